Source: an optimization exercise on an open RTL-to-GDS flow (aim: small area). Production flows keep margins and buffers that such runs may drop.
Only simulation tests tie the RTL to the original design; equivalence was not proved.
Order is by start time. A run may have started before the one above it ended, and the first run may already hold edits.
The series may have gaps, and a smaller design here may also do less where the tests do not look.
Power is estimated from default activity; no workload was simulated.

`design/flow/run.sh`:
```
#!/bin/bash
# synth_recipe.tcl (not shown) runs the flow's synth.tcl, then flattens the netlist and writes it again
# the make line also repeats each setting of config.mk as NAME=value (left out here)
make -C /OpenROAD-flow-scripts/flow DESIGN_CONFIG=/design/flow/config.mk WORK_HOME=/design/flow/orfs CLKGATE_MAP_FILE= SYNTH_SCRIPT=/design/flow/synth_recipe.tcl finish
```
`design/flow/constraint.sdc`:
```
create_clock -name core_clock -period 10.0 [get_ports {clk}]
set_input_delay 2.0000 -clock core_clock [delete_from_list [all_inputs] [get_ports {clk}]]
set_output_delay 2.0000 -clock core_clock [all_outputs]
set_load 0.01 [all_outputs]
```
`design/flow/config.mk`:
```
export PLATFORM = sky130hd
export DESIGN_NAME = pid_periph
export DESIGN_NICKNAME = pid_periph
export VERILOG_FILES = /design/flow/design.v
export SDC_FILE = /design/flow/constraint.sdc
export NUM_CORES = 4
export LEC_CHECK = 0
export CAP_MARGIN = 20
export CORE_MARGIN = 2
export CORE_UTILIZATION = 40
export SLEW_MARGIN = 20
```
`design/flow/design.v`:
```
`timescale 1ns/1ps
module AXILiteS_s_axi_Reg_Interface
#(parameter
    C_S_AXI_ADDR_WIDTH = 8,
    C_S_AXI_DATA_WIDTH = 32
)(
    input  wire                          ACLK,
    input  wire                          ARESET,
    input  wire [C_S_AXI_ADDR_WIDTH-1:0] AWADDR,
    input  wire                          AWVALID,
    output wire                          AWREADY,
    input  wire [C_S_AXI_DATA_WIDTH-1:0] WDATA,
    input  wire [C_S_AXI_DATA_WIDTH/8-1:0] WSTRB,
    input  wire                          WVALID,
    output wire                          WREADY,
    output wire [1:0]                    BRESP,
    output wire                          BVALID,
    input  wire                          BREADY,
    input  wire [C_S_AXI_ADDR_WIDTH-1:0] ARADDR,
    input  wire                          ARVALID,
    output wire                          ARREADY,
    output wire [C_S_AXI_DATA_WIDTH-1:0] RDATA,
    output wire [1:0]                    RRESP,
    output wire                          RVALID,
    input  wire                          RREADY,
    output wire [31:0]                   reg0_out,
    output wire [31:0]                   reg1_out,
    output wire [31:0]                   reg2_out,
    output wire [31:0]                   reg3_out,
    output wire [31:0]                   reg4_out,
    output wire [31:0]                   reg5_out,
    output wire [31:0]                   reg6_out,
    output wire [31:0]                   reg7_out,
    output wire [31:0]                   reg8_out,
    output wire [31:0]                   reg9_out,
    output wire [31:0]                   reg10_out,
    output wire [31:0]                   reg11_out,
    output wire [31:0]                   reg12_out,
    output wire [31:0]                   reg13_out,
    output wire [31:0]                   reg14_out,
    output wire [31:0]                   reg15_out,
    output wire [31:0]                   reg16_out,
    output wire [31:0]                   reg17_out,
    output wire [31:0]                   reg18_out,
    output wire [31:0]                   reg19_out,
    output wire [31:0]                   reg20_out,
    output wire [31:0]                   reg21_out,
    output wire [31:0]                   reg22_out,
    output wire [31:0]                   reg23_out,
    output wire [31:0]                   reg24_out,
    output wire [31:0]                   reg25_out,
    output wire [31:0]                   reg26_out,
    output wire [31:0]                   reg27_out,
    output wire [31:0]                   reg28_out,
    output wire [31:0]                   reg29_out,
    output wire [31:0]                   reg30_out,
    output wire [31:0]                   reg31_out,        
    input wire [31:0]                   reg0_in,
    input wire [31:0]                   reg1_in,
    input wire [31:0]                   reg2_in,
    input wire [31:0]                   reg3_in,
    input wire [31:0]                   reg4_in,
    input wire [31:0]                   reg5_in,
    input wire [31:0]                   reg6_in,
    input wire [31:0]                   reg7_in,
    input wire [31:0]                   reg8_in,
    input wire [31:0]                   reg9_in,
    input wire [31:0]                   reg10_in,
    input wire [31:0]                   reg11_in,
    input wire [31:0]                   reg12_in,
    input wire [31:0]                   reg13_in,
    input wire [31:0]                   reg14_in,
    input wire [31:0]                   reg15_in,
    input wire [31:0]                   reg16_in,
    input wire [31:0]                   reg17_in,
    input wire [31:0]                   reg18_in,
    input wire [31:0]                   reg19_in,
    input wire [31:0]                   reg20_in,
    input wire [31:0]                   reg21_in,
    input wire [31:0]                   reg22_in,
    input wire [31:0]                   reg23_in,
    input wire [31:0]                   reg24_in,
    input wire [31:0]                   reg25_in,
    input wire [31:0]                   reg26_in,
    input wire [31:0]                   reg27_in,
    input wire [31:0]                   reg28_in,
    input wire [31:0]                   reg29_in,
    input wire [31:0]                   reg30_in,
    input wire [31:0]                   reg31_in        
);
localparam
    ADDR_OUT_REG0             = 8'h00,
    ADDR_OUT_REG1             = 8'h04,
    ADDR_OUT_REG2             = 8'h08,
    ADDR_OUT_REG3             = 8'h0C,
    ADDR_OUT_REG4             = 8'h10,
    ADDR_OUT_REG5             = 8'h14,
    ADDR_OUT_REG6             = 8'h18,
    ADDR_OUT_REG7             = 8'h1C,
    ADDR_OUT_REG8             = 8'h20,
    ADDR_OUT_REG9             = 8'h24,
    ADDR_OUT_REG10            = 8'h28,
    ADDR_OUT_REG11            = 8'h2C,
    ADDR_OUT_REG12            = 8'h30,
    ADDR_OUT_REG13            = 8'h34,
    ADDR_OUT_REG14            = 8'h38,
    ADDR_OUT_REG15            = 8'h3C,
    ADDR_OUT_REG16            = 8'h40,
    ADDR_OUT_REG17            = 8'h44,
    ADDR_OUT_REG18            = 8'h48,
    ADDR_OUT_REG19            = 8'h4C,
    ADDR_OUT_REG20            = 8'h50,
    ADDR_OUT_REG21            = 8'h54,
    ADDR_OUT_REG22            = 8'h58,
    ADDR_OUT_REG23            = 8'h5C,
    ADDR_OUT_REG24            = 8'h60,
    ADDR_OUT_REG25            = 8'h64,
    ADDR_OUT_REG26            = 8'h68,
    ADDR_OUT_REG27            = 8'h6C,
    ADDR_OUT_REG28            = 8'h70,
    ADDR_OUT_REG29            = 8'h74,
    ADDR_OUT_REG30            = 8'h78,
    ADDR_OUT_REG31            = 8'h7C,
    ADDR_IN_REG0             = 8'h80,
    ADDR_IN_REG1             = 8'h84,
    ADDR_IN_REG2             = 8'h88,
    ADDR_IN_REG3             = 8'h8C,
    ADDR_IN_REG4             = 8'h90,
    ADDR_IN_REG5             = 8'h94,
    ADDR_IN_REG6             = 8'h98,
    ADDR_IN_REG7             = 8'h9C,
    ADDR_IN_REG8             = 8'hA0,
    ADDR_IN_REG9             = 8'hA4,
    ADDR_IN_REG10            = 8'hA8,
    ADDR_IN_REG11            = 8'hAC,
    ADDR_IN_REG12            = 8'hB0,
    ADDR_IN_REG13            = 8'hB4,
    ADDR_IN_REG14            = 8'hB8,
    ADDR_IN_REG15            = 8'hBC,
    ADDR_IN_REG16            = 8'hC0,
    ADDR_IN_REG17            = 8'hC4,
    ADDR_IN_REG18            = 8'hC8,
    ADDR_IN_REG19            = 8'hCC,
    ADDR_IN_REG20            = 8'hD0,
    ADDR_IN_REG21            = 8'hD4,
    ADDR_IN_REG22            = 8'hD8,
    ADDR_IN_REG23            = 8'hDC,
    ADDR_IN_REG24            = 8'hE0,
    ADDR_IN_REG25            = 8'hE4,
    ADDR_IN_REG26            = 8'hE8,
    ADDR_IN_REG27            = 8'hEC,
    ADDR_IN_REG28            = 8'hF0,
    ADDR_IN_REG29            = 8'hF4,
    ADDR_IN_REG30            = 8'hF8,
    ADDR_IN_REG31            = 8'hFC,
    WRIDLE                  = 2'd0,
    WRDATA                  = 2'd1,
    WRRESP                  = 2'd2,
    WRRESET                 = 2'd3,
    RDIDLE                  = 2'd0,
    RDDATA                  = 2'd1,
    RDRESET                 = 2'd2,
    ADDR_BITS         = C_S_AXI_ADDR_WIDTH;
    wire                          ACLK_EN;
    assign ACLK_EN = 1'b1;
    reg  [1:0]                    wstate;
    reg  [1:0]                    wnext;
    reg  [ADDR_BITS-1:0]          waddr;
    wire [31:0]                   wmask;
    wire                          aw_hs;
    wire                          w_hs;
    reg  [1:0]                    rstate;
    reg  [1:0]                    rnext;
    reg  [31:0]                   rdata;
    wire                          ar_hs;
    wire [ADDR_BITS-1:0]          raddr;
    reg [31:0]                   reg0_out_r;
    reg [31:0]                   reg1_out_r;
    reg [31:0]                   reg2_out_r;
    reg [31:0]                   reg3_out_r;
    reg [31:0]                   reg4_out_r;
    reg [31:0]                   reg5_out_r;
    reg [31:0]                   reg6_out_r;
    reg [31:0]                   reg7_out_r;
    reg [31:0]                   reg8_out_r;
    reg [31:0]                   reg9_out_r;
    reg [31:0]                   reg10_out_r;
    reg [31:0]                   reg11_out_r;
    reg [31:0]                   reg12_out_r;
    reg [31:0]                   reg13_out_r;
    reg [31:0]                   reg14_out_r;
    reg [31:0]                   reg15_out_r;
    reg [31:0]                   reg16_out_r;
    reg [31:0]                   reg17_out_r;
    reg [31:0]                   reg18_out_r;
    reg [31:0]                   reg19_out_r;
    reg [31:0]                   reg20_out_r;
    reg [31:0]                   reg21_out_r;
    reg [31:0]                   reg22_out_r;
    reg [31:0]                   reg23_out_r;
    reg [31:0]                   reg24_out_r;
    reg [31:0]                   reg25_out_r;
    reg [31:0]                   reg26_out_r;
    reg [31:0]                   reg27_out_r;
    reg [31:0]                   reg28_out_r;
    reg [31:0]                   reg29_out_r;
    reg [31:0]                   reg30_out_r;
    reg [31:0]                   reg31_out_r;      
    assign AWREADY = (wstate == WRIDLE);
    assign WREADY  = (wstate == WRDATA);
    assign BRESP   = 2'b00;   
    assign BVALID  = (wstate == WRRESP);
    assign wmask   = { {8{WSTRB[3]}}, {8{WSTRB[2]}}, {8{WSTRB[1]}}, {8{WSTRB[0]}} };
    assign aw_hs   = AWVALID & AWREADY;
    assign w_hs    = WVALID & WREADY;
    always @(posedge ACLK) begin
        if (ARESET)
            wstate <= WRRESET;
        else if (ACLK_EN)
            wstate <= wnext;
    end
    always @(*) begin
        case (wstate)
            WRIDLE:
                if (AWVALID)
                    wnext = WRDATA;
                else
                    wnext = WRIDLE;
            WRDATA:
                if (WVALID)
                    wnext = WRRESP;
                else
                    wnext = WRDATA;
            WRRESP:
                if (BREADY)
                    wnext = WRIDLE;
                else
                    wnext = WRRESP;
            default:
                wnext = WRIDLE;
        endcase
    end
    always @(posedge ACLK) begin
        if (ACLK_EN) begin
            if (aw_hs)
                waddr <= AWADDR[ADDR_BITS-1:0];
        end
    end
    assign ARREADY = (rstate == RDIDLE);
    assign RDATA   = rdata;
    assign RRESP   = 2'b00;   
    assign RVALID  = (rstate == RDDATA);
    assign ar_hs   = ARVALID & ARREADY;
    assign raddr   = ARADDR[ADDR_BITS-1:0];
    always @(posedge ACLK) begin
        if (ARESET)
            rstate <= RDRESET;
        else if (ACLK_EN)
            rstate <= rnext;
    end
    always @(*) begin
        case (rstate)
            RDIDLE:
                if (ARVALID)
                    rnext = RDDATA;
                else
                    rnext = RDIDLE;
            RDDATA:
                if (RREADY & RVALID)
                    rnext = RDIDLE;
                else
                    rnext = RDDATA;
            default:
                rnext = RDIDLE;
        endcase
    end
    always @(posedge ACLK) begin
        if (ACLK_EN) begin
            if (ar_hs) begin
                rdata <= 32'b0;
                case (raddr)
                    ADDR_IN_REG0: begin
                        rdata <= reg0_in;
                    end
                    ADDR_IN_REG1: begin
                        rdata <= reg1_in;
                    end
                    ADDR_IN_REG2: begin
                        rdata <= reg2_in;
                    end
                    ADDR_IN_REG3: begin
                        rdata <= reg3_in;
                    end
                    ADDR_IN_REG4: begin
                        rdata <= reg4_in;
                    end
                    ADDR_IN_REG5: begin
                        rdata <= reg5_in;
                    end
                    ADDR_IN_REG6: begin
                        rdata <= reg6_in;
                    end
                    ADDR_IN_REG7: begin
                        rdata <= reg7_in;
                    end
                    ADDR_IN_REG8: begin
                        rdata <= reg8_in;
                    end
                    ADDR_IN_REG9: begin
                        rdata <= reg9_in;
                    end
                    ADDR_IN_REG10: begin
                        rdata <= reg10_in;
                    end
                    ADDR_IN_REG11: begin
                        rdata <= reg11_in;
                    end
                    ADDR_IN_REG12: begin
                        rdata <= reg12_in;
                    end
                    ADDR_IN_REG13: begin
                        rdata <= reg13_in;
                    end
                    ADDR_IN_REG14: begin
                        rdata <= reg14_in;
                    end
                    ADDR_IN_REG15: begin
                        rdata <= reg15_in;
                    end
                    ADDR_IN_REG16: begin
                        rdata <= reg16_in;
                    end
                    ADDR_IN_REG17: begin
                        rdata <= reg17_in;
                    end
                    ADDR_IN_REG18: begin
                        rdata <= reg18_in;
                    end
                    ADDR_IN_REG19: begin
                        rdata <= reg19_in;
                    end
                    ADDR_IN_REG20: begin
                        rdata <= reg20_in;
                    end
                    ADDR_IN_REG21: begin
                        rdata <= reg21_in;
                    end
                    ADDR_IN_REG22: begin
                        rdata <= reg22_in;
                    end
                    ADDR_IN_REG23: begin
                        rdata <= reg23_in;
                    end
                    ADDR_IN_REG24: begin
                        rdata <= reg24_in;
                    end
                    ADDR_IN_REG25: begin
                        rdata <= reg25_in;
                    end
                    ADDR_IN_REG26: begin
                        rdata <= reg26_in;
                    end
                    ADDR_IN_REG27: begin
                        rdata <= reg27_in;
                    end
                    ADDR_IN_REG28: begin
                        rdata <= reg28_in;
                    end
                    ADDR_IN_REG29: begin
                        rdata <= reg29_in;
                    end
                    ADDR_IN_REG30: begin
                        rdata <= reg30_in;
                    end
                    ADDR_IN_REG31: begin
                        rdata <= reg31_in;
                    end
                endcase
            end
        end
    end
    assign reg0_out   = reg0_out_r;
    assign reg1_out   = reg1_out_r;
    assign reg2_out   = reg2_out_r;
    assign reg3_out   = reg3_out_r;
    assign reg4_out   = reg4_out_r;
    assign reg5_out   = reg5_out_r;
    assign reg6_out   = reg6_out_r;
    assign reg7_out   = reg7_out_r;
    assign reg8_out   = reg8_out_r;
    assign reg9_out   = reg9_out_r;
    assign reg10_out   = reg10_out_r;
    assign reg11_out   = reg11_out_r;
    assign reg12_out   = reg12_out_r;
    assign reg13_out   = reg13_out_r;
    assign reg14_out   = reg14_out_r;
    assign reg15_out   = reg15_out_r;
    assign reg16_out   = reg16_out_r;
    assign reg17_out   = reg17_out_r;
    assign reg18_out   = reg18_out_r;
    assign reg19_out   = reg19_out_r;
    assign reg20_out   = reg20_out_r;
    assign reg21_out   = reg21_out_r;
    assign reg22_out   = reg22_out_r;
    assign reg23_out   = reg23_out_r;
    assign reg24_out   = reg24_out_r;
    assign reg25_out   = reg25_out_r;
    assign reg26_out   = reg26_out_r;
    assign reg27_out   = reg27_out_r;
    assign reg28_out   = reg28_out_r;
    assign reg29_out   = reg29_out_r;
    assign reg30_out   = reg30_out_r;
    assign reg31_out   = reg31_out_r;
    always @(posedge ACLK) begin
        if (ARESET) begin
            reg0_out_r <= 0;
            reg1_out_r <= 0;
            reg2_out_r <= 0;
            reg3_out_r <= 0;
            reg4_out_r <= 0;
            reg5_out_r <= 0;
            reg6_out_r <= 0;
            reg7_out_r <= 0;
            reg8_out_r <= 0;
            reg9_out_r <= 0;
            reg10_out_r <= 0;
            reg11_out_r <= 0;
            reg12_out_r <= 0;
            reg13_out_r <= 0;
            reg14_out_r <= 0;
            reg15_out_r <= 0;
            reg16_out_r <= 0;
            reg17_out_r <= 0;
            reg18_out_r <= 0;
            reg19_out_r <= 0;
            reg20_out_r <= 0;
            reg21_out_r <= 0;
            reg22_out_r <= 0;
            reg23_out_r <= 0;
            reg24_out_r <= 0;
            reg25_out_r <= 0;
            reg26_out_r <= 0;
            reg27_out_r <= 0;
            reg28_out_r <= 0;
            reg29_out_r <= 0;
            reg30_out_r <= 0;
            reg31_out_r <= 0;
        end else if (ACLK_EN) begin
            if (w_hs) begin
                case (waddr)
                    ADDR_OUT_REG0: reg0_out_r[31:0] <= (WDATA[31:0] & wmask) | (reg0_out_r[31:0] & ~wmask);
                    ADDR_OUT_REG1: reg1_out_r[31:0] <= (WDATA[31:0] & wmask) | (reg1_out_r[31:0] & ~wmask);
                    ADDR_OUT_REG2: reg2_out_r[31:0] <= (WDATA[31:0] & wmask) | (reg2_out_r[31:0] & ~wmask);
                    ADDR_OUT_REG3: reg3_out_r[31:0] <= (WDATA[31:0] & wmask) | (reg3_out_r[31:0] & ~wmask);
                    ADDR_OUT_REG4: reg4_out_r[31:0] <= (WDATA[31:0] & wmask) | (reg4_out_r[31:0] & ~wmask);
                    ADDR_OUT_REG5: reg5_out_r[31:0] <= (WDATA[31:0] & wmask) | (reg5_out_r[31:0] & ~wmask);
                    ADDR_OUT_REG6: reg6_out_r[31:0] <= (WDATA[31:0] & wmask) | (reg6_out_r[31:0] & ~wmask);
                    ADDR_OUT_REG7: reg7_out_r[31:0] <= (WDATA[31:0] & wmask) | (reg7_out_r[31:0] & ~wmask);
                    ADDR_OUT_REG8: reg8_out_r[31:0] <= (WDATA[31:0] & wmask) | (reg8_out_r[31:0] & ~wmask);
                    ADDR_OUT_REG9: reg9_out_r[31:0] <= (WDATA[31:0] & wmask) | (reg9_out_r[31:0] & ~wmask);
                    ADDR_OUT_REG10: reg10_out_r[31:0] <= (WDATA[31:0] & wmask) | (reg10_out_r[31:0] & ~wmask);
                    ADDR_OUT_REG11: reg11_out_r[31:0] <= (WDATA[31:0] & wmask) | (reg11_out_r[31:0] & ~wmask);
                    ADDR_OUT_REG12: reg12_out_r[31:0] <= (WDATA[31:0] & wmask) | (reg12_out_r[31:0] & ~wmask);
                    ADDR_OUT_REG13: reg13_out_r[31:0] <= (WDATA[31:0] & wmask) | (reg13_out_r[31:0] & ~wmask);
                    ADDR_OUT_REG14: reg14_out_r[31:0] <= (WDATA[31:0] & wmask) | (reg14_out_r[31:0] & ~wmask);
                    ADDR_OUT_REG15: reg15_out_r[31:0] <= (WDATA[31:0] & wmask) | (reg15_out_r[31:0] & ~wmask);
                    ADDR_OUT_REG16: reg16_out_r[31:0] <= (WDATA[31:0] & wmask) | (reg16_out_r[31:0] & ~wmask);
                    ADDR_OUT_REG17: reg17_out_r[31:0] <= (WDATA[31:0] & wmask) | (reg17_out_r[31:0] & ~wmask);
                    ADDR_OUT_REG18: reg18_out_r[31:0] <= (WDATA[31:0] & wmask) | (reg18_out_r[31:0] & ~wmask);
                    ADDR_OUT_REG19: reg19_out_r[31:0] <= (WDATA[31:0] & wmask) | (reg19_out_r[31:0] & ~wmask);
                    ADDR_OUT_REG20: reg20_out_r[31:0] <= (WDATA[31:0] & wmask) | (reg20_out_r[31:0] & ~wmask);
                    ADDR_OUT_REG21: reg21_out_r[31:0] <= (WDATA[31:0] & wmask) | (reg21_out_r[31:0] & ~wmask);
                    ADDR_OUT_REG22: reg22_out_r[31:0] <= (WDATA[31:0] & wmask) | (reg22_out_r[31:0] & ~wmask);
                    ADDR_OUT_REG23: reg23_out_r[31:0] <= (WDATA[31:0] & wmask) | (reg23_out_r[31:0] & ~wmask);
                    ADDR_OUT_REG24: reg24_out_r[31:0] <= (WDATA[31:0] & wmask) | (reg24_out_r[31:0] & ~wmask);
                    ADDR_OUT_REG25: reg25_out_r[31:0] <= (WDATA[31:0] & wmask) | (reg25_out_r[31:0] & ~wmask);
                    ADDR_OUT_REG26: reg26_out_r[31:0] <= (WDATA[31:0] & wmask) | (reg26_out_r[31:0] & ~wmask);
                    ADDR_OUT_REG27: reg27_out_r[31:0] <= (WDATA[31:0] & wmask) | (reg27_out_r[31:0] & ~wmask);
                    ADDR_OUT_REG28: reg28_out_r[31:0] <= (WDATA[31:0] & wmask) | (reg28_out_r[31:0] & ~wmask);
                    ADDR_OUT_REG29: reg29_out_r[31:0] <= (WDATA[31:0] & wmask) | (reg29_out_r[31:0] & ~wmask);
                    ADDR_OUT_REG30: reg30_out_r[31:0] <= (WDATA[31:0] & wmask) | (reg30_out_r[31:0] & ~wmask);
                    ADDR_OUT_REG31: reg31_out_r[31:0] <= (WDATA[31:0] & wmask) | (reg31_out_r[31:0] & ~wmask);
                endcase
            end  
        end
    end
endmodule
`timescale 1ns/1ps
module Quad_decoder #
(
    parameter integer COUNT_BITS = 16,    
    parameter         SATURATE   = 0      
)
(
    input  wire clk,
    input  wire rst,          
    input  wire A1,
    input  wire B1,
    input  wire A2,
    input  wire B2,
    output wire [31:0] count_out
);
    reg a1_ff1, a1_ff2, b1_ff1, b1_ff2;
    reg a2_ff1, a2_ff2, b2_ff1, b2_ff2;
    always @(posedge clk) begin
        a1_ff1 <= A1;  a1_ff2 <= a1_ff1;
        b1_ff1 <= B1;  b1_ff2 <= b1_ff1;
        a2_ff1 <= A2;  a2_ff2 <= a2_ff1;
        b2_ff1 <= B2;  b2_ff2 <= b2_ff1;
    end
    wire a1_s = a1_ff2, b1_s = b1_ff2;
    wire a2_s = a2_ff2, b2_s = b2_ff2;
    reg [1:0] st1, st2;               
    wire [1:0] now1 = {a1_s, b1_s};
    wire [1:0] now2 = {a2_s, b2_s};
    reg [COUNT_BITS-1:0] cnt1, cnt2;
    function [COUNT_BITS-1:0] inc;
        input [COUNT_BITS-1:0] x;
        begin
            if (SATURATE && &x) inc = x;             
            else                inc = x + {{(COUNT_BITS-1){1'b0}},1'b1};
        end
    endfunction
    function [COUNT_BITS-1:0] dec;
        input [COUNT_BITS-1:0] x;
        begin
            if (SATURATE && (x == {COUNT_BITS{1'b0}})) dec = x;  
            else                                       dec = x - {{(COUNT_BITS-1){1'b0}},1'b1};
        end
    endfunction
    function [1:0] quad_step;
        input [1:0] prev;
        input [1:0] curr;
        begin
            case ({prev,curr})
                4'b00_01, 4'b01_11, 4'b11_10, 4'b10_00: quad_step = 2'b01;  
                4'b00_10, 4'b10_11, 4'b11_01, 4'b01_00: quad_step = 2'b11;  
                default:                                   quad_step = 2'b00;  
            endcase
        end
    endfunction
    always @(posedge clk) begin
        if (rst) begin
            st1  <= 2'b00;
            st2  <= 2'b00;
            cnt1 <= {1'b1, {COUNT_BITS-1{1'b0}}};
            cnt2 <= {1'b1, {COUNT_BITS-1{1'b0}}};
        end else begin
            case (quad_step(st1, now1))
                2'b01: cnt1 <= inc(cnt1);
                2'b11: cnt1 <= dec(cnt1);
                default: ;  
            endcase
            st1 <= now1;
            case (quad_step(st2, now2))
                2'b01: cnt2 <= inc(cnt2);
                2'b11: cnt2 <= dec(cnt2);
                default: ;  
            endcase
            st2 <= now2;
        end
    end
    assign count_out = { cnt2[15:0], cnt1[15:0] };
endmodule
`timescale 1ns/1ps
module pwm_generator #(
    parameter integer MAX_COUNT = 10000   
)(
    input  wire                  clk,
    input  wire                  rst,           
    input  wire signed [31:0]    duty_in,       
    output reg                   Dir_A,         
    output reg                   Dir_B,         
    output reg                   PWM_Out        
);
    reg [31:0] cnt;
    reg [31:0] duty_mag_lat;
    wire [31:0] duty_abs = duty_in[31] ? (~duty_in + 32'd1) : duty_in;
    always @(posedge clk) begin
        if (rst) begin
            cnt          <= 32'd0;
            duty_mag_lat <= 32'd0;
            Dir_A        <= 1'b0;
            Dir_B        <= 1'b0;
            PWM_Out      <= 1'b0;
        end else begin
            if (cnt >= (MAX_COUNT-1))
                cnt <= 32'd0;
            else
                cnt <= cnt + 32'd1;
            if (cnt == 32'd0) begin
                if (duty_in > 0) begin
                    Dir_A <= 1'b1;
                    Dir_B <= 1'b0;
                end else if (duty_in < 0) begin
                    Dir_A <= 1'b0;
                    Dir_B <= 1'b1;
                end else begin
                    Dir_A <= 1'b0;
                    Dir_B <= 1'b0;
                end
                if (duty_abs >= MAX_COUNT[31:0])
                    duty_mag_lat <= MAX_COUNT[31:0];
                else
                    duty_mag_lat <= duty_abs;
            end
            PWM_Out <= (duty_mag_lat != 32'd0) && (cnt < duty_mag_lat);
        end
    end
endmodule
module custom_bram_controller #(
    parameter BASE_ADDR = 32'h4000_0000,   
    parameter NUM_LOC  = 4           
)(
    input A_CLK,
    input A_RESETN,
    input [32*NUM_LOC -1:0] write_data,   
    input [NUM_LOC-1:0]  read_strobe,     
    input [NUM_LOC-1:0] write_strobe,    
    output reg [32*NUM_LOC - 1:0] read_data,
    output reg [NUM_LOC-1:0]  read_done,     
    output reg [NUM_LOC-1:0] write_done,    
    output reg [31:0] addrb,
    output clkb,
    output reg [31:0] dinb,
    input [31:0] doutb,
    output reg enb,
    output rstb,
    output reg [3:0] web
);
    assign clkb = A_CLK;
    assign rstb = !A_RESETN;
    reg [$clog2(NUM_LOC)-1:0] reg_counter;
    reg [$clog2(NUM_LOC)-1:0] last_reg_counter;
    localparam  ST_CHECK_READ   = 2'b00,
                ST_READ_VAL     = 2'b01,
                ST_CHECK_WRITE  = 2'b10,
                ST_WRITE_VAL    = 2'b11;
    reg [1:0] state;
    always @(posedge A_CLK) begin
        if (!A_RESETN) begin
            state <= ST_CHECK_READ;
            reg_counter <= 0;
        end else begin
            case (state)
                ST_CHECK_READ: begin
                    if (read_strobe[reg_counter]) begin
                        state <= ST_READ_VAL;
                    end else begin
                        state <= ST_CHECK_WRITE;
                    end
                end
                ST_READ_VAL: begin
                    state <= ST_CHECK_WRITE;
                end
                ST_CHECK_WRITE: begin
                    if (write_strobe[reg_counter]) begin
                        state <= ST_WRITE_VAL;
                    end else begin
                        state <= ST_CHECK_READ;
                        if (reg_counter == NUM_LOC - 1) begin
                            reg_counter <= 0;
                        end else begin
                            reg_counter <= reg_counter + 1;
                        end
                        last_reg_counter <= reg_counter;
                    end
                end
                ST_WRITE_VAL: begin
                    state <= ST_CHECK_READ;
                    if (reg_counter == NUM_LOC - 1) begin
                        reg_counter <= 0;
                    end else begin
                        reg_counter <= reg_counter + 1;
                    end
                    last_reg_counter <= reg_counter;
                end
                default: begin
                    state <= ST_CHECK_READ;
                    reg_counter <= 0;
                end
            endcase
        end
    end
    always @(posedge A_CLK) begin
        if (!A_RESETN) begin
            enb        <= 1'b0;
            web        <= 4'b0000;
            addrb      <= 32'b0;
            dinb       <= 32'd0;
            write_done <= 'd0;
            read_done  <= 'd0;
            read_data  <= 'd0;
        end else begin
            enb        <= 1'b0;
            web        <= 4'b0000;
            dinb       <= 32'd0;
            case (state)
                ST_WRITE_VAL: begin
                    enb   <= 1'b1;
                    web   <= 4'b1111;
                    addrb <= BASE_ADDR + (reg_counter << 2);
                    dinb  <= write_data[reg_counter*32 +: 32];  
                    write_done[reg_counter] <= 1'b1;
                end
                ST_READ_VAL: begin
                    enb   <= 1'b1;
                    web   <= 4'b0000;
                    addrb <= BASE_ADDR + (reg_counter << 2);
                    read_data[reg_counter*32 +: 32] <= doutb;
                    read_done[reg_counter] <= 1'b1;
                end
                default: begin
                    write_done[last_reg_counter] <= 1'b0;
                    read_done[last_reg_counter]  <= 1'b0;
                end
            endcase
        end
    end
endmodule
module slot0_reader #(
    parameter integer NUM_LOC  = 4,
    parameter integer WORD_W   = 32
)(
    input  wire                      clk,
    input  wire                      rstn,          
    input  wire [WORD_W*NUM_LOC-1:0] read_data,
    input  wire [NUM_LOC-1:0]        read_done,
    output wire [NUM_LOC-1:0]        read_strobe,
    output reg  [WORD_W-1:0]         slot0_value
);
    assign read_strobe = { {(NUM_LOC-1){1'b0}}, 1'b1 };
    always @(posedge clk) begin
        if (!rstn) begin
            slot0_value <= {WORD_W{1'b0}};
        end else if (read_done[0]) begin
            slot0_value <= read_data[0*WORD_W +: WORD_W];
        end
    end
endmodule
`timescale 1ns/1ps
module split32 (
    input  wire [31:0] data_in,
    output wire out16,
    output wire out15, output wire out14, output wire out13, output wire out12,
    output wire out11, output wire out10, output wire out9,  output wire out8,
    output wire out7,  output wire out6,  output wire out5,  output wire out4,
    output wire out3,  output wire out2,  output wire out1,  output wire out0
);
    assign {out16,
            out15, out14, out13, out12,
            out11, out10, out9,  out8,
            out7,  out6,  out5,  out4,
            out3,  out2,  out1,  out0} = data_in[16:0];
endmodule
module led_driver (
    input  wire [31:0] data_in,               
    output wire [15:0] led_16bits_tri_o       
);
    assign led_16bits_tri_o = data_in[31:16];
endmodule
`timescale 1ns/1ps
module pid_periph (
    input  wire        clk,
    input  wire        rst,             
    input  wire [7:0]  AWADDR,
    input  wire        AWVALID,
    output wire        AWREADY,
    input  wire [31:0] WDATA,
    input  wire [3:0]  WSTRB,
    input  wire        WVALID,
    output wire        WREADY,
    output wire [1:0]  BRESP,
    output wire        BVALID,
    input  wire        BREADY,
    input  wire [7:0]  ARADDR,
    input  wire        ARVALID,
    output wire        ARREADY,
    output wire [31:0] RDATA,
    output wire [1:0]  RRESP,
    output wire        RVALID,
    input  wire        RREADY,
    output wire [31:0] mac_sub_a,
    output wire [31:0] mac_sub_b,
    output wire [31:0] mac_sub_c,
    output wire [31:0] mac_add_a,
    output wire [31:0] mac_add_b,
    output wire [31:0] mac_add_c,
    output wire [31:0] mul_a,
    output wire [31:0] mul_b,
    output wire [31:0] add_a,
    output wire [31:0] add_b,
    output wire [31:0] sub_a,
    output wire [31:0] sub_b,
    output wire [16:0] fpu_ctrl,
    input  wire [31:0] mac_sub_r,
    input  wire [31:0] mac_add_r,
    input  wire [31:0] mul_r,
    input  wire [31:0] add_r,
    input  wire [31:0] sub_r,
    input  wire [16:0] fpu_status,
    input  wire        A1,
    input  wire        B1,
    input  wire        A2,
    input  wire        B2,
    output wire        Dir_A,
    output wire        Dir_B,
    output wire        PWM_Out,
    output wire [31:0] addrb,
    output wire [31:0] dinb,
    input  wire [31:0] doutb,
    output wire        enb,
    output wire        rstb,
    output wire [3:0]  web,
    output wire [15:0] led
);
    wire        rstn = ~rst;
    wire [31:0] reg13_out;
    wire [31:0] reg14_out;
    wire [31:0] quad_count;
    wire [31:0] unused_out0, unused_out15, unused_out16, unused_out17, unused_out18,
                unused_out19, unused_out20, unused_out21, unused_out22, unused_out23,
                unused_out24, unused_out25, unused_out26, unused_out27, unused_out28,
                unused_out29, unused_out30, unused_out31;
    AXILiteS_s_axi_Reg_Interface #(
        .C_S_AXI_ADDR_WIDTH (8),
        .C_S_AXI_DATA_WIDTH (32)
    ) u_regs (
        .ACLK      (clk),
        .ARESET    (rst),
        .AWADDR    (AWADDR),
        .AWVALID   (AWVALID),
        .AWREADY   (AWREADY),
        .WDATA     (WDATA),
        .WSTRB     (WSTRB),
        .WVALID    (WVALID),
        .WREADY    (WREADY),
        .BRESP     (BRESP),
        .BVALID    (BVALID),
        .BREADY    (BREADY),
        .ARADDR    (ARADDR),
        .ARVALID   (ARVALID),
        .ARREADY   (ARREADY),
        .RDATA     (RDATA),
        .RRESP     (RRESP),
        .RVALID    (RVALID),
        .RREADY    (RREADY),
        .reg0_out  (unused_out0),
        .reg1_out  (mac_sub_a),
        .reg2_out  (mac_sub_b),
        .reg3_out  (mac_sub_c),
        .reg4_out  (mac_add_a),
        .reg5_out  (mac_add_b),
        .reg6_out  (mac_add_c),
        .reg7_out  (mul_a),
        .reg8_out  (mul_b),
        .reg9_out  (add_a),
        .reg10_out (add_b),
        .reg11_out (sub_a),
        .reg12_out (sub_b),
        .reg13_out (reg13_out),
        .reg14_out (reg14_out),
        .reg15_out (unused_out15),
        .reg16_out (unused_out16),
        .reg17_out (unused_out17),
        .reg18_out (unused_out18),
        .reg19_out (unused_out19),
        .reg20_out (unused_out20),
        .reg21_out (unused_out21),
        .reg22_out (unused_out22),
        .reg23_out (unused_out23),
        .reg24_out (unused_out24),
        .reg25_out (unused_out25),
        .reg26_out (unused_out26),
        .reg27_out (unused_out27),
        .reg28_out (unused_out28),
        .reg29_out (unused_out29),
        .reg30_out (unused_out30),
        .reg31_out (unused_out31),
        .reg0_in   (32'hBEEFBABE),
        .reg1_in   (mac_sub_r),
        .reg2_in   (mac_add_r),
        .reg3_in   (mul_r),
        .reg4_in   (add_r),
        .reg5_in   (sub_r),
        .reg6_in   ({15'd0, fpu_status}),
        .reg7_in   (quad_count),
        .reg8_in   (32'd0),
        .reg9_in   (32'd0),
        .reg10_in  (32'd0),
        .reg11_in  (32'd0),
        .reg12_in  (32'd0),
        .reg13_in  (32'd0),
        .reg14_in  (32'd0),
        .reg15_in  (32'd0),
        .reg16_in  (32'd0),
        .reg17_in  (32'd0),
        .reg18_in  (32'd0),
        .reg19_in  (32'd0),
        .reg20_in  (32'd0),
        .reg21_in  (32'd0),
        .reg22_in  (32'd0),
        .reg23_in  (32'd0),
        .reg24_in  (32'd0),
        .reg25_in  (32'd0),
        .reg26_in  (32'd0),
        .reg27_in  (32'd0),
        .reg28_in  (32'd0),
        .reg29_in  (32'd0),
        .reg30_in  (32'd0),
        .reg31_in  (32'd0)
    );
    split32 u_split (
        .data_in (reg13_out),
        .out16 (fpu_ctrl[16]),
        .out15 (fpu_ctrl[15]), .out14 (fpu_ctrl[14]), .out13 (fpu_ctrl[13]), .out12 (fpu_ctrl[12]),
        .out11 (fpu_ctrl[11]), .out10 (fpu_ctrl[10]), .out9  (fpu_ctrl[9]),  .out8  (fpu_ctrl[8]),
        .out7  (fpu_ctrl[7]),  .out6  (fpu_ctrl[6]),  .out5  (fpu_ctrl[5]),  .out4  (fpu_ctrl[4]),
        .out3  (fpu_ctrl[3]),  .out2  (fpu_ctrl[2]),  .out1  (fpu_ctrl[1]),  .out0  (fpu_ctrl[0])
    );
    Quad_decoder #(
        .COUNT_BITS (16),
        .SATURATE   (0)
    ) u_quad (
        .clk       (clk),
        .rst       (rst),
        .A1        (A1),
        .B1        (B1),
        .A2        (A2),
        .B2        (B2),
        .count_out (quad_count)
    );
    pwm_generator #(
        .MAX_COUNT (4096)
    ) u_pwm (
        .clk     (clk),
        .rst     (rst),
        .duty_in (reg14_out),
        .Dir_A   (Dir_A),
        .Dir_B   (Dir_B),
        .PWM_Out (PWM_Out)
    );
    wire [127:0] bram_read_data;
    wire [3:0]   bram_read_done;
    wire [3:0]   bram_read_strobe;
    wire [3:0]   bram_write_done;
    wire         bram_clkb;
    wire [31:0]  slot0_value;
    custom_bram_controller #(
        .BASE_ADDR (32'h0000_0000),
        .NUM_LOC   (4)
    ) u_bram (
        .A_CLK        (clk),
        .A_RESETN     (rstn),
        .write_data   (128'd0),
        .read_strobe  (bram_read_strobe),
        .write_strobe (4'd0),
        .read_data    (bram_read_data),
        .read_done    (bram_read_done),
        .write_done   (bram_write_done),
        .addrb        (addrb),
        .clkb         (bram_clkb),
        .dinb         (dinb),
        .doutb        (doutb),
        .enb          (enb),
        .rstb         (rstb),
        .web          (web)
    );
    slot0_reader #(
        .NUM_LOC (4),
        .WORD_W  (32)
    ) u_slot0 (
        .clk         (clk),
        .rstn        (rstn),
        .read_data   (bram_read_data),
        .read_done   (bram_read_done),
        .read_strobe (bram_read_strobe),
        .slot0_value (slot0_value)
    );
    led_driver u_led (
        .data_in          (slot0_value),
        .led_16bits_tri_o (led)
    );
endmodule
```
==> run notes, run 1 <==
- Syn_area_per_cell: 8.23 µm²
- Most used DFF post-synth: dfxtp_1
- Drt pass-1 iters: 7
- Num rows: 95
- FF-to-FF path depth: 15
- Clock transition at path regs: 0.06 ns
- Synth cell types: 66
- GP Congestion: 0.890
- Clock Tree Buf Depth: 3
- Final WS setup: 4.93 ns
- Syn. warnings: 5
- # fillers: 6329
- Crit share post-route: 0.507
- Worst hold stages: 0
- R2R Path Start: u_quad.b2_ff2
- Drt total wl: 107000 µm
- CP required: 8.00 ns
- Kind of critical path: in2out
- Post-synthesis sequential area ratio: 0.483
- CP endpoint kind: primary output
- CTS resizes: 0
- CP peak stage delay: 0.66 ns
- Hold Path Sink: u_quad.b1_ff2
- Max stage delay cell, worst path: clkdlybuf4s50_1
- Io pins: 803
- IO buf count: 720
- # DRC: 0
- Worst R2R End: u_quad.cnt2[15]
- Number of global-route vias before repair: 24500
- Slew @ Worst Pin: 1.16 ns
- # H-tree levels: 3
- Die area: 69600 µm²
- Startpoint types: input port
- Setup Fix Bufs, Post-CTS: 0
- Core ar.: 67000 µm²
- Die X: 264 µm
- Root Buffer Master: clkbuf_16
- Async set or reset register ratio after synthesis: 0
- Crit-path max FO: 91
- Avg WL per Cell: 22.3 µm
- FF+latch count, synth: 631
- Area contributors post-synth: dfxtp_1, a21oi_1, nand3_1
- Die Span Y: 264 µm
- Number of synthesized flops with an enable pin: 42
- Antenna violations before repair: 7
- CP Cell Sequence: buf_8 > clkdlybuf4s50_1
- Top cell type's share of synthesized area: 0.437
- Clock latency (worst-skew pair): 0.61 ns
- Maximum VDD drop: 0.119 mV
- Area delta synth->final: 36.7%
- Unrepaired setup endpoints after global routing: false
- Vias: 26100
- Status: timing/DRC/antenna clean
- Post-DR vias/cell: 5.42
- Rel. slew slack: 0.227
- Worst EP arrival: 3.07 ns
- Largest net degree at the start of global routing: 211
- Total grt overflow: 0
- Max Cap Viol: 0
- Crit-path leading delay family: buffers and inverters
- PD cells: 162 nW/µm²
- CTS Buf Count: 71
- Most numerous cell in the Yosys netlist: nand2_1
- Crit path buf inv count: 2
- Final setup viols: 0
- CTS Hold Bufs: 0
- Clock Sinks: 631
- Hold Startpoint: u_quad.b1_ff1
- Max Slew Vio Count: 0
- Hold Crit Class: reg2reg
- Final ANT Viol Nets: 0
- Mapped Cells: 3280
- Final Hold Vio Count: 0
- Setup WS pre-CTS: 4.58 ns
- TNS Setup: 0 ns
- R2R Setup Slk: 5.09 ns
- Final net count: 4222
- Hold WS: 0.331 ns
- Final HPWL DP: 76500 µm
- Share of cells above drive strength 1: 0.0512
- First-pass GRT wire length: 159000 µm
- Final Skew: 0.0202 ns
- CTS tree: built
- Global-route usage over all layers: 0.296
- Commonest cells in the netlist: nand2_1, dfxtp_1, a21oi_1
- Synth area leader: dfxtp_1
- Initial Utilization: 0.403
- Leak: 12.7 nW
- FMAX: 197 MHz
- Minimum clock period: 5.07 ns
- Cell Area, Synth: 27000 µm²
- DR iter-0 viols: 2098
[cell type report]
cell class              count  area (µm²)  share of cell area
repair buffers            759        7510               0.203
clock inverters            24         330             0.00895
diodes                      7        17.5            0.000475
clock buffers             102        2080              0.0562
flip-flops and latches    631       13100               0.354
inverters                  57         214             0.00580
well taps                 873        1090              0.0296
multi-input cells        2356       12600               0.342
[power by group]
part	switching, W	internal [W]	leakage, nW
sequential	0.0000643	0.00260	5.19
combinational	0.000354	0.000252	6.35
clock	0.00109	0.00163	1.18
[logic make-up after synthesis]
kind of cell | share of synthesized area
adder cells (fa/ha/maj) | 0.0348
multiplexers | 0.0140
other | 0.000139
buffers and inverters | 0.0650
flip-flops | 0.483
AO/OA/AOI/OAI | 0.160
XOR/XNOR | 0.0162
AND/OR/NAND/NOR | 0.227
[how the worst max path moves through the flow]
stage	from	endpoint	slack [ns]	cells past startpoint
floorplan	u_quad.b2_ff2	u_quad.cnt2[15]	5.84	15
global placement	WVALID	register	4.56	8
detailed placement	WVALID	register	4.58	8
CTS	rst	rstb	4.88	2
global route	u_quad.b2_ff2	u_quad.cnt2[15]	4.77	15
finish	rst	rstb	4.93	2
[per-stage QoR]
stage / power, W / utilization / instance area (µm²) / cells
global route: 0.00619 / 0.550 / 36900 / 4809
floorplan: 0.00308 / - / 27300 / 3365
CTS: 0.00603 / 0.550 / 36900 / 4802
global placement: 0.00332 / 0.514 / 34500 / 4676
detailed placement: 0.00332 / 0.514 / 34500 / 4676
finish: 0.00599 / 0.550 / 36900 / 4809
[cell usage in the layout (no fill, tap or decap), types with 10 or more instances in the layout]
cell               n
nor3_1            42
xnor2_1           33
buf_4             42
o21ai_0           40
clkbuf_1          15
o21ai_2           10
clkbuf_16         73
a22oi_1           43
nand3_1          496
edfxtp_1          42
a211oi_1          12
inv_1             57
a21o_1            23
a221oi_1          26
nor2_2            13
dfxtp_1          589
mux2i_1           30
clkdlybuf4s50_1  715
a21oi_1          511
xor2_1            16
conb_1            86
nand2_1          599
clkbuf_8          14
nand4_1           13
clkinv_2          11
nor2_1            99
a22o_1            21
ha_1              72
nor4_1            27
[layer usage]
metal | GRT usage | up-vias | routed length (µm)
met5 | 0 | - | 0
met4 | 0.105 | 0 | 3460
met3 | 0.0856 | 165 | 9520
met2 | 0.487 | 1011 | 50400
met1 | 0.368 | 12400 | 43900
li1 | - | 12500 | -
==> inputs of run 2 (changes only) <==
==> design/flow/design.v (replaced) <==
`timescale 1ns/1ps
module AXILiteS_s_axi_Reg_Interface (
    input  wire         ACLK,
    input  wire         ARESET,
    input  wire [7:0]   AWADDR,
    input  wire         AWVALID,
    output wire         AWREADY,
    input  wire [31:0]  WDATA,
    input  wire [3:0]   WSTRB,
    input  wire         WVALID,
    output wire         WREADY,
    output wire [1:0]   BRESP,
    output wire         BVALID,
    input  wire         BREADY,
    input  wire [7:0]   ARADDR,
    input  wire         ARVALID,
    output wire         ARREADY,
    output wire [31:0]  RDATA,
    output wire [1:0]   RRESP,
    output wire         RVALID,
    input  wire         RREADY,
    output reg  [383:0] regs_out,      
    output reg  [16:0]  reg13_out,
    output reg  [11:0]  duty_lo,       
    output reg          duty_z1,       
    output reg          duty_o1,       
    output reg          duty_z2,       
    output reg          duty_o2,       
    output reg          duty_z3,       
    output reg          duty_o3,       
    output reg          duty_s,        
    input  wire [31:0]  reg0_in,
    input  wire [31:0]  reg1_in,
    input  wire [31:0]  reg2_in,
    input  wire [31:0]  reg3_in,
    input  wire [31:0]  reg4_in,
    input  wire [31:0]  reg5_in,
    input  wire [31:0]  reg6_in,
    input  wire [31:0]  reg7_in
);
    reg aw_rdy, w_rdy, b_vld;
    reg ar_rdy, r_vld;
    reg [3:0]  waddr;    
    reg [31:0] rdata;
    assign AWREADY = aw_rdy;
    assign WREADY  = w_rdy;
    assign BVALID  = b_vld;
    assign BRESP   = 2'b00;
    assign ARREADY = ar_rdy;
    assign RVALID  = r_vld;
    assign RRESP   = 2'b00;
    assign RDATA   = rdata;
    always @(posedge ACLK) begin
        if (ARESET) begin
            aw_rdy <= 1'b0;
            w_rdy  <= 1'b0;
            b_vld  <= 1'b0;
            ar_rdy <= 1'b0;
            r_vld  <= 1'b0;
        end else begin
            aw_rdy <= (~aw_rdy & ~w_rdy & ~b_vld) | (aw_rdy & ~AWVALID) | (b_vld & BREADY);
            w_rdy  <= (aw_rdy & AWVALID) | (w_rdy & ~WVALID);
            b_vld  <= (w_rdy & WVALID) | (b_vld & ~BREADY);
            ar_rdy <= (~ar_rdy & ~r_vld) | (ar_rdy & ~ARVALID) | (r_vld & RREADY);
            r_vld  <= (ar_rdy & ARVALID) | (r_vld & ~RREADY);
        end
    end
    always @(posedge ACLK)
        if (aw_rdy)
            waddr <= (AWADDR[7:6] == 2'b00 && AWADDR[1:0] == 2'b00) ? AWADDR[5:2] : 4'd0;
    always @(posedge ACLK)
        if (~r_vld) begin
            if (ARADDR[7:5] == 3'b100 && ARADDR[1:0] == 2'b00)
                case (ARADDR[4:2])
                    3'd0: rdata <= reg0_in;
                    3'd1: rdata <= reg1_in;
                    3'd2: rdata <= reg2_in;
                    3'd3: rdata <= reg3_in;
                    3'd4: rdata <= reg4_in;
                    3'd5: rdata <= reg5_in;
                    3'd6: rdata <= reg6_in;
                    default: rdata <= reg7_in;
                endcase
            else
                rdata <= 32'd0;
        end
    wire        we = w_rdy & WVALID;
    wire [31:0] wd = WDATA & {32{~ARESET}};
    wire [3:0]  wb = WSTRB & {4{we}};
    genvar r, b;
    generate
        for (r = 1; r <= 12; r = r + 1) begin : g_reg
            for (b = 0; b < 4; b = b + 1) begin : g_byte
                always @(posedge ACLK)
                    if (ARESET | (wb[b] & (waddr == r)))
                        regs_out[(r-1)*32 + b*8 +: 8] <= wd[b*8 +: 8];
            end
        end
    endgenerate
    wire sel13 = (waddr == 4'd13);
    always @(posedge ACLK) if (ARESET | (wb[0] & sel13)) reg13_out[7:0]  <= wd[7:0];
    always @(posedge ACLK) if (ARESET | (wb[1] & sel13)) reg13_out[15:8] <= wd[15:8];
    always @(posedge ACLK) if (ARESET | (wb[2] & sel13)) reg13_out[16]   <= wd[16];
    wire sel14 = (waddr == 4'd14);
    always @(posedge ACLK) if (ARESET | (wb[0] & sel14)) duty_lo[7:0] <= wd[7:0];
    always @(posedge ACLK)
        if (ARESET | (wb[1] & sel14)) begin
            duty_lo[11:8] <= wd[11:8];
            duty_z1 <= ~|wd[15:12];
            duty_o1 <= &wd[15:12];
        end
    always @(posedge ACLK)
        if (ARESET | (wb[2] & sel14)) begin
            duty_z2 <= ~|wd[23:16];
            duty_o2 <= &wd[23:16];
        end
    always @(posedge ACLK)
        if (ARESET | (wb[3] & sel14)) begin
            duty_s  <= wd[31];
            duty_z3 <= ~|wd[30:24];
            duty_o3 <= &wd[30:24];
        end
endmodule
`timescale 1ns/1ps
module Quad_decoder (
    input  wire        clk,
    input  wire        rst,
    input  wire        A1,
    input  wire        B1,
    input  wire        A2,
    input  wire        B2,
    output wire [31:0] count_out
);
    reg a1_ff1, a1_ff2, b1_ff1, b1_ff2;
    reg a2_ff1, a2_ff2, b2_ff1, b2_ff2;
    always @(posedge clk) begin
        a1_ff1 <= A1;  a1_ff2 <= a1_ff1;
        b1_ff1 <= B1;  b1_ff2 <= b1_ff1;
        a2_ff1 <= A2;  a2_ff2 <= a2_ff1;
        b2_ff1 <= B2;  b2_ff2 <= b2_ff1;
    end
    reg [1:0]  st1, st2;
    reg [15:0] cnt1, cnt2;
    wire step1 = a1_ff2 ^ b1_ff2 ^ st1[1] ^ st1[0];
    wire down1 = a1_ff2 ^ st1[0];
    wire step2 = a2_ff2 ^ b2_ff2 ^ st2[1] ^ st2[0];
    wire down2 = a2_ff2 ^ st2[0];
    always @(posedge clk) begin
        if (rst) begin
            st1 <= 2'b00;
            st2 <= 2'b00;
        end else begin
            st1 <= {a1_ff2, b1_ff2};
            st2 <= {a2_ff2, b2_ff2};
        end
    end
    always @(posedge clk) begin
        if (rst)
            cnt1 <= 16'h8000;
        else if (step1)
            cnt1 <= cnt1 + {{15{down1}}, 1'b1};
    end
    always @(posedge clk) begin
        if (rst)
            cnt2 <= 16'h8000;
        else if (step2)
            cnt2 <= cnt2 + {{15{down2}}, 1'b1};
    end
    assign count_out = {cnt2, cnt1};
endmodule
`timescale 1ns/1ps
module pwm_generator (
    input  wire        clk,
    input  wire        rst,
    input  wire [11:0] duty_lo,
    input  wire        duty_z1, duty_o1, duty_z2, duty_o2, duty_z3, duty_o3,
    input  wire        duty_s,
    output reg         Dir_A,
    output reg         Dir_B,
    output reg         PWM_Out
);
    reg [11:0] cnt;
    reg [11:0] lim;
    reg        le;
    wire small_pos = duty_z1 & duty_z2 & duty_z3;    
    wire small_neg = duty_o1 & duty_o2 & duty_o3;    
    always @(posedge clk) begin
        if (rst) begin
            cnt     <= 12'd0;
            lim     <= 12'd0;
            le      <= 1'b0;
            Dir_A   <= 1'b0;
            Dir_B   <= 1'b0;
            PWM_Out <= 1'b0;
        end else begin
            cnt <= cnt + 12'd1;
            if (cnt == 12'd0) begin
                Dir_A <= ~duty_s & ~(small_pos & (duty_lo == 12'd0));
                Dir_B <= duty_s;
                if (duty_s) begin
                    lim <= small_neg ? ~duty_lo : 12'hFFF;
                    le  <= 1'b1;
                end else begin
                    lim <= small_pos ? duty_lo : 12'hFFF;
                    le  <= ~small_pos;
                end
            end
            PWM_Out <= le ? (cnt <= lim) : (cnt < lim);
        end
    end
endmodule
`timescale 1ns/1ps
module custom_bram_controller (
    input  wire        clk,
    input  wire        rst,
    output wire        enb,
    output wire        capture,     
    output wire [31:0] addrb,
    output wire [31:0] dinb,
    output wire [3:0]  web,
    output wire        rstb
);
    reg [3:0] phase;
    always @(posedge clk) begin
        if (rst || phase == 4'd8)
            phase <= 4'd0;
        else
            phase <= phase + 4'd1;
    end
    assign enb     = (phase == 4'd2);
    assign capture = (phase == 4'd2);
    assign addrb   = 32'd0;
    assign dinb    = 32'd0;
    assign web     = 4'd0;
    assign rstb    = rst;
endmodule
`timescale 1ns/1ps
module slot0_reader (
    input  wire        clk,
    input  wire        rst,
    input  wire [15:0] doutb_hi,
    input  wire        capture,
    output reg  [15:0] slot0_hi
);
    reg [15:0] sample;
    always @(posedge clk)
        sample <= doutb_hi;
    always @(posedge clk) begin
        if (rst)
            slot0_hi <= 16'd0;
        else if (capture)
            slot0_hi <= sample;
    end
endmodule
`timescale 1ns/1ps
module split32 (
    input  wire [16:0] data_in,
    output wire [16:0] data_out
);
    assign data_out = data_in;
endmodule
module led_driver (
    input  wire [15:0] data_in,
    output wire [15:0] led_16bits_tri_o
);
    assign led_16bits_tri_o = data_in;
endmodule
`timescale 1ns/1ps
module pid_periph (
    input  wire        clk,
    input  wire        rst,             
    input  wire [7:0]  AWADDR,
    input  wire        AWVALID,
    output wire        AWREADY,
    input  wire [31:0] WDATA,
    input  wire [3:0]  WSTRB,
    input  wire        WVALID,
    output wire        WREADY,
    output wire [1:0]  BRESP,
    output wire        BVALID,
    input  wire        BREADY,
    input  wire [7:0]  ARADDR,
    input  wire        ARVALID,
    output wire        ARREADY,
    output wire [31:0] RDATA,
    output wire [1:0]  RRESP,
    output wire        RVALID,
    input  wire        RREADY,
    output wire [31:0] mac_sub_a,
    output wire [31:0] mac_sub_b,
    output wire [31:0] mac_sub_c,
    output wire [31:0] mac_add_a,
    output wire [31:0] mac_add_b,
    output wire [31:0] mac_add_c,
    output wire [31:0] mul_a,
    output wire [31:0] mul_b,
    output wire [31:0] add_a,
    output wire [31:0] add_b,
    output wire [31:0] sub_a,
    output wire [31:0] sub_b,
    output wire [16:0] fpu_ctrl,
    input  wire [31:0] mac_sub_r,
    input  wire [31:0] mac_add_r,
    input  wire [31:0] mul_r,
    input  wire [31:0] add_r,
    input  wire [31:0] sub_r,
    input  wire [16:0] fpu_status,
    input  wire        A1,
    input  wire        B1,
    input  wire        A2,
    input  wire        B2,
    output wire        Dir_A,
    output wire        Dir_B,
    output wire        PWM_Out,
    output wire [31:0] addrb,
    output wire [31:0] dinb,
    input  wire [31:0] doutb,
    output wire        enb,
    output wire        rstb,
    output wire [3:0]  web,
    output wire [15:0] led
);
    wire [383:0] regs_out;
    wire [16:0]  reg13_out;
    wire [11:0]  duty_lo;
    wire         duty_z1, duty_o1, duty_z2, duty_o2, duty_z3, duty_o3, duty_s;
    wire [31:0]  quad_count;
    AXILiteS_s_axi_Reg_Interface u_regs (
        .ACLK      (clk),
        .ARESET    (rst),
        .AWADDR    (AWADDR),
        .AWVALID   (AWVALID),
        .AWREADY   (AWREADY),
        .WDATA     (WDATA),
        .WSTRB     (WSTRB),
        .WVALID    (WVALID),
        .WREADY    (WREADY),
        .BRESP     (BRESP),
        .BVALID    (BVALID),
        .BREADY    (BREADY),
        .ARADDR    (ARADDR),
        .ARVALID   (ARVALID),
        .ARREADY   (ARREADY),
        .RDATA     (RDATA),
        .RRESP     (RRESP),
        .RVALID    (RVALID),
        .RREADY    (RREADY),
        .regs_out  (regs_out),
        .reg13_out (reg13_out),
        .duty_lo   (duty_lo),
        .duty_z1   (duty_z1),
        .duty_o1   (duty_o1),
        .duty_z2   (duty_z2),
        .duty_o2   (duty_o2),
        .duty_z3   (duty_z3),
        .duty_o3   (duty_o3),
        .duty_s    (duty_s),
        .reg0_in   (32'hBEEFBABE),
        .reg1_in   (mac_sub_r),
        .reg2_in   (mac_add_r),
        .reg3_in   (mul_r),
        .reg4_in   (add_r),
        .reg5_in   (sub_r),
        .reg6_in   ({15'd0, fpu_status}),
        .reg7_in   (quad_count)
    );
    assign {sub_b, sub_a, add_b, add_a, mul_b, mul_a,
            mac_add_c, mac_add_b, mac_add_a, mac_sub_c, mac_sub_b, mac_sub_a} = regs_out;
    split32 u_split (
        .data_in  (reg13_out),
        .data_out (fpu_ctrl)
    );
    Quad_decoder u_quad (
        .clk       (clk),
        .rst       (rst),
        .A1        (A1),
        .B1        (B1),
        .A2        (A2),
        .B2        (B2),
        .count_out (quad_count)
    );
    pwm_generator u_pwm (
        .clk     (clk),
        .rst     (rst),
        .duty_lo (duty_lo),
        .duty_z1 (duty_z1),
        .duty_o1 (duty_o1),
        .duty_z2 (duty_z2),
        .duty_o2 (duty_o2),
        .duty_z3 (duty_z3),
        .duty_o3 (duty_o3),
        .duty_s  (duty_s),
        .Dir_A   (Dir_A),
        .Dir_B   (Dir_B),
        .PWM_Out (PWM_Out)
    );
    wire        capture;
    wire [15:0] slot0_hi;
    custom_bram_controller u_bram (
        .clk     (clk),
        .rst     (rst),
        .enb     (enb),
        .capture (capture),
        .addrb   (addrb),
        .dinb    (dinb),
        .web     (web),
        .rstb    (rstb)
    );
    slot0_reader u_slot0 (
        .clk      (clk),
        .rst      (rst),
        .doutb_hi (doutb[31:16]),
        .capture  (capture),
        .slot0_hi (slot0_hi)
    );
    led_driver u_led (
        .data_in          (slot0_hi),
        .led_16bits_tri_o (led)
    );
endmodule
==> run 2 against run 1 <==
Net effect:
- via count down 37%
- first-iteration DRC count down 58%
- utilization is 2.6 points higher
- global-route usage fell by 2.1 points
- cell count down 33%
- final area shrank 12%
- largest cell class unchanged
- largest power group is now sequential cells
==> run notes, run 2 <==
- Status: timing/DRC/antenna clean
- Worst EP arrival: 2.94 ns
- R2R Path Start: u_quad.a1_ff2
- Dpl cells: 3122
- Biggest register: u_regs.regs_out
- # fillers: 4639
- Final ANT Viol Nets: 0
- Met1 Use GR: 0.289
- Worst hold stages: 0
- Number of synthesized flops with an enable pin: 456
- Largest regs: u_regs.regs_out (384), u_regs.rdata (32), u_regs.reg13_out (17)
- Async set or reset register ratio after synthesis: 0
- CTS tree: built
- Max Slew Vio Count: 0
- CP endpoint kind: primary output
- Cell Area, Synth: 22600 µm²
- Sequential power share: 0.480
- First-pass GRT wire length: 114000 µm
- Startpoint types: register
- Number of global-route vias before repair: 16300
- Kind of critical path: reg2out
- Sw Pwr: 0.00152 W
- Clock Power Share: 0.352
- Root Buffer Master: clkbuf_16
- Drt pass-1 iters: 5
- Mapped Cells: 1678
- Core ar.: 56100 µm²
- CTS Hold Bufs: 0
- GRT met3 Usage: 0.0933
- Final HPWL DP: 62600 µm
- Most used DFF post-synth: edfxtp_1
- Drt total wl: 82900 µm
- Hold Crit Class: reg2reg
- Vias: 16500
- Commonest non-fill, non-tap cell in the layout: clkdlybuf4s50_1
- Hold Startpoint: u_quad.a2_ff1
- Final Hold Vio Count: 0
- TNS Setup: 0 ns
- CTS Buf Count: 58
- Num rows: 87
- CP required: 8.00 ns
- FMAX: 202 MHz
- CP peak stage delay: 0.64 ns
- Total grt overflow: 0
- Sw frac: 0.260
- Synth area leader: edfxtp_1
- Post-synthesis sequential area ratio: 0.707
- Clock Sinks: 569
- Setup Fix Bufs, Post-CTS: 0
- Commonest cells in the netlist: edfxtp_1, nand2_1, nor2_1
- M2 GR Usage: 0.488
- Adder-cell share of the synthesized area: 0.0290
- Leak: 12.0 nW
- Rel. slew slack: 0.245
- Post-synthesis mux area share: 0.0154
- Final WS setup: 5.06 ns
- Worst R2R End: u_quad.cnt1[12]
- Max stage delay cell, worst path: clkdlybuf4s50_1
- Compound-Gate Fraction of Synth Area: 0.100
- IO buf count: 714
- Layout Cells excl Fill: 3232
- # H-tree levels: 2
- Most numerous cell in the Yosys netlist: edfxtp_1
- Final Skew: 0.0183 ns
- CP Cell Sequence: inv_1 > ha_1 > nand2_1 > clkinv_1 > clkdlybuf4s50_1
- Final setup viols: 0
- Syn. warnings: 5
- Xor/xnor cell area share of the yosys netlist: 0.0128
- Crit path launch: u_bram.phase[0]
- Setup WS pre-CTS: 5.10 ns
- Top cell type's share of synthesized area: 0.607
- Antenna violations before repair: 7
- Final net count: 2751
- Largest net degree at the start of global routing: 67
- Clock transition at path regs: 0.06 ns
- Internal power: 0.00434 W
- Syn_area_per_cell: 13.4 µm²
- Power share of the combinational group: 0.169
- CTS resizes: 0
- Minimum clock period: 4.94 ns
- Die X: 241 µm
- Slew @ Worst Pin: 1.12 ns
- Most frequent cells in the layout: clkdlybuf4s50_1, edfxtp_1, nand2_1
- Die area: 58300 µm²
- Clock latency (worst-skew pair): 0.62 ns
- GP Congestion: 0.951
- Max FFs per register: 384
- Area delta synth->final: 43.2%
- FF+latch count, synth: 569
- R2R Setup Slk: 7.22 ns
- Crit-path max FO: 17
- # DRC: 0
- Unrepaired setup endpoints after global routing: false
- Crit share post-route: 0.494
- Avg WL per Cell: 25.7 µm
- Combinational family with the most area after synthesis: compound AO/OA/AOI/OAI gates
- Hold Path Sink: u_quad.a2_ff2
- Max Cap Viol: 0
- FF-to-FF path depth: 11
- Die Span Y: 241 µm
- Global-route usage over all layers: 0.274
- PD cells: 182 nW/µm²
- Synth cell types: 68
- Share of cells above drive strength 1: 0.0704
- Area contributors post-synth: edfxtp_1, dfxtp_1, nand2_1
- Initial Utilization: 0.402
- Io pins: 803
- Clock Tree Buf Depth: 3
- Maximum VDD drop: 0.180 mV
- Post-DR vias/cell: 5.11
- DR iter-0 viols: 889
- Busiest layer in global routing: met2
- Synth Area in Simple Gates: 0.0933
[run 2: cell count changes in the layout (fill, tap and decap cells not counted), moves of 24 or more]
cell      previous run  this run
a21oi_1            511       105
a22oi_1             43         3
dfxtp_1            589       113
edfxtp_1            42       456
inv_1               57        27
nand2_1            599       171
nand3_1            496        22
nor2b_1              9        39
nor3_1              42        18
o21ai_0             40        77
[run 2: area by class of cell]
class	count	area, µm²	share of cell area
Clock inverter	33	265	0.00821
Timing Repair Buffer	765	7510	0.233
Antenna cell	4	10.0	0.000310
Sequential cell	569	16000	0.494
Clock buffer	71	1520	0.0471
Tap cell	756	946	0.0293
Multi-Input combinational cell	1003	5980	0.185
Inverter	31	116	0.00360
[run 2: worst max-delay path by stage]
stage | to | slack [ns] | depth (start not counted)
floorplan | rstb | 5.88 | 1
global placement | u_regs.rdata[12] | 5.12 | 7
detailed placement | u_regs.rdata[12] | 5.10 | 7
CTS | enb | 4.96 | 5
global route | enb | 4.85 | 5
finish | enb | 5.06 | 5
[run 2: cell families after synthesis]
kind of cell	Yosys count
buffers and inverters	177
adder cells (fa/ha/maj)	51
XOR/XNOR	33
AND/OR/NAND/NOR	457
other	1
AO/OA/AOI/OAI	357
flip-flops	569
multiplexers	33
[run 2: routing by layer]
metal,wire length [µm],up-vias
li1,-,7580
met1,28500,8084
met2,42400,698
met3,7910,143
met4,4150,4
met5,27,-
[run 2: power by group through the flow]
| stage | combinational, W | sequential (W) | clock (W) |
|---|---|---|---|
| floorplan | 0.000460 | 0.00289 | 0 |
| global placement | 0.000973 | 0.00286 | 0 |
| detailed placement | 0.000984 | 0.00286 | 0 |
| CTS | 0.000989 | 0.00282 | 0.00210 |
| global route | 0.00107 | 0.00283 | 0.00220 |
| finish | 0.000988 | 0.00281 | 0.00206 |
[run 2: worst max-delay path: cells and delay by family, from the launching register on]
family                   cells  cell delay, ns
adder cells (fa/ha/maj)      1            0.19
buffers and inverters        3            1.32
flip-flops                   1            0.37
AND/OR/NAND/NOR              1            0.45
[run 2: stage by stage]
stage	utilization	power, W	area [µm²]	hold slack, ns
after floorplan	-	0.00335	22800	0.310
after global routing	0.576	0.00610	32300	0.330
after detailed placement	0.543	0.00385	30500	0.315
final	0.576	0.00586	32300	0.326
after global placement	0.543	0.00383	30500	0.313
after CTS	0.575	0.00590	32300	0.329
==> inputs of run 3 (changes only) <==
==> design/flow/flow/run.sh (new file) <==
#!/bin/bash
# The standard layout, with the smallest buffer on every port and a clock tree
# without dummy loads.
set -euo pipefail
export BUFFER_PORTS_ARGS="-buffer_cell sky130_fd_sc_hd__buf_1"
export CTS_ARGS="-sink_clustering_enable -repair_clock_nets -dont_use_dummy_load"
bash standard.sh > standard.log 2>&1
==> design/flow/standard.sh (new file) <==
#!/bin/bash
# synth_recipe.tcl (not shown) runs the flow's synth.tcl, then flattens the netlist and writes it again
# the make line also repeats each setting of config.mk as NAME=value (left out here)
make -C /OpenROAD-flow-scripts/flow DESIGN_CONFIG=/design/flow/config.mk WORK_HOME=/design/flow/orfs CLKGATE_MAP_FILE= SYNTH_SCRIPT=/design/flow/synth_recipe.tcl "${@:-finish}"
removed: design/flow/run.sh
==> run 3 against run 2 <==
Net effect:
- clock skew rose by 0.044 ns
- area after synthesis unchanged
- die area unchanged
- synthesized cell count unchanged
- combinational power shrank about 20%
- maximum frequency is 9.0% higher
- critical path type unchanged
- critical endpoint unchanged
==> run notes, run 3 <==
- Clock Tree Buf Depth: 3
- Clock latency (worst-skew pair): 0.62 ns
- Die X: 241 µm
- Clock Sinks: 569
- Worst EP arrival: 2.54 ns
- FF-to-FF path depth: 10
- Worst hold stages: 0
- Total grt overflow: 0
- Drt pass-1 iters: 6
- Final net count: 2748
- Max stage delay cell, worst path: clkinv_1
- Commonest cells in the netlist: edfxtp_1, nand2_1, nor2_1
- Synth cell types: 68
- Root Buffer Master: clkbuf_16
- Final setup viols: 0
- Mapped Cells: 1678
- First-pass GRT wire length: 106000 µm
- Final ANT Viol Nets: 0
- CTS Hold Bufs: 0
- Antenna violations before repair: 4
- Crit-path leading delay family: buffers and inverters
- # H-tree levels: 2
- Hold Crit Class: reg2reg
- Crit path buf inv count: 3
- IO buf count: 714
- Worst R2R End: u_quad.cnt2[12]
- Syn_area_per_cell: 13.4 µm²
- DP Area: 26000 µm²
- R2R Setup Slk: 6.82 ns
- Vias: 16300
- Number of synthesized flops with an enable pin: 456
- FF+latch count, synth: 569
- Die area: 58300 µm²
- Leak: 10.0 nW
- PD cells: 197 nW/µm²
- Max FFs per register: 384
- Area delta synth->final: 21.9%
- Most numerous cell in the Yosys netlist: edfxtp_1
- Setup Fix Bufs, Post-CTS: 0
- ANT cells: 0
- Avg WL per Cell: 24.5 µm
- CTS resizes: 0
- Largest regs: u_regs.regs_out (384), u_regs.rdata (32), u_regs.reg13_out (17)
- Crit-path max FO: 17
- Post-synthesis sequential area ratio: 0.707
- Io pins: 803
- Rel. slew slack: 0.258
- Final Skew: 0.0619 ns
- Max Slew Vio Count: 0
- Most used DFF post-synth: edfxtp_1
- Final Hold Vio Count: 0
- TNS Setup: 0 ns
- R2R Path Start: u_quad.a2_ff2
- Share of cells above drive strength 1: 0.0619
- FMAX: 220 MHz
- Dpl cells: 3119
- Commonest non-fill, non-tap cell in the layout: buf_1
- Critical Path Stages: 5
- DR iter-0 viols: 1063
- CP required: 8.00 ns
- Global-route usage over all layers: 0.254
- Hold Path Sink: u_quad.a2_ff2
- Max Cap Viol: 0
- Fin area: 27500 µm²
- Post-DR vias/cell: 5.12
- Layout Cells excl Fill: 3179
- # DRC: 0
- Final HPWL DP: 58600 µm
- Core ar.: 56100 µm²
- CTS Buf Count: 57
- CP peak stage delay: 0.60 ns
- Biggest register: u_regs.regs_out
- Synth area leader: edfxtp_1
- Die Span Y: 241 µm
- GP Congestion: 0.912
- Number of global-route vias before repair: 15800
- # fillers: 5065
- Minimum clock period: 4.54 ns
- Kind of critical path: reg2out
- Top cell type's share of synthesized area: 0.607
- CP endpoint kind: primary output
- Drt total wl: 77900 µm
- Crit share post-route: 0.454
- Cell Area, Synth: 22600 µm²
- Unrepaired setup endpoints after global routing: false
- Area contributors post-synth: edfxtp_1, dfxtp_1, nand2_1
- Clock transition at path regs: 0.05 ns
- Slew @ Worst Pin: 1.11 ns
- Startpoint types: register
- Hold Startpoint: u_quad.a2_ff1
- Status: timing/DRC/antenna clean
- CTS tree: built
- Largest net degree at the start of global routing: 66
- Most frequent cells in the layout: buf_1, edfxtp_1, nand2_1
- Maximum VDD drop: 0.173 mV
- Syn. warnings: 5
- PnR Total Power: 0.00541 W
- CP Cell Sequence: inv_1 > ha_1 > nand2_1 > clkinv_1 > buf_1
- Async set or reset register ratio after synthesis: 0
- Num rows: 87
- Initial Utilization: 0.402
[run 3: stage by stage]
step | util | setup WS, ns | hold slack [ns]
final | 0.490 | 5.46 | 0.329
after global routing | 0.490 | 5.30 | 0.336
after CTS | 0.490 | 5.42 | 0.327
after detailed placement | 0.464 | 5.25 | 0.316
after global placement | 0.464 | 5.22 | 0.315
after floorplan | - | 5.88 | 0.310
[run 3: cell type report]
| class | instances | area (µm²) | share of cell area |
|---|---|---|---|
| timing repair buffer | 763 | 3060 | 0.111 |
| inverter | 31 | 116 | 0.00423 |
| sequential | 569 | 16000 | 0.580 |
| clock buffer | 57 | 1430 | 0.0519 |
| tap | 756 | 946 | 0.0344 |
| multi-input combinational | 1003 | 5990 | 0.218 |
[run 3: report_power, final]
| part | internal [W] | switching (W) | total (W) |
|---|---|---|---|
| Sequential | 0.00273 | 0.0000871 | 0.00282 |
| Combinational | 0.000272 | 0.000521 | 0.000793 |
| Clock | 0.000992 | 0.000813 | 0.00180 |
[run 3: cell families (layout without fill, tap and decap cells)]
family | Yosys count | count (layout) | share of synthesized area
multiplexers | 33 | 33 | 0.0154
buffers and inverters | 177 | 851 | 0.0420
XOR/XNOR | 33 | 33 | 0.0128
AO/OA/AOI/OAI | 357 | 357 | 0.100
other | 1 | 72 | 0.000166
flip-flops | 569 | 569 | 0.707
AND/OR/NAND/NOR | 457 | 457 | 0.0933
adder cells (fa/ha/maj) | 51 | 51 | 0.0290
[run 3: worst max path at each step]
| stage | startpoint | endpoint | slack, ns |
|---|---|---|---|
| 4_1_cts | u_bram.phase[0] | enb | 5.42 |
| 3_3_place_gp | ARADDR[3] | u_regs.rdata[12] | 5.22 |
| 5_1_grt | u_bram.phase[0] | enb | 5.30 |
| 3_5_place_dp | ARADDR[3] | u_regs.rdata[12] | 5.25 |
| 2_1_floorplan | rst | rstb | 5.88 |
| 6_report | u_bram.phase[0] | enb | 5.46 |
[run 3: layer usage]
metal / vias up / global-route usage / part of all wire
li1: 7532 / - / -
met1: 7835 / 0.275 / 0.35
met2: 785 / 0.462 / 0.52
met3: 123 / 0.0732 / 0.089
met4: 6 / 0.110 / 0.043
met5: - / 0 / 0.00055
[run 3: worst register-to-register path, cell delays in order (launching register included)]
cell	delay, ns
dfxtp_1	0.36
xor2_2	0.78
inv_2	0.09
fa_1	0.43
nand2b_1	0.20
a21oi_1	0.24
o31a_1	0.27
o2111a_1	0.24
nor3_1	0.05
or3_1	0.30
a21oi_1	0.14
==> inputs of run 4 (changes only) <==
==> design/flow/flow/run.sh (replaced) <==
#!/bin/bash
# The standard layout, with the smallest buffer on every port and a smaller
# clock tree (clkbuf_8 leaves, no dummy loads); placement is not timing
# driven, so synthesis buffers are removed by a hook before placement.
set -euo pipefail
export BUFFER_PORTS_ARGS="-buffer_cell sky130_fd_sc_hd__buf_1"
export CTS_ARGS="-sink_clustering_enable -repair_clock_nets -dont_use_dummy_load -buf_list sky130_fd_sc_hd__clkbuf_8 -sink_clustering_size 15 -sink_clustering_max_diameter 60"
export PRE_GLOBAL_PLACE_TCL="$PWD/flow/pre_gpl.tcl"
bash standard.sh > standard.log 2>&1
==> design/flow/flow/pre_gpl.tcl (new file) <==
remove_buffers
--- a/design/flow/config.mk
+++ b/design/flow/config.mk
@@ -7,5 +7,6 @@
 export LEC_CHECK = 0
 export CAP_MARGIN = 20
 export CORE_MARGIN = 2
-export CORE_UTILIZATION = 40
+export CORE_UTILIZATION = 70
+export GPL_TIMING_DRIVEN = 0
 export SLEW_MARGIN = 20
==> run 4 against run 3 <==
Net effect:
- the run now fails in I/O pin placement
- area after synthesis stayed put
- synthesized cell count stayed put
==> run notes, run 4 <==
- Initial Utilization: 0.713
- Top cell type's share of synthesized area: 0.607
- FF+latch count, synth: 569
- Post-synthesis sequential area ratio: 0.707
- Syn. warnings: 5
- Number of synthesized flops with an enable pin: 456
- Syn_area_per_cell: 13.4 µm²
- Num rows: 65
- Async set or reset register ratio after synthesis: 0
- Die X: 184 µm
- Run Error: [ERROR PPL-0024] Number of IO pins (803) exceeds maximum number of available positions (658). Increase the die perimeter from 734.08um to 1092.08um.
- Most used DFF post-synth: edfxtp_1
- Synth area leader: edfxtp_1
- Most numerous cell in the Yosys netlist: edfxtp_1
- Status: aborted with a tool error
- Commonest cells in the netlist: edfxtp_1, nand2_1, nor2_1
- Synth cell types: 68
- Stop stage: I/O pin placement
- Area contributors post-synth: edfxtp_1, dfxtp_1, nand2_1
- Die Span Y: 184 µm
- Cell Area, Synth: 22600 µm²
- Mapped Cells: 1678
==> run 4: cell counts after synthesis <==
Identical to the previous run, type by type.
==> run 4: cell families after synthesis <==
| group | count (synthesis) | synth area share |
|---|---|---|
| flip-flops | 569 | 0.707 |
| AND/OR/NAND/NOR | 457 | 0.0933 |
| AO/OA/AOI/OAI | 357 | 0.100 |
| buffers and inverters | 177 | 0.0420 |
| adder cells (fa/ha/maj) | 51 | 0.0290 |
| XOR/XNOR | 33 | 0.0128 |
| multiplexers | 33 | 0.0154 |
| other | 1 | 0.000166 |
==> inputs of run 5 (changes only) <==
==> design/flow/flow/run.sh (replaced) <==
#!/bin/bash
# The standard layout, with the smallest buffer on every port and a smaller
# clock tree (clkbuf_8 leaves, no dummy loads).
set -euo pipefail
export BUFFER_PORTS_ARGS="-buffer_cell sky130_fd_sc_hd__buf_1"
export CTS_ARGS="-sink_clustering_enable -repair_clock_nets -dont_use_dummy_load -buf_list sky130_fd_sc_hd__clkbuf_8 -sink_clustering_size 15 -sink_clustering_max_diameter 60"
bash standard.sh > standard.log 2>&1
--- a/design/flow/config.mk
+++ b/design/flow/config.mk
@@ -7,6 +7,5 @@
 export LEC_CHECK = 0
 export CAP_MARGIN = 20
 export CORE_MARGIN = 2
-export CORE_UTILIZATION = 70
-export GPL_TIMING_DRIVEN = 0
+export CORE_UTILIZATION = 60
 export SLEW_MARGIN = 20
removed: design/flow/flow/pre_gpl.tcl
==> run 5 against run 4 <==
Net effect:
- the flow again stops in I/O pin placement
- synthesized cell count stayed put
- area after synthesis stayed put
==> run notes, run 5 <==
- Status: aborted with a tool error
- Stop stage: I/O pin placement
- Run Error: [ERROR PPL-0024] Number of IO pins (803) exceeds maximum number of available positions (710). Increase the die perimeter from 791.62um to 1092.08um.
- Adder-cell share of the synthesized area: 0.0290
- Die X: 198 µm
- Commonest cells in the netlist: edfxtp_1, nand2_1, nor2_1
- Num rows: 71
- Die Span Y: 198 µm
- Synth area leader: edfxtp_1
- FF+latch count, synth: 569
- Area contributors post-synth: edfxtp_1, dfxtp_1, nand2_1
- Top cell type's share of synthesized area: 0.607
- Syn. warnings: 5
- Most numerous cell in the Yosys netlist: edfxtp_1
- Xor/xnor cell area share of the yosys netlist: 0.0128
- Post-synthesis mux area share: 0.0154
- Post-synthesis sequential area ratio: 0.707
- Synth Area in Simple Gates: 0.0933
- Mapped Cells: 1678
- Most used DFF post-synth: edfxtp_1
- Combinational family with the most area after synthesis: compound AO/OA/AOI/OAI gates
- Syn_area_per_cell: 13.4 µm²
- Compound-Gate Fraction of Synth Area: 0.100
- Number of synthesized flops with an enable pin: 456
- Async set or reset register ratio after synthesis: 0
- Synth cell types: 68
- Initial Utilization: 0.605
- Cell Area, Synth: 22600 µm²
-- run 5: cell counts after synthesis --
No cell type changed its count.
-- run 5: kinds of logic after synthesis --
family	after synthesis
and+or+nand+nor	457
DFF	569
muxes	33
adders and majority gates	51
xor gates and xnor gates	33
other	1
AOI/OAI and AO/OA	357
buffers and inverters	177
==> inputs of run 6 (changes only) <==
--- a/design/flow/flow/run.sh
+++ b/design/flow/flow/run.sh
@@ -4,4 +4,5 @@
 set -euo pipefail
 export BUFFER_PORTS_ARGS="-buffer_cell sky130_fd_sc_hd__buf_1"
 export CTS_ARGS="-sink_clustering_enable -repair_clock_nets -dont_use_dummy_load -buf_list sky130_fd_sc_hd__clkbuf_8 -sink_clustering_size 15 -sink_clustering_max_diameter 60"
+export PLACE_PINS_ARGS="-min_distance 1 -min_distance_in_tracks"
 bash standard.sh > standard.log 2>&1
==> run 6 against run 5 <==
Net effect:
- now clean on timing, DRC and antenna
- synthesized cell count unchanged
- area after synthesis did not move
==> run notes, run 6 <==
- Minimum clock period: 4.73 ns
- Total grt overflow: 0
- Mapped Cells: 1678
- DP Area: 25600 µm²
- Hold Crit Class: reg2reg
- Fin area: 26200 µm²
- Root Buffer Master: clkbuf_8
- Die area: 39200 µm²
- Final ANT Viol Nets: 0
- Clock Tree Buf Depth: 3
- Io pins: 803
- CTS tree: built
- Share of cells above drive strength 1: 0.0534
- TNS Setup: 0 ns
- DR iter-0 viols: 1054
- First-pass GRT wire length: 93600 µm
- Max stage delay cell, worst path: clkbuf_4
- Startpoint types: input port
- CTS Hold Bufs: 0
- FMAX: 212 MHz
- Number of synthesized flops with an enable pin: 456
- PD cells: 178 nW/µm²
- Most frequent cells in the layout: buf_1, edfxtp_1, nand2_1
- # H-tree levels: 2
- Unrepaired setup endpoints after global routing: false
- FF+latch count, synth: 569
- Area contributors post-synth: edfxtp_1, dfxtp_1, nand2_1
- Largest regs: u_regs.regs_out (384), u_regs.rdata (32), u_regs.reg13_out (17)
- Post-DR vias/cell: 5.74
- Crit path buf inv count: 2
- Commonest non-fill, non-tap cell in the layout: buf_1
- Synth area leader: edfxtp_1
- Final setup viols: 0
- Met1 Use GR: 0.373
- Die X: 198 µm
- Vias: 16500
- Final net count: 2723
- Num rows: 71
- Maximum VDD drop: 0.134 mV
- Crit share post-route: 0.473
- GRT met3 Usage: 0.129
- Worst EP arrival: 2.73 ns
- Syn. warnings: 5
- Slew @ Worst Pin: 1.09 ns
- CP peak stage delay: 0.50 ns
- CP required: 8.00 ns
- Setup Fix Bufs, Post-CTS: 0
- Cell Area, Synth: 22600 µm²
- # DRC: 0
- Syn_area_per_cell: 13.4 µm²
- Leak: 9.56 nW
- Most used DFF post-synth: edfxtp_1
- # fillers: 2773
- Drt pass-1 iters: 7
- Post-synthesis sequential area ratio: 0.707
- Async set or reset register ratio after synthesis: 0
- Number of global-route vias before repair: 15800
- Top cell type's share of synthesized area: 0.607
- Busiest layer in global routing: met2
- Largest net degree at the start of global routing: 88
- Initial Utilization: 0.605
- Biggest register: u_regs.regs_out
- Final Hold Vio Count: 0
- Antenna violations before repair: 5
- Kind of critical path: in2out
- Avg WL per Cell: 22.7 µm
- Clock transition at path regs: 0.09 ns
- Max Slew Vio Count: 0
- Max Cap Viol: 0
- Most numerous cell in the Yosys netlist: edfxtp_1
- CTS Buf Count: 45
- Final Skew: 0.0712 ns
- Crit-path leading delay family: buffers and inverters
- Crit-path max FO: 38
- Commonest cells in the netlist: edfxtp_1, nand2_1, nor2_1
- Final HPWL DP: 47400 µm
- Synth cell types: 68
- Area delta synth->final: 16.3%
- M2 GR Usage: 0.508
- CP endpoint kind: primary output
- Global-route usage over all layers: 0.324
- Clock latency (worst-skew pair): 0.64 ns
- Max FFs per register: 384
- Drt total wl: 65300 µm
- Die Span Y: 198 µm
- GP Congestion: 0.970
- Core ar.: 37300 µm²
- CP Cell Sequence: clkbuf_4 > buf_1
- CTS resizes: 0
- Rel. slew slack: 0.272
- Status: timing/DRC/antenna clean
- Clock Sinks: 569
- IO buf count: 714
[run 6: cell counts after synthesis]
Identical to the previous run, type by type.
[run 6: kinds of logic (layout without fill, tap and decap cells)]
family / count (synthesis) / count (layout) / share of synthesized area
adder cells (fa/ha/maj): 51 / 51 / 0.0290
other: 1 / 78 / 0.000166
XOR/XNOR: 33 / 33 / 0.0128
buffers and inverters: 177 / 826 / 0.0420
AND/OR/NAND/NOR: 457 / 457 / 0.0933
multiplexers: 33 / 33 / 0.0154
flip-flops: 569 / 569 / 0.707
AO/OA/AOI/OAI: 357 / 357 / 0.100
[run 6: routing by layer]
metal  vias up  wire (µm)
met2       945      30300
met3       204       7680
met1      7909      23100
met4         4       4060
li1       7459          -
met5         -        128
[run 6: final timing paths]
path	startpoint	end	slack, ns	depth (start not counted)
max reg2reg	u_quad.a2_ff2	u_quad.cnt2[12]	7.24	11
max	rst	rstb	5.27	2
min reg2reg	u_quad.b2_ff1	u_quad.b2_ff2	0.33	0
min	u_quad.b2_ff1	u_quad.b2_ff2	0.33	0
[run 6: layout make-up]
class	count	area, µm²	share of cell area
multi-input cells	1003	5980	0.228
repair buffers	750	2950	0.113
flip-flops and latches	569	16000	0.608
clock buffers	45	619	0.0236
inverters	31	116	0.00444
well taps	474	593	0.0226
diodes	6	15.0	0.000572
[run 6: power by group]
group          total (W)  internal, W  switching (W)
registers        0.00281      0.00272      0.0000833
logic           0.000770     0.000268       0.000502
clock network    0.00108     0.000403       0.000680
[run 6: through the flow]
step / worst slack, ns / total power (W) / std cells / util / hold slack [ns]
after CTS: 5.30 / 0.00468 / 2870 / 0.702 / 0.336
final: 5.27 / 0.00466 / 2878 / 0.703 / 0.334
after floorplan: 5.88 / 0.00335 / 1749 / - / 0.310
after global routing: 5.21 / 0.00485 / 2876 / 0.703 / 0.349
after detailed placement: 5.15 / 0.00362 / 2825 / 0.685 / 0.315
after global placement: 5.20 / 0.00359 / 2825 / 0.685 / 0.313
==> inputs of run 7 (changes only) <==
==> design/flow/flow/run.sh (replaced) <==
#!/bin/bash
# The standard layout, with the smallest buffer on every port and a smaller
# clock tree (clkbuf_8 leaves, no dummy loads); placement is not timing
# driven, so synthesis buffers are removed by a hook before placement.
set -euo pipefail
export BUFFER_PORTS_ARGS="-buffer_cell sky130_fd_sc_hd__buf_1"
export CTS_ARGS="-sink_clustering_enable -repair_clock_nets -dont_use_dummy_load -buf_list sky130_fd_sc_hd__clkbuf_8 -sink_clustering_size 15 -sink_clustering_max_diameter 60"
export PRE_GLOBAL_PLACE_TCL="$PWD/flow/pre_gpl.tcl"
export PLACE_PINS_ARGS="-min_distance 1 -min_distance_in_tracks"
bash standard.sh > standard.log 2>&1
==> design/flow/flow/pre_gpl.tcl (new file) <==
remove_buffers
--- a/design/flow/config.mk
+++ b/design/flow/config.mk
@@ -7,5 +7,6 @@
 export LEC_CHECK = 0
 export CAP_MARGIN = 20
 export CORE_MARGIN = 2
-export CORE_UTILIZATION = 60
+export CORE_UTILIZATION = 70
+export GPL_TIMING_DRIVEN = 0
 export SLEW_MARGIN = 20
==> run 7 against run 6 <==
Net effect:
- still clean
- combinational power grew 0.9%
- sequential cell count is the same
- wire length shrank 1.3%
- worst hold slack lost 0.0067 ns
- clock power is essentially flat
- worst setup slack lost 0.12 ns
- critical path type unchanged
- highest routed layer unchanged
==> run notes, run 7 <==
- CP required: 8.00 ns
- Mapped Cells: 1678
- Kind of critical path: in2out
- Die area: 33700 µm²
- Crit path launch: rst
- Crit share post-route: 0.485
- Root Buffer Master: clkbuf_8
- Synth cell types: 68
- Rel. slew slack: 0.229
- Antenna violations before repair: 6
- Vias: 16900
- Setup Fix Bufs, Post-CTS: 0
- CTS Buf Count: 46
- Largest regs: u_regs.regs_out (384), u_regs.rdata (32), u_regs.reg13_out (17)
- Num rows: 65
- Max Slew Vio Count: 0
- Biggest register: u_regs.regs_out
- Final ANT Viol Nets: 0
- GP Congestion: 0.930
- Top cell type's share of synthesized area: 0.607
- Clock Sinks: 569
- Post-DR vias/cell: 6.08
- First-pass GRT wire length: 91300 µm
- Core ar.: 31600 µm²
- FMAX: 206 MHz
- R2R Path Start: u_quad.st2[0]
- Busiest layer in global routing: met2
- Share of cells above drive strength 1: 0.0501
- Met1 Use GR: 0.433
- Number of synthesized flops with an enable pin: 456
- CTS tree: built
- Drt total wl: 64400 µm
- Unrepaired setup endpoints after global routing: false
- CTS Hold Bufs: 0
- Async set or reset register ratio after synthesis: 0
- Final Util: 0.827
- Layout Cells excl Fill: 2781
- Area contributors post-synth: edfxtp_1, dfxtp_1, nand2_1
- Sequential cell area: 16000 µm²
- Max Cap Viol: 0
- Initial Utilization: 0.713
- GRT met3 Usage: 0.0998
- Most numerous cell in the Yosys netlist: edfxtp_1
- Post-synthesis sequential area ratio: 0.707
- Io pins: 803
- Drt pass-1 iters: 6
- Slew @ Worst Pin: 1.15 ns
- Synth area leader: edfxtp_1
- Global-route usage over all layers: 0.361
- Maximum VDD drop: 0.169 mV
- Minimum clock period: 4.85 ns
- Cell Area, Synth: 22600 µm²
- Commonest cells in the netlist: edfxtp_1, nand2_1, nor2_1
- IO buf count: 714
- FF+latch count, synth: 569
- Die X: 184 µm
- PD cells: 179 nW/µm²
- Max stage delay cell, worst path: buf_2
- Crit-path max FO: 30
- Syn_area_per_cell: 13.4 µm²
- Final HPWL DP: 45900 µm
- # fillers: 1814
- Worst EP arrival: 2.85 ns
- Largest net degree at the start of global routing: 42
- Number of global-route vias before repair: 15800
- M2 GR Usage: 0.610
- Total grt overflow: 0
- Area delta synth->final: 15.9%
- Die Span Y: 184 µm
- Critical Path Stages: 2
- Avg WL per Cell: 23.2 µm
- Crit-path leading delay family: buffers and inverters
- Clock Tree Buf Depth: 3
- Syn. warnings: 5
- Commonest non-fill, non-tap cell in the layout: buf_1
- Final net count: 2699
- R2R Setup Slk: 6.80 ns
- Dpl cells: 2730
- Clock transition at path regs: 0.09 ns
- CP endpoint kind: primary output
- Final Hold Vio Count: 0
- PnR Total Power: 0.00468 W
- CP peak stage delay: 0.62 ns
- CP Cell Sequence: buf_2 > buf_1
- DP Area: 25400 µm²
- Status: timing/DRC/antenna clean
- Crit path buf inv count: 2
- Hold Crit Class: reg2reg
- # H-tree levels: 2
- DR iter-0 viols: 1909
- Clock latency (worst-skew pair): 0.59 ns
- CP Capture Point: rstb
- Final WS setup: 5.15 ns
- Area of the multi-input gates: 6060 µm²
- Fin area: 26200 µm²
- Final setup viols: 0
- Leak: 9.50 nW
- Startpoint types: input port
- Final Skew: 0.0579 ns
- Worst R2R End: u_quad.cnt2[14]
- Most frequent cells in the layout: buf_1, edfxtp_1, nand2_1
- CTS resizes: 0
- FF-to-FF path depth: 9
- # DRC: 0
- Setup WS pre-CTS: 5.20 ns
- Most used DFF post-synth: edfxtp_1
- Max FFs per register: 384
## run 7: cell counts after synthesis
No cell type changed its count.
## run 7: layer usage
layer | share of wire | wire (µm)
met4 | 0.051 | 3260
met5 | 0.00020 | 13
met1 | 0.34 | 21600
met3 | 0.12 | 7550
met2 | 0.50 | 32000
## run 7: how the worst min path moves through the flow
stage,startpoint,to,slack (ns),depth (start not counted)
after global routing,u_quad.b1_ff1,u_quad.b1_ff2,0.35,0
after detailed placement,u_quad.b1_ff1,u_quad.b1_ff2,0.31,0
after floorplan,u_quad.a1_ff1,u_quad.a1_ff2,0.31,0
after CTS,u_quad.b1_ff1,u_quad.b1_ff2,0.33,0
final,u_quad.b1_ff1,u_quad.b1_ff2,0.33,0
after global placement,u_quad.a2_ff1,u_quad.a2_ff2,0.31,0
## run 7: layout make-up
class | count | share of cell area
antenna | 5 | 0.000478
clock buffer | 46 | 0.0242
inverter | 31 | 0.00445
multi-input combinational | 1003 | 0.232
sequential | 569 | 0.610
tap | 402 | 0.0192
timing repair buffer | 725 | 0.110
## run 7: metrics by stage
stage / TNS (ns) / hold slack [ns]
3_3_place_gp: -176.99 / 0.312
4_1_cts: 0 / 0.332
5_1_grt: 0 / 0.346
2_1_floorplan: 0 / 0.310
3_5_place_dp: 0 / 0.315
6_report: 0 / 0.327
## run 7: cell families (layout without fill, tap and decap cells)
group / count (synthesis) / after routing / share of synthesized area
AOI/OAI and AO/OA: 357 / 357 / 0.100
xor gates and xnor gates: 33 / 33 / 0.0128
adders and majority gates: 51 / 51 / 0.0290
buffers and inverters: 177 / 802 / 0.0420
DFF: 569 / 569 / 0.707
muxes: 33 / 33 / 0.0154
other: 1 / 77 / 0.000166
and+or+nand+nor: 457 / 457 / 0.0933
## run 7: power by group
part	switching, W	internal, W
logic	0.000510	0.000267
clock network	0.000684	0.000412
registers	0.0000782	0.00272
total	0.00127	0.00340
==> inputs of run 8 (changes only) <==
--- a/design/flow/design.v
+++ b/design/flow/design.v
@@ -68,54 +68,57 @@
     always @(posedge ACLK)
         if (aw_rdy)
             waddr <= (AWADDR[7:6] == 2'b00 && AWADDR[1:0] == 2'b00) ? AWADDR[5:2] : 4'd0;
-    always @(posedge ACLK)
-        if (~r_vld) begin
-            if (ARADDR[7:5] == 3'b100 && ARADDR[1:0] == 2'b00)
-                case (ARADDR[4:2])
-                    3'd0: rdata <= reg0_in;
-                    3'd1: rdata <= reg1_in;
-                    3'd2: rdata <= reg2_in;
-                    3'd3: rdata <= reg3_in;
-                    3'd4: rdata <= reg4_in;
-                    3'd5: rdata <= reg5_in;
-                    3'd6: rdata <= reg6_in;
-                    default: rdata <= reg7_in;
-                endcase
-            else
-                rdata <= 32'd0;
+    wire       rvalid_addr = (ARADDR[7:5] == 3'b100) && (ARADDR[1:0] == 2'b00);
+    wire [7:0] rsel;
+    genvar k;
+    generate
+        for (k = 0; k < 8; k = k + 1) begin : g_rsel
+            assign rsel[k] = rvalid_addr & (ARADDR[4:2] == k);
         end
+    endgenerate
+    wire [31:0] rmux = ({32{rsel[0]}} & reg0_in) | ({32{rsel[1]}} & reg1_in) |
+                       ({32{rsel[2]}} & reg2_in) | ({32{rsel[3]}} & reg3_in) |
+                       ({32{rsel[4]}} & reg4_in) | ({32{rsel[5]}} & reg5_in) |
+                       ({32{rsel[6]}} & reg6_in) | ({32{rsel[7]}} & reg7_in);
+    always @(posedge ACLK)
+        if (~r_vld)
+            rdata <= rmux;
     wire        we = w_rdy & WVALID;
     wire [31:0] wd = WDATA & {32{~ARESET}};
-    wire [3:0]  wb = WSTRB & {4{we}};
+    wire [3:0]  wb = (WSTRB & {4{we}}) | {4{ARESET}};
+    wire [15:0] sel;
     genvar r, b;
     generate
+        for (r = 0; r < 16; r = r + 1) begin : g_sel
+            assign sel[r] = (waddr == r) | ARESET;
+        end
         for (r = 1; r <= 12; r = r + 1) begin : g_reg
             for (b = 0; b < 4; b = b + 1) begin : g_byte
                 always @(posedge ACLK)
-                    if (ARESET | (wb[b] & (waddr == r)))
+                    if (sel[r] & wb[b])
                         regs_out[(r-1)*32 + b*8 +: 8] <= wd[b*8 +: 8];
             end
         end
     endgenerate
-    wire sel13 = (waddr == 4'd13);
-    always @(posedge ACLK) if (ARESET | (wb[0] & sel13)) reg13_out[7:0]  <= wd[7:0];
-    always @(posedge ACLK) if (ARESET | (wb[1] & sel13)) reg13_out[15:8] <= wd[15:8];
-    always @(posedge ACLK) if (ARESET | (wb[2] & sel13)) reg13_out[16]   <= wd[16];
-    wire sel14 = (waddr == 4'd14);
-    always @(posedge ACLK) if (ARESET | (wb[0] & sel14)) duty_lo[7:0] <= wd[7:0];
+    wire sel13 = sel[13];
+    always @(posedge ACLK) if (wb[0] & sel13) reg13_out[7:0]  <= wd[7:0];
+    always @(posedge ACLK) if (wb[1] & sel13) reg13_out[15:8] <= wd[15:8];
+    always @(posedge ACLK) if (wb[2] & sel13) reg13_out[16]   <= wd[16];
+    wire sel14 = sel[14];
+    always @(posedge ACLK) if (wb[0] & sel14) duty_lo[7:0] <= wd[7:0];
     always @(posedge ACLK)
-        if (ARESET | (wb[1] & sel14)) begin
+        if (wb[1] & sel14) begin
             duty_lo[11:8] <= wd[11:8];
             duty_z1 <= ~|wd[15:12];
             duty_o1 <= &wd[15:12];
         end
     always @(posedge ACLK)
-        if (ARESET | (wb[2] & sel14)) begin
+        if (wb[2] & sel14) begin
             duty_z2 <= ~|wd[23:16];
             duty_o2 <= &wd[23:16];
         end
     always @(posedge ACLK)
-        if (ARESET | (wb[3] & sel14)) begin
+        if (wb[3] & sel14) begin
             duty_s  <= wd[31];
             duty_z3 <= ~|wd[30:24];
             duty_o3 <= &wd[30:24];
@@ -123,12 +126,7 @@
 endmodule
 `timescale 1ns/1ps
 module Quad_decoder (
-    input  wire        clk,
-    input  wire        rst,
-    input  wire        A1,
-    input  wire        B1,
-    input  wire        A2,
-    input  wire        B2,
+    input  wire        clk, rst, A1, B1, A2, B2,
     output wire [31:0] count_out
 );
     reg a1_ff1, a1_ff2, b1_ff1, b1_ff2;
@@ -146,25 +144,21 @@
     wire step2 = a2_ff2 ^ b2_ff2 ^ st2[1] ^ st2[0];
     wire down2 = a2_ff2 ^ st2[0];
     always @(posedge clk) begin
-        if (rst) begin
-            st1 <= 2'b00;
-            st2 <= 2'b00;
-        end else begin
-            st1 <= {a1_ff2, b1_ff2};
-            st2 <= {a2_ff2, b2_ff2};
-        end
-    end
-    always @(posedge clk) begin
-        if (rst)
-            cnt1 <= 16'h8000;
-        else if (step1)
-            cnt1 <= cnt1 + {{15{down1}}, 1'b1};
+        if (rst) begin st1 <= 2'b00; st2 <= 2'b00; end
+        else begin st1 <= {a1_ff2, b1_ff2}; st2 <= {a2_ff2, b2_ff2}; end
     end
+    wire [15:0] x1 = cnt1 ^ {16{down1}};
+    wire [15:0] x2 = cnt2 ^ {16{down2}};
+    wire [15:0] t1, t2;
+    assign t1[0] = step1; assign t2[0] = step2;
+    genvar i;
+    generate for (i = 1; i < 16; i = i + 1) begin : g
+        assign t1[i] = t1[i-1] & x1[i-1];
+        assign t2[i] = t2[i-1] & x2[i-1];
+    end endgenerate
     always @(posedge clk) begin
-        if (rst)
-            cnt2 <= 16'h8000;
-        else if (step2)
-            cnt2 <= cnt2 + {{15{down2}}, 1'b1};
+        if (rst) begin cnt1 <= 16'h8000; cnt2 <= 16'h8000; end
+        else begin cnt1 <= cnt1 ^ t1; cnt2 <= cnt2 ^ t2; end
     end
     assign count_out = {cnt2, cnt1};
 endmodule
@@ -184,6 +178,20 @@
     reg        le;
     wire small_pos = duty_z1 & duty_z2 & duty_z3;    
     wire small_neg = duty_o1 & duty_o2 & duty_o3;    
+    wire is_small  = duty_s ? small_neg : small_pos;
+    wire [11:0] tog;
+    wire [12:0] c;
+    assign tog[0] = 1'b1;
+    assign c[0]   = le;
+    genvar i;
+    generate
+        for (i = 0; i < 12; i = i + 1) begin : g_bit
+            if (i > 0) begin : g_tog
+                assign tog[i] = tog[i-1] & cnt[i-1];
+            end
+            assign c[i+1] = (lim[i] & ~cnt[i]) | (c[i] & (lim[i] | ~cnt[i]));
+        end
+    endgenerate
     always @(posedge clk) begin
         if (rst) begin
             cnt     <= 12'd0;
@@ -193,19 +201,14 @@
             Dir_B   <= 1'b0;
             PWM_Out <= 1'b0;
         end else begin
-            cnt <= cnt + 12'd1;
+            cnt <= cnt ^ tog;
             if (cnt == 12'd0) begin
                 Dir_A <= ~duty_s & ~(small_pos & (duty_lo == 12'd0));
                 Dir_B <= duty_s;
-                if (duty_s) begin
-                    lim <= small_neg ? ~duty_lo : 12'hFFF;
-                    le  <= 1'b1;
-                end else begin
-                    lim <= small_pos ? duty_lo : 12'hFFF;
-                    le  <= ~small_pos;
-                end
+                lim   <= (duty_lo ^ {12{duty_s}}) | {12{~is_small}};
+                le    <= duty_s | ~small_pos;
             end
-            PWM_Out <= le ? (cnt <= lim) : (cnt < lim);
+            PWM_Out <= c[12];
         end
     end
 endmodule
==> design/flow/flow/run.sh (replaced) <==
#!/bin/bash
# The standard layout, with the smallest buffer on every port and a smaller
# clock tree (clkbuf_8 leaves, no dummy loads).
set -euo pipefail
export BUFFER_PORTS_ARGS="-buffer_cell sky130_fd_sc_hd__buf_1"
export CTS_ARGS="-sink_clustering_enable -repair_clock_nets -dont_use_dummy_load -buf_list sky130_fd_sc_hd__clkbuf_8 -sink_clustering_size 15 -sink_clustering_max_diameter 60"
export PLACE_PINS_ARGS="-min_distance 1 -min_distance_in_tracks"
bash standard.sh > standard.log 2>&1
--- a/design/flow/config.mk
+++ b/design/flow/config.mk
@@ -7,6 +7,5 @@
 export LEC_CHECK = 0
 export CAP_MARGIN = 20
 export CORE_MARGIN = 2
-export CORE_UTILIZATION = 70
-export GPL_TIMING_DRIVEN = 0
+export CORE_UTILIZATION = 60
 export SLEW_MARGIN = 20
removed: design/flow/flow/pre_gpl.tcl
==> run 8 against run 7 <==
Net effect:
- area after synthesis fell by 5.1%
- worst hold slack improved by 0.0057 ns
- critical endpoint is now u_regs.rdata[27]
- clock skew rose by 0.018 ns
- cell count fell by 4.6%
- critical path type is now in2reg
- final area fell by 4.2%
- sequential cell count did not move
- utilization fell by 12 points
- die area rose by 10%
- combinational power fell by 34%
- first-iteration DRC count fell by 38%
==> run notes, run 8 <==
- Status: timing/DRC/antenna clean
- Startpoint types: input port
- Async set or reset register ratio after synthesis: 0
- Syn. warnings: 5
- Final Hold Vio Count: 0
- Max FFs per register: 384
- FMAX: 221 MHz
- Critical Path Stages: 8
- Synth cell types: 69
- First-pass GRT wire length: 85400 µm
- Drt pass-1 iters: 5
- Most numerous cell in the Yosys netlist: edfxtp_1
- Clock transition at path regs: 0.10 ns
- CP peak stage delay: 0.72 ns
- Final ANT Viol Nets: 0
- GP Congestion: 0.963
- Syn_area_per_cell: 14.7 µm²
- Commonest non-fill, non-tap cell in the layout: buf_1
- TNS Setup: 0 ns
- Sequential power share: 0.635
- Clock Sinks: 569
- Final HPWL DP: 44500 µm
- Slew @ Worst Pin: 1.12 ns
- Crit share post-route: 0.453
- Hold Crit Class: reg2reg
- R2R Setup Slk: 7.37 ns
- Num rows: 69
- Commonest cells in the netlist: edfxtp_1, nor2_1, dfxtp_1
- Initial Utilization: 0.605
- CTS Buf Count: 45
- CTS Hold Bufs: 0
- IO buf count: 714
- Post-synthesis sequential area ratio: 0.745
- Max Cap Viol: 0
- Setup Fix Bufs, Post-CTS: 0
- Most frequent cells in the layout: buf_1, edfxtp_1, nor2_1
- CP required: 10.43 ns
- Max Slew Vio Count: 0
- Biggest register: u_regs.regs_out
- Post-DR vias/cell: 5.63
- Minimum clock period: 4.53 ns
- Top cell type's share of synthesized area: 0.640
- Avg WL per Cell: 23.3 µm
- Most used DFF post-synth: edfxtp_1
- Clock Tree Buf Depth: 3
- Total grt overflow: 0
- Mapped Cells: 1461
- Root Buffer Master: clkbuf_8
- PD cells: 175 nW/µm²
- FF-to-FF path depth: 11
- Max stage delay cell, worst path: buf_1
- Sw frac: 0.254
- R2R Path Start: u_pwm.cnt[0]
- Antenna violations before repair: 10
- Synth area leader: edfxtp_1
- Unrepaired setup endpoints after global routing: false
- FF+latch count, synth: 569
- Share of cells above drive strength 1: 0.0572
- Rel. slew slack: 0.251
- Vias: 14900
- Number of global-route vias before repair: 14000
- Final net count: 2473
- Cell Area, Synth: 21400 µm²
- Crit path launch: ARADDR[4]
- Global-route usage over all layers: 0.316
- Drt total wl: 61800 µm
- Worst EP arrival: 4.96 ns
- Largest regs: u_regs.regs_out (384), u_regs.rdata (32), u_regs.reg13_out (17)
- Final Util: 0.708
- Die X: 193 µm
- Area delta synth->final: 17.0%
- Power share of the combinational group: 0.117
- Largest net degree at the start of global routing: 82
- Leak: 8.60 nW
- # DRC: 0
- Area contributors post-synth: edfxtp_1, dfxtp_1, buf_4
- Sw Pwr: 0.00111 W
- Crit-path leading delay family: buffers and inverters
- Crit-path max FO: 39
- DR iter-0 viols: 1178
- Maximum VDD drop: 0.152 mV
- Clock latency (worst-skew pair): 0.63 ns
- Internal power: 0.00328 W
- Final setup viols: 0
- CTS resizes: 0
- PnR Total Power: 0.00439 W
- CTS tree: built
- Number of synthesized flops with an enable pin: 456
- CP Capture Point: u_regs.rdata[27]
- Crit path buf inv count: 3
- Die Span Y: 193 µm
- Core ar.: 35400 µm²
- Final Skew: 0.0755 ns
- Kind of critical path: in2reg
- Worst R2R End: u_pwm.cnt[10]
- Die area: 37200 µm²
- CP endpoint kind: register
- Io pins: 803
- Clock Power Share: 0.248
- # H-tree levels: 2
- CP Cell Sequence: buf_1 > inv_1 > nor3_4 > buf_4 > nand2_1 > o211ai_1 > o21ai_0 > nand3_1
==> run 8: cell types whose count changed after synthesis, moves of 15 or more <==
cell / delta
nand2_1: -95
o21ai_0: -50
a21oi_1: -43
ha_1: -35
a221oi_1: +20
a311oi_1: +18
nor2_1: +15
==> run 8: final cells by class <==
class,count,area [µm²]
Antenna cell,7,17.5
Clock buffer,45,619
Fill cell,2567,10300
Inverter,35,131
Multi-Input combinational cell,785,4780
Sequential cell,569,16000
Tap cell,461,577
Timing Repair Buffer,751,2960
==> run 8: power by group through the flow <==
stage	clock, W	sequential (W)	combinational (W)
finish	0.00109	0.00279	0.000515
global route	0.00119	0.00280	0.000556
CTS	0.00111	0.00279	0.000508
detailed placement	0	0.00284	0.000505
global placement	0	0.00283	0.000496
floorplan	0	0.00287	0.000263
==> run 8: how the worst min path moves through the flow <==
stage	to	slack [ns]	startpoint	depth (start not counted)
finish	u_quad.a2_ff2	0.33	u_quad.a2_ff1	0
global route	u_quad.b1_ff2	0.34	u_quad.b1_ff1	0
CTS	u_quad.b1_ff2	0.34	u_quad.b1_ff1	0
detailed placement	u_quad.b1_ff2	0.32	u_quad.b1_ff1	0
global placement	u_quad.b1_ff2	0.31	u_quad.b1_ff1	0
floorplan	u_quad.a1_ff2	0.31	u_quad.a1_ff1	0
==> run 8: through the flow <==
step | cell area (µm²) | worst slack, ns | std cells | hold WS (ns)
2_1_floorplan | 21700 | 5.88 | 1532 | 0.310
5_1_grt | 25000 | 5.26 | 2651 | 0.343
6_report | 25000 | 5.47 | 2653 | 0.333
3_5_place_dp | 24400 | 4.80 | 2601 | 0.317
3_3_place_gp | 24400 | 4.88 | 2601 | 0.312
4_1_cts | 25000 | 5.40 | 2646 | 0.340
==> run 8: cell families (layout without fill, tap and decap cells) <==
family / after synthesis / count (layout) / synth area share
other: 1 / 79 / 0.000175
buffers and inverters: 178 / 831 / 0.0466
and+or+nand+nor: 377 / 377 / 0.0868
adders and majority gates: 16 / 16 / 0.00912
muxes: 31 / 31 / 0.0157
DFF: 569 / 569 / 0.745
AOI/OAI and AO/OA: 238 / 238 / 0.0753
xor gates and xnor gates: 51 / 51 / 0.0212
==> run 8: metal layers <==
metal	vias to the layer above	global-route usage	wire length, µm
met5	-	0	49
met4	8	0.168	3380
met3	162	0.128	8210
met2	937	0.491	28500
met1	7147	0.380	21700
li1	6683	-	-
==> inputs of run 9 (changes only) <==
==> design/flow/flow/run.sh (replaced) <==
#!/bin/bash
# The standard layout with these changes:
# - synthesis maps logic with an area-oriented ABC script (flow/abc.script)
#   instead of ORFS's delay-oriented one; everything else in synthesis,
#   including flip-flop mapping and naming, is ORFS's own script unchanged;
# - the smallest buffer (buf_1) on every port;
# - a smaller clock tree (clkbuf_8, small sink clusters, no dummy loads);
# - pins may sit one track apart.
set -euo pipefail
WORK="$PWD"
rm -rf "$WORK/scripts"
cp -r "$FLOW_HOME/scripts" "$WORK/scripts"
cp "$WORK/flow/abc.script" "$WORK/scripts/abc_speed.script"
export SCRIPTS_DIR="$WORK/scripts"
export BUFFER_PORTS_ARGS="-buffer_cell sky130_fd_sc_hd__buf_1"
export CTS_ARGS="-sink_clustering_enable -repair_clock_nets -dont_use_dummy_load -buf_list sky130_fd_sc_hd__clkbuf_8 -sink_clustering_size 15 -sink_clustering_max_diameter 60"
export PLACE_PINS_ARGS="-min_distance 1 -min_distance_in_tracks"
bash standard.sh > standard.log 2>&1
==> design/flow/flow/abc.script (new file) <==
&get -n
&st
&dc2
&dch
&nf -a -p
&put
==> run 9 against run 8 <==
Net effect:
- still clean
- sequential share of layout area grew 2.2 points
- die area decreased by 5.1%
- count of clock-buffer cells in the layout grew 1
- via count shrank 2.7%
- wire length shrank 2.2%
- synthesized cell count fell by 13%
- sequential cell count did not move
- critical path depth is 6 lower
- critical endpoint is now rstb
- largest cell class unchanged
==> run notes, run 9 <==
- # fillers: 2360
- IO buf count: 714
- Total grt overflow: 0
- PD cells: 177 nW/µm²
- Share of cells above drive strength 1: 0.0460
- Final Hold Vio Count: 0
- Post-synthesis sequential area ratio: 0.786
- Crit-path leading delay family: buffers and inverters
- Num rows: 67
- Clock latency (worst-skew pair): 0.61 ns
- Mapped Cells: 1276
- Clock Tree Buf Depth: 3
- Root Buffer Master: clkbuf_8
- Initial Utilization: 0.607
- Antenna violations before repair: 3
- FMAX: 204 MHz
- Max Cap Viol: 0
- CTS resizes: 0
- Most used DFF post-synth: edfxtp_1
- Post-DR vias/cell: 5.77
- Largest regs: u_regs.regs_out (384), u_regs.rdata (32), u_regs.reg13_out (17)
- Number of global-route vias before repair: 13700
- Commonest cells in the netlist: edfxtp_1, nor2_1, dfxtp_1
- Synth area leader: edfxtp_1
- Status: timing/DRC/antenna clean
- Crit-path max FO: 59
- Most numerous cell in the Yosys netlist: edfxtp_1
- Max FFs per register: 384
- Unrepaired setup endpoints after global routing: false
- Minimum clock period: 4.90 ns
- Max stage delay cell, worst path: clkbuf_4
- Hold WS: 0.337 ns
- Drt pass-1 iters: 7
- Area contributors post-synth: edfxtp_1, dfxtp_1, buf_4
- CP peak stage delay: 0.63 ns
- Startpoint types: input port
- CP Cell Sequence: clkbuf_4 > buf_1
- Setup WS pre-CTS: 5.11 ns
- Die Span Y: 188 µm
- Clock transition at path regs: 0.09 ns
- TNS Setup: 0 ns
- CP required: 8.00 ns
- Crit path buf inv count: 2
- Final net count: 2354
- PnR Total Power: 0.00429 W
- Syn_area_per_cell: 15.9 µm²
- Maximum VDD drop: 0.146 mV
- Cell Area, Synth: 20300 µm²
- # H-tree levels: 2
- Avg WL per Cell: 24.0 µm
- Setup Fix Bufs, Post-CTS: 0
- Biggest register: u_regs.regs_out
- Die area: 35300 µm²
- Final WS setup: 5.10 ns
- # DRC: 0
- Rel. slew slack: 0.244
- Global-route usage over all layers: 0.331
- Max Slew Vio Count: 0
- Hold Crit Class: reg2reg
- Largest net degree at the start of global routing: 60
- Io pins: 803
- Async set or reset register ratio after synthesis: 0
- Most frequent cells in the layout: buf_1, edfxtp_1, dfxtp_1
- Core ar.: 33400 µm²
- CTS Hold Bufs: 0
- Final Skew: 0.0342 ns
- Leak: 8.35 nW
- Final Util: 0.724
- Kind of critical path: in2out
- Final setup viols: 0
- Clock Sinks: 569
- FF+latch count, synth: 569
- Synth cell types: 41
- Commonest non-fill, non-tap cell in the layout: buf_1
- Final ANT Viol Nets: 0
- Vias: 14500
- CTS Buf Count: 46
- Syn. warnings: 5
- Die X: 188 µm
- Number of synthesized flops with an enable pin: 456
- Area delta synth->final: 19.2%
- DR iter-0 viols: 1380
- Final HPWL DP: 42800 µm
- Top cell type's share of synthesized area: 0.674
- CTS tree: built
- Slew @ Worst Pin: 1.13 ns
- Drt total wl: 60400 µm
- Crit share post-route: 0.490
- Worst EP arrival: 2.90 ns
- First-pass GRT wire length: 85600 µm
- CP endpoint kind: primary output
- GP Congestion: 0.986
run 9: cell types whose count changed after synthesis, moves of 17 or more:
cell      before  now
nand2_1       76   15
a22oi_1        5   62
clkbuf_1      52    0
inv_1         34    0
a221oi_1      32    0
a222oi_1       1   25
a311oi_1      20    0
mux2i_1       19    0
nor2_1       136  117
o22ai_1       22    3
clkinv_1       1   19
o21a_1         1   18
run 9: where the power goes:
part / internal [W] / leakage (nW) / switching [W]
sequential: 0.00271 / 5.41 / 0.0000581
combinational: 0.000119 / 2.62 / 0.000310
clock: 0.000412 / 0.331 / 0.000689
total: 0.00324 / 8.35 / 0.00106
run 9: final timing paths:
check	startpoint	end	slack [ns]	cells past startpoint
worst max-delay path	rst	rstb	5.10	2
worst max register to register	u_quad.a1_ff2	u_quad.cnt1[15]	6.37	9
worst min-delay path	u_quad.a2_ff1	u_quad.a2_ff2	0.34	0
worst min register to register	u_quad.a2_ff1	u_quad.a2_ff2	0.34	0
run 9: kinds of logic (layout without fill, tap and decap cells):
family          Yosys count  after routing  share of synthesized area
flops                   569            569                      0.786
simple gates            306            306                     0.0762
compound gates          262            262                     0.0850
buf+inv                  92            811                     0.0305
xor+xnor                 31             31                     0.0134
fa+ha+maj                14             14                    0.00863
other cells               1             76                   0.000185
mux                       1              1                   0.000554
run 9: stage by stage:
| step | instance area [µm²] | std cells |
|---|---|---|
| global route | 24200 | 2517 |
| finish | 24200 | 2518 |
| floorplan | 20600 | 1347 |
| detailed placement | 23600 | 2468 |
| CTS | 24200 | 2514 |
| global placement | 23600 | 2468 |
run 9: final cells by class:
| cell class | instances | area (µm²) | share of cell area |
|---|---|---|---|
| diodes | 4 | 10.0 | 0.000413 |
| clock buffers | 46 | 633 | 0.0261 |
| inverters | 19 | 72.6 | 0.00300 |
| multi-input cells | 686 | 4060 | 0.168 |
| flip-flops and latches | 569 | 16000 | 0.659 |
| well taps | 448 | 561 | 0.0232 |
| repair buffers | 746 | 2920 | 0.121 |
run 9: routing by layer:
metal | wire length [µm] | GRT usage | vias up | share of wire
met3 | 7360 | 0.125 | 237 | 0.12
met2 | 28200 | 0.519 | 969 | 0.47
li1 | - | - | 6315 | -
met1 | 21200 | 0.399 | 7008 | 0.35
met5 | 0 | 0.00275 | - | 0
met4 | 3700 | 0.181 | 0 | 0.061
==> inputs of run 10 (changes only) <==
--- a/design/flow/config.mk
+++ b/design/flow/config.mk
@@ -5,7 +5,7 @@
 export SDC_FILE = /design/flow/constraint.sdc
 export NUM_CORES = 4
 export LEC_CHECK = 0
-export CAP_MARGIN = 20
+export CAP_MARGIN = 0
 export CORE_MARGIN = 2
 export CORE_UTILIZATION = 60
-export SLEW_MARGIN = 20
+export SLEW_MARGIN = 0
==> run 10 against run 9 <==
Net effect:
- still clean
- register-to-register slack gained 0.03 ns
- cell count is the same
- clock power is essentially flat
- count of clock-buffer cells in the layout is the same
- area after synthesis is the same
- sequential cell count is the same
- clock skew grew 0.073 ns
- via count grew 0.19%
- worst hold slack gained 0.0030 ns
- synthesized cell count is the same
- wire length grew 0.21%
- global-route usage grew 0.12 points
- critical path type unchanged
- highest routed layer is now met5
==> run notes, run 10 <==
- Sequential cell area: 16000 µm²
- Final Skew: 0.107 ns
- Post-DR vias/cell: 5.78
- Die area: 35300 µm²
- Leak: 8.35 nW
- Max Slew Vio Count: 0
- Most frequent cells in the layout: buf_1, edfxtp_1, dfxtp_1
- Clock latency (worst-skew pair): 0.63 ns
- Initial Utilization: 0.607
- Biggest register: u_regs.regs_out
- FF-to-FF path depth: 9
- Max Cap Viol: 0
- Syn_area_per_cell: 15.9 µm²
- Most used DFF post-synth: edfxtp_1
- Max FFs per register: 384
- GP Congestion: 0.986
- Largest regs: u_regs.regs_out (384), u_regs.rdata (32), u_regs.reg13_out (17)
- Global-route usage over all layers: 0.332
- Rel. slew slack: 0.115
- Top cell type's share of synthesized area: 0.674
- DR iter-0 viols: 1412
- Share of cells above drive strength 1: 0.0440
- Num rows: 67
- Worst EP arrival: 2.95 ns
- Vias: 14600
- Area contributors post-synth: edfxtp_1, dfxtp_1, buf_4
- Synth cell types: 41
- Maximum VDD drop: 0.152 mV
- CTS tree: built
- Total grt overflow: 0
- Largest net degree at the start of global routing: 60
- Crit share post-route: 0.495
- CP Cell Sequence: clkbuf_4 > buf_1
- Most numerous cell in the Yosys netlist: edfxtp_1
- CTS Buf Count: 46
- Async set or reset register ratio after synthesis: 0
- Drt total wl: 60500 µm
- Minimum clock period: 4.95 ns
- Mapped Cells: 1276
- Final Hold Vio Count: 0
- CP required: 8.00 ns
- Commonest non-fill, non-tap cell in the layout: buf_1
- Setup Fix Bufs, Post-CTS: 0
- Number of global-route vias before repair: 13800
- Synth area leader: edfxtp_1
- Dpl cells: 2468
- CP endpoint kind: primary output
- Clock transition at path regs: 0.08 ns
- R2R Setup Slk: 6.40 ns
- Crit-path max FO: 59
- Post-synthesis sequential area ratio: 0.786
- IO buf count: 714
- Unrepaired setup endpoints after global routing: false
- FMAX: 202 MHz
- Hold Startpoint: u_quad.a1_ff1
- TNS Setup: 0 ns
- Final setup viols: 0
- Drt pass-1 iters: 6
- CTS Hold Bufs: 0
- Avg WL per Cell: 24.0 µm
- Status: timing/DRC/antenna clean
- Slew @ Worst Pin: 1.32 ns
- First-pass GRT wire length: 85700 µm
- Root Buffer Master: clkbuf_8
- CP peak stage delay: 0.59 ns
- Hold Path Sink: u_quad.a1_ff2
- Worst R2R End: u_quad.cnt1[15]
- R2R Path Start: u_quad.a1_ff2
- Setup WS pre-CTS: 5.12 ns
- Die X: 188 µm
- Clock Sinks: 569
- Area of the multi-input gates: 4050 µm²
- Number of synthesized flops with an enable pin: 456
- Final HPWL DP: 43000 µm
- # fillers: 2358
- Final WS setup: 5.05 ns
- Worst hold stages: 0
- Max stage delay cell, worst path: clkbuf_4
- PD cells: 177 nW/µm²
- # DRC: 0
- Syn. warnings: 5
- Clock Tree Buf Depth: 3
- CTS resizes: 0
- Kind of critical path: in2out
- Final net count: 2354
- Area delta synth->final: 19.2%
- Io pins: 803
- Crit path buf inv count: 2
- Crit-path leading delay family: buffers and inverters
- Die Span Y: 188 µm
- Final ANT Viol Nets: 0
- Layout Cells excl Fill: 2518
- Startpoint types: input port
- FF+latch count, synth: 569
- Hold Crit Class: reg2reg
- Commonest cells in the netlist: edfxtp_1, nor2_1, dfxtp_1
- # H-tree levels: 2
- Core ar.: 33400 µm²
- Antenna violations before repair: 5
- Cell Area, Synth: 20300 µm²
run 10: cell types whose count changed in the layout (fill, tap and decap cells not counted):
cell,previous run,this run
nor2b_2,5,2
clkinv_1,18,19
clkinv_2,1,0
nor2b_1,47,50
run 10: layout make-up:
cell class / count / share of cell area
Timing Repair Buffer: 746 / 0.121
Sequential cell: 569 / 0.659
Tap cell: 448 / 0.0232
Antenna cell: 4 / 0.000414
Clock buffer: 46 / 0.0262
Multi-Input combinational cell: 686 / 0.167
Inverter: 19 / 0.00295
run 10: power by group:
part | switching, W | leakage, nW | internal, W
Sequential | 0.0000580 | 5.41 | 0.00271
Combinational | 0.000310 | 2.61 | 0.000119
Clock | 0.000684 | 0.331 | 0.000412
Total | 0.00105 | 8.35 | 0.00324
run 10: kinds of logic (layout without fill, tap and decap cells):
logic type,Yosys count,after routing,share of synthesized area
DFF,569,569,0.786
and+or+nand+nor,306,306,0.0762
muxes,1,1,0.000554
buffers and inverters,92,811,0.0305
xor gates and xnor gates,31,31,0.0134
AOI/OAI and AO/OA,262,262,0.0850
other,1,76,0.000185
adders and majority gates,14,14,0.00863
run 10: per-stage QoR:
step	hold WS, ns	util	total power (W)	area (µm²)
CTS	0.337	0.723	0.00430	24200
global route	0.350	0.724	0.00442	24200
finish	0.340	0.724	0.00429	24200
floorplan	0.310	-	0.00304	20600
global placement	0.312	0.704	0.00322	23600
detailed placement	0.315	0.704	0.00324	23600
run 10: layer usage:
metal | GRT usage | part of all wire | routed length (µm) | up-vias
met4 | 0.192 | 0.065 | 3940 | 2
li1 | - | - | - | 6325
met1 | 0.400 | 0.35 | 21000 | 6989
met3 | 0.119 | 0.12 | 7210 | 233
met2 | 0.520 | 0.47 | 28300 | 1008
met5 | 0.00962 | 0.00079 | 48 | -
run 10: how the worst max path moves through the flow:
| stage | start | to | slack (ns) | depth (start not counted) |
|---|---|---|---|---|
| after detailed placement | rst | rstb | 5.12 | 2 |
| after global routing | rst | rstb | 5.04 | 2 |
| after floorplan | ARADDR[6] | u_regs.rdata[0] | 5.32 | 6 |
| final | rst | rstb | 5.05 | 2 |
| after global placement | rst | rstb | 5.13 | 2 |
| after CTS | rst | rstb | 5.12 | 2 |
==> inputs of run 11 (changes only) <==
--- a/design/flow/flow/run.sh
+++ b/design/flow/flow/run.sh
@@ -5,7 +5,8 @@
 #   including flip-flop mapping and naming, is ORFS's own script unchanged;
 # - the smallest buffer (buf_1) on every port;
 # - a smaller clock tree (clkbuf_8, small sink clusters, no dummy loads);
-# - pins may sit one track apart.
+# - pins may sit one track apart;
+# - constant outputs share their tie cells.
 set -euo pipefail
 WORK="$PWD"
 rm -rf "$WORK/scripts"
@@ -15,4 +16,5 @@
 export BUFFER_PORTS_ARGS="-buffer_cell sky130_fd_sc_hd__buf_1"
 export CTS_ARGS="-sink_clustering_enable -repair_clock_nets -dont_use_dummy_load -buf_list sky130_fd_sc_hd__clkbuf_8 -sink_clustering_size 15 -sink_clustering_max_diameter 60"
 export PLACE_PINS_ARGS="-min_distance 1 -min_distance_in_tracks"
+export SKIP_REPAIR_TIE_FANOUT=1
 bash standard.sh > standard.log 2>&1
--- a/design/flow/config.mk
+++ b/design/flow/config.mk
@@ -5,7 +5,7 @@
 export SDC_FILE = /design/flow/constraint.sdc
 export NUM_CORES = 4
 export LEC_CHECK = 0
-export CAP_MARGIN = 0
+export CAP_MARGIN = 20
 export CORE_MARGIN = 2
 export CORE_UTILIZATION = 60
-export SLEW_MARGIN = 0
+export SLEW_MARGIN = 20
==> run 11 against run 10 <==
Net effect:
- sequential cell count unchanged
- cell count decreased by 2.5%
- maximum frequency grew 3.2%
- die area did not move
- sequential share of layout area grew 0.61 points
- final area is 0.91% lower
- non-clock buffer count rose by 9
- still clean
- global-route usage is 1.1 points lower
- highest routed layer unchanged
==> run notes, run 11 <==
- Max FFs per register: 384
- Async set or reset register ratio after synthesis: 0
- Commonest non-fill, non-tap cell in the layout: buf_1
- Biggest register: u_regs.regs_out
- CTS Buf Count: 44
- Mapped Cells: 1276
- Kind of critical path: in2out
- Drt pass-1 iters: 8
- CTS Hold Bufs: 0
- Global-route usage over all layers: 0.321
- Leak: 8.15 nW
- Top cell type's share of synthesized area: 0.674
- Area delta synth->final: 18.1%
- Synth cell types: 41
- PD cells: 178 nW/µm²
- Most numerous cell in the Yosys netlist: edfxtp_1
- Final ANT Viol Nets: 0
- Syn_area_per_cell: 15.9 µm²
- Largest net degree at the start of global routing: 73
- Clock transition at path regs: 0.09 ns
- Worst R2R End: u_quad.cnt1[15]
- Worst EP arrival: 2.79 ns
- Final setup viols: 0
- GP Congestion: 0.955
- Die X: 188 µm
- Startpoint types: input port
- Core ar.: 33400 µm²
- Compound-Gate Fraction of Synth Area: 0.0850
- Clock Tree Buf Depth: 3
- Max Cap Viol: 0
- Crit-path max FO: 48
- CP Cell Sequence: clkbuf_4 > buf_1
- Clock Sinks: 569
- Final Hold Vio Count: 0
- Post-DR vias/cell: 5.81
- FF+latch count, synth: 569
- Share of cells above drive strength 1: 0.0490
- Unrepaired setup endpoints after global routing: false
- FMAX: 209 MHz
- Setup Fix Bufs, Post-CTS: 0
- Die area: 35300 µm²
- Final HPWL DP: 41700 µm
- Worst hold stages: 0
- Clock latency (worst-skew pair): 0.62 ns
- Final net count: 2290
- Synth Area in Simple Gates: 0.0762
- Post-synthesis sequential area ratio: 0.786
- Status: timing/DRC/antenna clean
- Hold Startpoint: u_quad.a2_ff1
- R2R Path Start: u_quad.a1_ff2
- Fin area: 24000 µm²
- Initial Utilization: 0.607
- Cell Area, Synth: 20300 µm²
- Post-synthesis mux area share: 0.000554
- Rel. slew slack: 0.214
- First-pass GRT wire length: 83600 µm
- CP peak stage delay: 0.57 ns
- Total grt overflow: 0
- DR iter-0 viols: 1405
- Root Buffer Master: clkbuf_8
- Die Span Y: 188 µm
- Adder-cell share of the synthesized area: 0.00863
- Most used DFF post-synth: edfxtp_1
- # DRC: 0
- Crit path buf inv count: 2
- Combinational family with the most area after synthesis: compound AO/OA/AOI/OAI gates
- IO buf count: 714
- Most frequent cells in the layout: buf_1, edfxtp_1, dfxtp_1
- CP endpoint kind: primary output
- Drt total wl: 58300 µm
- Io pins: 803
- # H-tree levels: 2
- Critical Path Stages: 2
- CP required: 8.00 ns
- Commonest cells in the netlist: edfxtp_1, nor2_1, dfxtp_1
- Vias: 14300
- Hold Crit Class: reg2reg
- CTS resizes: 0
- Crit-path leading delay family: buffers and inverters
- Hold WS: 0.343 ns
- Hold Path Sink: u_quad.a2_ff2
- R2R Setup Slk: 6.78 ns
- Avg WL per Cell: 23.7 µm
- Slew @ Worst Pin: 1.18 ns
- Largest regs: u_regs.regs_out (384), u_regs.rdata (32), u_regs.reg13_out (17)
- Minimum clock period: 4.79 ns
- Xor/xnor cell area share of the yosys netlist: 0.0134
- Syn. warnings: 5
- Number of synthesized flops with an enable pin: 456
- CTS tree: built
- TNS Setup: 0 ns
- Maximum VDD drop: 0.163 mV
- Max stage delay cell, worst path: clkbuf_4
- Max Slew Vio Count: 0
- Num rows: 67
- Crit share post-route: 0.479
- Synth area leader: edfxtp_1
- DP Area: 23300 µm²
- # fillers: 2370
- FF-to-FF path depth: 9
- Number of global-route vias before repair: 13700
- Final Skew: 0.0800 ns
- Antenna violations before repair: 4
- Area contributors post-synth: edfxtp_1, dfxtp_1, buf_4
run 11: cell counts after synthesis:
No cell type changed its count.
run 11: worst max-delay path by stage:
stage / startpoint / to / slack, ns
6_report: rst / rstb / 5.21
5_1_grt: rst / rstb / 5.16
4_1_cts: rst / rstb / 5.19
3_5_place_dp: rst / rstb / 5.19
3_3_place_gp: rst / u_bram.phase[3] / 5.21
2_1_floorplan: ARADDR[6] / u_regs.rdata[0] / 5.32
run 11: through the flow:
step | utilization | setup slack, ns | cells | total power (W)
2_1_floorplan | - | 5.32 | 1276 | 0.00304
3_3_place_gp | 0.698 | 5.21 | 2406 | 0.00322
3_5_place_dp | 0.698 | 5.19 | 2406 | 0.00324
4_1_cts | 0.716 | 5.19 | 2450 | 0.00427
5_1_grt | 0.717 | 5.16 | 2453 | 0.00440
6_report | 0.717 | 5.21 | 2454 | 0.00426
run 11: layout make-up:
cell class	instances	area, µm²	area share
diodes	4	10.0	0.000417
well taps	448	561	0.0234
clock buffers	44	606	0.0253
inverters	19	72.6	0.00303
multi-input cells	615	3790	0.158
repair buffers	755	2990	0.125
flip-flops and latches	569	16000	0.665
run 11: worst reg2reg max path: cells and delay by family (launching register included):
family,cells,cell delay (ns)
AOI/OAI and AO/OA,5,1.10
and+or+nand+nor,2,0.83
xor gates and xnor gates,2,0.77
DFF,1,0.40
run 11: per-layer routing:
metal,vias up,wire [µm],track usage,share of wire
li1,6268,-,-,-
met1,6862,20300,0.378,0.35
met2,902,27800,0.520,0.48
met3,221,6660,0.116,0.11
met4,2,3420,0.171,0.059
met5,-,71,0.0151,0.0012
run 11: where the power goes:
| group | leakage [nW] | internal (W) | switching, W | total [W] |
|---|---|---|---|---|
| sequential | 5.41 | 0.00270 | 0.0000575 | 0.00276 |
| combinational | 2.43 | 0.000122 | 0.000306 | 0.000428 |
| clock | 0.316 | 0.000395 | 0.000677 | 0.00107 |
| total | 8.15 | 0.00322 | 0.00104 | 0.00426 |
run 11: cells by family (layout without fill, tap and decap cells):
logic type / Yosys count / count (layout)
buffers and inverters: 92 / 818
adder cells (fa/ha/maj): 14 / 14
multiplexers: 1 / 1
AO/OA/AOI/OAI: 262 / 262
AND/OR/NAND/NOR: 306 / 306
XOR/XNOR: 31 / 31
flip-flops: 569 / 569
other: 1 / 5
==> inputs of run 12 (changes only) <==
--- a/design/flow/design.v
+++ b/design/flow/design.v
@@ -169,7 +169,7 @@
     input  wire [11:0] duty_lo,
     input  wire        duty_z1, duty_o1, duty_z2, duty_o2, duty_z3, duty_o3,
     input  wire        duty_s,
-    output reg         Dir_A,
+    output wire        Dir_A,
     output reg         Dir_B,
     output reg         PWM_Out
 );
@@ -192,18 +192,17 @@
             assign c[i+1] = (lim[i] & ~cnt[i]) | (c[i] & (lim[i] | ~cnt[i]));
         end
     endgenerate
+    assign Dir_A = ~Dir_B & (le | (|lim));
     always @(posedge clk) begin
         if (rst) begin
             cnt     <= 12'd0;
             lim     <= 12'd0;
             le      <= 1'b0;
-            Dir_A   <= 1'b0;
             Dir_B   <= 1'b0;
             PWM_Out <= 1'b0;
         end else begin
             cnt <= cnt ^ tog;
             if (cnt == 12'd0) begin
-                Dir_A <= ~duty_s & ~(small_pos & (duty_lo == 12'd0));
                 Dir_B <= duty_s;
                 lim   <= (duty_lo ^ {12{duty_s}}) | {12{~is_small}};
                 le    <= duty_s | ~small_pos;
==> design/flow/flow/abc.script (replaced) <==
&get -n
&st
&dc2
&dch -f
&nf -a -p -R 1000
&put
==> run 12 against run 11 <==
Net effect:
- clock skew is 0.038 ns lower
- worst setup slack better by 0.16 ns
- via count is 3.6% lower
- sequential power hardly changed
- utilization is 0.25 points lower
- first-iteration DRC count is 24% lower
- synthesized cell count is 0.71% lower
- register-to-register slack worse by 0.76 ns
==> run notes, run 12 <==
- Die Span Y: 188 µm
- First-pass GRT wire length: 79600 µm
- DR top layer: met4
- # DRC: 0
- Drt total wl: 55500 µm
- CTS Buf Count: 45
- Clock Sinks: 568
- Largest net degree at the start of global routing: 73
- Clock latency (worst-skew pair): 0.59 ns
- Unrepaired setup endpoints after global routing: false
- Post-synthesis sequential area ratio: 0.788
- Commonest non-fill, non-tap cell in the layout: buf_1
- Critical Path Most Common Cell: clkinv_1
- Mapped Cells: 1267
- Num rows: 67
- CTS tree: built
- # fillers: 2392
- Met2 wire len: 26800 µm
- Most used DFF post-synth: edfxtp_1
- Max FFs per register: 384
- Root Buffer Master: clkbuf_8
- GP Congestion: 0.913
- Synth cell types: 36
- Area contributors post-synth: edfxtp_1, dfxtp_1, buf_4
- Rel. slew slack: 0.191
- FF+latch count, synth: 568
- Post-Route M1 WL: 19800 µm
- Clock transition at path regs: 0.09 ns
- Share of cells above drive strength 1: 0.0484
- Crit path launch: u_bram.phase[0]
- Crit share post-route: 0.463
- Layout Cells excl Fill: 2432
- Slew @ Worst Pin: 1.21 ns
- Synth area leader: edfxtp_1
- Kind of critical path: reg2out
- PD cells: 178 nW/µm²
- Syn_area_per_cell: 16.0 µm²
- Most numerous cell in the Yosys netlist: edfxtp_1
- Biggest register: u_regs.regs_out
- Max stage delay cell, worst path: clkinv_1
- Crit-path max FO: 17
- CP endpoint kind: primary output
- IO buf count: 714
- Final Skew: 0.0422 ns
- Async set or reset register ratio after synthesis: 0
- Max Cap Viol: 0
- Number of synthesized flops with an enable pin: 456
- Drt pass-1 iters: 9
- Largest regs: u_regs.regs_out (384), u_regs.rdata (32), u_regs.reg13_out (17)
- Die X: 188 µm
- Leak: 8.02 nW
- Global-route usage over all layers: 0.304
- Setup Fix Bufs, Post-CTS: 0
- CTS resizes: 0
- Max Slew Vio Count: 0
- Startpoint types: register
- Commonest cells in the netlist: edfxtp_1, dfxtp_1, nor2_1
- Io pins: 803
- Core ar.: 33400 µm²
- Minimum clock period: 4.63 ns
- Final net count: 2270
- # H-tree levels: 2
- CP Cell Sequence: clkinv_1 > ha_1 > nand2_1 > clkinv_1 > buf_1
- Status: timing/DRC/antenna clean
- Number of global-route vias before repair: 13300
- Post-DR vias/cell: 5.65
- Syn. warnings: 5
- Worst EP arrival: 2.63 ns
- Final Hold Vio Count: 0
- R2R Setup Slk: 6.02 ns
- Avg WL per Cell: 22.8 µm
- Antenna violations before repair: 2
- Most frequent cells in the layout: buf_1, edfxtp_1, dfxtp_1
- Clock Tree Buf Depth: 3
- Hold Startpoint: u_quad.a2_ff1
- R2R Path Start: u_quad.a1_ff2
- CP required: 8.00 ns
- Initial Utilization: 0.606
- Area delta synth->final: 17.9%
- CTS Hold Bufs: 0
- Die area: 35200 µm²
- Hold Crit Class: reg2reg
- Dpl cells: 2385
- Final setup viols: 0
- TNS Setup: 0 ns
- Final HPWL DP: 39500 µm
- FMAX: 216 MHz
- DR iter-0 viols: 1069
- Total grt overflow: 0
- WL met3: 5530 µm
- CP peak stage delay: 0.62 ns
- Final ANT Viol Nets: 0
- Cell Area, Synth: 20200 µm²
- Vias: 13700
- Maximum VDD drop: 0.151 mV
- Top cell type's share of synthesized area: 0.678
- PnR Total Power: 0.00424 W
[run 12: cell types whose count changed after synthesis, sizes merged, moves of 6 or more]
cell    delta
a21oi     +21
nor2      -23
o21a      -18
xnor2     +16
a31oi      -6
and2       -8
a22oi      -8
nand2     +33
a211oi    -12
o21ai     -16
[run 12: path summary, 6_finish.rpt]
path | endpoint | cells past startpoint
worst min-delay path | u_quad.a2_ff2 | 0
worst max-delay path | enb | 5
worst min register to register | u_quad.a2_ff2 | 0
worst max register to register | u_quad.cnt1[15] | 13
[run 12: routing by layer]
layer | track usage | vias up
met5 | 0 | -
met4 | 0.167 | 0
met3 | 0.0911 | 161
met2 | 0.503 | 810
met1 | 0.359 | 6607
li1 | - | 6165
[run 12: final cells by class]
cell class / count / area [µm²] / share of cell area
clock buffer: 45 / 619 / 0.0260
antenna: 2 / 5.00 / 0.000210
tap: 448 / 561 / 0.0235
inverter: 17 / 63.8 / 0.00268
multi-input combinational: 609 / 3730 / 0.157
timing repair buffer: 743 / 2920 / 0.123
sequential: 568 / 15900 / 0.669
[run 12: kinds of logic (layout without fill, tap and decap cells)]
| logic type | count (synthesis) | in the layout | synth area share |
|---|---|---|---|
| AO/OA/AOI/OAI | 224 | 224 | 0.0706 |
| XOR/XNOR | 52 | 52 | 0.0225 |
| adder cells (fa/ha/maj) | 17 | 17 | 0.0102 |
| buffers and inverters | 90 | 805 | 0.0303 |
| flip-flops | 568 | 568 | 0.788 |
| other | 1 | 3 | 0.000186 |
| AND/OR/NAND/NOR | 315 | 315 | 0.0778 |
[run 12: critical path, delay by kind of cell (launching register included)]
| kind | cells | cell delay (ns) |
|---|---|---|
| adder cells (fa/ha/maj) | 1 | 0.21 |
| AND/OR/NAND/NOR | 1 | 0.46 |
| flip-flops | 1 | 0.39 |
| buffers and inverters | 3 | 1.00 |
[run 12: metrics by stage]
stage                     utilization  cell area [µm²]  hold slack, ns  setup slack [ns]
after CTS                       0.714            23800           0.339              5.34
after global placement          0.694            23200           0.314              5.39
after detailed placement        0.695            23200           0.317              5.31
final                           0.714            23800           0.342              5.37
after global routing            0.714            23800           0.350              5.12
after floorplan                     -            20200           0.310              5.41
[run 12: power breakdown]
| group | internal, W | switching (W) | total, W |
|---|---|---|---|
| Sequential | 0.00270 | 0.0000577 | 0.00276 |
| Combinational | 0.000121 | 0.000296 | 0.000417 |
| Clock | 0.000403 | 0.000662 | 0.00107 |
==> inputs of run 13 (changes only) <==
--- a/design/flow/flow/run.sh
+++ b/design/flow/flow/run.sh
@@ -6,7 +6,10 @@
 # - the smallest buffer (buf_1) on every port;
 # - a smaller clock tree (clkbuf_8, small sink clusters, no dummy loads);
 # - pins may sit one track apart;
-# - constant outputs share their tie cells.
+# - constant outputs share their tie cells;
+# - placement is not timing driven, so synthesis buffers are removed by a
+#   hook (flow/pre_gpl.tcl) before global placement, as timing-driven
+#   placement would.
 set -euo pipefail
 WORK="$PWD"
 rm -rf "$WORK/scripts"
@@ -17,4 +20,5 @@
 export CTS_ARGS="-sink_clustering_enable -repair_clock_nets -dont_use_dummy_load -buf_list sky130_fd_sc_hd__clkbuf_8 -sink_clustering_size 15 -sink_clustering_max_diameter 60"
 export PLACE_PINS_ARGS="-min_distance 1 -min_distance_in_tracks"
 export SKIP_REPAIR_TIE_FANOUT=1
+export PRE_GLOBAL_PLACE_TCL="$WORK/flow/pre_gpl.tcl"
 bash standard.sh > standard.log 2>&1
==> design/flow/flow/pre_gpl.tcl (new file) <==
remove_buffers
--- a/design/flow/config.mk
+++ b/design/flow/config.mk
@@ -7,5 +7,6 @@
 export LEC_CHECK = 0
 export CAP_MARGIN = 20
 export CORE_MARGIN = 2
-export CORE_UTILIZATION = 60
+export CORE_UTILIZATION = 70
+export GPL_TIMING_DRIVEN = 0
 export SLEW_MARGIN = 20
==> run 13 against run 12 <==
Net effect:
- critical path depth fell by 2
- highest routed layer is now met5
- sequential share of layout area rose by 0.35 points
- global-route usage rose by 5.7 points
- sequential power barely moved
- worst setup slack got worse by 0.16 ns
- critical path type is now in2out
==> run notes, run 13 <==
- Final Util: 0.831
- Root Buffer Master: clkbuf_8
- Syn. warnings: 5
- CTS Hold Bufs: 0
- CTS tree: built
- R2R Path Start: u_quad.a2_ff2
- First-pass GRT wire length: 81300 µm
- Synth cell types: 36
- Io pins: 803
- Setup Fix Bufs, Post-CTS: 0
- GP Congestion: 0.918
- Num rows: 62
- CTS resizes: 0
- Worst EP arrival: 2.78 ns
- Final ANT Viol Nets: 0
- Fin area: 23700 µm²
- Hold Startpoint: u_quad.a1_ff1
- Slew @ Worst Pin: 1.21 ns
- Die Span Y: 174 µm
- IO buf count: 714
- Die area: 30200 µm²
- Maximum VDD drop: 0.193 mV
- Rel. slew slack: 0.195
- Commonest cells in the netlist: edfxtp_1, dfxtp_1, nor2_1
- Mapped Cells: 1267
- Startpoint types: input port
- Max Slew Vio Count: 0
- Leak: 7.94 nW
- CP required: 8.00 ns
- Largest net degree at the start of global routing: 73
- Clock Sinks: 568
- Clock transition at path regs: 0.09 ns
- PnR Total Power: 0.00423 W
- Status: timing/DRC/antenna clean
- Crit-path max FO: 24
- TNS Setup: 0 ns
- Post-synthesis sequential area ratio: 0.788
- Max Cap Viol: 0
- Core ar.: 28500 µm²
- PD cells: 178 nW/µm²
- CTS Buf Count: 43
- Kind of critical path: in2out
- Final Hold Vio Count: 0
- Max FFs per register: 384
- Vias: 14100
- Total grt overflow: 0
- Final setup viols: 0
- Number of synthesized flops with an enable pin: 456
- Final HPWL DP: 39900 µm
- Avg WL per Cell: 23.9 µm
- # fillers: 1534
- Final Skew: 0.0399 ns
- Syn_area_per_cell: 16.0 µm²
- Largest regs: u_regs.regs_out (384), u_regs.rdata (32), u_regs.reg13_out (17)
- Hold WS: 0.336 ns
- DR iter-0 viols: 1409
- Commonest non-fill, non-tap cell in the layout: buf_1
- # DRC: 0
- Drt pass-1 iters: 6
- Max stage delay cell, worst path: buf_2
- Post-DR vias/cell: 6.02
- Async set or reset register ratio after synthesis: 0
- Hold Crit Class: reg2reg
- Crit path launch: rst
- Crit share post-route: 0.478
- CP endpoint kind: primary output
- Area contributors post-synth: edfxtp_1, dfxtp_1, buf_4
- Synth area leader: edfxtp_1
- FF+latch count, synth: 568
- # H-tree levels: 2
- DP Area: 23100 µm²
- Final net count: 2251
- Most used DFF post-synth: edfxtp_1
- CP Cell Sequence: buf_2 > buf_16 > buf_1
- Number of global-route vias before repair: 13800
- Drt total wl: 56200 µm
- Initial Utilization: 0.708
- Area delta synth->final: 17.3%
- Top cell type's share of synthesized area: 0.678
- Global-route usage over all layers: 0.361
- FMAX: 209 MHz
- Most frequent cells in the layout: buf_1, edfxtp_1, dfxtp_1
- Clock Tree Buf Depth: 3
- CP peak stage delay: 0.36 ns
- Share of cells above drive strength 1: 0.0433
- Antenna violations before repair: 1
- Die X: 174 µm
- Most numerous cell in the Yosys netlist: edfxtp_1
- Minimum clock period: 4.78 ns
- Unrepaired setup endpoints after global routing: false
- Cell Area, Synth: 20200 µm²
- Clock latency (worst-skew pair): 0.58 ns
- Biggest register: u_regs.regs_out
run 13: cell counts after synthesis:
No cell type changed its count.
run 13: where the power goes:
group	internal [W]	total [W]	leakage (nW)	switching [W]
Sequential	0.00270	0.00276	5.40	0.0000609
Clock	0.000387	0.00104	0.309	0.000657
Combinational	0.000121	0.000422	2.24	0.000302
Total	0.00321	0.00423	7.94	0.00102
run 13: cell families after synthesis:
family                     share of synthesized area
DFF                                            0.788
and+or+nand+nor                               0.0778
AOI/OAI and AO/OA                             0.0706
buffers and inverters                         0.0303
xor gates and xnor gates                      0.0225
adders and majority gates                     0.0102
other                                       0.000186
run 13: path summary, 6_finish.rpt:
check / end / slack (ns) / depth (start not counted)
worst max-delay path: rstb / 5.22 / 3
worst min register to register: u_quad.a1_ff2 / 0.34 / 0
worst min-delay path: u_quad.a1_ff2 / 0.34 / 0
worst max register to register: u_quad.cnt2[15] / 5.91 / 13
run 13: layer usage:
layer,up-vias,GRT usage,routed length [µm]
li1,6117,-,-
met1,6750,0.407,18400
met2,1016,0.591,26800
met3,240,0.120,6670
met4,6,0.235,4150
met5,-,0.0256,126
run 13: final cells by class:
type	count	area, µm²	share of cell area
repair buffers	726	2850	0.120
well taps	384	480	0.0203
diodes	1	2.50	0.000106
flip-flops and latches	568	15900	0.672
inverters	17	63.8	0.00269
multi-input cells	609	3790	0.160
clock buffers	43	592	0.0250
run 13: critical path: cells and delay by family:
kind	cells	cell delay (ns)
buffers and inverters	3	0.76
run 13: through the flow:
stage	std cells	setup slack, ns
5_1_grt	2347	5.18
6_report	2348	5.22
2_1_floorplan	1267	5.41
3_5_place_dp	2304	5.24
4_1_cts	2347	5.22
3_3_place_gp	2292	1.39
==> inputs of run 14 (changes only) <==
--- a/design/flow/config.mk
+++ b/design/flow/config.mk
@@ -7,6 +7,6 @@
 export LEC_CHECK = 0
 export CAP_MARGIN = 20
 export CORE_MARGIN = 2
-export CORE_UTILIZATION = 70
+export CORE_UTILIZATION = 80
 export GPL_TIMING_DRIVEN = 0
 export SLEW_MARGIN = 20
==> run 14 against run 13 <==
Net effect:
- combinational power rose by about 10%
- register-to-register slack got worse by 0.36 ns
- final area fell by 0.40%
- utilization rose by 12 points
- area after synthesis did not move
- first-iteration DRC count rose by 150%
- synthesized cell count did not move
- global-route usage rose by 17 points
- maximum frequency rose by 0.34%
- sequential cell count did not move
- critical path depth rose by 2
- wire length rose by 29%
==> run notes, run 14 <==
- Io pins: 803
- DP Area: 23000 µm²
- CP required: 8.00 ns
- Antenna violations before repair: 4
- CTS Buf Count: 43
- Number of global-route vias before repair: 15700
- Clock transition at path regs: 0.09 ns
- # DRC: 0
- FF+latch count, synth: 568
- Avg WL per Cell: 31.6 µm
- Total grt overflow: 0
- Critical Path Most Common Cell: clkinv_1
- Clock Sinks: 568
- Fin area: 23600 µm²
- Syn. warnings: 5
- Commonest cells in the netlist: edfxtp_1, dfxtp_1, nor2_1
- Worst EP arrival: 2.77 ns
- Most frequent cells in the layout: buf_1, edfxtp_1, dfxtp_1
- Crit share post-route: 0.477
- Crit-path leading delay family: buffers and inverters
- Commonest non-fill, non-tap cell in the layout: buf_1
- Final ANT Viol Nets: 0
- Final setup viols: 0
- Syn_area_per_cell: 16.0 µm²
- GP Congestion: 0.951
- Most numerous cell in the Yosys netlist: edfxtp_1
- Global-route usage over all layers: 0.532
- Area delta synth->final: 16.9%
- Synth area leader: edfxtp_1
- Clock latency (worst-skew pair): 0.59 ns
- Post-synthesis sequential area ratio: 0.788
- Die area: 26600 µm²
- Largest net degree at the start of global routing: 73
- Final WS setup: 5.23 ns
- CTS Hold Bufs: 0
- Most used DFF post-synth: edfxtp_1
- Startpoint types: register
- Num rows: 58
- TNS Setup: 0 ns
- Maximum VDD drop: 0.230 mV
- CP Cell Sequence: clkinv_1 > ha_1 > nand2_1 > clkinv_1 > buf_1
- Max stage delay cell, worst path: clkinv_1
- Max FFs per register: 384
- Leak: 7.92 nW
- Async set or reset register ratio after synthesis: 0
- Slew @ Worst Pin: 1.32 ns
- CTS tree: built
- Minimum clock period: 4.77 ns
- Final Hold Vio Count: 0
- Area contributors post-synth: edfxtp_1, dfxtp_1, buf_4
- Crit-path max FO: 17
- # H-tree levels: 2
- Crit path buf inv count: 3
- Root Buffer Master: clkbuf_8
- # fillers: 632
- Hold Crit Class: reg2reg
- Vias: 16500
- First-pass GRT wire length: 101000 µm
- Cell Area, Synth: 20200 µm²
- DR iter-0 viols: 3454
- Final Skew: 0.0320 ns
- Number of synthesized flops with an enable pin: 456
- Core ar.: 25000 µm²
- Final HPWL DP: 43400 µm
- Kind of critical path: reg2out
- CP endpoint kind: primary output
- Final net count: 2248
- PD cells: 185 nW/µm²
- IO buf count: 714
- Max Cap Viol: 0
- Post-DR vias/cell: 7.18
- Top cell type's share of synthesized area: 0.678
- Drt pass-1 iters: 8
- Mapped Cells: 1267
- Max Slew Vio Count: 0
- Synth cell types: 36
- Largest regs: u_regs.regs_out (384), u_regs.rdata (32), u_regs.reg13_out (17)
- Biggest register: u_regs.regs_out
- CP peak stage delay: 0.63 ns
- Unrepaired setup endpoints after global routing: false
- Status: timing/DRC/antenna clean
- Die Span Y: 163 µm
- Setup Fix Bufs, Post-CTS: 0
- CTS resizes: 0
- Clock Tree Buf Depth: 3
- Share of cells above drive strength 1: 0.0429
- Initial Utilization: 0.810
- Die X: 163 µm
- Drt total wl: 72500 µm
- Rel. slew slack: 0.116
- Setup WS pre-CTS: 5.32 ns
- FMAX: 210 MHz
## run 14: cell counts after synthesis
No cell type changed its count.
## run 14: path summary, 6_finish.rpt
kind	start	end	slack [ns]	depth (start not counted)
worst max-delay path	u_bram.phase[0]	enb	5.23	5
worst min register to register	u_quad.a2_ff1	u_quad.a2_ff2	0.34	0
worst min-delay path	u_quad.a2_ff1	u_quad.a2_ff2	0.34	0
worst max register to register	u_quad.a1_ff2	u_quad.cnt1[15]	5.55	13
## run 14: where the power goes
part / internal (W) / total [W] / switching (W)
Combinational: 0.000120 / 0.000466 / 0.000346
Clock: 0.000389 / 0.00111 / 0.000723
Sequential: 0.00270 / 0.00278 / 0.0000829
## run 14: per-layer routing
metal | GRT usage | up-vias | share of wire
met1 | 0.586 | 7493 | 0.27
li1 | - | 6131 | -
met5 | 0.0114 | - | 0.00048
met4 | 0.438 | 2 | 0.11
met2 | 0.823 | 2195 | 0.45
met3 | 0.205 | 665 | 0.16
## run 14: final cells by class
class                           count  area, µm²  area share
Multi-Input combinational cell    609       3790       0.161
Antenna cell                        5       12.5    0.000530
Tap cell                          330        413      0.0175
Clock buffer                       43        592      0.0251
Timing Repair Buffer              723       2810       0.119
Inverter                           17       63.8     0.00270
Sequential cell                   568      15900       0.675
## run 14: cell families (layout without fill, tap and decap cells)
group                    count (synthesis)  count (layout)  synth area share
buffers and inverters                   90             783            0.0303
AO/OA/AOI/OAI                          224             224            0.0706
AND/OR/NAND/NOR                        315             315            0.0778
adder cells (fa/ha/maj)                 17              17            0.0102
XOR/XNOR                                52              52            0.0225
flip-flops                             568             568             0.788
other                                    1               6          0.000186
## run 14: worst register-to-register path, cell delays in order (launching register included)
cell	delay [ns]
dfxtp_1	0.37
xnor2_2	0.38
buf_6	0.24
xnor2_1	0.15
and2_0	0.31
a21boi_0	0.45
o21ai_0	0.34
a21oi_1	0.43
o21ai_0	0.30
a21oi_1	0.43
a21boi_0	0.47
o21ai_0	0.21
a21oi_1	0.16
o21ai_0	0.09
## run 14: per-stage QoR
stage / hold WS [ns] / total power, W / instances / util
after floorplan: 0.310 / 0.00303 / 1267 / -
after global placement: 0.313 / 0.00319 / 2238 / 0.912
after detailed placement: 0.321 / 0.00324 / 2247 / 0.921
after CTS: 0.340 / 0.00429 / 2290 / 0.944
after global routing: 0.345 / 0.00441 / 2292 / 0.946
final: 0.343 / 0.00436 / 2295 / 0.946
==> inputs of run 15 (changes only) <==
--- a/design/flow/design.v
+++ b/design/flow/design.v
@@ -222,15 +222,15 @@
     output wire [3:0]  web,
     output wire        rstb
 );
-    reg [3:0] phase;
+    reg [4:0] ring;
     always @(posedge clk) begin
-        if (rst || phase == 4'd8)
-            phase <= 4'd0;
+        if (rst)
+            ring <= 5'd0;
         else
-            phase <= phase + 4'd1;
+            ring <= {ring[3:0], ~(ring[4] | ring[3])};
     end
-    assign enb     = (phase == 4'd2);
-    assign capture = (phase == 4'd2);
+    assign enb     = ring[1] & ~ring[2];
+    assign capture = ring[1] & ~ring[2];
     assign addrb   = 32'd0;
     assign dinb    = 32'd0;
     assign web     = 4'd0;
--- a/design/flow/config.mk
+++ b/design/flow/config.mk
@@ -7,6 +7,6 @@
 export LEC_CHECK = 0
 export CAP_MARGIN = 20
 export CORE_MARGIN = 2
-export CORE_UTILIZATION = 80
+export CORE_UTILIZATION = 70
 export GPL_TIMING_DRIVEN = 0
 export SLEW_MARGIN = 20
==> run 15 against run 14 <==
Net effect:
- count of clock-buffer cells in the layout grew 1
- critical path depth is 1 lower
- wire length decreased by 22%
- non-clock buffer count unchanged
- first-iteration DRC count fell by 55%
- area after synthesis is 0.19% lower
- utilization is 12 points lower
- worst setup slack worse by 0.44 ns
- maximum frequency shrank 8.4%
- cell count increased by 1.9%
- clock skew grew 0.021 ns
- largest cell class unchanged
==> run notes, run 15 <==
- GP Congestion: 0.989
- Max Cap Viol: 0
- Top cell type's share of synthesized area: 0.679
- Final net count: 2239
- Syn. warnings: 5
- Final setup viols: 0
- FMAX: 192 MHz
- Crit-path max FO: 31
- CTS Hold Bufs: 0
- Minimum clock period: 5.21 ns
- DR iter-0 viols: 1558
- Hold Crit Class: reg2reg
- Status: timing/DRC/antenna clean
- Synth cell types: 40
- Async set or reset register ratio after synthesis: 0
- Final ANT Viol Nets: 0
- Rel. slew slack: 0.186
- Met2 wire len: 27400 µm
- Drt total wl: 56400 µm
- Synth Area in Simple Gates: 0.0830
- Io pins: 803
- CP Cell Sequence: buf_2 > buf_12 > buf_16 > buf_1
- Post-DR vias/cell: 6.04
- Final Skew: 0.0529 ns
- PD cells: 179 nW/µm²
- Hold WS: 0.340 ns
- Leak: 7.95 nW
- Number of synthesized flops with an enable pin: 456
- Num rows: 62
- Mapped Cells: 1260
- Drt pass-1 iters: 9
- Avg WL per Cell: 24.1 µm
- Xor/xnor cell area share of the yosys netlist: 0.0208
- Maximum VDD drop: 0.145 mV
- Total grt overflow: 0
- Largest regs: u_regs.regs_out (384), u_regs.rdata (32), u_regs.reg13_out (17)
- Cell Area, Synth: 20200 µm²
- Largest net degree at the start of global routing: 73
- # DRC: 0
- Commonest non-fill, non-tap cell in the layout: buf_1
- Syn_area_per_cell: 16.0 µm²
- Post-Route M1 WL: 18400 µm
- Die X: 174 µm
- Startpoint types: input port
- Crit share post-route: 0.521
- Root Buffer Master: clkbuf_8
- Area delta synth->final: 17.3%
- Worst EP arrival: 3.21 ns
- Most numerous cell in the Yosys netlist: edfxtp_1
- Unrepaired setup endpoints after global routing: false
- Compound-Gate Fraction of Synth Area: 0.0682
- IO buf count: 714
- Max stage delay cell, worst path: buf_2
- Clock Sinks: 569
- Final HPWL DP: 40500 µm
- # H-tree levels: 2
- Combinational family with the most area after synthesis: simple AND/OR/NAND/NOR gates
- Clock Tree Buf Depth: 3
- Area contributors post-synth: edfxtp_1, dfxtp_1, buf_4
- Commonest cells in the netlist: edfxtp_1, dfxtp_1, nor2_1
- CTS Buf Count: 44
- CP endpoint kind: primary output
- Die area: 30200 µm²
- CP required: 8.00 ns
- Synth area leader: edfxtp_1
- Vias: 14100
- Max Slew Vio Count: 0
- CTS resizes: 0
- Final Hold Vio Count: 0
- Setup Fix Bufs, Post-CTS: 0
- Post-synthesis mux area share: 0
- First-pass GRT wire length: 82300 µm
- TNS Setup: 0 ns
- Number of global-route vias before repair: 13900
- DR top layer: met5
- Max FFs per register: 384
- Slew @ Worst Pin: 1.22 ns
- Initial Utilization: 0.707
- Post-synthesis sequential area ratio: 0.791
- CP peak stage delay: 0.53 ns
- FF+latch count, synth: 569
- Global-route usage over all layers: 0.365
- Biggest register: u_regs.regs_out
- Most used DFF post-synth: edfxtp_1
- Most frequent cells in the layout: buf_1, edfxtp_1, dfxtp_1
- Core ar.: 28500 µm²
- Share of cells above drive strength 1: 0.0415
- WL met3: 7060 µm
- Clock latency (worst-skew pair): 0.59 ns
- Antenna violations before repair: 2
- Die Span Y: 174 µm
- Adder-cell share of the synthesized area: 0.00682
- Kind of critical path: in2out
- # fillers: 1584
- CTS tree: built
- Clock transition at path regs: 0.09 ns
[run 15: kinds of logic (layout without fill, tap and decap cells)]
group           after synthesis  in the layout
compound gates              205            205
xor+xnor                     48             48
fa+ha+maj                    11             11
buf+inv                      88            782
flops                       569            569
other cells                   1              2
simple gates                338            338
[run 15: final timing paths]
| path | from | to | slack (ns) | cells after the start |
|---|---|---|---|---|
| worst max register to register | u_quad.st2[0] | u_quad.cnt2[15] | 6.12 | 13 |
| worst min register to register | u_quad.b1_ff1 | u_quad.b1_ff2 | 0.34 | 0 |
| worst max-delay path | rst | rstb | 4.79 | 4 |
| worst min-delay path | u_quad.b1_ff1 | u_quad.b1_ff2 | 0.34 | 0 |
[run 15: where the power goes]
| group | leakage [nW] | total (W) | switching (W) | internal (W) |
|---|---|---|---|---|
| sequential | 5.41 | 0.00276 | 0.0000608 | 0.00270 |
| clock | 0.316 | 0.00105 | 0.000658 | 0.000395 |
| combinational | 2.22 | 0.000421 | 0.000302 | 0.000119 |
[run 15: per-stage QoR]
stage	setup WS [ns]	std cells	utilization	power [W]	area, µm²
after floorplan	5.25	1260	-	0.00303	20200
after global placement	1.25	2285	0.798	0.00320	22800
after detailed placement	4.82	2294	0.807	0.00323	23000
after CTS	4.81	2338	0.828	0.00424	23600
after global routing	4.75	2339	0.829	0.00435	23700
final	4.79	2339	0.829	0.00424	23700
[run 15: final cells by class]
| cell class | instances | area [µm²] | area share |
|---|---|---|---|
| Inverter | 15 | 56.3 | 0.00238 |
| Sequential cell | 569 | 16000 | 0.675 |
| Clock buffer | 44 | 606 | 0.0256 |
| Timing Repair Buffer | 723 | 2820 | 0.119 |
| Tap cell | 384 | 480 | 0.0203 |
| Multi-Input combinational cell | 603 | 3730 | 0.158 |
| Antenna cell | 1 | 2.50 | 0.000106 |
[run 15: worst max-delay path: cells and delay by family]
kind	cells	cell delay [ns]
buffers and inverters	4	1.18
[run 15: metal layers]
metal / vias up / track usage
met3: 202 / 0.123
met1: 6740 / 0.419
li1: 6097 / -
met2: 1077 / 0.607
met5: - / 0.0192
met4: 2 / 0.196
==> inputs of run 16 (changes only) <==
--- a/design/flow/config.mk
+++ b/design/flow/config.mk
@@ -9,4 +9,5 @@
 export CORE_MARGIN = 2
 export CORE_UTILIZATION = 70
 export GPL_TIMING_DRIVEN = 0
+export PLACE_DENSITY = 0.9
 export SLEW_MARGIN = 20
==> run 16 against run 15 <==
Net effect:
- non-clock buffer count is 1 higher
- worst setup slack better by 0.41 ns
- count of clock-buffer cells in the layout stayed put
- cell count hardly changed
- critical endpoint unchanged
- highest routed layer unchanged
- register-to-register slack worse by 0.09 ns
- global-route usage is 5.1 points higher
- largest cell class unchanged
- sequential power hardly changed
==> run notes, run 16 <==
- Crit-path leading delay family: buffers and inverters
- Max Slew Vio Count: 0
- Commonest cells in the netlist: edfxtp_1, dfxtp_1, nor2_1
- Xor/xnor cell area share of the yosys netlist: 0.0208
- Post-synthesis mux area share: 0
- Final WS setup: 5.20 ns
- Setup WS pre-CTS: 5.24 ns
- Clock transition at path regs: 0.09 ns
- Mapped Cells: 1260
- Io pins: 803
- # DRC: 0
- Synth area leader: edfxtp_1
- CTS Buf Count: 44
- CP endpoint kind: primary output
- Leak: 7.96 nW
- Vias: 15000
- Minimum clock period: 4.80 ns
- Antenna violations before repair: 2
- Num rows: 62
- Initial Utilization: 0.707
- Clock Tree Buf Depth: 3
- Final HPWL DP: 42400 µm
- Adder-cell share of the synthesized area: 0.00682
- Final Hold Vio Count: 0
- Most numerous cell in the Yosys netlist: edfxtp_1
- Total grt overflow: 0
- FF+latch count, synth: 569
- Core ar.: 28500 µm²
- First-pass GRT wire length: 91800 µm
- Final setup viols: 0
- CTS tree: built
- Slew @ Worst Pin: 1.19 ns
- Area delta synth->final: 17.4%
- Post-DR vias/cell: 6.43
- Die X: 174 µm
- Max stage delay cell, worst path: buf_2
- # H-tree levels: 2
- Share of cells above drive strength 1: 0.0450
- Syn_area_per_cell: 16.0 µm²
- Combinational family with the most area after synthesis: simple AND/OR/NAND/NOR gates
- Die Span Y: 174 µm
- Status: timing/DRC/antenna clean
- Largest regs: u_regs.regs_out (384), u_regs.rdata (32), u_regs.reg13_out (17)
- Most used DFF post-synth: edfxtp_1
- Synth cell types: 40
- Root Buffer Master: clkbuf_8
- Largest net degree at the start of global routing: 73
- Avg WL per Cell: 27.4 µm
- Sw frac: 0.249
- Sequential power share: 0.647
- Max FFs per register: 384
- Post-synthesis sequential area ratio: 0.791
- Hold Crit Class: reg2reg
- Internal power: 0.00322 W
- Number of synthesized flops with an enable pin: 456
- Crit share post-route: 0.480
- Synth Area in Simple Gates: 0.0830
- FMAX: 208 MHz
- TNS Setup: 0 ns
- Power share of the combinational group: 0.103
- Crit path buf inv count: 3
- Global-route usage over all layers: 0.416
- Unrepaired setup endpoints after global routing: false
- Setup Fix Bufs, Post-CTS: 0
- Sw Pwr: 0.00107 W
- Number of global-route vias before repair: 14700
- Final Skew: 0.0781 ns
- Rel. slew slack: 0.202
- DR iter-0 viols: 1998
- IO buf count: 714
- Area contributors post-synth: edfxtp_1, dfxtp_1, buf_4
- Die area: 30200 µm²
- Cell Area, Synth: 20200 µm²
- Drt total wl: 64100 µm
- Final net count: 2240
- Clock Sinks: 569
- Async set or reset register ratio after synthesis: 0
- Top cell type's share of synthesized area: 0.679
- Crit-path max FO: 26
- Final ANT Viol Nets: 0
- Clock latency (worst-skew pair): 0.61 ns
- Syn. warnings: 5
- Clock Power Share: 0.250
- Max Cap Viol: 0
- CP required: 8.00 ns
- Commonest non-fill, non-tap cell in the layout: buf_1
- Compound-Gate Fraction of Synth Area: 0.0682
- Most frequent cells in the layout: buf_1, edfxtp_1, dfxtp_1
- Maximum VDD drop: 0.169 mV
- Worst EP arrival: 2.80 ns
- GP Congestion: 0.970
- Kind of critical path: in2out
- Drt pass-1 iters: 12
- CP peak stage delay: 0.34 ns
- Startpoint types: input port
- PD cells: 181 nW/µm²
- CTS resizes: 0
- Biggest register: u_regs.regs_out
- CTS Hold Bufs: 0
- CP Cell Sequence: buf_2 > buf_16 > buf_1
==> run 16: cell counts after synthesis <==
No cell type changed its count.
==> run 16: routing by layer <==
metal	GRT usage	routed length [µm]	vias up
li1	-	-	6094
met1	0.477	19700	7003
met2	0.651	28900	1570
met3	0.178	10200	378
met4	0.254	5220	2
met5	0.00801	34	-
==> run 16: layout make-up <==
class	instances	area, µm²
diodes	2	5.00
clock buffers	44	606
fillers	1317	4860
inverters	15	56.3
multi-input cells	603	3740
flip-flops and latches	569	16000
well taps	384	480
repair buffers	724	2840
==> run 16: power by group through the flow <==
stage | sequential (W) | clock (W) | combinational (W)
after global routing | 0.00278 | 0.00113 | 0.000459
after global placement | 0.00281 | 0 | 0.000387
after detailed placement | 0.00282 | 0 | 0.000414
after floorplan | 0.00286 | 0 | 0.000172
final | 0.00277 | 0.00107 | 0.000441
after CTS | 0.00277 | 0.00107 | 0.000421
==> run 16: through the flow <==
step / power [W] / hold WS, ns / area, µm² / std cells / utilization
after global placement: 0.00320 / 0.311 / 22800 / 2285 / 0.798
after CTS: 0.00426 / 0.340 / 23700 / 2339 / 0.829
after global routing: 0.00437 / 0.349 / 23700 / 2341 / 0.830
after floorplan: 0.00303 / 0.310 / 20200 / 1260 / -
after detailed placement: 0.00323 / 0.318 / 23100 / 2295 / 0.808
final: 0.00429 / 0.337 / 23700 / 2341 / 0.830
==> run 16: worst paths after layout <==
kind	from	endpoint	slack, ns	cells after the start
min	u_quad.a1_ff1	u_quad.a1_ff2	0.34	0
max	rst	rstb	5.20	3
max reg2reg	u_quad.a1_ff2	u_quad.cnt1[15]	6.03	13
min reg2reg	u_quad.a1_ff1	u_quad.a1_ff2	0.34	0
==> run 16: cell families after synthesis <==
logic type      count (synthesis)
compound gates                205
simple gates                  338
flops                         569
buf+inv                        88
fa+ha+maj                      11
xor+xnor                       48
other cells                     1
==> run 16: worst register-to-register path, stage by stage (launching register included) <==
cell	delay, ns
dfxtp_1	0.36
xnor2_2	0.36
buf_6	0.23
xnor2_1	0.12
and2_0	0.23
a21boi_0	0.43
o21ai_0	0.30
a21oi_1	0.35
o21ai_0	0.24
a21oi_1	0.35
a21boi_0	0.43
o21ai_0	0.20
a21oi_1	0.17
o21ai_0	0.09
==> inputs of run 17 (changes only) <==
--- a/design/flow/config.mk
+++ b/design/flow/config.mk
@@ -7,7 +7,6 @@
 export LEC_CHECK = 0
 export CAP_MARGIN = 20
 export CORE_MARGIN = 2
-export CORE_UTILIZATION = 70
+export CORE_UTILIZATION = 75
 export GPL_TIMING_DRIVEN = 0
-export PLACE_DENSITY = 0.9
 export SLEW_MARGIN = 20
==> run 17 against run 16 <==
Net effect:
- count of clock-buffer cells in the layout down 1
- first-iteration DRC count shrank 6.0%
- critical path depth is 1 lower
- final area is 0.50% lower
- clock power is essentially flat
- worst setup slack gained 0.091 ns
- critical path type unchanged
- largest cell class unchanged
==> run notes, run 17 <==
- Slew @ Worst Pin: 1.26 ns
- CTS Buf Count: 43
- CP required: 8.00 ns
- Most frequent cells in the layout: buf_1, edfxtp_1, dfxtp_1
- Worst hold stages: 0
- Max stage delay cell, worst path: buf_2
- Die X: 168 µm
- Internal power: 0.00321 W
- Final HPWL DP: 41700 µm
- Crit-path leading delay family: buffers and inverters
- PnR Total Power: 0.00426 W
- Max Slew Vio Count: 0
- Hold Startpoint: u_quad.b2_ff1
- DR iter-0 viols: 1878
- # DRC: 0
- Sw Pwr: 0.00105 W
- Power share of the combinational group: 0.101
- Clock Power Share: 0.248
- Antenna violations before repair: 1
- Drt pass-1 iters: 12
- Clock latency (worst-skew pair): 0.59 ns
- Vias: 14800
- Max FFs per register: 384
- # H-tree levels: 2
- Hold Crit Class: reg2reg
- Area contributors post-synth: edfxtp_1, dfxtp_1, buf_4
- TNS Setup: 0 ns
- Setup WS pre-CTS: 5.34 ns
- Final net count: 2237
- FF+latch count, synth: 569
- Maximum VDD drop: 0.161 mV
- Number of global-route vias before repair: 14100
- Final Hold Vio Count: 0
- CTS Hold Bufs: 0
- R2R Setup Slk: 5.95 ns
- Top cell type's share of synthesized area: 0.679
- Global-route usage over all layers: 0.418
- Share of cells above drive strength 1: 0.0425
- Biggest register: u_regs.regs_out
- Hold Path Sink: u_quad.b2_ff2
- Async set or reset register ratio after synthesis: 0
- Mapped Cells: 1260
- CP peak stage delay: 0.45 ns
- Num rows: 60
- Clock Tree Buf Depth: 3
- Sequential power share: 0.651
- Crit path buf inv count: 2
- Largest regs: u_regs.regs_out (384), u_regs.rdata (32), u_regs.reg13_out (17)
- Final ANT Viol Nets: 0
- Minimum clock period: 4.71 ns
- Clock Sinks: 569
- Syn. warnings: 5
- Cell Area, Synth: 20200 µm²
- Worst R2R End: u_quad.cnt1[15]
- Die area: 28200 µm²
- Synth area leader: edfxtp_1
- Root Buffer Master: clkbuf_8
- Unrepaired setup endpoints after global routing: false
- Status: timing/DRC/antenna clean
- First-pass GRT wire length: 86200 µm
- Final setup viols: 0
- Commonest cells in the netlist: edfxtp_1, dfxtp_1, nor2_1
- Core ar.: 26700 µm²
- CTS resizes: 0
- Final Util: 0.884
- Drt total wl: 60500 µm
- Number of synthesized flops with an enable pin: 456
- CTS tree: built
- Initial Utilization: 0.757
- Setup Fix Bufs, Post-CTS: 0
- Post-synthesis sequential area ratio: 0.791
- Total grt overflow: 0
- Worst EP arrival: 2.71 ns
- Area delta synth->final: 16.8%
- Leak: 7.93 nW
- Most used DFF post-synth: edfxtp_1
- Startpoint types: input port
- Avg WL per Cell: 26.4 µm
- Hold WS: 0.326 ns
- Post-DR vias/cell: 6.46
- Sw frac: 0.246
- FMAX: 212 MHz
- Crit share post-route: 0.471
- Final WS setup: 5.29 ns
- CP Cell Sequence: buf_2 > buf_1
- Kind of critical path: in2out
- Die Span Y: 168 µm
- Syn_area_per_cell: 16.0 µm²
- IO buf count: 714
- Synth cell types: 40
- Max Cap Viol: 0
- FF-to-FF path depth: 13
- PD cells: 181 nW/µm²
- Most numerous cell in the Yosys netlist: edfxtp_1
- Commonest non-fill, non-tap cell in the layout: buf_1
- Crit-path max FO: 20
- Clock transition at path regs: 0.10 ns
- Final Skew: 0.0440 ns
- Largest net degree at the start of global routing: 73
- Io pins: 803
- GP Congestion: 0.912
- R2R Path Start: u_quad.a1_ff2
- CP endpoint kind: primary output
- Rel. slew slack: 0.160
## run 17: logic make-up after synthesis
| group | after synthesis | synth area share |
|---|---|---|
| flops | 569 | 0.791 |
| simple gates | 338 | 0.0830 |
| compound gates | 205 | 0.0682 |
| buf+inv | 88 | 0.0300 |
| xor+xnor | 48 | 0.0208 |
| fa+ha+maj | 11 | 0.00682 |
| other cells | 1 | 0.000186 |
## run 17: worst reg2reg max path, delay by kind of cell (launching register included)
family,cells,cell delay (ns)
AO/OA/AOI/OAI,9,2.61
XOR/XNOR,2,0.49
flip-flops,1,0.37
buffers and inverters,1,0.24
AND/OR/NAND/NOR,1,0.24
## run 17: worst max path at each step
stage | slack, ns | endpoint | from | cells after the start
after global placement | 1.12 | u_regs.regs_out[111] | rst | 3
final | 5.29 | rstb | rst | 2
after detailed placement | 5.34 | rstb | rst | 2
after floorplan | 5.25 | u_regs.rdata[22] | ARADDR[6] | 6
after CTS | 5.33 | rstb | rst | 2
after global routing | 5.27 | rstb | rst | 2
## run 17: power by group through the flow
stage          combinational (W)  clock (W)  sequential, W
5_1_grt                 0.000451    0.00112        0.00278
3_5_place_dp            0.000412          0        0.00282
4_1_cts                 0.000416    0.00105        0.00277
6_report                0.000431    0.00106        0.00277
3_3_place_gp            0.000387          0        0.00281
2_1_floorplan           0.000172          0        0.00286
## run 17: layout make-up
type	count	area, µm²
Tap cell	341	427
Fill cell	1147	3080
Inverter	15	56.3
Multi-Input combinational cell	603	3740
Clock buffer	43	592
Timing Repair Buffer	722	2790
Antenna cell	1	2.50
Sequential cell	569	16000
## run 17: stage by stage
step                area, µm²  std cells
detailed placement      23000       2250
floorplan               20200       1260
global route            23600       2294
global placement        22700       2242
finish                  23600       2294
CTS                     23500       2293
## run 17: metal layers
| metal | wire length, µm | share of wire | up-vias | track usage |
|---|---|---|---|---|
| li1 | - | - | 6093 | - |
| met1 | 19000 | 0.31 | 6951 | 0.493 |
| met2 | 28900 | 0.48 | 1433 | 0.679 |
| met3 | 8020 | 0.13 | 346 | 0.134 |
| met4 | 4620 | 0.076 | 0 | 0.257 |
| met5 | 0 | 0 | - | 0.00348 |

-- what the ideal ports hide --
In the flow no input, the clock included, has a driving cell. The finished layouts below were timed again as built, in two steps. Step 1, drivers: a clkbuf_16 drives clk and a buf_2 each remaining input, both assumed. Step 2 also shifts input and output timing later by t, the mid clock arrival at the registers, as if the neighbouring blocks saw the same clock. Three values: ideal, step 1, step 2; two values: the first two.
run	t (ns)	setup WS [ns]	hold WS [ns]	worst setup path at the end	slew at the worst register clock pin (ns)
run 1	0.663	4.933 / 4.880 / 4.562	0.331 / 0.331 / 0.331	input to register	0.07 / 0.07
run 2	0.671	5.056 / 4.992 / 5.013	0.326 / 0.326 / 0.326	input to register	0.06 / 0.06
run 3	0.652	5.464 / 5.400 / 5.119	0.329 / 0.329 / 0.329	input to register	0.07 / 0.07
run 6	0.656	5.273 / 5.229 / 5.009	0.334 / 0.334 / 0.334	input to register	0.10 / 0.10
run 7	0.609	5.151 / 5.121 / 5.082	0.327 / 0.327 / 0.327	input to register	0.10 / 0.10
run 8	0.633	5.471 / 5.441 / 4.836	0.333 / 0.333 / 0.333	input to register	0.10 / 0.10
run 9	0.639	5.102 / 5.078 / 5.074	0.337 / 0.337 / 0.337	input to register	0.09 / 0.09
run 10	0.635	5.054 / 5.028 / 5.028	0.340 / 0.340 / 0.340	input to output	0.10 / 0.10
run 11	0.631	5.207 / 5.178 / 5.178	0.343 / 0.343 / 0.343	input to output	0.10 / 0.10
run 12	0.605	5.372 / 5.320 / 5.291	0.342 / 0.342 / 0.342	input to register	0.10 / 0.10
run 13	0.613	5.215 / 5.194 / 5.194	0.336 / 0.336 / 0.336	input to output	0.10 / 0.10
run 14	0.628	5.231 / 5.179 / 5.220	0.343 / 0.343 / 0.343	input to output	0.11 / 0.11
run 15	0.614	4.793 / 4.762 / 4.762	0.340 / 0.340 / 0.340	input to output	0.10 / 0.10
run 16	0.624	5.202 / 5.180 / 5.180	0.337 / 0.337 / 0.337	input to output	0.11 / 0.11
run 17	0.619	5.293 / 5.268 / 5.268	0.326 / 0.326 / 0.326	input to output	0.10 / 0.10
After both steps every run listed still meets setup and hold. The setup slack of run 8, which loses most, moves by -0.030 ns with the drivers and by -0.635 ns with both steps.
